Background: an optimization exercise with open tools, aiming at small area and a short achievable clock period. Do not read the settings as production practice.
Where RTL was checked, it was by simulation tests only, not by an equivalence proof against the original.
Runs are listed by start time; runs that overlapped did not see each other's results, and the first one shown may already differ from the original design.
Not every run is shown, and edits may drop behaviour that the tests do not exercise.
No functional check of the RTL was part of runs 3 and 4.

===== flow/config.mk =====
export PLATFORM = sky130hd
export DESIGN_NAME = mod_cpu
export DESIGN_NICKNAME = mod_cpu
export VERILOG_FILES = /design/flow/design.v
export SDC_FILE = /design/flow/constraint.sdc
export NUM_CORES = 8
export LEC_CHECK = 0
export CAP_MARGIN = 20
export CORE_MARGIN = 2
export CORE_UTILIZATION = 30
export PLACE_DENSITY = 0.45
export SLEW_MARGIN = 20

===== flow/constraint.sdc =====
create_clock -name core_clock -period 20.0 [get_ports {clk_i}]
set_input_delay 4.0000 -clock core_clock [delete_from_list [all_inputs] [get_ports {clk_i}]]
set_output_delay 4.0000 -clock core_clock [all_outputs]
set_load 0.01 [all_outputs]

===== flow/design.v =====
module mod_alu (
    input logic [32-1:0] pc_i,
    input logic [32-1:0] alu_operand_1_i,
    input logic [32-1:0] alu_operand_2_i,
    input logic [32-1:0] immediate_i,
    input logic [7-1:0] opcode_i,
    input logic [3-1:0] funct3_i,
    input logic [7-1:0] funct7_i,
    output logic [32-1:0] target_address_o,
    output logic b_cond_met_o,
    output logic [32-1:0] alu_result_o
);
  logic [32-1:0] pc_plus_immediate;
  logic [32-1:0] next_pc_i;
  logic [32-1:0] effective_addr;
  logic [32-1:0] jump_register_addr;
  logic [4:0] immediate_shift_amount;
  logic [4:0] register_shift_amount;
  assign next_pc_i = pc_i + 4;
  assign pc_plus_immediate = pc_i + immediate_i;
  assign effective_addr = alu_operand_1_i + immediate_i;
  assign jump_register_addr = {effective_addr[31:1], 1'b0};
  assign immediate_shift_amount = immediate_i[4:0];
  assign register_shift_amount = alu_operand_2_i[4:0];
  always_comb begin
    case (opcode_i)
      7'b0110111: alu_result_o = immediate_i;
      7'b0010111: alu_result_o = pc_plus_immediate;
      7'b1101111: alu_result_o = next_pc_i;
      7'b1100111: alu_result_o = next_pc_i;
      7'b0000011, 7'b0100011: alu_result_o = effective_addr;
      7'b0010011: begin
        case (funct3_i)
          3'b000: alu_result_o = alu_operand_1_i + immediate_i;
          3'b010:
          alu_result_o = ($signed(alu_operand_1_i) < $signed(immediate_i)) ? 32'b1 : 32'b0;
          3'b011: alu_result_o = (alu_operand_1_i < immediate_i) ? 32'b1 : 32'b0;
          3'b100: alu_result_o = alu_operand_1_i ^ immediate_i;
          3'b110: alu_result_o = alu_operand_1_i | immediate_i;
          3'b111: alu_result_o = alu_operand_1_i & immediate_i;
          3'b001: alu_result_o = alu_operand_1_i << immediate_shift_amount;
          3'b101: begin
            case (funct7_i)
              7'b0000000: alu_result_o = alu_operand_1_i >> immediate_shift_amount;
              7'b0100000: alu_result_o = $signed(alu_operand_1_i) >>> immediate_shift_amount;
              default: alu_result_o = 32'b0;
            endcase
          end
          default: alu_result_o = 32'b0;
        endcase
      end
      7'b0110011: begin
        case (funct3_i)
          3'b000: begin
            case (funct7_i)
              7'b0000000: alu_result_o = alu_operand_1_i + alu_operand_2_i;
              7'b0100000: alu_result_o = alu_operand_1_i - alu_operand_2_i;
              default: alu_result_o = 32'b0;
            endcase
          end
          3'b001: alu_result_o = alu_operand_1_i << register_shift_amount;
          3'b010:
          alu_result_o = ($signed(alu_operand_1_i) < $signed(alu_operand_2_i)) ? 32'b1 : 32'b0;
          3'b011: alu_result_o = (alu_operand_1_i < alu_operand_2_i) ? 32'b1 : 32'b0;
          3'b100: alu_result_o = alu_operand_1_i ^ alu_operand_2_i;
          3'b101: begin
            case (funct7_i)
              7'b0000000: alu_result_o = alu_operand_1_i >> register_shift_amount;
              7'b0100000: alu_result_o = $signed(alu_operand_1_i) >>> register_shift_amount;
              default: alu_result_o = 32'b0;
            endcase
          end
          3'b110: alu_result_o = alu_operand_1_i | alu_operand_2_i;
          3'b111: alu_result_o = alu_operand_1_i & alu_operand_2_i;
          default: alu_result_o = 32'b0;
        endcase
      end
      default: alu_result_o = 32'b0;
    endcase
  end
  always_comb begin
    case (opcode_i)
      7'b1101111: target_address_o = pc_plus_immediate;
      7'b1100111: target_address_o = jump_register_addr;
      7'b1100011: target_address_o = pc_plus_immediate;
      default: target_address_o = 32'b0;
    endcase
  end
  always_comb begin
    case (opcode_i)
      7'b1101111, 7'b1100111: b_cond_met_o = 1'b1;
      7'b1100011: begin
        case (funct3_i)
          3'b000: b_cond_met_o = (alu_operand_1_i == alu_operand_2_i) ? 1'b1 : 1'b0;
          3'b001: b_cond_met_o = (alu_operand_1_i != alu_operand_2_i) ? 1'b1 : 1'b0;
          3'b100:
          b_cond_met_o = ($signed(alu_operand_1_i) < $signed(alu_operand_2_i)) ? 1'b1 : 1'b0;
          3'b101:
          b_cond_met_o = ($signed(alu_operand_1_i) >= $signed(alu_operand_2_i)) ? 1'b1 : 1'b0;
          3'b110: b_cond_met_o = (alu_operand_1_i < alu_operand_2_i) ? 1'b1 : 1'b0;
          3'b111: b_cond_met_o = (alu_operand_1_i >= alu_operand_2_i) ? 1'b1 : 1'b0;
          default: b_cond_met_o = 1'b0;
        endcase
      end
      default: b_cond_met_o = 1'b0;
    endcase
  end
endmodule
module mod_control (
    input logic [7-1:0] opcode_i,
    output logic reg_write_en_o,
    output logic mem_to_reg_o,
    output logic mem_write_en_o,
    output logic mem_read_en_o,
    output logic alu_op2_src_o,
    output logic b_instr_o,
    output logic j_instr_o
);
  logic default_reg_write_en_o;
  logic default_mem_to_reg_o;
  logic default_mem_write_en_o;
  logic default_mem_read_en_o;
  logic default_alu_op2_src_o;
  logic default_b_instr_o;
  logic default_j_instr_o;
  assign default_reg_write_en_o = 1'b0;
  assign default_mem_to_reg_o   = 1'b0;
  assign default_mem_write_en_o = 1'b0;
  assign default_mem_read_en_o  = 1'b0;
  assign default_alu_op2_src_o  = 1'b0;
  assign default_b_instr_o      = 1'b0;
  assign default_j_instr_o      = 1'b0;
  always_comb begin
    reg_write_en_o = default_reg_write_en_o;
    mem_to_reg_o   = default_mem_to_reg_o;
    mem_write_en_o = default_mem_write_en_o;
    mem_read_en_o  = default_mem_read_en_o;
    alu_op2_src_o  = default_alu_op2_src_o;
    b_instr_o      = default_b_instr_o;
    j_instr_o      = default_j_instr_o;
    unique case (opcode_i)
      7'b0010111, 7'b0110111: begin
        reg_write_en_o = 1'b1;
        alu_op2_src_o  = 1'b1;
      end
      7'b0010011: begin
        reg_write_en_o = 1'b1;
        alu_op2_src_o  = 1'b1;
      end
      7'b0110011: begin
        reg_write_en_o = 1'b1;
      end
      7'b0000011: begin
        reg_write_en_o = 1'b1;
        mem_to_reg_o   = 1'b1;
        mem_read_en_o  = 1'b1;
        alu_op2_src_o  = 1'b1;
      end
      7'b0100011: begin
        mem_write_en_o = 1'b1;
        alu_op2_src_o  = 1'b1;
      end
      7'b1101111, 7'b1100111: begin
        reg_write_en_o = 1'b1;
        alu_op2_src_o  = 1'b1;
        j_instr_o      = 1'b1;
      end
      7'b1100011: begin
        b_instr_o = 1'b1;
      end
      default: begin
      end
    endcase
  end
endmodule
module mod_ex (
    input logic rst_i,
    input logic clk_i,
    input logic [32-1:0] pc_i,
    input logic [32-1:0] immediate_i,
    input logic [3-1:0] funct3_i,
    input logic [7-1:0] funct7_i,
    input logic [7-1:0] opcode_i,
    input logic [32-1:0] alu_operand_1_i,
    input logic [32-1:0] alu_operand_2_i,
    output logic [32-1:0] target_address_o,
    output logic b_cond_met_o,
    output logic [32-1:0] alu_result_o,
    output logic ex_stb_o
);
  logic muldiv_stb_o;
  logic [32-1:0] alu_result, muldiv_data;
  mod_alu u_alu (
      .pc_i(pc_i),
      .alu_operand_1_i(alu_operand_1_i),
      .alu_operand_2_i(alu_operand_2_i),
      .immediate_i(immediate_i),
      .opcode_i(opcode_i),
      .funct3_i(funct3_i),
      .funct7_i(funct7_i),
      .target_address_o(target_address_o),
      .b_cond_met_o(b_cond_met_o),
      .alu_result_o(alu_result)
  );
  mod_muldiv u_muldiv (
      .clk_i(clk_i),
      .rst_i(rst_i),
      .opcode_i(opcode_i),
      .funct3_i(funct3_i),
      .funct7_i(funct7_i),
      .muldiv_rs0_i(alu_operand_1_i),
      .muldiv_rs1_i(alu_operand_2_i),
      .muldiv_stb_o(muldiv_stb_o),
      .muldiv_data (muldiv_data)
  );
  always_comb begin
    if (opcode_i == 7'b0110011 && funct7_i == 7'b0000001) begin
      alu_result_o = muldiv_data;
      ex_stb_o = muldiv_stb_o;
    end else begin
      alu_result_o = alu_result;
      ex_stb_o = 1;
    end
  end
endmodule
module mod_ex2mem (
    input logic clk_i,
    input logic stall_i,
    input logic rst_i,
    input logic reg_write_en_i,   
    input logic mem_to_reg_i,
    input logic mem_write_en_i,
    input logic mem_read_en_i,
    input logic [3-1:0] funct3_i,   
    input logic [5-1:0] rd_i,
    input logic [          32-1:0] alu_out_i,
    input logic [          32-1:0] reg_2_i,
    input logic [          32-1:0] instr_i,
    output logic                       reg_write_en_o,
    output logic                       mem_to_reg_o,
    output logic                       mem_write_en_o,
    output logic                       mem_read_en_o,
    output logic [  3-1:0] funct3_o,
    output logic [5-1:0] rd_o,
    output logic [          32-1:0] alu_out_o,
    output logic [          32-1:0] reg_2_o,
    output logic [          32-1:0] instr_o
);
  always_ff @(posedge clk_i) begin
    if (rst_i) begin
      reg_write_en_o <= 0;
      mem_to_reg_o   <= 0;
      mem_write_en_o <= 0;
      mem_read_en_o  <= 0;
      funct3_o       <= 0;
      rd_o           <= 0;
      alu_out_o      <= 0;
      reg_2_o        <= 0;
      instr_o        <= 0;
    end else if (!stall_i) begin
      reg_write_en_o <= reg_write_en_i;
      mem_to_reg_o   <= mem_to_reg_i;
      mem_write_en_o <= mem_write_en_i;
      mem_read_en_o  <= mem_read_en_i;
      funct3_o       <= funct3_i;
      rd_o           <= rd_i;
      alu_out_o      <= alu_out_i;
      reg_2_o        <= reg_2_i;
      instr_o        <= instr_i;
    end
  end
endmodule
module mod_hazard (
    input logic [5-1:0] rs1_E_i,
    input logic [5-1:0] rs2_E_i,
    input logic [5-1:0] rd_M_i,
    input logic [5-1:0] rd_W_i,
    input logic                       reg_write_en_M_i,
    input logic                       reg_write_en_W_i,
    input logic [5-1:0] rs1_D_i,
    input logic [5-1:0] rs2_D_i,
    input logic                       mem_to_reg_E_i,
    input logic b_taken_E_i,
    output logic [1:0] alu_op1_sel_o,
    output logic [1:0] alu_op2_sel_o,
    output logic pc_stall_o,
    output logic if2id_stall_o,
    output logic if2id_flush_o,
    output logic id2ex_flush_o
);
  logic lw_hazard;
  assign pc_stall_o    = lw_hazard;
  assign if2id_stall_o = lw_hazard;
  assign id2ex_flush_o = lw_hazard || b_taken_E_i;
  assign if2id_flush_o = b_taken_E_i;
  always_comb begin
    if (reg_write_en_M_i && rd_M_i != 0) begin
      alu_op1_sel_o = (rd_M_i == rs1_E_i) ? 2'b01 : 2'b00;
      alu_op2_sel_o = (rd_M_i == rs2_E_i) ? 2'b01 : 2'b00;
    end else if (reg_write_en_W_i && rd_W_i != 0) begin
      alu_op1_sel_o = (rd_W_i == rs1_E_i && rd_M_i != rs1_E_i) ? 2'b10 : 2'b00;
      alu_op2_sel_o = (rd_W_i == rs2_E_i && rd_M_i != rs2_E_i) ? 2'b10 : 2'b00;
    end else begin
      alu_op1_sel_o = 2'b00;
      alu_op2_sel_o = 2'b00;
    end
    lw_hazard = (((rs1_D_i == rs1_E_i && rs1_D_i != 0) || (rs2_D_i == rs2_E_i && rs2_E_i != 0)) && mem_to_reg_E_i) ? 1'b1 : 1'b0;
  end
endmodule
module mod_id2ex (
    input logic clk_i,
    input logic stall_i,
    input logic rst_i,
    input logic [7-1:0] opcode_i,         
    input logic [3-1:0] funct3_i,         
    input logic [7-1:0] funct7_i,         
    input logic                     reg_write_en_i,   
    input logic                     mem_to_reg_i,
    input logic                     mem_write_en_i,
    input logic                     mem_read_en_i,
    input logic                     b_instr_i,
    input logic                     j_instr_i,
    input logic [          32-1:0] reg_1_i,       
    input logic [          32-1:0] reg_2_i,       
    input logic [          32-1:0] immediate_i,   
    input logic [          32-1:0] pc_i,          
    input logic [5-1:0] rs1_i,         
    input logic [5-1:0] rs2_i,         
    input logic [5-1:0] rd_i,
    input logic [          32-1:0] instr_i,
    output logic [  7-1:0] opcode_o,
    output logic [  3-1:0] funct3_o,
    output logic [  7-1:0] funct7_o,
    output logic                       reg_write_en_o,
    output logic                       mem_to_reg_o,
    output logic                       mem_write_en_o,
    output logic                       mem_read_en_o,
    output logic                       b_instr_o,
    output logic                       j_instr_o,
    output logic [          32-1:0] reg_1_o,
    output logic [          32-1:0] reg_2_o,
    output logic [          32-1:0] immediate_o,
    output logic [          32-1:0] pc_o,
    output logic [5-1:0] rs1_o,
    output logic [5-1:0] rs2_o,
    output logic [5-1:0] rd_o,
    output logic [          32-1:0] instr_o
);
  always_ff @(posedge clk_i) begin
    if (rst_i) begin
      opcode_o       <= 0;
      funct3_o       <= 0;
      funct7_o       <= 0;
      reg_write_en_o <= 0;
      mem_to_reg_o   <= 0;
      mem_write_en_o <= 0;
      mem_read_en_o  <= 0;
      b_instr_o      <= 0;
      j_instr_o      <= 0;
      reg_1_o        <= 0;
      reg_2_o        <= 0;
      immediate_o    <= 0;
      pc_o           <= 0;
      rs1_o          <= 0;
      rs2_o          <= 0;
      rd_o           <= 0;
      instr_o        <= 0;
    end else if (!stall_i) begin
      opcode_o       <= opcode_i;
      funct3_o       <= funct3_i;
      funct7_o       <= funct7_i;
      reg_write_en_o <= reg_write_en_i;
      mem_to_reg_o   <= mem_to_reg_i;
      mem_write_en_o <= mem_write_en_i;
      mem_read_en_o  <= mem_read_en_i;
      b_instr_o      <= b_instr_i;
      j_instr_o      <= j_instr_i;
      reg_1_o        <= reg_1_i;
      reg_2_o        <= reg_2_i;
      immediate_o    <= immediate_i;
      pc_o           <= pc_i;
      rs1_o          <= rs1_i;
      rs2_o          <= rs2_i;
      rd_o           <= rd_i;
      instr_o        <= instr_i;
    end
  end
endmodule
module mod_if2id (
    input logic clk_i,
    input logic stall_i,
    input logic rst_i,
    input  logic [32-1:0] pc_i,
    input  logic [32-1:0] instr_i,
    output logic [32-1:0] pc_o,
    output logic [32-1:0] instr_o
);
  always_ff @(posedge clk_i) begin
    if (rst_i) begin
      pc_o    <= 0;
      instr_o <= 0;
    end else if (!stall_i) begin
      pc_o    <= pc_i;
      instr_o <= instr_i;
    end
  end
endmodule
module mod_instr_decode (
    input  logic [          32-1:0] instr_i,
    output logic [  7-1:0] funct7_o,
    output logic [5-1:0] rs2_o,
    output logic [5-1:0] rs1_o,
    output logic [  3-1:0] funct3_o,
    output logic [5-1:0] rd_o,
    output logic [  7-1:0] opcode_o,
    output logic [          32-1:0] immediate_o
);
  logic [32-1:0] i_immediate;
  logic [32-1:0] s_immediate;
  logic [32-1:0] b_immediate;
  logic [32-1:0] u_immediate;
  logic [32-1:0] j_immediate;
  logic [32-1:0] data;
  assign data = instr_i;
  assign funct7_o = data[31:25];
  assign funct3_o = data[14:12];
  assign rs1_o = data[19:15];
  assign rs2_o = data[24:20];
  assign rd_o = data[11:7];
  assign opcode_o = data[6:0];
  assign i_immediate = {{20{data[31]}}, data[31:20]};
  assign s_immediate = {{20{data[31]}}, data[31:25], data[11:7]};
  assign b_immediate = {{20{data[31]}}, data[7], data[30:25], data[11:8], 1'b0};
  assign u_immediate = {data[31:12], 12'b0};
  assign j_immediate = {{12{data[31]}}, data[19:12], data[20], data[30:21], 1'b0};
  always_comb begin
    unique case (opcode_o)
      7'b0010011, 7'b0000011, 7'b1100111: begin
        immediate_o = i_immediate;
      end
      7'b0100011: begin
        immediate_o = s_immediate;
      end
      7'b1100011: begin
        immediate_o = b_immediate;
      end
      7'b0110111, 7'b0010111: begin
        immediate_o = u_immediate;
      end
      7'b1101111: begin
        immediate_o = j_immediate;
      end
      default: begin
        immediate_o = 32'b0;
      end
    endcase
  end
endmodule
module mod_mem2wb (
    input logic clk_i,
    input logic stall_i,
    input logic rst_i,
    input logic reg_write_en_i,   
    input logic mem_to_reg_i,
    input logic [5-1:0] rd_i,
    input logic [          32-1:0] mem_read_i,
    input logic [          32-1:0] alu_out_i,
    input logic [          32-1:0] instr_i,
    output logic                       reg_write_en_o,
    output logic                       mem_to_reg_o,
    output logic [5-1:0] rd_o,
    output logic [          32-1:0] mem_read_o,
    output logic [          32-1:0] alu_out_o,
    output logic [          32-1:0] instr_o
);
  always_ff @(posedge clk_i) begin
    if (rst_i) begin
      reg_write_en_o <= 0;
      mem_to_reg_o   <= 0;
      rd_o           <= 0;
      mem_read_o     <= 0;
      alu_out_o      <= 0;
      instr_o        <= 0;
    end else if (!stall_i) begin
      reg_write_en_o <= reg_write_en_i;
      mem_to_reg_o   <= mem_to_reg_i;
      rd_o           <= rd_i;
      mem_read_o     <= mem_read_i;
      alu_out_o      <= alu_out_i;
      instr_o        <= instr_i;
    end
  end
endmodule
module mod_mem_byteenable (
    input logic [3-1:0] funct3_i,
    input logic [32-1:0] memory_address_unaligned_i,
    output logic [32-1:0] memory_address_aligned_o,
    output logic [4-1:0] memory_byteenable_o
);
  logic [32-3:0] unused_byte_offset;
  logic [1:0] mem_load_store_byte_offset;
  assign {unused_byte_offset, mem_load_store_byte_offset} = memory_address_unaligned_i % 4;
  assign memory_address_aligned_o = memory_address_unaligned_i & 32'hFFFFFFFC;
  always_comb begin
    /*verilator lint_off CASEOVERLAP*/
    case (funct3_i)
      3'b000, 3'b100, 3'b000: begin
        memory_byteenable_o = 4'b0001 << mem_load_store_byte_offset;
      end
      3'b001, 3'b101, 3'b001: begin
        memory_byteenable_o = 4'b0011 << mem_load_store_byte_offset;
      end
      3'b010, 3'b010: begin
        memory_byteenable_o = 4'b1111;
      end
      default: begin
        memory_byteenable_o = 0;
      end
    endcase
    /*verilator lint_on CASEOVERLAP*/
  end
endmodule
module mod_mem_cache (
    input logic clk_i,
    input logic rst_i,
    input logic abort_i,
    input logic [32-1:0] address_i,
    input logic [32-1:0] writedata_i,
    input logic read_i,
    input logic write_i,
    input logic [4-1:0] byteenable_i,
    output logic [32-1:0] readdata_o,
    output logic [32-1:0] address_o,
    output logic stb_o,
    output logic busy_o,
    input logic [32-1:0] memory_readdata_i,
    input logic memory_operation_stb_i, 
    output logic [32-1:0] memory_address_o,
    output logic [32-1:0] memory_writedata_o,
    output logic memory_write_o,
    output logic memory_read_o,
    output logic [4-1:0] memory_byteenable_o
);
  enum {
    IDLE,
    WRITE,
    MISS,
    ABORT,
    DONE
  }
      current_state, next_state;
  assign busy_o = current_state != IDLE;
  localparam CACHE_BANK_BITS = 5;
  localparam CACHE_BANK_ENTRIES = 2 ** CACHE_BANK_BITS;
  localparam CACHE_TAG_BITS = 28;
  typedef logic [32-1:0] xlen_t;
  typedef logic [CACHE_TAG_BITS-1:0] cache_tag_t;
  typedef struct packed {
    cache_tag_t tag;
    logic valid;
    xlen_t data;
  } cache_row_t;
  logic [4-1:0] memory_byteenable_q;
  logic [32-1:0] memory_address_q, memory_writedata_q, address_q;
  logic memory_write_q, memory_read_q;
  assign memory_byteenable_o = memory_byteenable_q;
  assign memory_address_o = memory_address_q;
  assign memory_writedata_o = memory_writedata_q;
  assign memory_write_o = memory_write_q;
  assign memory_read_o = memory_read_q;
  assign address_o = address_q;
  cache_tag_t [CACHE_BANK_ENTRIES-1:0] cache_tags;
  logic [CACHE_BANK_ENTRIES-1:0] cache_valids;
  xlen_t [CACHE_BANK_ENTRIES-1:0] cache_datas;
  logic [CACHE_BANK_BITS-1:0] cache_row_number;
  assign cache_row_number = current_state == IDLE ? address_i[CACHE_BANK_BITS-1+2:2] : memory_address_q[CACHE_BANK_BITS-1+2:2];
  cache_row_t cache_row;
  assign cache_row.tag = cache_tags[cache_row_number];
  assign cache_row.valid = cache_valids[cache_row_number];
  assign cache_row.data = cache_datas[cache_row_number];
  cache_tag_t cache_row_tag;
  assign cache_row_tag = cache_row.tag;
  logic cache_row_valid;
  assign cache_row_valid = cache_row.valid;
  xlen_t cache_row_data;
  assign cache_row_data = cache_row.data;
  assign stb_o = current_state == DONE;
  xlen_t readdata_q;
  assign readdata_o = readdata_q;
  logic [CACHE_TAG_BITS-1:0] address_tag;
  assign address_tag = current_state == IDLE ? address_i[31-:CACHE_TAG_BITS] : memory_address_q[31-:CACHE_TAG_BITS];
  always_ff @(posedge clk_i) begin
    if (rst_i) begin
      cache_tags   <= '0;
      cache_valids <= '0;
      cache_datas  <= '0;
    end else if (!abort_i && current_state != next_state && next_state == DONE) begin
      if (current_state == MISS) begin
        cache_tags[cache_row_number] <= address_tag;
        cache_datas[cache_row_number] <= memory_readdata_i;
        cache_valids[cache_row_number] <= 1;
      end else if (current_state == WRITE) begin
        if (memory_byteenable_q == 4'b1111) begin
          cache_tags[cache_row_number]   <= address_tag;
          cache_datas[cache_row_number]  <= memory_writedata_q;
          cache_valids[cache_row_number] <= 1;
        end else begin
          cache_valids[cache_row_number] <= 0;
        end
      end
    end
  end
  always_ff @(posedge clk_i) begin
    if (rst_i || abort_i) begin
      memory_address_q <= 0;
      memory_writedata_q <= 0;
      memory_byteenable_q <= 0;
      memory_read_q <= 0;
      memory_write_q <= 0;
    end else if (current_state != next_state) begin 
      case (next_state)
        MISS: begin
          memory_address_q <= address_i;
          memory_writedata_q <= 0;
          memory_byteenable_q <= byteenable_i;
          memory_read_q <= 1;
          memory_write_q <= 0;
        end
        WRITE: begin
          memory_address_q <= address_i;
          memory_writedata_q <= writedata_i;
          memory_byteenable_q <= byteenable_i;
          memory_read_q <= 0;
          memory_write_q <= 1;
        end
        default: begin
          memory_address_q <= 0;
          memory_writedata_q <= 0;
          memory_byteenable_q <= 0;
          memory_read_q <= 0;
          memory_write_q <= 0;
        end
      endcase
    end
  end
  always_comb begin
    next_state = current_state;
    case (current_state)
      IDLE: begin
        if (abort_i) begin
          next_state = IDLE;
        end else if (write_i) begin
          next_state = WRITE;
        end else if (read_i) begin
          if (cache_row_valid && cache_row_tag == address_tag) begin
            next_state = DONE;
          end else begin
            next_state = MISS;
          end
        end else begin
          next_state = IDLE;
        end
      end
      DONE: begin
        next_state = IDLE;
      end
      MISS: begin
        if (memory_operation_stb_i) begin 
          next_state = DONE;
        end else if (abort_i) begin
          next_state = ABORT;
        end else begin
          next_state = MISS;
        end
      end
      ABORT: begin
        if (memory_operation_stb_i) begin
          next_state = DONE;
        end
      end
      WRITE: begin
        if (memory_operation_stb_i) begin
          next_state = DONE;
        end else if (abort_i) begin
          next_state = ABORT;
        end else begin
          next_state = WRITE;
        end
      end
    endcase
  end
  always_ff @(posedge clk_i) begin
    if (rst_i) begin
      current_state <= IDLE;
    end else begin
      current_state <= next_state;
    end
  end
  always_ff @(posedge clk_i) begin
    if (rst_i || abort_i) begin
      address_q  <= 0;
      readdata_q <= 0;
    end else if (current_state != next_state) begin
      case (next_state)
        DONE: begin
          if (current_state == IDLE) begin
            address_q <= address_i;
          end else if (current_state == ABORT) begin
            address_q <= 0;
          end else begin
            address_q <= memory_address_q;
          end
          if (current_state == IDLE) begin
            readdata_q <= cache_row_data;
          end else if (current_state == ABORT) begin
            readdata_q <= 0;
          end else if (current_state == MISS) begin
            readdata_q <= memory_readdata_i;
          end
        end
        IDLE: begin
        end
        default: begin
          address_q  <= 0;
          readdata_q <= 0;
        end
      endcase
    end
  end
endmodule
module mod_mem_ctrl (
    input logic clk_i,
    input logic rst_i,
    input logic [32-1:0] instruction_address_i, 
    input logic instruction_address_stb_i,
    output logic [32-1:0] instruction_readdata_o,
    output logic instruction_readdata_stb_o,
    input logic [32-1:0] loadstore_address_i,
    input logic loadstore_address_stb_i,
    input logic [32-1:0] loadstore_writedata_i,
    input logic loadstore_writedata_stb_i,
    output logic [32-1:0] loadstore_readdata_o,
    output logic loadstore_stb_o,
    input  logic [4-1:0] loadstore_byteenable_i,
    output logic [4-1:0] memory_byteenable_o,
    input logic memory_waitrequest_i,
    input logic [32-1:0] memory_readdata_i,
    output logic [32-1:0] memory_writedata_o,
    output logic [32-1:0] memory_address_o,
    output logic memory_write_o,
    output logic memory_read_o
);
  logic [32-1:0] loadstore_writedata_q;
  logic [32-1:0] instruction_readdata_q, loadstore_readdata_q;
  logic [4-1:0] memory_byteenable_q;
  logic [32-1:0] memory_address_q;
  logic memory_write_q, memory_read_q;
  enum {
    IDLE,
    WAIT_LOAD,
    WAIT_STORE,
    WAIT_IFETCH,
    DONE_LOAD,
    DONE_STORE,
    DONE_IFETCH
  }
      current_state, next_state;
  logic waitrequest_d;
  assign waitrequest_d = memory_waitrequest_i;
  always_comb begin
    case (current_state)
      IDLE: begin
        if (loadstore_address_stb_i && loadstore_writedata_stb_i) begin
          next_state = WAIT_STORE;
        end else if (loadstore_address_stb_i) begin
          next_state = WAIT_LOAD;
        end else if (instruction_address_stb_i) begin
          next_state = WAIT_IFETCH;
        end else begin
          next_state = current_state;
        end
      end
      WAIT_LOAD: begin
        if (waitrequest_d == 0) begin
          next_state = DONE_LOAD;
        end else begin
          next_state = current_state;
        end
      end
      WAIT_STORE: begin
        if (waitrequest_d == 0) begin
          next_state = DONE_STORE;
        end else begin
          next_state = current_state;
        end
      end
      WAIT_IFETCH: begin
        if (waitrequest_d == 0) begin
          next_state = DONE_IFETCH;
        end else begin
          next_state = current_state;
        end
      end
      DONE_LOAD: begin
        next_state = IDLE;
      end
      DONE_STORE: begin
        next_state = IDLE;
      end
      DONE_IFETCH: begin
        next_state = IDLE;
      end
      default: begin
        next_state = IDLE;
      end
    endcase
  end
  always_ff @(posedge clk_i) begin
    if (rst_i) begin
      current_state <= IDLE;
    end else begin
      current_state <= next_state;
    end
  end
  always_ff @(posedge clk_i) begin
    if (rst_i) begin
      memory_address_q <= 0;
      loadstore_writedata_q <= 0;
      memory_byteenable_q <= 0;
      memory_read_q <= 0;
      memory_write_q <= 0;
    end else if (current_state != next_state) begin 
      case (next_state)
        WAIT_LOAD: begin
          memory_address_q <= loadstore_address_i;
          memory_byteenable_q <= loadstore_byteenable_i;
          memory_read_q <= 1;
        end
        WAIT_STORE: begin
          memory_address_q <= loadstore_address_i;
          loadstore_writedata_q <= loadstore_writedata_i;
          memory_byteenable_q <= loadstore_byteenable_i;
          memory_write_q <= 1;
        end
        WAIT_IFETCH: begin
          memory_address_q <= instruction_address_i;
          memory_byteenable_q <= 4'b1111;
          memory_read_q <= 1;
        end
        default: begin
          memory_address_q <= 0;
          loadstore_writedata_q <= 0;
          memory_byteenable_q <= 0;
          memory_read_q <= 0;
          memory_write_q <= 0;
        end
      endcase
    end
  end
  assign memory_address_o = memory_address_q;
  assign memory_writedata_o = loadstore_writedata_q;
  assign memory_byteenable_o = memory_byteenable_q;
  assign memory_read_o = memory_read_q;
  assign memory_write_o = memory_write_q;
  always_ff @(posedge clk_i) begin
    if (rst_i) begin
      instruction_readdata_q <= 0;
      loadstore_readdata_q   <= 0;
    end else if (current_state != next_state) begin
      case (current_state)
        IDLE: begin
        end
        DONE_LOAD: begin
          loadstore_readdata_q <= memory_readdata_i;
        end
        DONE_STORE: begin
        end
        DONE_IFETCH: begin
          instruction_readdata_q <= memory_readdata_i;
        end
        default: begin
          instruction_readdata_q <= 0;
          loadstore_readdata_q   <= 0;
        end
      endcase
    end
  end
  assign loadstore_readdata_o = (current_state == DONE_LOAD) ? memory_readdata_i : loadstore_readdata_q;
  assign loadstore_stb_o = current_state == DONE_STORE || current_state == DONE_LOAD;
  assign instruction_readdata_o = (current_state == DONE_IFETCH) ? memory_readdata_i : instruction_readdata_q;
  assign instruction_readdata_stb_o = current_state == DONE_IFETCH;
endmodule
module mod_mem_data_cache (
    input logic clk_i,
    input logic rst_i,
    input logic [32-1:0] address_i,
    input logic [32-1:0] writedata_i,
    input logic read_i,
    input logic write_i,
    input logic [4-1:0] byteenable_i,
    output logic [32-1:0] readdata_o,
    output logic stb_o,
    output logic busy_o,
    input logic [32-1:0] memory_readdata_i,
    input logic memory_operation_stb_i,
    output logic [32-1:0] memory_address_o,
    output logic [32-1:0] memory_writedata_o,
    output logic memory_write_o,
    output logic memory_read_o,
    output logic [4-1:0] memory_byteenable_o
);
  mod_mem_cache u_mem_cache (
      .clk_i(clk_i),
      .rst_i(rst_i),
      .abort_i(1'b0),
      .address_i(address_i),
      .writedata_i(writedata_i),
      .read_i(read_i),
      .write_i(write_i),
      .byteenable_i(byteenable_i),
      .readdata_o(readdata_o),
      /*verilator lint_off PINCONNECTEMPTY*/
      .address_o(),
      /*verilator lint_on PINCONNECTEMPTY*/
      .stb_o(stb_o),
      .busy_o(busy_o),
      .memory_readdata_i(memory_readdata_i),
      .memory_operation_stb_i(memory_operation_stb_i),
      .memory_address_o(memory_address_o),
      .memory_writedata_o(memory_writedata_o),
      .memory_write_o(memory_write_o),
      .memory_read_o(memory_read_o),
      .memory_byteenable_o(memory_byteenable_o)
  );
endmodule
module mod_mem_instruction_cache (
    input logic clk_i,
    input logic rst_i,
    input logic abort_i,
    input logic [32-1:0] address_i,
    input logic read_i,
    output logic [32-1:0] readdata_o,
    output logic stb_o,
    output logic [32-1:0] address_o,
    output logic busy_o,
    input logic [32-1:0] memory_readdata_i,
    input logic memory_operation_stb_i,
    output logic [32-1:0] memory_address_o,
    output logic memory_read_o
);
  logic [4-1:0] byteenable;
  assign byteenable = 4'b1111;
  mod_mem_cache u_mem_cache (
      .clk_i(clk_i),
      .rst_i(rst_i),
      .abort_i(abort_i),
      .address_i(address_i),
      .writedata_i(32'b0),
      .read_i(read_i),
      .write_i(1'b0),
      .byteenable_i(byteenable),
      .readdata_o(readdata_o),
      .address_o(address_o),
      .stb_o(stb_o),
      .busy_o(busy_o),
      .memory_readdata_i(memory_readdata_i),
      .memory_operation_stb_i(memory_operation_stb_i),
      .memory_address_o(memory_address_o),
      /*verilator lint_off PINCONNECTEMPTY*/
      .memory_writedata_o(),
      .memory_write_o(),
      /*verilator lint_on PINCONNECTEMPTY*/
      .memory_read_o(memory_read_o),
      /*verilator lint_off PINCONNECTEMPTY*/
      .memory_byteenable_o()
      /*verilator lint_on PINCONNECTEMPTY*/
  );
endmodule
module mod_mem_load_data_aligner (
    input logic [3-1:0] funct3_i,
    input logic [32-1:0] memory_address_unaligned_i,
    input logic [32-1:0] memory_readdata_i,
    output logic [32-1:0] aligned_value_o
);
  logic [32-3:0] unused_byte_offset;
  logic [1:0] mem_load_store_byte_offset;
  assign {unused_byte_offset, mem_load_store_byte_offset} = memory_address_unaligned_i % 4;
  function automatic logic [32-1:0] signextend16to32(input [15:0] x);
    begin
      signextend16to32 = ((x & 16'h8000) != 0) ? {16'hFFFF, x} : {16'b0, x};
    end
  endfunction
  function automatic logic [32-1:0] zeroextend16to32(input [15:0] x);
    begin
      zeroextend16to32 = {16'b0, x};
    end
  endfunction
  function automatic logic [32-1:0] signextend8to32(input [7:0] x);
    begin
      signextend8to32 = ((x & 8'h80) != 0) ? {24'hFFFFFF, x} : {24'b0, x};
    end
  endfunction
  function automatic logic [32-1:0] zeroextend8to32(input [7:0] x);
    begin
      zeroextend8to32 = {24'b0, x};
    end
  endfunction
  always_comb begin
    case (funct3_i)
      3'b000: begin
        case (mem_load_store_byte_offset)
          0: aligned_value_o = signextend8to32(memory_readdata_i[7:0]);
          1: aligned_value_o = signextend8to32(memory_readdata_i[15:8]);
          2: aligned_value_o = signextend8to32(memory_readdata_i[23:16]);
          default: aligned_value_o = signextend8to32(memory_readdata_i[31:24]);
        endcase
      end
      3'b001: begin
        case (mem_load_store_byte_offset)
          0: aligned_value_o = signextend16to32(memory_readdata_i[15:0]);
          default: aligned_value_o = signextend16to32(memory_readdata_i[31:16]);
        endcase
      end
      3'b010: begin
        aligned_value_o = memory_readdata_i;
      end
      3'b100: begin
        case (mem_load_store_byte_offset)
          0: aligned_value_o = zeroextend8to32(memory_readdata_i[7:0]);
          1: aligned_value_o = zeroextend8to32(memory_readdata_i[15:8]);
          2: aligned_value_o = zeroextend8to32(memory_readdata_i[23:16]);
          default: aligned_value_o = zeroextend8to32(memory_readdata_i[31:24]);
        endcase
      end
      3'b101: begin
        case (mem_load_store_byte_offset)
          0: aligned_value_o = zeroextend16to32(memory_readdata_i[15:0]);
          default: aligned_value_o = zeroextend16to32(memory_readdata_i[31:16]);
        endcase
      end
      default: begin
        aligned_value_o = 0;
      end
    endcase
  end
endmodule
module mod_mem_store_data_aligner (
    input logic [3-1:0] funct3_i,
    input logic [32-1:0] memory_address_unaligned_i,
    input logic [32-1:0] register_value_i,
    output logic [32-1:0] aligned_value_o
);
  logic [32-3:0] unused_byte_offset;
  logic [1:0] mem_load_store_byte_offset;
  assign {unused_byte_offset, mem_load_store_byte_offset} = memory_address_unaligned_i % 4;
  always_comb begin
    case (funct3_i)
      3'b000: begin
        case (mem_load_store_byte_offset)
          3: aligned_value_o = (register_value_i << 24) & 32'hFF000000;
          2: aligned_value_o = (register_value_i << 16) & 32'h00FF0000;
          1: aligned_value_o = (register_value_i << 8) & 32'h0000FF00;
          default: aligned_value_o = register_value_i & 32'h000000FF;
        endcase
      end
      3'b001: begin
        aligned_value_o = (mem_load_store_byte_offset == 0) ? (register_value_i & 32'h0000FFFF) : (register_value_i << 16);
      end
      3'b010: begin
        aligned_value_o = register_value_i;
      end
      default: begin
        aligned_value_o = 0;
      end
    endcase
  end
endmodule
module mod_muldiv(
    input logic                                   clk_i,
    input logic                                   rst_i,
	input logic [7-1:0] 			  opcode_i,
    input logic [3-1:0] 			  funct3_i,
	input logic [7-1:0] 			  funct7_i,
	input logic [32-1:0]                       muldiv_rs0_i,
	input logic [32-1:0]                       muldiv_rs1_i,
	output logic                               	  muldiv_stb_o,
	output logic [32-1:0]                   	  muldiv_data	
);
	logic is_muldiv_special, muldiv_trigger;
	reg [3-1:0] previous_funct3;
    reg [32-1:0] previous_muldiv_rs0;
    reg [32-1:0] previous_muldiv_rs1;
    always_comb begin
		if((opcode_i == 7'b0110011)&(funct7_i == 7'b0000001)) begin
			case(funct3_i)
				3'b000: begin
					if((previous_funct3 == 3'b001)&(previous_muldiv_rs0 == muldiv_rs0_i)&(previous_muldiv_rs1 == muldiv_rs1_i)) begin
						is_muldiv_special = 1;
					end
					else begin
						is_muldiv_special = 0;
					end
				end
				3'b001: begin
					if((previous_funct3 == 3'b000)&(previous_muldiv_rs0 == muldiv_rs0_i)&(previous_muldiv_rs1 == muldiv_rs1_i)) begin
						is_muldiv_special = 1;
					end
					else begin
						is_muldiv_special = 0;
					end
				end
				3'b100: begin
					if((previous_funct3 == 3'b110)&(previous_muldiv_rs0 == muldiv_rs0_i)&(previous_muldiv_rs1 == muldiv_rs1_i)) begin
						is_muldiv_special = 1;
					end
					else begin
						is_muldiv_special = 0;
					end
				end
				3'b101: begin
					if((previous_funct3 == 3'b111)&(previous_muldiv_rs0 == muldiv_rs0_i)&(previous_muldiv_rs1 == muldiv_rs1_i)) begin
						is_muldiv_special = 1;
					end
					else begin
						is_muldiv_special = 0;
					end
				end
				3'b110: begin
					if((previous_funct3 == 3'b100)&(previous_muldiv_rs0 == muldiv_rs0_i)&(previous_muldiv_rs1 == muldiv_rs1_i)) begin
						is_muldiv_special = 1;
					end
					else begin
						is_muldiv_special = 0;
					end
				end
				3'b111: begin
					if((previous_funct3 == 3'b101)&(previous_muldiv_rs0 == muldiv_rs0_i)&(previous_muldiv_rs1 == muldiv_rs1_i)) begin
						is_muldiv_special = 1;
					end
					else begin
						is_muldiv_special = 0;
					end
				end
				default: is_muldiv_special = 0;
				endcase
		end
		else begin
			is_muldiv_special = 0;
		end
		muldiv_trigger = ((previous_funct3 != funct3_i)|(previous_muldiv_rs0 != muldiv_rs0_i)|(previous_muldiv_rs1 != muldiv_rs1_i))&!(is_muldiv_special);
    end
    always_ff@(posedge clk_i) begin
		if((opcode_i == 7'b0110011)&(funct7_i == 7'b0000001)) begin
			if(muldiv_trigger) begin
				previous_funct3 <= funct3_i;
				previous_muldiv_rs0 <= muldiv_rs0_i;
				previous_muldiv_rs1 <= muldiv_rs1_i;
			end
		end
    end
	logic muldiv_rs0_sign;
	logic muldiv_rs1_sign;
	logic [32-1:0] muldiv_rs0_data;
	logic [32-1:0] muldiv_rs1_data;
	logic muldiv_direct;
	logic highest_pos_compare;
	always_comb begin
		muldiv_rs0_sign = funct3_i[2] ? (~funct3_i[0] & muldiv_rs0_i[31]) : ( (funct3_i[1:0]!=2'b11) & muldiv_rs0_i[31] );
		muldiv_rs1_sign = funct3_i[2] ? (~funct3_i[0] & muldiv_rs1_i[31]) : ( ~funct3_i[1] & muldiv_rs1_i[31] );	
		muldiv_rs0_data = muldiv_rs0_sign ? ( ~muldiv_rs0_i + 1'b1 ) : muldiv_rs0_i;
		muldiv_rs1_data = muldiv_rs1_sign ? ( ~muldiv_rs1_i + 1'b1 ) : muldiv_rs1_i;		
		muldiv_direct = funct3_i[2] ? ((muldiv_rs1_data==0)|(muldiv_rs0_data<muldiv_rs1_data)) : ((muldiv_rs0_data==0)|(muldiv_rs1_data==0));
		highest_pos_compare = highest_pos(muldiv_rs0_data)<highest_pos(muldiv_rs1_data);
	end
    logic [5:0] i, i_next;
    logic [31:0] mul_a, mul_b;
	logic mul_valid_out;
	logic [63:0] mul_data;
	logic [63:0] mul_data_negative;
	logic [31:0] mp;
	logic [31:0] mp_next;
	logic [63:0] mc;
	logic [63:0] mc_next;
	logic [63:0] acc;
	logic [63:0] acc_next;
    logic [3:0] mp_nibble;
    assign mp_nibble = mp[3:0];
    function [5:0] highest_pos(input [32-1:0] d);
	integer k;
	begin
	    highest_pos = 0;
	    for (k=0;k<32;k++) begin
		    if ( d[k] )
	            highest_pos = k[5:0];
		end
	end
	endfunction
    always_comb begin
        mul_a = highest_pos_compare ? muldiv_rs1_data : muldiv_rs0_data;
		mul_b = highest_pos_compare ? muldiv_rs0_data : muldiv_rs1_data;
        if (muldiv_trigger == 1) begin
			if (muldiv_direct) begin
				i_next = 8;
				acc_next = 0;
				mp_next = 0;
				mc_next = 0;
			end
			else begin
				mp_next = mul_b;
				mc_next = {32'b0,mul_a};
				acc_next = 0;
				i_next = 0;
			end
        end
        else if (i != 8) begin
            acc_next = acc + mp_nibble * mc;
            mp_next = mp >> 4;
            mc_next = mc << 4;
            if (mp_next==0) begin
                i_next=8;
            end
            else begin
                i_next = i + 1;
            end
        end
		else begin
			mp_next = mp;
			mc_next = mc;
			acc_next = acc;
			i_next = i;
		end
    end
    always_ff @(posedge clk_i) begin
		if(rst_i) begin
			mp <= 0;
			mc <= 0;
			acc <= 0;
			i <= 0;
			mul_data <= 0;
			mul_data_negative <= 0;
			mul_valid_out <= 0;
		end
		else begin
			mp <= mp_next;
			mc <= mc_next;
			acc <= acc_next;
			i <= i_next;
			if (i_next==8) begin
				mul_data <= acc_next;
				mul_data_negative <= ~acc_next+1'b1;
				mul_valid_out <= 1'b1;
			end
			else begin
				mul_data <= 0;
				mul_data_negative <= 0;
				mul_valid_out <= 0;
			end
		end
    end
	logic [63:0] dividend_copy;
    logic [63:0] dividend_copy_next;
    logic [63:0] divisor_copy;
    logic [63:0] divisor_copy_next; 
    logic [31:0] quotient;
    logic [31:0] quotient_next;
    logic [5:0] j, j_next;
	logic div_valid_out;
	logic [31:0] div_quotient;
	logic [31:0] div_quotient_negative;
	logic [31:0] div_remainder;
	logic [31:0] div_remainder_negative;
    always_comb begin
        if (muldiv_trigger == 1) begin
			if (muldiv_direct) begin
				if(muldiv_rs1_data==0) begin
					j_next = 32;
					if(muldiv_rs0_sign) begin
						quotient_next = 32'b1;
					end
					else begin
						quotient_next = 32'hFFFFFFFF;
					end
					dividend_copy_next = {32'b0,muldiv_rs0_data};
					divisor_copy_next = 0;
				end
				else begin
					j_next = 32;
					quotient_next = 0;
					dividend_copy_next = {32'b0,muldiv_rs0_data};
					divisor_copy_next = 0;
				end
			end
			else begin
				j_next = highest_pos(muldiv_rs1_data)+31-highest_pos(muldiv_rs0_data);
				dividend_copy_next = {32'b0, muldiv_rs0_data};
				divisor_copy_next = {1'b0, muldiv_rs1_data, 31'b0} >> j_next;
				quotient_next = quotient << j_next;
			end
        end
        else if (j != 32) begin
            quotient_next = quotient << 1;
			dividend_copy_next = dividend_copy;
            if(dividend_copy >= divisor_copy) begin
                dividend_copy_next = dividend_copy - divisor_copy;
                quotient_next[0] = 1'b1;
            end
            divisor_copy_next = divisor_copy >> 1;
            j_next = j + 1;
        end
		else begin
			j_next = j;
			dividend_copy_next = dividend_copy;
			divisor_copy_next = divisor_copy;
			quotient_next = quotient;			
		end
    end
    always_ff@(posedge clk_i) begin
		if(rst_i) begin
			dividend_copy <= 0;
			divisor_copy <= 0;
			quotient <= 0;
			j <= 0;
			div_quotient <= 0;
			div_remainder <= 0;
			div_valid_out <= 0;
		end
		else begin
			dividend_copy <= dividend_copy_next;
			divisor_copy <= divisor_copy_next;
			quotient <= quotient_next;
			j <= j_next;
			if(j_next == 32) begin
				div_quotient <= quotient_next;
				div_quotient_negative <= ~quotient_next + 1'b1;
				div_remainder <= dividend_copy_next[31:0];
				div_remainder_negative <= ~dividend_copy_next[31:0] + 1'b1;
				div_valid_out <= 1'b1;
			end
			else begin
				div_quotient <= 0;
				div_quotient_negative <= 0;
				div_remainder <= 0;
				div_remainder_negative <= 0;
				div_valid_out <= 0;
			end
		end
    end
	always_comb begin
		if(opcode_i == 7'b0110011) begin
			if(muldiv_trigger) begin
				muldiv_data = 0;
				muldiv_stb_o = 0;
			end
			else begin
				case(funct3_i) 
					3'b000: begin
						muldiv_data = (muldiv_rs0_sign ^ muldiv_rs1_sign)? mul_data_negative[31:0] : mul_data[31:0];
						muldiv_stb_o = mul_valid_out;
					end
					3'b001,3'b010,3'b011: begin
						muldiv_data = (muldiv_rs0_sign ^ muldiv_rs1_sign)? mul_data_negative[63:32] : mul_data[63:32];
						muldiv_stb_o = mul_valid_out;
					end
					3'b100, 3'b101: begin
						muldiv_data = (muldiv_rs0_sign ^ muldiv_rs1_sign)? div_quotient_negative : div_quotient;
						muldiv_stb_o = div_valid_out;
					end
					3'b110, 3'b111: begin
						muldiv_data = (muldiv_rs0_sign)? div_remainder_negative : div_remainder;
						muldiv_stb_o = div_valid_out;
					end
					default: begin
						muldiv_data = 0;
						muldiv_stb_o = 0;
					end
				endcase
			end
		end
		else begin
			muldiv_data = 0;
			muldiv_stb_o = 0;
		end
	end
endmodule
module mod_pc (
    input logic clk_i,
    input logic rst_i,
    input  logic             stall_i,
    input  logic [32-1:0] pc_i,
    input  logic             pc_stb_i,
    output logic [32-1:0] pc_o
);
  logic [32-1:0] pc;
  assign pc_o = pc;
  always_ff @(posedge clk_i) begin
    if (rst_i) begin
      pc <= 32'hBFC00000;
    end else if (pc == 0) begin
      pc <= 0;
    end else if (pc_stb_i) begin
      pc <= pc_i;
    end else if (!stall_i) begin
      if (pc_stb_i) begin
        pc <= pc_i;
      end else begin
        pc <= pc + 4;
      end
    end
  end
endmodule
module mod_reg_file (
    input  logic                       clk_i,
    input  logic                       rst_i,
    input  logic                       write_enable_i,
    input  logic [5-1:0] read_addr_1_i,
    input  logic [5-1:0] read_addr_2_i,
    input  logic [5-1:0] write_addr_i,
    input  logic [          32-1:0] write_val_i,
    output logic [          32-1:0] reg_1_o,
    output logic [          32-1:0] reg_2_o,
    output logic [          32-1:0] register_a0
);
  logic [32-1:1][32-1:0] registers;
  assign reg_1_o = (read_addr_1_i == '0) ? 32'b0 : registers[read_addr_1_i];
  assign reg_2_o = (read_addr_2_i == '0) ? 32'b0 : registers[read_addr_2_i];
  assign register_a0 = registers[10];
  always_ff @(posedge clk_i) begin
    if (rst_i) begin   
      registers <= '0;
    end else if (write_enable_i && (write_addr_i != '0)) begin
      registers[write_addr_i] <= write_val_i;
    end
  end
endmodule
module mod_stall_control (
    input logic if_stall_req_i,
    input logic id_stall_req_i,
    input logic ex_stall_req_i,
    input logic mem_stall_req_i,
    output logic pc_stall_o,
    output logic if2id_stall_o,
    output logic id2ex_stall_o,
    output logic ex2mem_stall_o,
    output logic mem2wb_stall_o
);
  logic [4:0] stall_sig;
  assign pc_stall_o = stall_sig[0];
  assign if2id_stall_o = stall_sig[1];
  assign id2ex_stall_o = stall_sig[2];
  assign ex2mem_stall_o = stall_sig[3];
  assign mem2wb_stall_o = stall_sig[4];
  always_comb begin
    if (mem_stall_req_i) begin
      stall_sig = 5'b11111;
    end else if (ex_stall_req_i) begin
      stall_sig = 5'b01111;
    end else if (id_stall_req_i) begin
      stall_sig = 5'b00111;
    end else if (if_stall_req_i) begin
      stall_sig = 5'b00011;
    end else begin
      stall_sig = 5'b00000;
    end
  end
endmodule
module mod_cpu (
    input logic clk_i,
    input logic rst_i,
    output logic [31:0] register_a0,
    output logic [31:0] wb_adr_o,
    input logic [31:0] wb_dat_i,
    output logic [31:0] wb_dat_o,
    output logic wb_we_o,
    output logic [3:0] wb_sel_o,
    output logic wb_stb_o,
    input logic wb_ack_i,
    output logic wb_cyc_o
);
  logic read;
  logic waitrequest;
  assign waitrequest = !wb_ack_i;
  assign wb_stb_o = read || wb_we_o;
  assign wb_cyc_o = read || wb_we_o;
  logic pc_stall, if2id_stall, id2ex_stall, ex2mem_stall, mem2wb_stall;
  logic pc_stall_hazard, if2id_stall_hazard;
  logic if2id_flush_hazard, id2ex_flush_hazard;
  logic if2id_flush, id2ex_flush, ex2mem_flush, mem2wb_flush;
  assign if2id_flush  = if2id_flush_hazard;
  assign id2ex_flush  = id2ex_flush_hazard;
  assign ex2mem_flush = 0;
  assign mem2wb_flush = 0;
  logic [32-1:0] pc, id_pc_in;
  logic [32-1:0] ex_target_address;
  logic ex_branch_taken;
  mod_pc u_mod_pc (
      .clk_i(clk_i),
      .rst_i(rst_i),
      .stall_i(pc_stall || pc_stall_hazard),
      .pc_i(ex_target_address),
      .pc_stb_i(ex_branch_taken),
      .pc_o(pc)
  );
  logic is_instruction_read;
  assign is_instruction_read = !ex_branch_taken && (!pc_stall || pc == 32'hBFC00000);
  logic [32-1:0] mem_alu_out, mem_reg_2, mem_instr_o;
  logic mem_mem_write_en, mem_mem_read_en;
  /*verilator lint_off UNUSED*/
  logic instruction_cache_stb, instruction_cache_busy, data_cache_stb, data_cache_busy;
  /*verilator lint_on UNUSED*/
  logic is_data_load_operation, is_data_store_operation;
  assign is_data_load_operation  = mem_mem_read_en;
  assign is_data_store_operation = mem_mem_write_en;
  logic [32-1:0]
      instruction_cache_readdata,
      instruction_cache_readdata_address,
      data_cache_readdata,
      data_cache_writedata,
      data_cache_address,
      id_instruction_in;
  logic [32-1:0]
      mem_ctrl_instruction_address,
      mem_ctrl_instruction_readdata,
      c2m_loadstore_address,
      m2c_loadstore_readdata,
      c2m_loadstore_writedata;
  logic
      mem_ctrl_instruction_address_stb,
      mem_ctrl_instruction_readdata_stb,
      c2m_loadstore_read,
      c2m_loadstore_write,
      m2c_loadstore_stb;
  logic [4-1:0] c2m_loadstore_byteenable, data_cache_byteenable;
  mod_mem_ctrl u_mem_ctrl (
      .clk_i(clk_i),
      .rst_i(rst_i),
      .instruction_address_i(mem_ctrl_instruction_address),
      .instruction_address_stb_i(mem_ctrl_instruction_address_stb),
      .instruction_readdata_o(mem_ctrl_instruction_readdata),
      .instruction_readdata_stb_o(mem_ctrl_instruction_readdata_stb),
      .loadstore_address_i(c2m_loadstore_address),
      .loadstore_address_stb_i(c2m_loadstore_read || c2m_loadstore_write),
      .loadstore_writedata_i(c2m_loadstore_writedata),
      .loadstore_writedata_stb_i(c2m_loadstore_write),
      .loadstore_readdata_o(m2c_loadstore_readdata),
      .loadstore_stb_o(m2c_loadstore_stb),
      .loadstore_byteenable_i(c2m_loadstore_byteenable),
      .memory_byteenable_o(wb_sel_o),
      .memory_waitrequest_i(waitrequest),
      .memory_readdata_i(wb_dat_i),
      .memory_writedata_o(wb_dat_o),
      .memory_address_o(wb_adr_o),
      .memory_write_o(wb_we_o),
      .memory_read_o(read)
  );
  mod_mem_instruction_cache u_mod_mem_instruction_cache (
      .clk_i(clk_i),
      .rst_i(rst_i),
      .abort_i(ex_branch_taken),
      .address_i(pc & 32'hFFFFFFFC),
      .read_i(is_instruction_read),
      .readdata_o(instruction_cache_readdata),
      .address_o(instruction_cache_readdata_address),
      .stb_o(instruction_cache_stb),
      .busy_o(instruction_cache_busy),
      .memory_readdata_i(mem_ctrl_instruction_readdata),
      .memory_operation_stb_i(mem_ctrl_instruction_readdata_stb),
      .memory_address_o(mem_ctrl_instruction_address),
      .memory_read_o(mem_ctrl_instruction_address_stb)
  );
  mod_mem_data_cache u_mod_mem_data_cache (
      .clk_i(clk_i),
      .rst_i(rst_i),
      .address_i(data_cache_address & 32'hFFFFFFFC),
      .writedata_i(data_cache_writedata),
      .read_i(is_data_load_operation),
      .write_i(is_data_store_operation),
      .byteenable_i(data_cache_byteenable),
      .readdata_o(data_cache_readdata),
      .stb_o(data_cache_stb),
      .busy_o(data_cache_busy),
      .memory_readdata_i(m2c_loadstore_readdata),
      .memory_operation_stb_i(m2c_loadstore_stb),
      .memory_address_o(c2m_loadstore_address),
      .memory_writedata_o(c2m_loadstore_writedata),
      .memory_write_o(c2m_loadstore_write),
      .memory_read_o(c2m_loadstore_read),
      .memory_byteenable_o(c2m_loadstore_byteenable)
  );
  logic if2id_stall_input;
  assign if2id_stall_input = if2id_stall || if2id_stall_hazard;
  mod_if2id u_mod_if2id (
      .clk_i(clk_i),
      .stall_i(if2id_stall_input),
      .rst_i(rst_i || if2id_flush || (if2id_stall_input && !id2ex_stall)),
      .pc_i(instruction_cache_readdata_address),
      .instr_i(instruction_cache_readdata),
      .pc_o(id_pc_in),
      .instr_o(id_instruction_in)
  );
  logic [7-1:0] id_funct7;
  logic [5-1:0] id_rs1, id_rs2, id_rs2_muxed, id_rd;
  logic [3-1:0] id_funct3;
  logic [7-1:0] id_opcode;
  logic [32-1:0] id_immediate;
  mod_instr_decode u_mod_instr_decode (
      .instr_i(id_instruction_in),
      .funct7_o(id_funct7),
      .rs1_o(id_rs1),
      .rs2_o(id_rs2),
      .funct3_o(id_funct3),
      .rd_o(id_rd),
      .opcode_o(id_opcode),
      .immediate_o(id_immediate)
  );
  logic
      id_reg_write_en,
      id_mem_to_reg,
      id_mem_write_en,
      id_mem_read_en,
      id_alu_op2_src,
      id_b_instr,
      id_j_instr;
  assign id_rs2_muxed = id_alu_op2_src ? 0 : id_rs2;
  mod_control u_mod_control (
      .opcode_i(id_opcode),
      .reg_write_en_o(id_reg_write_en),
      .mem_to_reg_o(id_mem_to_reg),
      .mem_write_en_o(id_mem_write_en),
      .mem_read_en_o(id_mem_read_en),
      .alu_op2_src_o(id_alu_op2_src),
      .b_instr_o(id_b_instr),
      .j_instr_o(id_j_instr)
  );
  logic [32-1:0] id_reg_1_data, id_reg_1_data_muxed, id_reg_2_data, id_reg_2_data_muxed;
  logic [32-1:0] wb_value;
  logic wb_reg_write_en;
  logic [5-1:0] wb_rd;
  mod_reg_file u_mod_reg_file (
      .clk_i(clk_i),
      .rst_i(rst_i),
      .read_addr_1_i(id_rs1),
      .read_addr_2_i(id_rs2),
      .write_enable_i(wb_reg_write_en),
      .write_addr_i(wb_rd),
      .write_val_i(wb_value),
      .reg_1_o(id_reg_1_data),
      .reg_2_o(id_reg_2_data),
      .register_a0(register_a0)
  );
  assign id_reg_1_data_muxed = (wb_reg_write_en && id_rs1 == wb_rd) ? wb_value : id_reg_1_data;
  assign id_reg_2_data_muxed = (wb_reg_write_en && id_rs2 == wb_rd) ? wb_value : id_reg_2_data;
  logic [7-1:0] ex_opcode;
  logic [3-1:0] ex_funct3;
  logic [7-1:0] ex_funct7;
  logic ex_reg_write_en, ex_mem_to_reg, ex_mem_write_en, ex_mem_read_en, ex_b_instr, ex_j_instr;
  logic [32-1:0] ex_reg_1, ex_reg_2, ex_immediate, ex_pc, ex_instr_o;
  logic [5-1:0] ex_rs1, ex_rs2, ex_rd;
  mod_id2ex u_mod_id2ex (
      .clk_i         (clk_i),
      .stall_i       (id2ex_stall),
      .rst_i         (rst_i || id2ex_flush || (id2ex_stall && !ex2mem_stall)),
      .opcode_i      (id_opcode),
      .funct3_i      (id_funct3),
      .funct7_i      (id_funct7),
      .reg_write_en_i(id_reg_write_en),
      .mem_to_reg_i  (id_mem_to_reg),
      .mem_write_en_i(id_mem_write_en),
      .mem_read_en_i (id_mem_read_en),
      .b_instr_i     (id_b_instr),
      .j_instr_i     (id_j_instr),
      .reg_1_i       (id_reg_1_data_muxed),
      .reg_2_i       (id_reg_2_data_muxed),
      .immediate_i   (id_immediate),
      .pc_i          (id_pc_in),
      .rs1_i         (id_rs1),
      .rs2_i         (id_rs2_muxed),
      .rd_i          (id_rd),
      .instr_i       (id_instruction_in),
      .opcode_o      (ex_opcode),
      .funct3_o      (ex_funct3),
      .funct7_o      (ex_funct7),
      .reg_write_en_o(ex_reg_write_en),
      .mem_to_reg_o  (ex_mem_to_reg),
      .mem_write_en_o(ex_mem_write_en),
      .mem_read_en_o (ex_mem_read_en),
      .b_instr_o     (ex_b_instr),
      .j_instr_o     (ex_j_instr),
      .reg_1_o       (ex_reg_1),
      .reg_2_o       (ex_reg_2),
      .immediate_o   (ex_immediate),
      .pc_o          (ex_pc),
      .rs1_o         (ex_rs1),
      .rs2_o         (ex_rs2),
      .rd_o          (ex_rd),
      .instr_o       (ex_instr_o)
  );
  logic [1:0] alu_op1_sel, alu_op2_sel;
  logic [32-1:0] ex_alu_operand_1, ex_alu_operand_2;
  always_comb begin
    case (alu_op1_sel)
      2'b00: ex_alu_operand_1 = ex_reg_1;
      2'b01: ex_alu_operand_1 = mem_alu_out;
      2'b10: ex_alu_operand_1 = wb_value;
      default: begin
        ex_alu_operand_1 = 0;
      end
    endcase
  end
  always_comb begin
    case (alu_op2_sel)
      2'b00: ex_alu_operand_2 = ex_reg_2;
      2'b01: ex_alu_operand_2 = mem_alu_out;
      2'b10: ex_alu_operand_2 = wb_value;
      default: begin
        ex_alu_operand_2 = 0;
      end
    endcase
  end
  logic ex_b_cond_met;
  assign ex_branch_taken = ex_j_instr || (ex_b_instr && ex_b_cond_met);
  logic [32-1:0] ex_alu_result;
  logic ex_stb_o;
  mod_ex u_mod_ex (
      .rst_i(rst_i),
      .clk_i(clk_i),
      .pc_i(ex_pc),
      .alu_operand_1_i(ex_alu_operand_1),
      .alu_operand_2_i(ex_alu_operand_2),
      .immediate_i(ex_immediate),
      .opcode_i(ex_opcode),
      .funct3_i(ex_funct3),
      .funct7_i(ex_funct7),
      .target_address_o(ex_target_address),
      .b_cond_met_o(ex_b_cond_met),
      .alu_result_o(ex_alu_result),
      .ex_stb_o(ex_stb_o)
  );
  logic mem_reg_write_en, mem_mem_to_reg;
  logic [5-1:0] mem_rd;
  logic [3-1:0] mem_funct3;
  logic [32-1:0] mem_loaded_value;
  mod_ex2mem u_mod_ex2mem (
      .clk_i(clk_i),
      .stall_i(ex2mem_stall),
      .rst_i(rst_i || ex2mem_flush || (ex2mem_stall && !mem2wb_stall)),
      .reg_write_en_i(ex_reg_write_en),
      .mem_to_reg_i(ex_mem_to_reg),
      .mem_write_en_i(ex_mem_write_en),
      .mem_read_en_i(ex_mem_read_en),
      .funct3_i(ex_funct3),
      .rd_i(ex_rd),
      .alu_out_i(ex_alu_result),
      .reg_2_i(ex_alu_operand_2),
      .instr_i(ex_instr_o),
      .reg_write_en_o(mem_reg_write_en),
      .mem_to_reg_o(mem_mem_to_reg),
      .mem_write_en_o(mem_mem_write_en),
      .mem_read_en_o(mem_mem_read_en),
      .funct3_o(mem_funct3),
      .rd_o(mem_rd),
      .alu_out_o(mem_alu_out),
      .reg_2_o(mem_reg_2),
      .instr_o(mem_instr_o)
  );
  mod_mem_byteenable u_mod_mem_byteenable (
      .funct3_i(mem_funct3),
      .memory_address_unaligned_i(mem_alu_out),
      .memory_address_aligned_o(data_cache_address),
      .memory_byteenable_o(data_cache_byteenable)
  );
  mod_mem_load_data_aligner u_mod_mem_load_data_aligner (
      .funct3_i(mem_funct3),
      .memory_address_unaligned_i(mem_alu_out),
      .memory_readdata_i(data_cache_readdata),
      .aligned_value_o(mem_loaded_value)
  );
  mod_mem_store_data_aligner u_mod_mem_store_data_aligner (
      .funct3_i(mem_funct3),
      .memory_address_unaligned_i(mem_alu_out),
      .register_value_i(mem_reg_2),
      .aligned_value_o(data_cache_writedata)
  );
  logic             wb_mem_to_reg;
  logic [32-1:0] wb_mem_read;
  logic [32-1:0] wb_alu_out;
  /*verilator lint_off UNUSED*/
  logic [32-1:0] wb_instr_o;
  assign wb_value = wb_mem_to_reg ? wb_mem_read : wb_alu_out;
  mod_mem2wb u_mod_mem2wb (
      .clk_i(clk_i),
      .stall_i(mem2wb_stall),
      .rst_i(rst_i || mem2wb_flush),
      .reg_write_en_i(mem_reg_write_en),
      .mem_to_reg_i(mem_mem_to_reg),
      .rd_i(mem_rd),
      .mem_read_i(mem_loaded_value),
      .alu_out_i(mem_alu_out),
      .instr_i(mem_instr_o),
      .reg_write_en_o(wb_reg_write_en),
      .mem_to_reg_o(wb_mem_to_reg),
      .rd_o(wb_rd),
      .mem_read_o(wb_mem_read),
      .alu_out_o(wb_alu_out),
      .instr_o(wb_instr_o)
  );
  logic if_stall_req, id_stall_req, ex_stall_req, mem_stall_req;
  assign if_stall_req  = instruction_cache_busy;
  assign id_stall_req  = 0;
  assign ex_stall_req  = !ex_stb_o;
  assign mem_stall_req = !data_cache_stb && (mem_mem_read_en || mem_mem_write_en);
  mod_stall_control u_mod_stall_control (
      .if_stall_req_i(if_stall_req || id_b_instr || id_j_instr),
      .id_stall_req_i(id_stall_req),
      .ex_stall_req_i(ex_stall_req),
      .mem_stall_req_i(mem_stall_req),
      .pc_stall_o(pc_stall),
      .if2id_stall_o(if2id_stall),
      .id2ex_stall_o(id2ex_stall),
      .ex2mem_stall_o(ex2mem_stall),
      .mem2wb_stall_o(mem2wb_stall)
  );
  mod_hazard u_mod_hazard (
      .rs1_E_i(ex_rs1),
      .rs2_E_i(ex_rs2),
      .rd_M_i(mem_rd),
      .rd_W_i(wb_rd),
      .reg_write_en_M_i(mem_reg_write_en),
      .reg_write_en_W_i(wb_reg_write_en),
      .rs1_D_i(id_rs1),
      .rs2_D_i(id_rs2),
      .mem_to_reg_E_i(ex_mem_to_reg),
      .b_taken_E_i(ex_branch_taken),
      .alu_op1_sel_o(alu_op1_sel),
      .alu_op2_sel_o(alu_op2_sel),
      .pc_stall_o(pc_stall_hazard),
      .if2id_stall_o(if2id_stall_hazard),
      .if2id_flush_o(if2id_flush_hazard),
      .id2ex_flush_o(id2ex_flush_hazard)
  );
endmodule

===== flow/run.sh =====
#!/bin/bash
# synth_recipe.tcl (not shown) runs the flow's synth.tcl, then flattens the netlist and writes it again
# the make line also repeats each setting of config.mk as NAME=value (left out here)
make -C /OpenROAD-flow-scripts/flow DESIGN_CONFIG=/design/flow/config.mk WORK_HOME=/design/flow/orfs CLKGATE_MAP_FILE= SYNTH_SCRIPT=/design/flow/synth_recipe.tcl finish

==> results.toml, run 1 <==
[flow_run]
drv_cap = 0

[setup_path]
cp_top_family = "buffers and inverters"
critPathSlowestCell = "and2_1"
path_depth = 31
path_class = "reg2reg"
path_max_fanout = 55
cp_common_cell = "buf_4"
r2r_cells = 31
r2r_slack_ns = 8.10
worstSetupEndpointType = "flop"
path_buf_inv = 9
startpoint_type = "flop"
cp.arrival_ns = 12.93
critPathRequiredTime_ns = 21.03
critical_path.max_stage_delay_ns = 0.97

[grt]
antenna_found_initial = 173
grt.total_usage_pct = 31.55
grt_overflow = 0
grt_pass1_wl_um = 2451000
grt_start_max_net_pins = 196
first_global_vias = 294746

[clock_tree]
cts_made_buffers = 749
cts_tree = "built"
cts_resized = 0
ctsLongestPathBuffers = 5
path_clk_slew_ns = 0.06
h-tree-depth = 6
post-cts-setup-buffer-count = 0
clock_latency_ns = 1.22
cts_hold_repair.buffers = 0
clock_sinks = 6376
cts_root_buffer = "clkbuf_16"

[synth]
synth-seq-area-share_pct = 40.05
synth_top_family_by_area = "compound AO/OA/AOI/OAI gates"
synth.avg_cell_area_um2 = 8.178
synth_adder_area_share_pct = 3.066
yosys.area_share.simple_pct = 19.72
synth_xor_area_share_pct = 1.492
yosysTopAreaCell = "dfxtp_1"
synth_edf_count = 131
synth_area_mm2 = 0.3220
yosysUniqueCellTypes = 126
synthArstFlopShare_pct = 0
ys_ff_latch = 6376
synthMuxAreaShare_pct = 6.520
netlist_instances = 39375
synth_compound_area_share_pct = 24.20
yosys.area.top_type_share_pct = 38.82
netlist_top_cells_area = "dfxtp_1, nand2_1, a22o_1"
synthFlopType = "dfxtp_1"
yosysWarnings = 19

[route]
totalWireLength_um = 1793000
drt_iter0_drc = 43075
via_per_inst = 6.030
dr.pass1.iters = 8
route.detailed.drc = 0
wl_per_cell_um = 33.78
vias = 320074
final_antenna_net_count = 0

[layout]
fin_cells = 53080
syn2layout_area_growth_pct = 14.04
fillers = 111454
nNetsFinal = 38717
drive_gt1_share_pct = 9.953

[place]
dp_hpwl_um = 1216000
place_ws_ns = 8.534
place_inst = 51581
io_buffers = 135
gp_congestion = 1.013

[outcome]
status = "timing/DRC/antenna clean"

[sta]
fmax_mhz = 84.02
slew_viol_final = 0
hold_viol = 0
min_period_ns = 11.90
fin_tns_setup_ns = 0
slew_headroom_pct = 9.812
finalCritPeriodShare_pct = 59.51
fin_ws_ns = 8.098
worst_pin_slew_ns = 1.344
rsz0062_at_grt = "false"
setup_viol = 0
fin_skew_ns = 0.1473

[die]
io_pins = 138
fp.dieArea_mm2 = 1.082
core_mm2 = 1.070
start_util_pct = 30.09
row_count = 380
die_h_um = 1040
dieWidth_um = 1040

[min_path]
hp-class = "reg2reg"
min_path_cells = 2
==> cells in the mapped netlist (195+ instances only) <==
cell type	count
o22ai_1	235
mux2i_1	590
nand3_1	1305
nor3_1	415
fa_1	197
dfxtp_1	6245
xor2_1	195
a31oi_1	363
a22o_1	2092
a211oi_1	1385
a311oi_1	653
o21ai_0	2295
inv_1	663
ha_1	474
clkbuf_1	2960
a21oi_1	2171
mux4_2	615
o32ai_1	209
buf_1	367
nor2_1	4506
a22oi_1	413
and2_1	209
nand2_1	7080
and3_1	562
xnor2_1	350
==> per-stage QoR <==
| step | hold WS (ns) | area, µm² | utilization [%] |
|---|---|---|---|
| 3_3_place_gp | 0.4280 | 340600 | 31.82 |
| 3_5_place_dp | 0.4346 | 340900 | 31.85 |
| 2_1_floorplan | 0.4064 | 322100 | - |
| 6_report | 0.4457 | 367200 | 34.31 |
| 5_1_grt | 0.4655 | 367100 | 34.30 |
| 4_1_cts | 0.4431 | 366800 | 34.27 |
==> layout by cell type, fill, tap and decap left out, types with 196 or more instances in the layout <==
cell and count:
a211oi_1 1380, a21oi_1 2128, a22o_1 2092, a22oi_1 412
a311oi_1 635, a31oi_1 346, and2_1 201, and3_1 558
buf_4 1134, clkbuf_16 758, dfxtp_1 6226, fa_1 196
ha_1 470, inv_1 657, mux2i_1 552, mux4_2 615
nand2_1 7034, nand3_1 1296, nor2_1 4398, nor3_1 380
o21ai_0 2258, o22ai_1 233, o32ai_1 208, xnor2_1 335
==> final cells by class <==
class,instances,area (µm²),area share (%)
multi-input cells,28863,180500,49.15
flip-flops and latches,6376,129000,35.13
inverters,698,2686,0.7315
diodes,125,312.8,0.08518
well taps,14325,17920,4.881
clock buffers,1089,22060,6.008
repair buffers,1323,10960,2.983
clock inverters,281,3805,1.036
==> metal layers <==
| metal | vias up | wire [µm] | global-route usage, % |
|---|---|---|---|
| met5 | - | 313 | 0 |
| met4 | 44 | 117100 | 17.47 |
| met3 | 3773 | 165800 | 6.510 |
| met2 | 17745 | 750000 | 46.56 |
| met1 | 159767 | 759800 | 42.93 |
| li1 | 138745 | - | - |
==> sequential cells by signal (all words and copies together), names as in the netlist, 63 cells and up, named ones only <==
signal and count:
u_mod_ex.u_muldiv.acc 64, u_mod_ex.u_muldiv.dividend_copy 64, u_mod_ex.u_muldiv.divisor_copy 63, u_mod_ex.u_muldiv.mc 64, u_mod_ex.u_muldiv.mul_data 64, u_mod_ex.u_muldiv.mul_data_negative 63
u_mod_mem_data_cache.u_mem_cache.cache_datas 1024, u_mod_mem_data_cache.u_mem_cache.cache_tags 896, u_mod_mem_instruction_cache.u_mem_cache.cache_datas 1024, u_mod_mem_instruction_cache.u_mem_cache.cache_tags 896, u_mod_reg_file.registers 992
==> cell families (layout without fill, tap and decap cells) <==
family,after synthesis,after routing
fa+ha+maj,671,671
xor+xnor,547,547
compound gates,11283,11283
buf+inv,4166,3391
other cells,1,156
flops,6376,6376
mux,1315,1315
simple gates,15016,15016
==> path summary, 6_finish.rpt <==
| kind | from | endpoint |
|---|---|---|
| max | u_mod_mem2wb.rd_o[0]$_SDFFE_PP0N_ | flop |
| min | u_mod_if2id.pc_o[11]$_SDFFE_PP0P_ | u_mod_id2ex.pc_o[11]$_SDFFE_PP0P_ |
| max reg2reg | u_mod_mem2wb.rd_o[0]$_SDFFE_PP0N_ | flop |
| min reg2reg | u_mod_if2id.pc_o[11]$_SDFFE_PP0P_ | u_mod_id2ex.pc_o[11]$_SDFFE_PP0P_ |
==> worst reg2reg max path, delay by kind of cell (launching register included) <==
| kind | cells | cell delay [ns] |
|---|---|---|
| and+or+nand+nor | 6 | 3.15 |
| buffers and inverters | 9 | 3.84 |
| DFF | 1 | 0.72 |
| adders and majority gates | 2 | 0.54 |
| AOI/OAI and AO/OA | 14 | 3.57 |
Power of run 1 is not shown: the default activity estimate is doubtful for this run.
==> run 2: changes to the inputs <==
==> flow/design.v (replaced) <==
module mod_alu (
    input logic [32-1:0] pc_i,
    input logic [32-1:0] alu_operand_1_i,
    input logic [32-1:0] alu_operand_2_i,
    input logic [32-1:0] immediate_i,
    input logic c_lui_i,
    input logic c_auipc_i,
    input logic c_jal_i,
    input logic c_jalr_i,
    input logic c_br_i,
    input logic c_load_i,
    input logic c_store_i,
    input logic c_imm_i,
    input logic c_op_i,
    input logic [3-1:0] funct3_i,
    input logic f7_zero_i,   
    input logic f7_sub_i,    
    output logic [32-1:0] target_address_o,
    output logic branch_taken_o,
    output logic [32-1:0] alu_result_o
);
  logic [31:0] a, b;
  assign a = alu_operand_1_i;
  assign b = (c_op_i || c_br_i) ? alu_operand_2_i : immediate_i;
  logic sub;
  assign sub = c_br_i || ((c_op_i || c_imm_i) && funct3_i[2:1] == 2'b01)
               || (c_op_i && funct3_i == 3'b000 && f7_sub_i);
  logic [32:0] sum33;
  assign sum33 = {1'b0, a} + {1'b0, b ^ {32{sub}}} + {32'b0, sub};
  logic [31:0] sum;
  assign sum = sum33[31:0];
  logic ltu, lt;
  assign ltu = !sum33[32];
  assign lt  = (a[31] ^ b[31]) ? a[31] : ltu;
  logic eq;
  assign eq = alu_operand_1_i == alu_operand_2_i;
  logic cond;
  always_comb begin
    case (funct3_i)
      3'b000:  cond = eq;
      3'b001:  cond = !eq;
      3'b100:  cond = lt;
      3'b101:  cond = !lt;
      3'b110:  cond = ltu;
      3'b111:  cond = !ltu;
      default: cond = 1'b0;
    endcase
  end
  assign branch_taken_o = c_jal_i || c_jalr_i || (c_br_i && cond);
  logic [31:0] pc_imm, pc_4;
  assign pc_imm = pc_i + immediate_i;
  assign pc_4   = pc_i + 32'd4;
  assign target_address_o = c_jalr_i ? {sum[31:1], 1'b0} : pc_imm;
  logic [4:0] shamt;
  assign shamt = c_op_i ? alu_operand_2_i[4:0] : immediate_i[4:0];
  logic left;
  assign left = !funct3_i[2];
  logic [31:0] sh_in, sh_out, sh_res;
  always_comb begin
    for (int k = 0; k < 32; k++) sh_in[k] = left ? a[31-k] : a[k];
  end
  logic fill;
  assign fill = f7_sub_i && a[31] && !left;
  assign sh_out = 32'($signed({fill, sh_in}) >>> shamt);
  always_comb begin
    for (int k = 0; k < 32; k++) sh_res[k] = left ? sh_out[31-k] : sh_out[k];
  end
  logic sh_ok;
  assign sh_ok = left || f7_zero_i || f7_sub_i;
  always_comb begin
    alu_result_o = 32'b0;
    if (c_lui_i) alu_result_o = immediate_i;
    else if (c_auipc_i) alu_result_o = pc_imm;
    else if (c_jal_i || c_jalr_i) alu_result_o = pc_4;
    else if (c_load_i || c_store_i) alu_result_o = sum;
    else if (c_imm_i || c_op_i) begin
      case (funct3_i)
        3'b000: alu_result_o = (c_imm_i || f7_zero_i || f7_sub_i) ? sum : 32'b0;
        3'b010: alu_result_o = {31'b0, lt};
        3'b011: alu_result_o = {31'b0, ltu};
        3'b100: alu_result_o = a ^ b;
        3'b110: alu_result_o = a | b;
        3'b111: alu_result_o = a & b;
        default: alu_result_o = sh_ok ? sh_res : 32'b0;   
      endcase
    end
  end
endmodule
module mod_ex (
    input logic rst_i,
    input logic clk_i,
    input logic [32-1:0] pc_i,
    input logic [32-1:0] immediate_i,
    input logic c_lui_i,
    input logic c_auipc_i,
    input logic c_jal_i,
    input logic c_jalr_i,
    input logic c_br_i,
    input logic c_load_i,
    input logic c_store_i,
    input logic c_imm_i,
    input logic c_op_i,
    input logic [3-1:0] funct3_i,
    input logic f7_zero_i,
    input logic f7_sub_i,
    input logic f7_md_i,
    input logic [32-1:0] alu_operand_1_i,
    input logic [32-1:0] alu_operand_2_i,
    output logic [32-1:0] target_address_o,
    output logic branch_taken_o,
    output logic [32-1:0] alu_result_o,
    output logic ex_stb_o
);
  logic muldiv_stb;
  logic [32-1:0] alu_result, muldiv_data;
  logic is_md;
  assign is_md = c_op_i && f7_md_i;
  mod_alu u_alu (
      .pc_i(pc_i),
      .alu_operand_1_i(alu_operand_1_i),
      .alu_operand_2_i(alu_operand_2_i),
      .immediate_i(immediate_i),
      .c_lui_i(c_lui_i),
      .c_auipc_i(c_auipc_i),
      .c_jal_i(c_jal_i),
      .c_jalr_i(c_jalr_i),
      .c_br_i(c_br_i),
      .c_load_i(c_load_i),
      .c_store_i(c_store_i),
      .c_imm_i(c_imm_i),
      .c_op_i(c_op_i),
      .funct3_i(funct3_i),
      .f7_zero_i(f7_zero_i),
      .f7_sub_i(f7_sub_i),
      .target_address_o(target_address_o),
      .branch_taken_o(branch_taken_o),
      .alu_result_o(alu_result)
  );
  mod_muldiv u_muldiv (
      .clk_i(clk_i),
      .rst_i(rst_i),
      .is_muldiv_i(is_md),
      .funct3_i(funct3_i),
      .muldiv_rs0_i(alu_operand_1_i),
      .muldiv_rs1_i(alu_operand_2_i),
      .muldiv_stb_o(muldiv_stb),
      .muldiv_data(muldiv_data)
  );
  assign alu_result_o = is_md ? muldiv_data : alu_result;
  assign ex_stb_o = !is_md || muldiv_stb;
endmodule
module mod_mem_cache #(
    parameter int TAG_BITS = 25
) (
    input logic clk_i,
    input logic rst_i,
    input  logic [         4:0] rd_row_i,
    output logic [TAG_BITS-1:0] rd_tag_o,
    output logic                rd_valid_o,
    output logic [ 32-1:0]   rd_data_o,
    input logic                we_i,
    input logic                inv_i,
    input logic [         4:0] wr_row_i,
    input logic [TAG_BITS-1:0] wr_tag_i,
    input logic [ 32-1:0]   wr_data_i
);
  logic [31:0][TAG_BITS-1:0] tags;
  logic [31:0][32-1:0] datas;
  logic [31:0] valids;
  assign rd_tag_o   = tags[rd_row_i];
  assign rd_data_o  = datas[rd_row_i];
  assign rd_valid_o = valids[rd_row_i];
  always_ff @(posedge clk_i) begin
    for (int r = 0; r < 32; r++) begin
      if (we_i && wr_row_i == r[4:0]) begin
        tags[r]  <= wr_tag_i;
        datas[r] <= wr_data_i;
      end
    end
  end
  always_ff @(posedge clk_i) begin
    for (int r = 0; r < 32; r++) begin
      if (rst_i) valids[r] <= 1'b0;
      else if ((we_i || inv_i) && wr_row_i == r[4:0]) valids[r] <= we_i;
    end
  end
endmodule
module mod_mem_ctrl (
    input logic clk_i,
    input logic rst_i,
    input logic [32-1:0] instruction_address_i,
    input logic instruction_address_stb_i,
    output logic instruction_readdata_stb_o,
    input logic [32-1:0] loadstore_address_i,
    input logic loadstore_read_i,
    input logic loadstore_write_i,
    input logic [32-1:0] loadstore_writedata_i,
    input logic [4-1:0] loadstore_byteenable_i,
    output logic loadstore_stb_o,
    input logic memory_ack_i,
    output logic [32-1:0] memory_writedata_o,
    output logic [32-1:0] memory_address_o,
    output logic [4-1:0] memory_byteenable_o,
    output logic memory_write_o,
    output logic memory_strobe_o
);
  logic st_idle, st_wait_load, st_wait_store, st_wait_if, st_done_load, st_done_store, st_done_if;
  logic [31:2] addr_q;
  logic start_store, start_load, start_if;
  assign start_store = st_idle && loadstore_write_i;
  assign start_load  = st_idle && !loadstore_write_i && loadstore_read_i;
  assign start_if    = st_idle && !loadstore_write_i && !loadstore_read_i && instruction_address_stb_i;
  logic in_wait;
  assign in_wait = st_wait_load || st_wait_store || st_wait_if;
  always_ff @(posedge clk_i) begin
    if (rst_i) begin
      st_idle       <= 1'b1;
      st_wait_load  <= 1'b0;
      st_wait_store <= 1'b0;
      st_wait_if    <= 1'b0;
      st_done_load  <= 1'b0;
      st_done_store <= 1'b0;
      st_done_if    <= 1'b0;
    end else begin
      st_idle       <= (st_idle && !loadstore_write_i && !loadstore_read_i && !instruction_address_stb_i)
                     || st_done_load || st_done_store || st_done_if;
      st_wait_load  <= start_load || (st_wait_load && !memory_ack_i);
      st_wait_store <= start_store || (st_wait_store && !memory_ack_i);
      st_wait_if    <= start_if || (st_wait_if && !memory_ack_i);
      st_done_load  <= st_wait_load && memory_ack_i;
      st_done_store <= st_wait_store && memory_ack_i;
      st_done_if    <= st_wait_if && memory_ack_i;
    end
  end
  always_ff @(posedge clk_i) begin
    if (rst_i || (in_wait && memory_ack_i)) addr_q <= '0;
    else if (start_store || start_load) addr_q <= loadstore_address_i[31:2];
    else if (start_if) addr_q <= instruction_address_i[31:2];
  end
  assign memory_address_o = {addr_q, 2'b00};
  assign memory_writedata_o = st_wait_store ? loadstore_writedata_i : '0;
  assign memory_byteenable_o = st_wait_if ? 4'b1111 :
                               (st_wait_load || st_wait_store) ? loadstore_byteenable_i : 4'b0000;
  assign memory_write_o = st_wait_store;
  assign memory_strobe_o = in_wait;
  assign loadstore_stb_o = st_done_load || st_done_store;
  assign instruction_readdata_stb_o = st_done_if;
endmodule
module mod_mem_data_cache (
    input logic clk_i,
    input logic rst_i,
    input logic [32-1:0] address_i,   
    input logic [32-1:0] writedata_i,
    input logic read_i,
    input logic write_i,
    input logic [4-1:0] byteenable_i,
    output logic [32-1:0] readdata_o,
    output logic stb_o,
    input logic [32-1:0] memory_readdata_i,
    input logic memory_operation_stb_i,
    output logic [32-1:0] memory_address_o,
    output logic [32-1:0] memory_writedata_o,
    output logic [4-1:0] memory_byteenable_o,
    output logic memory_write_o,
    output logic memory_read_o
);
  logic st_idle, st_write, st_miss, st_done;
  logic [31:2] maddr_q;
  logic [31:0] wdata_q;
  logic [3:0] be_q;
  logic [31:0] data_q;
  logic [24:0] row_tag;
  logic row_valid;
  logic [31:0] row_data;
  logic miss_done, write_done;
  assign miss_done  = st_miss && memory_operation_stb_i;
  assign write_done = st_write && memory_operation_stb_i;
  mod_mem_cache #(.TAG_BITS(25)) u_store (
      .clk_i(clk_i),
      .rst_i(rst_i),
      .rd_row_i(address_i[6:2]),
      .rd_tag_o(row_tag),
      .rd_valid_o(row_valid),
      .rd_data_o(row_data),
      .we_i(miss_done || (write_done && be_q == 4'b1111)),
      .inv_i(write_done),
      .wr_row_i(maddr_q[6:2]),
      .wr_tag_i(maddr_q[31:7]),
      .wr_data_i(st_miss ? memory_readdata_i : wdata_q)
  );
  logic hit;
  assign hit = row_valid && (row_tag == address_i[31:7]);
  always_ff @(posedge clk_i) begin
    if (rst_i) begin
      st_idle  <= 1'b1;
      st_write <= 1'b0;
      st_miss  <= 1'b0;
      st_done  <= 1'b0;
    end else begin
      st_idle  <= st_done || (st_idle && !write_i && !read_i);
      st_write <= (st_idle && write_i) || (st_write && !memory_operation_stb_i);
      st_miss  <= (st_idle && !write_i && read_i && !hit) || (st_miss && !memory_operation_stb_i);
      st_done  <= (st_idle && !write_i && read_i && hit) || miss_done || write_done;
    end
  end
  always_ff @(posedge clk_i) begin
    if (st_idle) begin
      maddr_q <= address_i[31:2];
      wdata_q <= writedata_i;
      be_q    <= byteenable_i;
    end
  end
  always_ff @(posedge clk_i) begin
    if (!st_done) data_q <= st_miss ? memory_readdata_i : row_data;
  end
  assign stb_o = st_done;
  assign readdata_o = data_q;
  assign memory_address_o = {maddr_q, 2'b00};
  assign memory_writedata_o = wdata_q;
  assign memory_byteenable_o = be_q;
  assign memory_write_o = st_write;
  assign memory_read_o = st_miss;
endmodule
module mod_mem_instruction_cache (
    input logic clk_i,
    input logic rst_i,
    input logic abort_i,
    input logic [32-1:0] address_i,   
    input logic read_i,
    output logic [32-1:0] readdata_o,
    output logic [32-1:0] address_o,
    output logic busy_o,
    input logic [32-1:0] memory_readdata_i,
    input logic memory_operation_stb_i,
    output logic [32-1:0] memory_address_o,
    output logic memory_read_o
);
  logic st_idle, st_miss, st_abort, st_done;
  logic pend_q;
  logic [31:2] maddr_q;
  logic [31:2] addr_q;
  logic [31:0] data_q;
  logic [24:0] row_tag;
  logic row_valid;
  logic [31:0] row_data;
  mod_mem_cache #(.TAG_BITS(25)) u_store (
      .clk_i(clk_i),
      .rst_i(rst_i),
      .rd_row_i(address_i[6:2]),
      .rd_tag_o(row_tag),
      .rd_valid_o(row_valid),
      .rd_data_o(row_data),
      .we_i(pend_q),
      .inv_i(1'b0),
      .wr_row_i(addr_q[6:2]),
      .wr_tag_i(addr_q[31:7]),
      .wr_data_i(data_q)
  );
  logic hit;
  assign hit = row_valid && (row_tag == address_i[31:7]);
  logic lookup, go_done_hit, go_miss, miss_done, abort_done;
  assign lookup      = st_idle && read_i;
  assign go_done_hit = lookup && hit;
  assign go_miss     = lookup && !hit;
  assign miss_done   = st_miss && memory_operation_stb_i;
  assign abort_done  = st_abort && memory_operation_stb_i;
  always_ff @(posedge clk_i) begin
    if (rst_i) begin
      st_idle  <= 1'b1;
      st_miss  <= 1'b0;
      st_abort <= 1'b0;
      st_done  <= 1'b0;
    end else begin
      st_idle  <= st_done || (st_idle && (abort_i || !read_i));
      st_miss  <= (st_idle && !abort_i && go_miss) || (st_miss && !memory_operation_stb_i && !abort_i);
      st_abort <= (st_miss && !memory_operation_stb_i && abort_i) || (st_abort && !memory_operation_stb_i);
      st_done  <= (st_idle && !abort_i && go_done_hit) || miss_done || abort_done;
    end
  end
  always_ff @(posedge clk_i) begin
    if (st_idle) maddr_q <= address_i[31:2];
  end
  always_ff @(posedge clk_i) begin
    pend_q <= !rst_i && !abort_i && miss_done;
  end
  always_ff @(posedge clk_i) begin
    if (rst_i || abort_i) begin
      addr_q <= '0;
      data_q <= '0;
    end else if (go_done_hit) begin
      addr_q <= address_i[31:2];
      data_q <= row_data;
    end else if (go_miss || abort_done) begin
      addr_q <= '0;
      data_q <= '0;
    end else if (miss_done) begin
      addr_q <= maddr_q;
      data_q <= memory_readdata_i;
    end
  end
  assign busy_o = !st_idle;
  assign readdata_o = data_q;
  assign address_o = {addr_q, 2'b00};
  assign memory_read_o = st_miss;
  assign memory_address_o = {maddr_q, 2'b00};
endmodule
module mod_muldiv (
    input logic clk_i,
    input logic rst_i,
    input logic is_muldiv_i,   
    input logic [3-1:0] funct3_i,
    input logic [32-1:0] muldiv_rs0_i,
    input logic [32-1:0] muldiv_rs1_i,
    output logic muldiv_stb_o,   
    output logic [32-1:0] muldiv_data
);
  logic [2:0] f3;
  logic [31:0] rs0, rs1;
  assign f3  = funct3_i;
  assign rs0 = muldiv_rs0_i;
  assign rs1 = muldiv_rs1_i;
  logic [2:0] prev_f3;
  logic [31:0] prev_rs0, prev_rs1;
  logic ops_eq, f3_eq, pair;
  assign ops_eq = (prev_rs0 == rs0) && (prev_rs1 == rs1);
  assign f3_eq  = prev_f3 == f3;
  always_comb begin
    case (f3)
      3'b000:  pair = prev_f3 == 3'b001;
      3'b001:  pair = prev_f3 == 3'b000;
      3'b100:  pair = prev_f3 == 3'b110;
      3'b110:  pair = prev_f3 == 3'b100;
      3'b101:  pair = prev_f3 == 3'b111;
      3'b111:  pair = prev_f3 == 3'b101;
      default: pair = 1'b0;
    endcase
  end
  logic trigger;
  assign trigger = !(ops_eq && (f3_eq || (is_muldiv_i && pair)));
  always_ff @(posedge clk_i) begin
    if (is_muldiv_i && trigger) begin
      prev_f3  <= f3;
      prev_rs0 <= rs0;
      prev_rs1 <= rs1;
    end
  end
  logic s0, s1;
  assign s0 = f3[2] ? (!f3[0] && rs0[31]) : ((f3[1:0] != 2'b11) && rs0[31]);
  assign s1 = f3[2] ? (!f3[0] && rs1[31]) : (!f3[1] && rs1[31]);
  logic [31:0] m0, m1;
  assign m0 = s0 ? -rs0 : rs0;
  assign m1 = s1 ? -rs1 : rs1;
  function automatic logic [4:0] highest_pos(input logic [31:0] d);
    highest_pos = 5'd0;
    for (int k = 0; k < 32; k++) if (d[k]) highest_pos = k[4:0];
  endfunction
  logic [4:0] hp0, hp1;
  assign hp0 = highest_pos(m0);
  assign hp1 = highest_pos(m1);
  logic m0_zero, m1_zero;
  assign m0_zero = m0 == 32'b0;
  assign m1_zero = m1 == 32'b0;
  logic direct;
  assign direct = f3[2] ? (m1_zero || (m0 < m1)) : (m0_zero || m1_zero);
  logic hpc;   
  assign hpc = hp0 < hp1;
  logic mul_done;
  logic [2:0] mul_k;
  logic [31:0] mul_a, mul_b;
  logic [63:0] acc;
  logic [3:0] nib;
  assign nib = mul_b[{mul_k, 2'b00}+:4];
  logic [35:0] nib_a;
  assign nib_a = (nib[0] ? {4'b0, mul_a} : 36'b0) + (nib[1] ? {3'b0, mul_a, 1'b0} : 36'b0)
               + (nib[2] ? {2'b0, mul_a, 2'b0} : 36'b0) + (nib[3] ? {1'b0, mul_a, 3'b0} : 36'b0);
  always_ff @(posedge clk_i) begin
    if (rst_i) begin
      mul_done   <= 1'b0;
      mul_k      <= 3'd0;
      mul_b[3:0] <= 4'd0;
      acc        <= 64'd0;
    end else if (trigger) begin
      mul_done <= direct;
      mul_k    <= hpc ? hp0[4:2] : hp1[4:2];
      mul_b    <= hpc ? m0 : m1;
      mul_a    <= hpc ? m1 : m0;
      acc      <= 64'd0;
    end else if (!mul_done) begin
      acc <= {acc[59:0], 4'b0} + {28'b0, nib_a};
      if (mul_k == 3'd0) mul_done <= 1'b1;
      mul_k <= mul_k - 3'd1;
    end
  end
  logic [5:0] div_j;
  logic [31:0] dvd, dvs, quo;
  logic [4:0] rot;
  assign rot = hp0 - hp1;
  logic [31:0] m1_rot, align_mask;
  assign m1_rot = ({m1, m1} << rot) >> 32;
  always_comb begin
    for (int k = 0; k < 32; k++) align_mask[k] = (k[4:0] <= hp0);
  end
  logic [32:0] dvd_diff;
  assign dvd_diff = {1'b0, dvd} - {1'b0, dvs};
  logic ge;
  assign ge = !dvd_diff[32];
  always_ff @(posedge clk_i) begin
    if (rst_i) begin
      div_j <= 6'd0;
      dvd   <= 32'd0;
      dvs   <= 32'd0;
      quo   <= 32'd0;
    end else if (trigger) begin
      dvd <= m0;
      if (direct) begin
        div_j <= 6'd32;
        dvs   <= 32'd0;
        quo   <= m1_zero ? (s0 ? 32'd1 : 32'hFFFFFFFF) : 32'd0;
      end else begin
        div_j <= {1'b0, hp1} + 6'd31 - {1'b0, hp0};
        dvs   <= m1_rot & align_mask;
        quo   <= 32'd0;
      end
    end else if (div_j != 6'd32) begin
      quo   <= {quo[30:0], ge};
      if (ge) dvd <= dvd_diff[31:0];
      dvs   <= dvs >> 1;
      div_j <= div_j + 6'd1;
    end
  end
  logic mul_hi, neg;
  assign mul_hi = !f3[2] && (f3[1:0] != 2'b00);
  assign neg = (f3[2] && f3[1]) ? s0 : (s0 ^ s1);
  logic [31:0] sel;
  logic cin;
  always_comb begin
    case (f3)
      3'b000:  sel = acc[31:0];
      3'b001, 3'b010, 3'b011: sel = acc[63:32];
      3'b100, 3'b101: sel = quo;
      default: sel = dvd;
    endcase
  end
  assign cin = mul_hi ? (acc[31:0] == 32'b0) : 1'b1;
  assign muldiv_data = neg ? (~sel + {31'b0, cin}) : sel;
  assign muldiv_stb_o = !trigger && (f3[2] ? (div_j == 6'd32) : mul_done);
endmodule
module mod_pc (
    input logic clk_i,
    input logic rst_i,
    input  logic             stall_i,
    input  logic [32-1:0] pc_i,
    input  logic             pc_stb_i,
    output logic [32-1:0] pc_o
);
  logic [32-1:1] pc;
  assign pc_o = {pc, 1'b0};
  logic pc_zero;
  assign pc_zero = pc == '0;
  always_ff @(posedge clk_i) begin
    if (rst_i) begin
      pc <= 32'hBFC00000 >> 1;
    end else if (pc_zero) begin
      pc <= '0;
    end else if (pc_stb_i) begin
      pc <= pc_i[32-1:1];
    end else if (!stall_i) begin
      pc <= pc + 2;
    end
  end
endmodule
module mod_reg_file (
    input  logic                       clk_i,
    input  logic                       rst_i,
    input  logic                       write_enable_i,
    input  logic [5-1:0] read_addr_1_i,
    input  logic [5-1:0] read_addr_2_i,
    input  logic [5-1:0] write_addr_i,
    input  logic [          32-1:0] write_val_i,
    output logic [          32-1:0] reg_1_o,
    output logic [          32-1:0] reg_2_o,
    output logic [          32-1:0] register_a0
);
  logic [31:1][32-1:0] registers;
  logic [31:0][32-1:0] table_r;
  assign table_r = {registers, 32'b0};
  logic [32-1:0] wval;
  assign wval = rst_i ? '0 : write_val_i;
  always_ff @(posedge clk_i) begin
    for (int r = 1; r < 32; r++) begin
      if (rst_i || (write_enable_i && write_addr_i == r[4:0])) registers[r] <= wval;
    end
  end
  assign reg_1_o = table_r[read_addr_1_i];
  assign reg_2_o = table_r[read_addr_2_i];
  assign register_a0 = registers[10];
endmodule
module mod_cpu (
    input logic clk_i,
    input logic rst_i,
    output logic [31:0] register_a0,
    output logic [31:0] wb_adr_o,
    input logic [31:0] wb_dat_i,
    output logic [31:0] wb_dat_o,
    output logic wb_we_o,
    output logic [3:0] wb_sel_o,
    output logic wb_stb_o,
    input logic wb_ack_i,
    output logic wb_cyc_o
);
  logic mem_stall, ex_stall, if_stall_req, lw_hazard;
  logic pc_stall;   
  logic ex_branch_taken;
  logic [32-1:0] ex_target_address;
  logic [32-1:0] pc;
  logic [32-1:0] id_pc, id_instr;
  logic ex_c_lui, ex_c_auipc, ex_c_jal, ex_c_jalr, ex_c_br, ex_c_load, ex_c_store, ex_c_imm, ex_c_op;
  logic [2:0] ex_funct3;
  logic ex_f7_zero, ex_f7_sub, ex_f7_md;
  logic [32-1:0] ex_reg_1, ex_reg_2, ex_immediate, ex_pc;
  logic [4:0] ex_rs1, ex_rs2, ex_rd;
  logic mem_reg_write_en, mem_load, mem_store;
  logic [2:0] mem_funct3;
  logic [4:0] mem_rd;
  logic [32-1:0] mem_alu_out, mem_reg_2;
  logic wb_reg_write_en;
  logic [4:0] wb_rd;
  logic [32-1:0] wb_value;
  logic ic_busy;
  logic [32-1:0] ic_readdata, ic_readdata_address;
  logic [32-1:0] ic_mem_address;
  logic ic_mem_read, ic_mem_stb;
  logic dc_stb;
  logic [32-1:0] dc_readdata, dc_writedata;
  logic [3:0] dc_byteenable;
  logic [32-1:0] dc_mem_address, dc_mem_writedata;
  logic [3:0] dc_mem_byteenable;
  logic dc_mem_write, dc_mem_read, dc_mem_stb;
  mod_mem_ctrl u_mem_ctrl (
      .clk_i(clk_i),
      .rst_i(rst_i),
      .instruction_address_i(ic_mem_address),
      .instruction_address_stb_i(ic_mem_read),
      .instruction_readdata_stb_o(ic_mem_stb),
      .loadstore_address_i(dc_mem_address),
      .loadstore_read_i(dc_mem_read),
      .loadstore_write_i(dc_mem_write),
      .loadstore_writedata_i(dc_mem_writedata),
      .loadstore_byteenable_i(dc_mem_byteenable),
      .loadstore_stb_o(dc_mem_stb),
      .memory_ack_i(wb_ack_i),
      .memory_writedata_o(wb_dat_o),
      .memory_address_o(wb_adr_o),
      .memory_byteenable_o(wb_sel_o),
      .memory_write_o(wb_we_o),
      .memory_strobe_o(wb_stb_o)
  );
  assign wb_cyc_o = wb_stb_o;
  mod_pc u_mod_pc (
      .clk_i(clk_i),
      .rst_i(rst_i),
      .stall_i(pc_stall || lw_hazard),
      .pc_i(ex_target_address),
      .pc_stb_i(ex_branch_taken),
      .pc_o(pc)
  );
  logic is_instruction_read;
  assign is_instruction_read = !ex_branch_taken && (!pc_stall || pc == 32'hBFC00000);
  mod_mem_instruction_cache u_mod_mem_instruction_cache (
      .clk_i(clk_i),
      .rst_i(rst_i),
      .abort_i(ex_branch_taken),
      .address_i({pc[31:2], 2'b00}),
      .read_i(is_instruction_read),
      .readdata_o(ic_readdata),
      .address_o(ic_readdata_address),
      .busy_o(ic_busy),
      .memory_readdata_i(wb_dat_i),
      .memory_operation_stb_i(ic_mem_stb),
      .memory_address_o(ic_mem_address),
      .memory_read_o(ic_mem_read)
  );
  logic if2id_stall;
  assign if2id_stall = pc_stall || lw_hazard;
  always_ff @(posedge clk_i) begin
    if (rst_i || ex_branch_taken || (if2id_stall && !(mem_stall || ex_stall))) begin
      id_pc    <= '0;
      id_instr <= '0;
    end else if (!if2id_stall) begin
      id_pc    <= ic_readdata_address;
      id_instr <= ic_readdata;
    end
  end
  logic [6:0] id_opcode;
  logic [2:0] id_funct3;
  logic [6:0] id_funct7;
  logic [4:0] id_rs1, id_rs2, id_rd;
  assign id_opcode = id_instr[6:0];
  assign id_funct3 = id_instr[14:12];
  assign id_funct7 = id_instr[31:25];
  assign id_rs1 = id_instr[19:15];
  assign id_rs2 = id_instr[24:20];
  assign id_rd = id_instr[11:7];
  logic id_c_lui, id_c_auipc, id_c_jal, id_c_jalr, id_c_br, id_c_load, id_c_store, id_c_imm, id_c_op;
  assign id_c_lui   = id_opcode == 7'b0110111;
  assign id_c_auipc = id_opcode == 7'b0010111;
  assign id_c_jal   = id_opcode == 7'b1101111;
  assign id_c_jalr  = id_opcode == 7'b1100111;
  assign id_c_br    = id_opcode == 7'b1100011;
  assign id_c_load  = id_opcode == 7'b0000011;
  assign id_c_store = id_opcode == 7'b0100011;
  assign id_c_imm   = id_opcode == 7'b0010011;
  assign id_c_op    = id_opcode == 7'b0110011;
  logic id_alu_op2_src;
  assign id_alu_op2_src = id_c_lui || id_c_auipc || id_c_imm || id_c_load || id_c_store
                          || id_c_jal || id_c_jalr;
  logic [32-1:0] id_immediate;
  always_comb begin
    if (id_c_imm || id_c_load || id_c_jalr) id_immediate = {{20{id_instr[31]}}, id_instr[31:20]};
    else if (id_c_store) id_immediate = {{20{id_instr[31]}}, id_instr[31:25], id_instr[11:7]};
    else if (id_c_br)
      id_immediate = {{20{id_instr[31]}}, id_instr[7], id_instr[30:25], id_instr[11:8], 1'b0};
    else if (id_c_lui || id_c_auipc) id_immediate = {id_instr[31:12], 12'b0};
    else if (id_c_jal)
      id_immediate = {{12{id_instr[31]}}, id_instr[19:12], id_instr[20], id_instr[30:21], 1'b0};
    else id_immediate = '0;
  end
  logic [32-1:0] id_reg_1_data, id_reg_2_data, id_reg_1_fwd, id_reg_2_fwd;
  mod_reg_file u_mod_reg_file (
      .clk_i(clk_i),
      .rst_i(rst_i),
      .read_addr_1_i(id_rs1),
      .read_addr_2_i(id_rs2),
      .write_enable_i(wb_reg_write_en),
      .write_addr_i(wb_rd),
      .write_val_i(wb_value),
      .reg_1_o(id_reg_1_data),
      .reg_2_o(id_reg_2_data),
      .register_a0(register_a0)
  );
  assign id_reg_1_fwd = (wb_reg_write_en && id_rs1 == wb_rd) ? wb_value : id_reg_1_data;
  assign id_reg_2_fwd = (wb_reg_write_en && id_rs2 == wb_rd) ? wb_value : id_reg_2_data;
  assign lw_hazard = ((id_rs1 == ex_rs1 && id_rs1 != 0) || (id_rs2 == ex_rs2 && ex_rs2 != 0))
                     && ex_c_load;
  always_ff @(posedge clk_i) begin
    if (rst_i || lw_hazard || ex_branch_taken) begin
      ex_c_lui     <= 1'b0;
      ex_c_auipc   <= 1'b0;
      ex_c_jal     <= 1'b0;
      ex_c_jalr    <= 1'b0;
      ex_c_br      <= 1'b0;
      ex_c_load    <= 1'b0;
      ex_c_store   <= 1'b0;
      ex_c_imm     <= 1'b0;
      ex_c_op      <= 1'b0;
      ex_funct3    <= '0;
      ex_f7_zero   <= 1'b1;
      ex_f7_sub    <= 1'b0;
      ex_f7_md     <= 1'b0;
      ex_reg_1     <= '0;
      ex_reg_2     <= '0;
      ex_immediate <= '0;
      ex_pc        <= '0;
      ex_rs1       <= '0;
      ex_rs2       <= '0;
      ex_rd        <= '0;
    end else if (!(mem_stall || ex_stall)) begin
      ex_c_lui     <= id_c_lui;
      ex_c_auipc   <= id_c_auipc;
      ex_c_jal     <= id_c_jal;
      ex_c_jalr    <= id_c_jalr;
      ex_c_br      <= id_c_br;
      ex_c_load    <= id_c_load;
      ex_c_store   <= id_c_store;
      ex_c_imm     <= id_c_imm;
      ex_c_op      <= id_c_op;
      ex_funct3    <= id_funct3;
      ex_f7_zero   <= id_funct7 == 7'b0000000;
      ex_f7_sub    <= id_funct7 == 7'b0100000;
      ex_f7_md     <= id_funct7 == 7'b0000001;
      ex_reg_1     <= id_reg_1_fwd;
      ex_reg_2     <= id_reg_2_fwd;
      ex_immediate <= id_immediate;
      ex_pc        <= id_pc;
      ex_rs1       <= id_rs1;
      ex_rs2       <= id_alu_op2_src ? 5'd0 : id_rs2;
      ex_rd        <= id_rd;
    end
  end
  logic fw1_m, fw2_m, fw1_w, fw2_w;
  always_comb begin
    fw1_m = 1'b0;
    fw2_m = 1'b0;
    fw1_w = 1'b0;
    fw2_w = 1'b0;
    if (mem_reg_write_en && mem_rd != 0) begin
      fw1_m = mem_rd == ex_rs1;
      fw2_m = mem_rd == ex_rs2;
    end else if (wb_reg_write_en && wb_rd != 0) begin
      fw1_w = wb_rd == ex_rs1 && mem_rd != ex_rs1;
      fw2_w = wb_rd == ex_rs2 && mem_rd != ex_rs2;
    end
  end
  logic [32-1:0] ex_op1, ex_op2;
  assign ex_op1 = fw1_m ? mem_alu_out : fw1_w ? wb_value : ex_reg_1;
  assign ex_op2 = fw2_m ? mem_alu_out : fw2_w ? wb_value : ex_reg_2;
  logic [32-1:0] ex_alu_result;
  logic ex_stb;
  mod_ex u_mod_ex (
      .rst_i(rst_i),
      .clk_i(clk_i),
      .pc_i(ex_pc),
      .immediate_i(ex_immediate),
      .c_lui_i(ex_c_lui),
      .c_auipc_i(ex_c_auipc),
      .c_jal_i(ex_c_jal),
      .c_jalr_i(ex_c_jalr),
      .c_br_i(ex_c_br),
      .c_load_i(ex_c_load),
      .c_store_i(ex_c_store),
      .c_imm_i(ex_c_imm),
      .c_op_i(ex_c_op),
      .funct3_i(ex_funct3),
      .f7_zero_i(ex_f7_zero),
      .f7_sub_i(ex_f7_sub),
      .f7_md_i(ex_f7_md),
      .alu_operand_1_i(ex_op1),
      .alu_operand_2_i(ex_op2),
      .target_address_o(ex_target_address),
      .branch_taken_o(ex_branch_taken),
      .alu_result_o(ex_alu_result),
      .ex_stb_o(ex_stb)
  );
  logic ex_reg_write_en;
  assign ex_reg_write_en = ex_c_lui || ex_c_auipc || ex_c_imm || ex_c_op || ex_c_load
                           || ex_c_jal || ex_c_jalr;
  always_ff @(posedge clk_i) begin
    if (rst_i || (ex_stall && !mem_stall)) begin
      mem_reg_write_en <= 1'b0;
      mem_load         <= 1'b0;
      mem_store        <= 1'b0;
      mem_funct3       <= '0;
      mem_rd           <= '0;
      mem_alu_out      <= '0;
      mem_reg_2        <= '0;
    end else if (!(mem_stall || ex_stall)) begin
      mem_reg_write_en <= ex_reg_write_en;
      mem_load         <= ex_c_load;
      mem_store        <= ex_c_store;
      mem_funct3       <= ex_funct3;
      mem_rd           <= ex_rd;
      mem_alu_out      <= ex_alu_result;
      mem_reg_2        <= ex_op2;
    end
  end
  logic [1:0] mem_off;
  assign mem_off = mem_alu_out[1:0];
  always_comb begin
    case (mem_funct3)
      3'b000, 3'b100: dc_byteenable = 4'b0001 << mem_off;
      3'b001, 3'b101: dc_byteenable = 4'b0011 << mem_off;
      3'b010: dc_byteenable = 4'b1111;
      default: dc_byteenable = 4'b0000;
    endcase
  end
  always_comb begin
    case (mem_funct3)
      3'b000: begin
        case (mem_off)
          2'd3: dc_writedata = {mem_reg_2[7:0], 24'b0};
          2'd2: dc_writedata = {8'b0, mem_reg_2[7:0], 16'b0};
          2'd1: dc_writedata = {16'b0, mem_reg_2[7:0], 8'b0};
          default: dc_writedata = {24'b0, mem_reg_2[7:0]};
        endcase
      end
      3'b001: dc_writedata = (mem_off == 2'd0) ? {16'b0, mem_reg_2[15:0]} : {mem_reg_2[15:0], 16'b0};
      3'b010: dc_writedata = mem_reg_2;
      default: dc_writedata = '0;
    endcase
  end
  mod_mem_data_cache u_mod_mem_data_cache (
      .clk_i(clk_i),
      .rst_i(rst_i),
      .address_i({mem_alu_out[31:2], 2'b00}),
      .writedata_i(dc_writedata),
      .read_i(mem_load),
      .write_i(mem_store),
      .byteenable_i(dc_byteenable),
      .readdata_o(dc_readdata),
      .stb_o(dc_stb),
      .memory_readdata_i(wb_dat_i),
      .memory_operation_stb_i(dc_mem_stb),
      .memory_address_o(dc_mem_address),
      .memory_writedata_o(dc_mem_writedata),
      .memory_byteenable_o(dc_mem_byteenable),
      .memory_write_o(dc_mem_write),
      .memory_read_o(dc_mem_read)
  );
  logic [32-1:0] mem_loaded_value;
  logic [7:0] ld_byte;
  logic [15:0] ld_half;
  always_comb begin
    case (mem_off)
      2'd0: ld_byte = dc_readdata[7:0];
      2'd1: ld_byte = dc_readdata[15:8];
      2'd2: ld_byte = dc_readdata[23:16];
      default: ld_byte = dc_readdata[31:24];
    endcase
    ld_half = (mem_off == 2'd0) ? dc_readdata[15:0] : dc_readdata[31:16];
    case (mem_funct3)
      3'b000: mem_loaded_value = {{24{ld_byte[7]}}, ld_byte};
      3'b001: mem_loaded_value = {{16{ld_half[15]}}, ld_half};
      3'b010: mem_loaded_value = dc_readdata;
      3'b100: mem_loaded_value = {24'b0, ld_byte};
      3'b101: mem_loaded_value = {16'b0, ld_half};
      default: mem_loaded_value = '0;
    endcase
  end
  always_ff @(posedge clk_i) begin
    if (rst_i) begin
      wb_reg_write_en <= 1'b0;
      wb_rd           <= '0;
      wb_value        <= '0;
    end else if (!mem_stall) begin
      wb_reg_write_en <= mem_reg_write_en;
      wb_rd           <= mem_rd;
      wb_value        <= mem_load ? mem_loaded_value : mem_alu_out;
    end
  end
  assign mem_stall = !dc_stb && (mem_load || mem_store);
  assign ex_stall = !ex_stb;
  assign if_stall_req = ic_busy || id_c_br || id_c_jal || id_c_jalr;
  assign pc_stall = mem_stall || ex_stall || if_stall_req;
endmodule
==> run 2 against run 1 <==
  * Still clean
  * Register-to-register slack better by 1.4 ns
  * Cell count down 48%
  * Sequential share of layout area is 21 points higher
  * First-iteration DRC count decreased by 59%
  * Synthesized cell count fell by 61%
  * Die area decreased by 22%
==> results.toml, run 2 <==
[layout]
final_cell_mix = "edfxtp_1, mux4_2, nor2_1"
layout_commonest_cell = "edfxtp_1"
final_util_pct = 34.63
nNetsFinal = 16082
syn2layout_area_growth_pct = 14.95
drive_gt1_share_pct = 22.94
fin_cells = 27407
largestRegisters = "u_mod_mem_data_cache.u_store.datas x1024, u_mod_mem_instruction_cache.u_store.datas x1024, u_mod_reg_file.registers x992"

[synth]
yosysWarnings = 9
synth.avg_cell_area_um2 = 16.26
yosys-top-cells-count = "edfxtp_1, mux4_2, nor2_1"
yosysMostFrequentCell = "edfxtp_1"
yosysTopAreaCell = "edfxtp_1"
ys_ff_latch = 5603
netlist_top_cells_area = "edfxtp_1, mux4_2, dfxtp_1"
synthArstFlopShare_pct = 0
synth_area_mm2 = 0.2509
synth_edf_count = 4895
synthFlopType = "edfxtp_1"
yosysUniqueCellTypes = 111
netlist_instances = 15435
synth-seq-area-share_pct = 64.23
yosys.area.top_type_share_pct = 58.58

[sta]
fin_skew_ns = 0.1061
slew_viol_final = 0
worst_pin_slew_ns = 1.235
holdWs_ns = 0.4462
fmax_mhz = 94.85
setup_viol = 0
rsz0062_at_grt = "false"
fin_tns_setup_ns = 0
finalCritPeriodShare_pct = 52.71
hold_viol = 0
min_period_ns = 10.54
slew_headroom_pct = 17.05

[clock_tree]
cts_root_buffer = "clkbuf_16"
clock_sinks = 5603
clock_latency_ns = 1.17
ctsLongestPathBuffers = 4
path_clk_slew_ns = 0.06
cts_tree = "built"
cts_resized = 0
post-cts-setup-buffer-count = 0
h-tree-depth = 6
cts_made_buffers = 635
cts_hold_repair.buffers = 0

[place]
gp_congestion = 0.9420
dp_hpwl_um = 583900
place_inst = 26183
io_buffers = 135

[setup_path]
cp.arrival_ns = 11.45
critical_path.max_stage_delay_ns = 0.77
startpoint_type = "flop"
cp_common_cell = "buf_4"
path_max_fanout = 73
critPathRequiredTime_ns = 20.91
path_class = "reg2reg"
critPathSlowestCell = "buf_4"
cp_top_family = "compound AO/OA/AOI/OAI gates"
path_depth = 26
worstSetupEndpointType = "flop"
r2r_cells = 26
path_buf_inv = 4

[grt]
antenna_found_initial = 60
grt.total_usage_pct = 21.35
grt_overflow = 0
grt_start_max_net_pins = 139
first_global_vias = 147670
grt_pass1_wl_um = 1272000

[route]
drt_iter0_drc = 17736
vias = 150168
via_per_inst = 5.479
totalWireLength_um = 933100
dr.pass1.iters = 8
final_antenna_net_count = 0
route.detailed.drc = 0
wl_per_cell_um = 34.05

[min_path]
hp-class = "reg2reg"
min_path_cells = 2

[flow_run]
drv_cap = 0

[die]
core_mm2 = 0.8329
start_util_pct = 30.13
die_h_um = 918.5
row_count = 335
fp.dieArea_mm2 = 0.8437
io_pins = 138
dieWidth_um = 918.5

[outcome]
status = "timing/DRC/antenna clean"
run 2: cell types whose count changed after synthesis, sizes merged, moves of 289 or more:
cell	change
a211oi	-1187
a21oi	-1590
a22o	-2012
a311oi	-644
a31oi	-289
and3	-488
clkbuf	-2214
dfxtp	-5537
edfxtp	+4764
mux4	+1167
nand2	-6249
nand3	-1142
nor2	-3486
o21ai	-1801
run 2: routing by layer:
metal | routed length (µm) | GRT usage (%) | part of all wire (%)
met2 | 437300 | 34.36 | 47
met3 | 58300 | 3.168 | 6.2
met5 | 158 | 0 | 0.017
met1 | 403800 | 29.86 | 43
met4 | 33550 | 6.807 | 3.6
run 2: cells by family (layout without fill, tap and decap cells):
group,after synthesis,in the layout,synth area share [%]
adder cells (fa/ha/maj),342,342,1.985
flip-flops,5603,5603,64.23
multiplexers,2479,2479,18.85
other,1,64,0.001495
XOR/XNOR,466,466,1.642
AO/OA/AOI/OAI,2325,2325,6.101
AND/OR/NAND/NOR,2730,2730,4.854
buffers and inverters,1489,2277,2.333
run 2: worst paths after layout:
| kind | from | end | slack [ns] |
|---|---|---|---|
| max | mem_rd[1]$_SDFFE_PP0P_ | ex_reg_2[27]$_SDFFE_PP0P_ | 9.46 |
| min | u_mod_ex.u_muldiv.mul_b[3]$_SDFFE_PP0N_ | u_mod_ex.u_muldiv.mul_b[3]$_SDFFE_PP0N_ | 0.45 |
| max reg2reg | mem_rd[1]$_SDFFE_PP0P_ | ex_reg_2[27]$_SDFFE_PP0P_ | 9.46 |
| min reg2reg | u_mod_ex.u_muldiv.mul_b[3]$_SDFFE_PP0N_ | u_mod_ex.u_muldiv.mul_b[3]$_SDFFE_PP0N_ | 0.45 |
run 2: layout make-up:
class | instances | area, µm²
Sequential cell | 5603 | 161300
Antenna cell | 62 | 155.1
Inverter | 428 | 1639
Timing Repair Buffer | 695 | 5851
Tap cell | 11121 | 13910
Clock buffer | 824 | 17010
Fill cell | 79365 | 544400
Multi-Input combinational cell | 8344 | 85330
Clock inverter | 330 | 3246
run 2: stage by stage:
| step | cell area, µm² | setup WS, ns |
|---|---|---|
| floorplan | 250900 | 13.00 |
| global placement | 267400 | 9.458 |
| detailed placement | 267700 | 9.213 |
| CTS | 287900 | 9.142 |
| global route | 288400 | 8.863 |
| finish | 288400 | 9.457 |
run 2: tightest hold or removal path: stages (launching register included):
cell     delay [ns]
dfxtp_1        0.31
nand2_1        0.05
o21ai_1        0.05
Power of run 2 is not shown: the default activity estimate is doubtful for this run.
==> run 3: changes to the inputs <==
--- a/flow/design.v
+++ b/flow/design.v
@@ -167,9 +167,20 @@
   logic [31:0][TAG_BITS-1:0] tags;
   logic [31:0][32-1:0] datas;
   logic [31:0] valids;
-  assign rd_tag_o   = tags[rd_row_i];
-  assign rd_data_o  = datas[rd_row_i];
-  assign rd_valid_o = valids[rd_row_i];
+  logic [31:0] rsel;
+  always_comb begin
+    for (int r = 0; r < 32; r++) rsel[r] = rd_row_i == r[4:0];
+  end
+  always_comb begin
+    rd_tag_o   = '0;
+    rd_data_o  = '0;
+    rd_valid_o = 1'b0;
+    for (int r = 0; r < 32; r++) begin
+      rd_tag_o   = rd_tag_o | (tags[r] & {TAG_BITS{rsel[r]}});
+      rd_data_o  = rd_data_o | (datas[r] & {32{rsel[r]}});
+      rd_valid_o = rd_valid_o | (valids[r] & rsel[r]);
+    end
+  end
   always_ff @(posedge clk_i) begin
     for (int r = 0; r < 32; r++) begin
       if (we_i && wr_row_i == r[4:0]) begin
@@ -470,9 +481,8 @@
   logic [63:0] acc;
   logic [3:0] nib;
   assign nib = mul_b[{mul_k, 2'b00}+:4];
-  logic [35:0] nib_a;
-  assign nib_a = (nib[0] ? {4'b0, mul_a} : 36'b0) + (nib[1] ? {3'b0, mul_a, 1'b0} : 36'b0)
-               + (nib[2] ? {2'b0, mul_a, 2'b0} : 36'b0) + (nib[3] ? {1'b0, mul_a, 3'b0} : 36'b0);
+  logic [63:0] acc_step;
+  assign acc_step = {acc[59:0], 4'b0} + nib * mul_a;
   always_ff @(posedge clk_i) begin
     if (rst_i) begin
       mul_done   <= 1'b0;
@@ -486,7 +496,7 @@
       mul_a    <= hpc ? m1 : m0;
       acc      <= 64'd0;
     end else if (!mul_done) begin
-      acc <= {acc[59:0], 4'b0} + {28'b0, nib_a};
+      acc <= acc_step;
       if (mul_k == 3'd0) mul_done <= 1'b1;
       mul_k <= mul_k - 3'd1;
     end
@@ -582,8 +592,6 @@
     output logic [          32-1:0] register_a0
 );
   logic [31:1][32-1:0] registers;
-  logic [31:0][32-1:0] table_r;
-  assign table_r = {registers, 32'b0};
   logic [32-1:0] wval;
   assign wval = rst_i ? '0 : write_val_i;
   always_ff @(posedge clk_i) begin
@@ -591,8 +599,14 @@
       if (rst_i || (write_enable_i && write_addr_i == r[4:0])) registers[r] <= wval;
     end
   end
-  assign reg_1_o = table_r[read_addr_1_i];
-  assign reg_2_o = table_r[read_addr_2_i];
+  always_comb begin
+    reg_1_o = '0;
+    reg_2_o = '0;
+    for (int r = 1; r < 32; r++) begin
+      reg_1_o = reg_1_o | (registers[r] & {32{read_addr_1_i == r[4:0]}});
+      reg_2_o = reg_2_o | (registers[r] & {32{read_addr_2_i == r[4:0]}});
+    end
+  end
   assign register_a0 = registers[10];
 endmodule
 module mod_cpu (
@@ -714,6 +728,8 @@
   logic id_alu_op2_src;
   assign id_alu_op2_src = id_c_lui || id_c_auipc || id_c_imm || id_c_load || id_c_store
                           || id_c_jal || id_c_jalr;
+  logic [4:0] id_rs2_muxed;
+  assign id_rs2_muxed = id_alu_op2_src ? 5'd0 : id_rs2;
   logic [32-1:0] id_immediate;
   always_comb begin
     if (id_c_imm || id_c_load || id_c_jalr) id_immediate = {{20{id_instr[31]}}, id_instr[31:20]};
@@ -783,22 +799,33 @@
       ex_immediate <= id_immediate;
       ex_pc        <= id_pc;
       ex_rs1       <= id_rs1;
-      ex_rs2       <= id_alu_op2_src ? 5'd0 : id_rs2;
+      ex_rs2       <= id_rs2_muxed;
       ex_rd        <= id_rd;
     end
   end
   logic fw1_m, fw2_m, fw1_w, fw2_w;
-  always_comb begin
-    fw1_m = 1'b0;
-    fw2_m = 1'b0;
-    fw1_w = 1'b0;
-    fw2_w = 1'b0;
-    if (mem_reg_write_en && mem_rd != 0) begin
-      fw1_m = mem_rd == ex_rs1;
-      fw2_m = mem_rd == ex_rs2;
-    end else if (wb_reg_write_en && wb_rd != 0) begin
-      fw1_w = wb_rd == ex_rs1 && mem_rd != ex_rs1;
-      fw2_w = wb_rd == ex_rs2 && mem_rd != ex_rs2;
+  logic ex_reg_write_en;
+  assign ex_reg_write_en = ex_c_lui || ex_c_auipc || ex_c_imm || ex_c_op || ex_c_load
+                           || ex_c_jal || ex_c_jalr;
+  function automatic logic [1:0] fw_sel(input logic m_wen, input logic [4:0] m_rd,
+                                        input logic w_wen, input logic [4:0] w_rd,
+                                        input logic [4:0] rs);
+    if (m_wen && m_rd != 0) fw_sel = {m_rd == rs, 1'b0};
+    else if (w_wen && w_rd != 0) fw_sel = {1'b0, w_rd == rs && m_rd != rs};
+    else fw_sel = 2'b00;
+  endfunction
+  logic [1:0] fw1_go, fw2_go, fw1_ex, fw2_ex;
+  assign fw1_go = fw_sel(ex_reg_write_en, ex_rd, mem_reg_write_en, mem_rd, id_rs1);
+  assign fw2_go = fw_sel(ex_reg_write_en, ex_rd, mem_reg_write_en, mem_rd, id_rs2_muxed);
+  assign fw1_ex = fw_sel(1'b0, 5'd0, mem_reg_write_en, mem_rd, ex_rs1);
+  assign fw2_ex = fw_sel(1'b0, 5'd0, mem_reg_write_en, mem_rd, ex_rs2);
+  always_ff @(posedge clk_i) begin
+    if (rst_i || lw_hazard || ex_branch_taken) begin
+      {fw1_m, fw1_w} <= 2'b00;
+      {fw2_m, fw2_w} <= 2'b00;
+    end else if (!mem_stall) begin
+      {fw1_m, fw1_w} <= ex_stall ? fw1_ex : fw1_go;
+      {fw2_m, fw2_w} <= ex_stall ? fw2_ex : fw2_go;
     end
   end
   logic [32-1:0] ex_op1, ex_op2;
@@ -831,9 +858,6 @@
       .alu_result_o(ex_alu_result),
       .ex_stb_o(ex_stb)
   );
-  logic ex_reg_write_en;
-  assign ex_reg_write_en = ex_c_lui || ex_c_auipc || ex_c_imm || ex_c_op || ex_c_load
-                           || ex_c_jal || ex_c_jalr;
   always_ff @(posedge clk_i) begin
     if (rst_i || (ex_stall && !mem_stall)) begin
       mem_reg_write_en <= 1'b0;
==> run 3 against run 2 <==
  * Global-route usage grew 6.2 points
  * Cell area shrank 4.6%
  * Fmax grew 14%
  * Die area shrank 5.3%
  * Still clean
  * Worst setup slack gained 1.3 ns
  * Largest cell class unchanged
  * Sequential share of layout area grew 2.7 points
  * Wire length grew 24%
  * Register-to-register slack gained 1.3 ns
  * Synthesized cell count grew 13%
  * Critical path depth shrank 8
  * Via count grew 17%
==> results.toml, run 3 <==
[sta]
slew_headroom_pct = 12.53
fmax_mhz = 108.3
finalCritPeriodShare_pct = 46.18
worst_pin_slew_ns = 1.312
fin_skew_ns = 0.1093
rsz0062_at_grt = "false"
fin_ws_ns = 10.76
fin_tns_setup_ns = 0
hold_viol = 0
setup_viol = 0
min_period_ns = 9.236
slew_viol_final = 0

[synth]
yosysUniqueCellTypes = 106
yosys.area.top_type_share_pct = 61.87
synth_area_mm2 = 0.2376
synth_edf_count = 4895
yosysTopAreaCell = "edfxtp_1"
netlist_instances = 17438
netlist_top_cells_area = "edfxtp_1, dfxtp_1, a22oi_1"
synthArstFlopShare_pct = 0
yosysWarnings = 9
synth_adder_area_share_pct = 2.150
ys_ff_latch = 5607
synth_top_family_by_area = "compound AO/OA/AOI/OAI gates"
synthMuxAreaShare_pct = 2.082
yosys.area_share.simple_pct = 7.660
synth-seq-area-share_pct = 67.87
synth_compound_area_share_pct = 15.69
yosys-top-cells-count = "edfxtp_1, a22oi_1, nor2_1"
synthFlopType = "edfxtp_1"
yosysMostFrequentCell = "edfxtp_1"
synth_xor_area_share_pct = 1.876
synth.avg_cell_area_um2 = 13.62

[die]
row_count = 326
start_util_pct = 30.13
fp.dieArea_mm2 = 0.7990
die_h_um = 893.9
io_pins = 138
dieWidth_um = 893.9
core_mm2 = 0.7885

[route]
final_antenna_net_count = 0
via_per_inst = 6.144
vias = 176415
dr.pass1.iters = 8
wl_per_cell_um = 40.16
drt_iter0_drc = 30382
route.detailed.drc = 0
totalWireLength_um = 1153000

[clock_tree]
cts_made_buffers = 619
h-tree-depth = 6
cts_hold_repair.buffers = 0
cts_resized = 0
path_clk_slew_ns = 0.06
clock_sinks = 5607
ctsLongestPathBuffers = 4
cts_tree = "built"
post-cts-setup-buffer-count = 0
clock_latency_ns = 1.18
cts_root_buffer = "clkbuf_16"

[setup_path]
cp_top_family = "simple AND/OR/NAND/NOR gates"
cp-startpoint = "fw1_m$_SDFFE_PP0N_"
r2r_end = "u_mod_ex.u_muldiv.mul_a[31]$_DFFE_PP_"
cp.arrival_ns = 10.13
path_buf_inv = 3
worstSetupEndpointType = "flop"
path_class = "reg2reg"
critical_path.max_stage_delay_ns = 0.89
critPathSlowestCell = "clkinv_1"
critPathRequiredTime_ns = 20.89
r2r_cells = 18
path_max_fanout = 61
startpoint_type = "flop"
r2r_slack_ns = 10.76
r2r-start = "fw1_m$_SDFFE_PP0N_"
crit_chain = "buf_4 > o21a_1 > ha_1 > o311ai_1 > nor3_2 > and4_1 > nand4_1 > o21ai_0 > xnor2_1 > nand2_1 > nor4_1 > nand2_1 > inv_1 > ha_1 > a21o_1 > a31oi_4 > clkinv_1 > o21ai_0"

[grt]
grt.total_usage_pct = 27.60
grt_overflow = 0
antenna_found_initial = 101
grt_start_max_net_pins = 94
first_global_vias = 165351
grt_pass1_wl_um = 1524000

[place]
place_ws_ns = 11.16
io_buffers = 135
dp_hpwl_um = 671800
placed_area_mm2 = 0.2549
gp_congestion = 0.9426

[layout]
syn2layout_area_growth_pct = 15.84
regArea_mm2 = 0.1613
fillers = 76220
nNetsFinal = 18026
largestRegisters = "u_mod_mem_data_cache.u_store.datas x1024, u_mod_mem_instruction_cache.u_store.datas x1024, u_mod_reg_file.registers x992"
final_cell_mix = "edfxtp_1, a22oi_1, nand2_1"
layout_commonest_cell = "edfxtp_1"
multi_input_area_mm2 = 0.07216
final_cell_area_mm2 = 0.2752
drive_gt1_share_pct = 11.85

[flow_run]
drv_cap = 0

[min_path]
whs_endpoint = "u_mod_mem_instruction_cache.st_idle$_SDFF_PP1_"
min_path_cells = 1
hp-class = "reg2reg"
min_from = "u_mod_mem_instruction_cache.st_done$_SDFF_PP0_"

[outcome]
status = "timing/DRC/antenna clean"
run 3: cell families (layout without fill, tap and decap cells):
group                      Yosys count  after routing
DFF                               5607           5607
AOI/OAI and AO/OA                 5116           5116
and+or+nand+nor                   3824           3824
buffers and inverters             1609           2291
xor gates and xnor gates           502            502
muxes                              427            427
adders and majority gates          352            352
other                                1             98
run 3: worst max path at each step:
stage                                              to  slack [ns]  depth (start not counted)
6_report        u_mod_ex.u_muldiv.mul_a[31]$_DFFE_PP_       10.76                         18
5_1_grt         u_mod_ex.u_muldiv.mul_a[31]$_DFFE_PP_       10.32                         18
4_1_cts        u_mod_ex.u_muldiv.dvs[23]$_SDFFE_PP0P_       11.10                         22
3_5_place_dp   u_mod_ex.u_muldiv.dvs[23]$_SDFFE_PP0P_       11.16                         24
3_3_place_gp    u_mod_ex.u_muldiv.mul_b[21]$_DFFE_PP_       11.24                         18
2_1_floorplan  u_mod_ex.u_muldiv.acc[57]$_SDFFE_PP0N_       13.37                         27
run 3: area by class of cell:
class	instances	area share [%]
clock inverters	316	1.258
flip-flops and latches	5607	58.61
diodes	96	0.08729
inverters	354	0.4942
clock buffers	786	5.998
multi-input cells	10223	26.22
repair buffers	835	2.555
well taps	10496	4.772
run 3: metal layers:
layer | part of all wire (%) | up-vias | global-route usage (%)
met3 | 10 | 2496 | 6.600
li1 | - | 69967 | -
met5 | 0.019 | - | 0
met2 | 44 | 11515 | 42.41
met4 | 5.4 | 34 | 12.71
met1 | 40 | 92403 | 36.95
run 3: stage by stage:
step           hold slack [ns]  instances  util (%)
3_5_place_dp            0.4072      27513     32.33
4_1_cts                 0.4274      28615     34.86
3_3_place_gp            0.4100      27507     32.31
2_1_floorplan           0.3945      17439         -
6_report                0.4281      28713     34.90
5_1_grt                 0.4519      28681     34.89
Power of run 3 is not shown: the default activity estimate is doubtful for this run.
==> run 4: changes to the inputs <==
--- a/flow/design.v
+++ b/flow/design.v
@@ -150,22 +150,23 @@
   assign ex_stb_o = !is_md || muldiv_stb;
 endmodule
 module mod_mem_cache #(
-    parameter int TAG_BITS = 25
+    parameter int TAG_BITS  = 25,
+    parameter int DATA_BITS = 32
 ) (
     input logic clk_i,
     input logic rst_i,
     input  logic [         4:0] rd_row_i,
     output logic [TAG_BITS-1:0] rd_tag_o,
     output logic                rd_valid_o,
-    output logic [ 32-1:0]   rd_data_o,
+    output logic [DATA_BITS-1:0] rd_data_o,
     input logic                we_i,
     input logic                inv_i,
     input logic [         4:0] wr_row_i,
     input logic [TAG_BITS-1:0] wr_tag_i,
-    input logic [ 32-1:0]   wr_data_i
+    input logic [DATA_BITS-1:0] wr_data_i
 );
   logic [31:0][TAG_BITS-1:0] tags;
-  logic [31:0][32-1:0] datas;
+  logic [31:0][DATA_BITS-1:0] datas;
   logic [31:0] valids;
   logic [31:0] rsel;
   always_comb begin
@@ -177,7 +178,7 @@
     rd_valid_o = 1'b0;
     for (int r = 0; r < 32; r++) begin
       rd_tag_o   = rd_tag_o | (tags[r] & {TAG_BITS{rsel[r]}});
-      rd_data_o  = rd_data_o | (datas[r] & {32{rsel[r]}});
+      rd_data_o  = rd_data_o | (datas[r] & {DATA_BITS{rsel[r]}});
       rd_valid_o = rd_valid_o | (valids[r] & rsel[r]);
     end
   end
@@ -217,6 +218,9 @@
 );
   logic st_idle, st_wait_load, st_wait_store, st_wait_if, st_done_load, st_done_store, st_done_if;
   logic [31:2] addr_q;
+  logic [31:0] wdata_q;
+  logic [3:0] be_q;
+  logic stb_q;
   logic start_store, start_load, start_if;
   assign start_store = st_idle && loadstore_write_i;
   assign start_load  = st_idle && !loadstore_write_i && loadstore_read_i;
@@ -248,12 +252,22 @@
     else if (start_store || start_load) addr_q <= loadstore_address_i[31:2];
     else if (start_if) addr_q <= instruction_address_i[31:2];
   end
+  always_ff @(posedge clk_i) begin
+    if (rst_i || (in_wait && memory_ack_i)) begin
+      wdata_q <= '0;
+      be_q    <= '0;
+      stb_q   <= 1'b0;
+    end else if (start_store || start_load || start_if) begin
+      wdata_q <= start_store ? loadstore_writedata_i : '0;
+      be_q    <= start_if ? 4'b1111 : loadstore_byteenable_i;
+      stb_q   <= 1'b1;
+    end
+  end
   assign memory_address_o = {addr_q, 2'b00};
-  assign memory_writedata_o = st_wait_store ? loadstore_writedata_i : '0;
-  assign memory_byteenable_o = st_wait_if ? 4'b1111 :
-                               (st_wait_load || st_wait_store) ? loadstore_byteenable_i : 4'b0000;
+  assign memory_writedata_o = wdata_q;
+  assign memory_byteenable_o = be_q;
   assign memory_write_o = st_wait_store;
-  assign memory_strobe_o = in_wait;
+  assign memory_strobe_o = stb_q;
   assign loadstore_stb_o = st_done_load || st_done_store;
   assign instruction_readdata_stb_o = st_done_if;
 endmodule
@@ -338,7 +352,7 @@
     input logic abort_i,
     input logic [32-1:0] address_i,   
     input logic read_i,
-    output logic [32-1:0] readdata_o,
+    output logic [28:0] readdata_o,   
     output logic [32-1:0] address_o,
     output logic busy_o,
     input logic [32-1:0] memory_readdata_i,
@@ -350,11 +364,27 @@
   logic pend_q;
   logic [31:2] maddr_q;
   logic [31:2] addr_q;
-  logic [31:0] data_q;
+  logic [28:0] data_q;
   logic [24:0] row_tag;
   logic row_valid;
-  logic [31:0] row_data;
-  mod_mem_cache #(.TAG_BITS(25)) u_store (
+  logic [28:0] row_data;
+  function automatic logic [3:0] opcode_class(input logic [6:0] op);
+    case (op)
+      7'b0110111:    opcode_class = 4'd1;
+      7'b0010111:  opcode_class = 4'd2;
+      7'b1101111:    opcode_class = 4'd3;
+      7'b1100111:   opcode_class = 4'd4;
+      7'b1100011: opcode_class = 4'd5;
+      7'b0000011:   opcode_class = 4'd6;
+      7'b0100011:  opcode_class = 4'd7;
+      7'b0010011:    opcode_class = 4'd8;
+      7'b0110011:     opcode_class = 4'd9;
+      default:    opcode_class = 4'd0;
+    endcase
+  endfunction
+  logic [28:0] mem_word;
+  assign mem_word = {memory_readdata_i[31:7], opcode_class(memory_readdata_i[6:0])};
+  mod_mem_cache #(.TAG_BITS(25), .DATA_BITS(29)) u_store (
       .clk_i(clk_i),
       .rst_i(rst_i),
       .rd_row_i(address_i[6:2]),
@@ -396,19 +426,19 @@
   end
   always_ff @(posedge clk_i) begin
     if (rst_i || abort_i) begin
-      addr_q <= '0;
       data_q <= '0;
     end else if (go_done_hit) begin
-      addr_q <= address_i[31:2];
       data_q <= row_data;
     end else if (go_miss || abort_done) begin
-      addr_q <= '0;
       data_q <= '0;
     end else if (miss_done) begin
-      addr_q <= maddr_q;
-      data_q <= memory_readdata_i;
+      data_q <= mem_word;
     end
   end
+  always_ff @(posedge clk_i) begin
+    if (go_done_hit) addr_q <= address_i[31:2];
+    else if (miss_done) addr_q <= maddr_q;
+  end
   assign busy_o = !st_idle;
   assign readdata_o = data_q;
   assign address_o = {addr_q, 2'b00};
@@ -458,42 +488,66 @@
   logic s0, s1;
   assign s0 = f3[2] ? (!f3[0] && rs0[31]) : ((f3[1:0] != 2'b11) && rs0[31]);
   assign s1 = f3[2] ? (!f3[0] && rs1[31]) : (!f3[1] && rs1[31]);
-  logic [31:0] m0, m1;
-  assign m0 = s0 ? -rs0 : rs0;
-  assign m1 = s1 ? -rs1 : rs1;
+  logic [31:0] y0, y1, m0, m1;
+  assign y0 = rs0 ^ {32{s0}};
+  assign y1 = rs1 ^ {32{s1}};
+  assign m0 = y0 + {31'b0, s0};
+  assign m1 = y1 + {31'b0, s1};
   function automatic logic [4:0] highest_pos(input logic [31:0] d);
     highest_pos = 5'd0;
     for (int k = 0; k < 32; k++) if (d[k]) highest_pos = k[4:0];
   endfunction
+  function automatic logic carries_out_top(input logic [31:0] x);
+    carries_out_top = !x[0];
+    for (int k = 0; k < 31; k++) if (x[k] && !x[k+1]) carries_out_top = 1'b0;
+  endfunction
   logic [4:0] hp0, hp1;
-  assign hp0 = highest_pos(m0);
-  assign hp1 = highest_pos(m1);
+  assign hp0 = highest_pos(y0) + {4'b0, s0 && carries_out_top(rs0)};
+  assign hp1 = highest_pos(y1) + {4'b0, s1 && carries_out_top(rs1)};
   logic m0_zero, m1_zero;
-  assign m0_zero = m0 == 32'b0;
-  assign m1_zero = m1 == 32'b0;
+  assign m0_zero = rs0 == 32'b0;
+  assign m1_zero = rs1 == 32'b0;
+  logic [32:0] yd;
+  assign yd = {1'b0, y0} - {1'b0, y1};
+  logic yd_neg, yd_zero, yd_m1;
+  assign yd_neg  = yd[32];
+  assign yd_zero = y0 == y1;
+  assign yd_m1   = yd == 33'h1FFFFFFFF;
+  logic m_lt;
+  always_comb begin
+    case ({s0, s1})
+      2'b10:   m_lt = yd_neg && !yd_m1;
+      2'b01:   m_lt = yd_neg || yd_zero;
+      default: m_lt = yd_neg;
+    endcase
+  end
   logic direct;
-  assign direct = f3[2] ? (m1_zero || (m0 < m1)) : (m0_zero || m1_zero);
+  assign direct = f3[2] ? (m1_zero || m_lt) : (m0_zero || m1_zero);
   logic hpc;   
   assign hpc = hp0 < hp1;
-  logic mul_done;
+  logic mul_done, mul_sw;
   logic [2:0] mul_k;
-  logic [31:0] mul_a, mul_b;
+  logic [31:0] mul_x, mul_y;
   logic [63:0] acc;
   logic [3:0] nib;
-  assign nib = mul_b[{mul_k, 2'b00}+:4];
+  assign nib = mul_sw ? mul_x[{mul_k, 2'b00}+:4] : mul_y[{mul_k, 2'b00}+:4];
+  logic [31:0] mul_a;
+  assign mul_a = mul_sw ? mul_y : mul_x;
   logic [63:0] acc_step;
   assign acc_step = {acc[59:0], 4'b0} + nib * mul_a;
   always_ff @(posedge clk_i) begin
     if (rst_i) begin
       mul_done   <= 1'b0;
+      mul_sw     <= 1'b0;
       mul_k      <= 3'd0;
-      mul_b[3:0] <= 4'd0;
+      mul_y[3:0] <= 4'd0;
       acc        <= 64'd0;
     end else if (trigger) begin
       mul_done <= direct;
+      mul_sw   <= hpc;
       mul_k    <= hpc ? hp0[4:2] : hp1[4:2];
-      mul_b    <= hpc ? m0 : m1;
-      mul_a    <= hpc ? m1 : m0;
+      mul_x    <= m0;
+      mul_y    <= m1;
       acc      <= 64'd0;
     end else if (!mul_done) begin
       acc <= acc_step;
@@ -503,39 +557,49 @@
   end
   logic [5:0] div_j;
   logic [31:0] dvd, dvs, quo;
-  logic [4:0] rot;
-  assign rot = hp0 - hp1;
-  logic [31:0] m1_rot, align_mask;
-  assign m1_rot = ({m1, m1} << rot) >> 32;
+  logic div_first;
+  logic [4:0] div_rot, div_top;
+  logic [31:0] dvs_rot, align_mask, dvs_eff;
+  assign dvs_rot = ({dvs, dvs} << div_rot) >> 32;
   always_comb begin
-    for (int k = 0; k < 32; k++) align_mask[k] = (k[4:0] <= hp0);
+    for (int k = 0; k < 32; k++) align_mask[k] = (k[4:0] <= div_top);
   end
+  assign dvs_eff = div_first ? (dvs_rot & align_mask) : dvs;
   logic [32:0] dvd_diff;
-  assign dvd_diff = {1'b0, dvd} - {1'b0, dvs};
+  assign dvd_diff = {1'b0, dvd} - {1'b0, dvs_eff};
   logic ge;
   assign ge = !dvd_diff[32];
   always_ff @(posedge clk_i) begin
     if (rst_i) begin
-      div_j <= 6'd0;
-      dvd   <= 32'd0;
-      dvs   <= 32'd0;
-      quo   <= 32'd0;
+      div_j     <= 6'd0;
+      dvd       <= 32'd0;
+      dvs       <= 32'd0;
+      quo       <= 32'd0;
+      div_first <= 1'b0;
     end else if (trigger) begin
-      dvd <= m0;
+      dvd       <= m0;
+      div_first <= !direct;
       if (direct) begin
         div_j <= 6'd32;
         dvs   <= 32'd0;
         quo   <= m1_zero ? (s0 ? 32'd1 : 32'hFFFFFFFF) : 32'd0;
       end else begin
         div_j <= {1'b0, hp1} + 6'd31 - {1'b0, hp0};
-        dvs   <= m1_rot & align_mask;
+        dvs   <= m1;
         quo   <= 32'd0;
       end
     end else if (div_j != 6'd32) begin
-      quo   <= {quo[30:0], ge};
+      quo       <= {quo[30:0], ge};
       if (ge) dvd <= dvd_diff[31:0];
-      dvs   <= dvs >> 1;
-      div_j <= div_j + 6'd1;
+      dvs       <= dvs_eff >> 1;
+      div_j     <= div_j + 6'd1;
+      div_first <= 1'b0;
+    end
+  end
+  always_ff @(posedge clk_i) begin
+    if (trigger) begin
+      div_rot <= hp0 - hp1;
+      div_top <= hp0;
     end
   end
   logic mul_hi, neg;
@@ -627,7 +691,8 @@
   logic ex_branch_taken;
   logic [32-1:0] ex_target_address;
   logic [32-1:0] pc;
-  logic [32-1:0] id_pc, id_instr;
+  logic [32-1:0] id_pc;
+  logic [28:0] id_instr;   
   logic ex_c_lui, ex_c_auipc, ex_c_jal, ex_c_jalr, ex_c_br, ex_c_load, ex_c_store, ex_c_imm, ex_c_op;
   logic [2:0] ex_funct3;
   logic ex_f7_zero, ex_f7_sub, ex_f7_md;
@@ -641,7 +706,8 @@
   logic [4:0] wb_rd;
   logic [32-1:0] wb_value;
   logic ic_busy;
-  logic [32-1:0] ic_readdata, ic_readdata_address;
+  logic [28:0] ic_readdata;
+  logic [32-1:0] ic_readdata_address;
   logic [32-1:0] ic_mem_address;
   logic ic_mem_read, ic_mem_stb;
   logic dc_stb;
@@ -698,33 +764,36 @@
   assign if2id_stall = pc_stall || lw_hazard;
   always_ff @(posedge clk_i) begin
     if (rst_i || ex_branch_taken || (if2id_stall && !(mem_stall || ex_stall))) begin
-      id_pc    <= '0;
       id_instr <= '0;
     end else if (!if2id_stall) begin
-      id_pc    <= ic_readdata_address;
       id_instr <= ic_readdata;
     end
   end
-  logic [6:0] id_opcode;
+  always_ff @(posedge clk_i) begin
+    if (!if2id_stall) id_pc <= ic_readdata_address;
+  end
+  logic [32-1:0] id_ins;   
+  assign id_ins = {id_instr[28:4], 7'b0};
+  logic [3:0] id_code;
+  assign id_code = id_instr[3:0];
   logic [2:0] id_funct3;
   logic [6:0] id_funct7;
   logic [4:0] id_rs1, id_rs2, id_rd;
-  assign id_opcode = id_instr[6:0];
-  assign id_funct3 = id_instr[14:12];
-  assign id_funct7 = id_instr[31:25];
-  assign id_rs1 = id_instr[19:15];
-  assign id_rs2 = id_instr[24:20];
-  assign id_rd = id_instr[11:7];
+  assign id_funct3 = id_ins[14:12];
+  assign id_funct7 = id_ins[31:25];
+  assign id_rs1 = id_ins[19:15];
+  assign id_rs2 = id_ins[24:20];
+  assign id_rd = id_ins[11:7];
   logic id_c_lui, id_c_auipc, id_c_jal, id_c_jalr, id_c_br, id_c_load, id_c_store, id_c_imm, id_c_op;
-  assign id_c_lui   = id_opcode == 7'b0110111;
-  assign id_c_auipc = id_opcode == 7'b0010111;
-  assign id_c_jal   = id_opcode == 7'b1101111;
-  assign id_c_jalr  = id_opcode == 7'b1100111;
-  assign id_c_br    = id_opcode == 7'b1100011;
-  assign id_c_load  = id_opcode == 7'b0000011;
-  assign id_c_store = id_opcode == 7'b0100011;
-  assign id_c_imm   = id_opcode == 7'b0010011;
-  assign id_c_op    = id_opcode == 7'b0110011;
+  assign id_c_lui   = id_code == 4'd1;
+  assign id_c_auipc = id_code == 4'd2;
+  assign id_c_jal   = id_code == 4'd3;
+  assign id_c_jalr  = id_code == 4'd4;
+  assign id_c_br    = id_code == 4'd5;
+  assign id_c_load  = id_code == 4'd6;
+  assign id_c_store = id_code == 4'd7;
+  assign id_c_imm   = id_code == 4'd8;
+  assign id_c_op    = id_code == 4'd9;
   logic id_alu_op2_src;
   assign id_alu_op2_src = id_c_lui || id_c_auipc || id_c_imm || id_c_load || id_c_store
                           || id_c_jal || id_c_jalr;
@@ -732,13 +801,13 @@
   assign id_rs2_muxed = id_alu_op2_src ? 5'd0 : id_rs2;
   logic [32-1:0] id_immediate;
   always_comb begin
-    if (id_c_imm || id_c_load || id_c_jalr) id_immediate = {{20{id_instr[31]}}, id_instr[31:20]};
-    else if (id_c_store) id_immediate = {{20{id_instr[31]}}, id_instr[31:25], id_instr[11:7]};
+    if (id_c_imm || id_c_load || id_c_jalr) id_immediate = {{20{id_ins[31]}}, id_ins[31:20]};
+    else if (id_c_store) id_immediate = {{20{id_ins[31]}}, id_ins[31:25], id_ins[11:7]};
     else if (id_c_br)
-      id_immediate = {{20{id_instr[31]}}, id_instr[7], id_instr[30:25], id_instr[11:8], 1'b0};
-    else if (id_c_lui || id_c_auipc) id_immediate = {id_instr[31:12], 12'b0};
+      id_immediate = {{20{id_ins[31]}}, id_ins[7], id_ins[30:25], id_ins[11:8], 1'b0};
+    else if (id_c_lui || id_c_auipc) id_immediate = {id_ins[31:12], 12'b0};
     else if (id_c_jal)
-      id_immediate = {{12{id_instr[31]}}, id_instr[19:12], id_instr[20], id_instr[30:21], 1'b0};
+      id_immediate = {{12{id_ins[31]}}, id_ins[19:12], id_ins[20], id_ins[30:21], 1'b0};
     else id_immediate = '0;
   end
   logic [32-1:0] id_reg_1_data, id_reg_2_data, id_reg_1_fwd, id_reg_2_fwd;
@@ -770,13 +839,8 @@
       ex_c_imm     <= 1'b0;
       ex_c_op      <= 1'b0;
       ex_funct3    <= '0;
-      ex_f7_zero   <= 1'b1;
-      ex_f7_sub    <= 1'b0;
-      ex_f7_md     <= 1'b0;
       ex_reg_1     <= '0;
       ex_reg_2     <= '0;
-      ex_immediate <= '0;
-      ex_pc        <= '0;
       ex_rs1       <= '0;
       ex_rs2       <= '0;
       ex_rd        <= '0;
@@ -791,18 +855,22 @@
       ex_c_imm     <= id_c_imm;
       ex_c_op      <= id_c_op;
       ex_funct3    <= id_funct3;
-      ex_f7_zero   <= id_funct7 == 7'b0000000;
-      ex_f7_sub    <= id_funct7 == 7'b0100000;
-      ex_f7_md     <= id_funct7 == 7'b0000001;
       ex_reg_1     <= id_reg_1_fwd;
       ex_reg_2     <= id_reg_2_fwd;
-      ex_immediate <= id_immediate;
-      ex_pc        <= id_pc;
       ex_rs1       <= id_rs1;
       ex_rs2       <= id_rs2_muxed;
       ex_rd        <= id_rd;
     end
   end
+  always_ff @(posedge clk_i) begin
+    if (!(mem_stall || ex_stall)) begin
+      ex_f7_zero   <= id_funct7 == 7'b0000000;
+      ex_f7_sub    <= id_funct7 == 7'b0100000;
+      ex_f7_md     <= id_funct7 == 7'b0000001;
+      ex_immediate <= id_immediate;
+      ex_pc        <= id_pc;
+    end
+  end
   logic fw1_m, fw2_m, fw1_w, fw2_w;
   logic ex_reg_write_en;
   assign ex_reg_write_en = ex_c_lui || ex_c_auipc || ex_c_imm || ex_c_op || ex_c_load
==> flow/flow/run.sh (new file) <==
#!/bin/bash
# Layout: the standard flow (standard.sh), unchanged except that every
# setup repair (after floorplan, CTS and global routing) aims for a slack
# margin well above zero. The clock period and all constraints stay as they
# are; the margin only makes the resizer shorten the critical paths, which
# lowers the period the layout achieves.
export SETUP_SLACK_MARGIN=13.5
bash standard.sh finish > standard.log 2>&1
==> flow/standard.sh (new file) <==
#!/bin/bash
# synth_recipe.tcl (not shown) runs the flow's synth.tcl, then flattens the netlist and writes it again
# the make line also repeats each setting of config.mk as NAME=value (left out here)
make -C /OpenROAD-flow-scripts/flow DESIGN_CONFIG=/design/flow/config.mk WORK_HOME=/design/flow/orfs CLKGATE_MAP_FILE= SYNTH_SCRIPT=/design/flow/synth_recipe.tcl "${@:-finish}"
removed: flow/run.sh
==> run 4 against run 3 <==
  * Still clean on timing, DRC and antenna
  * Worst setup slack improved by 2.7 ns
  * Wire length is 6.8% higher
  * Clock-buffer cell count rose by 18
==> results.toml, run 4 <==
[outcome]
status = "timing/DRC/antenna clean"

[clock_tree]
clock_latency_ns = 1.17
clock_sinks = 5554
cts_root_buffer = "clkbuf_16"
cts_hold_repair.buffers = 0
cts_tree = "built"
cts_made_buffers = 623
h-tree-depth = 6
ctsLongestPathBuffers = 4
path_clk_slew_ns = 0.07

[sta]
setup_viol = 0
fin_skew_ns = 0.1272
worst_pin_slew_ns = 1.331
fin_tns_setup_ns = 0
slew_headroom_pct = 10.99
min_period_ns = 6.571
fin_ws_ns = 13.43
fmax_mhz = 152.2
slew_viol_final = 0
hold_viol = 0
finalCritPeriodShare_pct = 32.86
rsz0062_at_grt = "false"

[setup_path]
cp_top_family = "compound AO/OA/AOI/OAI gates"
path_buf_inv = 3
critical_path.max_stage_delay_ns = 0.64
crit_chain = "buf_12 > mux2i_1 > o21a_1 > clkinv_1 > xnor2_1 > ha_1 > a21o_1 > a211o_1 > a2111oi_0 > a221oi_1 > nand4_1 > nor4b_1 > nand4_1 > or3_4 > o31ai_4 > buf_12 > nand2_1 > o221a_2"
worstSetupEndpointType = "flop"
critPathSlowestCell = "clkinv_1"
startpoint_type = "flop"
path_class = "reg2reg"
path_depth = 18
r2r_cells = 18
cp.arrival_ns = 7.61
path_max_fanout = 17
critPathRequiredTime_ns = 21.04

[synth]
netlist_instances = 18061
ys_ff_latch = 5554
yosysTopAreaCell = "edfxtp_1"
yosys.area.top_type_share_pct = 61.03
synth_area_mm2 = 0.2428
synthFlopType = "edfxtp_1"
yosysUniqueCellTypes = 103
yosysMostFrequentCell = "edfxtp_1"
synth.avg_cell_area_um2 = 13.44
netlist_top_cells_area = "edfxtp_1, a22oi_1, dfxtp_1"
synthArstFlopShare_pct = 0
yosys-top-cells-count = "edfxtp_1, a22oi_1, nand2_1"
synth-seq-area-share_pct = 66.15
synth_edf_count = 4934
yosysWarnings = 10

[layout]
final_cell_area_mm2 = 0.2828
largestRegisters = "u_mod_mem_data_cache.u_store.datas x1024, u_mod_reg_file.registers x992, u_mod_mem_instruction_cache.u_store.datas x928"
final_cell_mix = "edfxtp_1, a22oi_1, nand2_1"
drive_gt1_share_pct = 14.16
nNetsFinal = 18805
syn2layout_area_growth_pct = 16.51
fillers = 78429
largest_reg_flops = 1024
layout_commonest_cell = "edfxtp_1"
top_register = "u_mod_mem_data_cache.u_store.datas"
final_util_pct = 35.06

[die]
core_mm2 = 0.8068
io_pins = 138
fp.dieArea_mm2 = 0.8164
start_util_pct = 30.09
row_count = 330
die_h_um = 903.5
dieWidth_um = 903.5

[grt]
antenna_found_initial = 112
first_global_vias = 171889
grt_start_max_net_pins = 84
grt_overflow = 0
grt.total_usage_pct = 28.82
grt_pass1_wl_um = 1617000

[route]
vias = 184731
dr.pass1.iters = 11
totalWireLength_um = 1232000
via_per_inst = 6.208
route.detailed.drc = 0
final_antenna_net_count = 0
wl_per_cell_um = 41.40
drt_iter0_drc = 31791

[place]
dp_hpwl_um = 758600
gp_congestion = 0.9944
placed_area_mm2 = 0.2610
io_buffers = 135
place_ws_ns = 11.11

[flow_run]
drv_cap = 0

[min_path]
hp-class = "reg2reg"
min_path_cells = 0
-- run 4: cell count changes after synthesis, moves of 60 or more --
cell | previous run | this run
nor2_1 | 1146 | 1042
o21ai_0 | 453 | 543
a2111oi_0 | 13 | 73
dfxtp_1 | 712 | 620
nor3_1 | 155 | 332
a21oi_1 | 777 | 668
and3_1 | 50 | 164
nand2_1 | 984 | 1142
a22o_1 | 460 | 347
mux2_2 | 83 | 241
a221oi_1 | 480 | 381
o211ai_1 | 53 | 145
-- run 4: layer usage --
layer	GRT usage, %	up-vias	share of wire, %
li1	-	72777	-
met2	44.00	12002	44
met1	39.58	97347	41
met3	6.093	2540	10
met5	0.1273	-	0.044
met4	12.71	65	5.4
-- run 4: cells by family (layout without fill, tap and decap cells) --
group,count (synthesis),after routing,synth area share [%]
AOI/OAI and AO/OA,5175,5175,15.55
xor gates and xnor gates,543,543,1.959
adders and majority gates,362,362,2.166
buffers and inverters,1654,2499,2.700
DFF,5554,5554,66.15
muxes,615,618,3.214
other,1,56,0.001545
and+or+nand+nor,4157,4160,8.266
-- run 4: layout make-up --
class | instances | area (µm²) | area share (%)
flip-flops and latches | 5554 | 160700 | 56.80
clock inverters | 326 | 3201 | 1.132
repair buffers | 1017 | 8775 | 3.102
clock buffers | 804 | 16510 | 5.837
multi-input cells | 10860 | 78670 | 27.81
inverters | 352 | 1384 | 0.4893
well taps | 10790 | 13500 | 4.773
diodes | 54 | 135.1 | 0.04778
-- run 4: per-stage QoR --
stage / hold WS [ns] / cells
after floorplan: 0.3821 / 18062
after global placement: 0.4010 / 28470
after detailed placement: 0.4020 / 28480
after CTS: 0.4155 / 29654
after global routing: 0.4210 / 29713
final: 0.4147 / 29757
-- run 4: what timing repair did --
item / in CTS / in global routing
setup endpoints to repair: 434 / 306
pin swaps: 11 / 26
resized for setup: 124 / 89
gates cloned: 13 / 5
setup buffers: 31 / 35
-- run 4: worst reg2reg max path: cells and delay by family (launching register included) --
family | cells | cell delay [ns]
flops | 1 | 0.42
fa+ha+maj | 1 | 0.39
mux | 1 | 0.27
xor+xnor | 1 | 0.64
simple gates | 5 | 1.41
compound gates | 7 | 2.30
buf+inv | 3 | 1.07
-- run 4: worst paths after layout --
path	from	end	slack [ns]
worst max-delay path	fw2_w$_SDFFE_PP0N_	u_mod_ex.u_muldiv.div_j[5]$_SDFFE_PP0P_	13.43
worst min-delay path	id_pc[20]$_DFFE_PP_	ex_pc[20]$_DFFE_PP_	0.41
worst min register to register	id_pc[20]$_DFFE_PP_	ex_pc[20]$_DFFE_PP_	0.41
worst max register to register	fw2_w$_SDFFE_PP0N_	u_mod_ex.u_muldiv.div_j[5]$_SDFFE_PP0P_	13.43
Power of run 4 is not shown: the default activity estimate is doubtful for this run.
==> run 5: changes to the inputs <==
--- a/flow/design.v
+++ b/flow/design.v
@@ -290,10 +290,6 @@
     output logic memory_read_o
 );
   logic st_idle, st_write, st_miss, st_done;
-  logic [31:2] maddr_q;
-  logic [31:0] wdata_q;
-  logic [3:0] be_q;
-  logic [31:0] data_q;
   logic [24:0] row_tag;
   logic row_valid;
   logic [31:0] row_data;
@@ -307,11 +303,11 @@
       .rd_tag_o(row_tag),
       .rd_valid_o(row_valid),
       .rd_data_o(row_data),
-      .we_i(miss_done || (write_done && be_q == 4'b1111)),
+      .we_i(miss_done || (write_done && byteenable_i == 4'b1111)),
       .inv_i(write_done),
-      .wr_row_i(maddr_q[6:2]),
-      .wr_tag_i(maddr_q[31:7]),
-      .wr_data_i(st_miss ? memory_readdata_i : wdata_q)
+      .wr_row_i(address_i[6:2]),
+      .wr_tag_i(address_i[31:7]),
+      .wr_data_i(st_miss ? memory_readdata_i : writedata_i)
   );
   logic hit;
   assign hit = row_valid && (row_tag == address_i[31:7]);
@@ -328,21 +324,11 @@
       st_done  <= (st_idle && !write_i && read_i && hit) || miss_done || write_done;
     end
   end
-  always_ff @(posedge clk_i) begin
-    if (st_idle) begin
-      maddr_q <= address_i[31:2];
-      wdata_q <= writedata_i;
-      be_q    <= byteenable_i;
-    end
-  end
-  always_ff @(posedge clk_i) begin
-    if (!st_done) data_q <= st_miss ? memory_readdata_i : row_data;
-  end
   assign stb_o = st_done;
-  assign readdata_o = data_q;
-  assign memory_address_o = {maddr_q, 2'b00};
-  assign memory_writedata_o = wdata_q;
-  assign memory_byteenable_o = be_q;
+  assign readdata_o = row_data;
+  assign memory_address_o = {address_i[31:2], 2'b00};
+  assign memory_writedata_o = writedata_i;
+  assign memory_byteenable_o = byteenable_i;
   assign memory_write_o = st_write;
   assign memory_read_o = st_miss;
 endmodule
--- a/flow/flow/run.sh
+++ b/flow/flow/run.sh
@@ -4,5 +4,5 @@
 # margin well above zero. The clock period and all constraints stay as they
 # are; the margin only makes the resizer shorten the critical paths, which
 # lowers the period the layout achieves.
-export SETUP_SLACK_MARGIN=13.5
+export SETUP_SLACK_MARGIN=14.5
 bash standard.sh finish > standard.log 2>&1
--- a/flow/config.mk
+++ b/flow/config.mk
@@ -7,6 +7,6 @@
 export LEC_CHECK = 0
 export CAP_MARGIN = 20
 export CORE_MARGIN = 2
-export CORE_UTILIZATION = 30
-export PLACE_DENSITY = 0.45
+export CORE_UTILIZATION = 45
+export PLACE_DENSITY = 0.6
 export SLEW_MARGIN = 20
==> run 5 against run 4 <==
  * The layout now fails its checks (max-capacitance violations, max-slew violations)
  * Worst hold slack improved by 0.00087 ns
  * Flip-flop and latch count down 98
  * Clock skew fell by 0.020 ns
  * Cell count down 13%
  * Wire length shrank 10%
  * First-iteration DRC count is 13% higher
  * Die area shrank 34%
  * Clock-buffer cell count down 38
  * Fmax rose by 6.4%
==> results.toml, run 5 <==
[sta]
min_period_ns = 6.177
setup_viol = 0
slew_headroom_pct = -0.6750
fin_skew_ns = 0.1075
fmax_mhz = 161.9
fin_tns_setup_ns = 0
finalCritPeriodShare_pct = 30.89
worst_pin_slew_ns = 1.500
rsz0062_at_grt = "true"
slew_viol_final = 7
hold_viol = 0

[setup_path]
r2r_end = "u_mod_ex.u_muldiv.acc[23]$_SDFFE_PP0N_"
r2r_slack_ns = 13.82
critPathRequiredTime_ns = 21.02
r2r_cells = 23
cp-startpoint = "u_mod_ex.u_muldiv.mul_y[30]$_DFFE_PP_"
r2r-start = "u_mod_ex.u_muldiv.mul_y[30]$_DFFE_PP_"
path_max_fanout = 7
worstSetupEndpointType = "flop"
startpoint_type = "flop"
path_class = "reg2reg"
cp.arrival_ns = 7.20
endpoint = "u_mod_ex.u_muldiv.acc[23]$_SDFFE_PP0N_"

[die]
die_h_um = 732.3
row_count = 267
dieWidth_um = 732.3
core_mm2 = 0.5285
io_pins = 138
start_util_pct = 45.16
fp.dieArea_mm2 = 0.5362

[place]
io_buffers = 135
gp_congestion = 1.079
dp_hpwl_um = 654900

[synth]
netlist_instances = 17804
yosysTopAreaCell = "edfxtp_1"
yosys.area.top_type_share_pct = 60.85
yosysMostFrequentCell = "edfxtp_1"
yosysUniqueCellTypes = 105
synth-seq-area-share_pct = 66.05
synth.avg_cell_area_um2 = 13.41
yosys-top-cells-count = "edfxtp_1, a22oi_1, nand2_1"
yosysWarnings = 10
synthFlopType = "edfxtp_1"
synth_edf_count = 4836
netlist_top_cells_area = "edfxtp_1, a22oi_1, dfxtp_1"
ys_ff_latch = 5456
synth_area_mm2 = 0.2387
synthArstFlopShare_pct = 0

[outcome]
violations = "max-capacitance violations, max-slew violations"
status = "failed layout checks"

[clock_tree]
h-tree-depth = 6
cts_made_buffers = 576
clock_latency_ns = 1.17
ctsLongestPathBuffers = 4
clock_sinks = 5456
cts_tree = "built"
path_clk_slew_ns = 0.06
cts_root_buffer = "clkbuf_16"

[grt]
grt.total_usage_pct = 39.46
antenna_found_initial = 62
grt_start_max_net_pins = 84
grt_pass1_wl_um = 1468000
first_global_vias = 170081
grt_overflow = 0

[layout]
largest_reg_flops = 1024
syn2layout_area_growth_pct = 16.74
nNetsFinal = 18726
largestRegisters = "u_mod_mem_data_cache.u_store.datas x1024, u_mod_reg_file.registers x992, u_mod_mem_instruction_cache.u_store.datas x928"
layout_commonest_cell = "edfxtp_1"
final_cell_mix = "edfxtp_1, a22oi_1, nand2_1"
top_register = "u_mod_mem_data_cache.u_store.datas"
drive_gt1_share_pct = 17.79

[min_path]
hp-class = "reg2reg"

[route]
drt_iter0_drc = 36076
vias = 185791
route.detailed.drc = 0
totalWireLength_um = 1108000
final_antenna_net_count = 0
via_per_inst = 7.196
wl_per_cell_um = 42.93
dr.pass1.iters = 11

[flow_run]
drv_cap = 1
-- run 5: cell types whose count changed after synthesis, sizes merged, moves of 60 or more --
cell    delta
o21ai    -106
edfxtp    -98
nand2     +91
a221oi    +89
and3      -85
a22oi     -68
clkbuf    -61
a22o      +60
-- run 5: kinds of logic (layout without fill, tap and decap cells) --
group / after synthesis / in the layout / share of synthesized area, %
flip-flops: 5456 / 5456 / 66.05
AO/OA/AOI/OAI: 5116 / 5121 / 15.73
AND/OR/NAND/NOR: 4125 / 4133 / 8.247
buffers and inverters: 1613 / 2585 / 2.691
multiplexers: 606 / 612 / 3.160
XOR/XNOR: 528 / 528 / 1.938
adder cells (fa/ha/maj): 359 / 359 / 2.186
other: 1 / 29 / 0.001571
-- run 5: how the worst min path moves through the flow --
stage / startpoint / end / cells after the start
final: id_pc[13]$_DFFE_PP_ / ex_pc[13]$_DFFE_PP_ / 0
after global placement: u_mod_mem_instruction_cache.st_done$_SDFF_PP0_ / u_mod_mem_instruction_cache.st_idle$_SDFF_PP1_ / 2
after detailed placement: u_mod_mem_instruction_cache.st_done$_SDFF_PP0_ / u_mod_mem_instruction_cache.st_idle$_SDFF_PP1_ / 2
after floorplan: u_mod_mem_instruction_cache.st_done$_SDFF_PP0_ / u_mod_mem_instruction_cache.st_idle$_SDFF_PP1_ / 2
after CTS: id_pc[27]$_DFFE_PP_ / ex_pc[27]$_DFFE_PP_ / 0
after global routing: id_pc[19]$_DFFE_PP_ / ex_pc[19]$_DFFE_PP_ / 0
-- run 5: worst max-delay path: stages (launching register included) --
cell and delay [ns]:
edfxtp_1 0.52, mux4_2 0.57, mux4_2 0.59, nand2_2 0.10, fa_1 0.42, inv_2 0.07
fa_1 0.42, fa_1 0.54, ha_4 0.22, a21o_1 0.19, a211o_1 0.25, a21o_1 0.18
or4_4 0.42, o22a_4 0.28, buf_4 0.14, buf_4 0.13, buf_6 0.12, a21bo_4 0.22
a21oi_2 0.12, nor2_1 0.05, nor2_1 0.12, xnor2_1 0.16, nand2_1 0.07, a21oi_1 0.15
-- run 5: area by class of cell --
type,count,area (µm²)
antenna,27,67.56
clock buffer,766,15710
clock inverter,275,2831
fill,44005,249900
inverter,321,1446
multi-input combinational,10755,80030
sequential,5456,158000
tap,6994,8751
timing repair buffer,1222,11790
timing repair inverter,1,5.005
-- run 5: per-stage QoR --
step                setup slack [ns]  hold slack [ns]  cells  area (µm²)  utilization, %
floorplan                      14.09           0.3821  17805      239200               -
global placement               12.02           0.4016  24268      250700           47.43
detailed placement             11.91           0.4024  24271      250800           47.45
CTS                            13.78           0.4057  25659      275500           52.13
global route                   13.63           0.4239  25793      278600           52.71
finish                         13.82           0.4156  25817      278600           52.72
-- run 5: per-layer routing --
| layer | routed length (µm) | vias to the layer above | GRT usage (%) |
|---|---|---|---|
| met3 | 161900 | 3763 | 12.45 |
| met4 | 85320 | 44 | 23.17 |
| met1 | 397600 | 93217 | 52.10 |
| met5 | 521 | - | 0.06231 |
| met2 | 463000 | 16777 | 57.23 |
| li1 | - | 71990 | - |
-- run 5: repair_timing --
item / 4_1_cts / 5_1_grt
setup endpoints to repair: 1664 / 686
resized for setup: 1176 / 354
pin swaps: 123 / 184
hold endpoints to repair: 0 / 0
cloned: 39 / 18
setup buffers: 308 / 101
hold buffers: 0 / 0
Power of run 5 is not shown: the default activity estimate is doubtful for this run.
==> run 6: changes to the inputs <==
--- a/flow/design.v
+++ b/flow/design.v
@@ -513,32 +513,51 @@
   assign hpc = hp0 < hp1;
   logic mul_done, mul_sw;
   logic [2:0] mul_k;
+  logic [3:0] nib;
   logic [31:0] mul_x, mul_y;
   logic [63:0] acc;
-  logic [3:0] nib;
-  assign nib = mul_sw ? mul_x[{mul_k, 2'b00}+:4] : mul_y[{mul_k, 2'b00}+:4];
-  logic [31:0] mul_a;
+  function automatic logic [6:0] top_nibble(input logic [31:0] m);
+    logic [7:0] nz;
+    logic seen;
+    for (int j = 0; j < 8; j++) nz[j] = |m[4*j+:4];
+    top_nibble = 7'd0;
+    seen = 1'b0;
+    for (int j = 7; j >= 0; j--) begin
+      if (nz[j] && !seen) top_nibble = {j[2:0], m[4*j+:4]};
+      seen = seen | nz[j];
+    end
+  endfunction
+  logic [6:0] top0, top1, top_b;
+  assign top0 = top_nibble(m0);
+  assign top1 = top_nibble(m1);
+  assign top_b = hpc ? top0 : top1;
+  logic [31:0] mul_a, mul_b;
   assign mul_a = mul_sw ? mul_y : mul_x;
+  assign mul_b = mul_sw ? mul_x : mul_y;
+  logic [2:0] mul_k_next;
+  assign mul_k_next = mul_k - 3'd1;
   logic [63:0] acc_step;
   assign acc_step = {acc[59:0], 4'b0} + nib * mul_a;
   always_ff @(posedge clk_i) begin
     if (rst_i) begin
-      mul_done   <= 1'b0;
-      mul_sw     <= 1'b0;
-      mul_k      <= 3'd0;
-      mul_y[3:0] <= 4'd0;
-      acc        <= 64'd0;
+      mul_done <= 1'b0;
+      mul_sw   <= 1'b0;
+      mul_k    <= 3'd0;
+      nib      <= 4'd0;
+      acc      <= 64'd0;
     end else if (trigger) begin
       mul_done <= direct;
       mul_sw   <= hpc;
-      mul_k    <= hpc ? hp0[4:2] : hp1[4:2];
+      mul_k    <= top_b[6:4];
+      nib      <= top_b[3:0];
       mul_x    <= m0;
       mul_y    <= m1;
       acc      <= 64'd0;
     end else if (!mul_done) begin
       acc <= acc_step;
       if (mul_k == 3'd0) mul_done <= 1'b1;
-      mul_k <= mul_k - 3'd1;
+      mul_k <= mul_k_next;
+      nib   <= mul_b[{mul_k_next, 2'b00}+:4];
     end
   end
   logic [5:0] div_j;
==> flow/flow/run.sh (replaced) <==
#!/bin/bash
# Layout: the standard flow (standard.sh), unchanged except that every
# setup repair (after floorplan, CTS and global routing) aims for a slack
# margin well above zero, and does not clone gates (cloning once overloaded a
# driver past its max slew / max capacitance). The clock period and all
# constraints stay as they are; the margin only makes the resizer shorten the
# critical paths, which lowers the period the layout achieves.
export SETUP_SLACK_MARGIN=14.2
export SKIP_GATE_CLONING=1
bash standard.sh finish > standard.log 2>&1
--- a/flow/config.mk
+++ b/flow/config.mk
@@ -7,6 +7,9 @@
 export LEC_CHECK = 0
 export CAP_MARGIN = 20
 export CORE_MARGIN = 2
-export CORE_UTILIZATION = 45
-export PLACE_DENSITY = 0.6
+export CORE_UTILIZATION = 50
+export CTS_BUF_LIST = sky130_fd_sc_hd__clkbuf_16
+export CTS_CLUSTER_DIAMETER = 80
+export CTS_CLUSTER_SIZE = 24
+export PLACE_DENSITY = 0.65
 export SLEW_MARGIN = 20
==> run 6 against run 5 <==
  * Now clean on timing, DRC and antenna
  * Via count shrank 2.3%
  * Clock-buffer cell count shrank 465
  * Critical path depth shrank 10
  * Cell area shrank 6.1%
  * Flip-flop and latch count grew 4
  * Register-to-register slack gained 0.12 ns
  * Global-route usage grew 2.2 points
  * Non-clock buffer count shrank 234
  * Worst setup slack gained 0.12 ns
  * First-iteration DRC count grew 11%
  * Clock skew grew 0.016 ns
  * Area after synthesis shrank 0.78%
  * Largest cell class unchanged
==> results.toml, run 6 <==
[grt]
met2_usage_pct = 59.01
grt_overflow = 0
antenna_found_initial = 78
grt_pass1_wl_um = 1385000
use_met3_pct = 15.81
use_met1_pct = 54.64
grt_most_used_layer = "met2"
grt.total_usage_pct = 41.62
grt_start_max_net_pins = 138
first_global_vias = 164943

[clock_tree]
h-tree-depth = 5
ctsLongestPathBuffers = 4
cts_hold_repair.buffers = 0
cts_root_buffer = "clkbuf_16"
clock_sinks = 5460
cts_made_buffers = 294
cts_tree = "built"
path_clk_slew_ns = 0.10
clock_latency_ns = 1.10

[place]
gp_congestion = 1.078
io_buffers = 135
placed_area_mm2 = 0.2476
dp_hpwl_um = 618800
place_ws_ns = 12.08
place_inst = 23284

[layout]
top_register = "u_mod_mem_data_cache.u_store.datas"
fillers = 38074
syn2layout_area_growth_pct = 10.44
largestRegisters = "u_mod_mem_data_cache.u_store.datas x1024, u_mod_reg_file.registers x992, u_mod_mem_instruction_cache.u_store.datas x928"
final_cell_mix = "edfxtp_1, a22oi_1, nand2_1"
layout_commonest_cell = "edfxtp_1"
fin_cells = 24081
nNetsFinal = 17990
drive_gt1_share_pct = 12.74
final_cell_area_mm2 = 0.2615
largest_reg_flops = 1024

[synth]
yosys-top-cells-count = "edfxtp_1, a22oi_1, nor2_1"
synthFlopType = "edfxtp_1"
yosysUniqueCellTypes = 128
yosysWarnings = 10
ys_ff_latch = 5460
synth.avg_cell_area_um2 = 13.49
netlist_top_cells_area = "edfxtp_1, a22oi_1, dfxtp_1"
netlist_instances = 17556
synth-seq-area-share_pct = 66.62
synthArstFlopShare_pct = 0
synth_area_mm2 = 0.2368
yosysTopAreaCell = "edfxtp_1"
yosys.area.top_type_share_pct = 61.38
yosysMostFrequentCell = "edfxtp_1"
synth_edf_count = 4840

[setup_path]
cp_top_family = "compound AO/OA/AOI/OAI gates"
cp.arrival_ns = 6.85
critPathRequiredTime_ns = 20.80
critPathSlowestCell = "a31oi_1"
worstSetupEndpointType = "flop"
startpoint_type = "flop"
crit_chain = "buf_12 > and2_2 > buf_4 > a22oi_1 > nor4_1 > nand4_1 > nor4_4 > buf_4 > a21oi_1 > a21oi_2 > buf_4 > o221ai_1 > a31oi_1"
critical_path.max_stage_delay_ns = 0.93
path_class = "reg2reg"
path_buf_inv = 4
path_max_fanout = 26
cp_common_cell = "buf_4"

[die]
fp.dieArea_mm2 = 0.4791
core_mm2 = 0.4714
start_util_pct = 50.24
row_count = 252
die_h_um = 692.2
dieWidth_um = 692.2
io_pins = 138

[sta]
fin_tns_setup_ns = 0
slew_viol_final = 0
setup_viol = 0
finalCritPeriodShare_pct = 30.27
min_period_ns = 6.053
fin_ws_ns = 13.95
fmax_mhz = 165.2
hold_viol = 0
rsz0062_at_grt = "true"
fin_skew_ns = 0.1232
worst_pin_slew_ns = 1.366
slew_headroom_pct = 8.947

[route]
wl_per_cell_um = 43.19
final_antenna_net_count = 0
via_per_inst = 7.541
dr.pass1.iters = 12
vias = 181603
drt_iter0_drc = 39891
totalWireLength_um = 1040000
route.detailed.drc = 0

[outcome]
status = "timing/DRC/antenna clean"

[flow_run]
drv_cap = 0

[min_path]
hp-class = "reg2reg"
==> run 6: cell types whose count changed in the layout (fill, tap and decap cells not counted), moves of 75 or more <==
cell and delta:
inv_1 +108, clkbuf_16 -303, buf_4 -144, clkbuf_1 -148, nor2_1 +137, nand2_1 -119, buf_6 -126, clkinv_1 -99
a22oi_1 +76, clkinv_2 -75
==> run 6: worst paths after layout <==
path / from / to / slack (ns) / cells after the start
worst max-delay path: ex_c_op$_SDFFE_PP0P_ / mem_alu_out[3]$_SDFFE_PP0P_ / 13.95 / 13
worst min-delay path: id_pc[31]$_DFFE_PP_ / ex_pc[31]$_DFFE_PP_ / 0.33 / 0
worst min register to register: id_pc[31]$_DFFE_PP_ / ex_pc[31]$_DFFE_PP_ / 0.33 / 0
worst max register to register: ex_c_op$_SDFFE_PP0P_ / mem_alu_out[3]$_SDFFE_PP0P_ / 13.95 / 13
==> run 6: cell type report <==
| type | instances | area (µm²) | area share (%) |
|---|---|---|---|
| flip-flops and latches | 5460 | 158000 | 60.40 |
| clock inverters | 165 | 1583 | 0.6052 |
| multi-input cells | 10515 | 76080 | 29.09 |
| diodes | 95 | 237.7 | 0.09090 |
| well taps | 6223 | 7786 | 2.977 |
| inverters | 334 | 1451 | 0.5550 |
| repair buffers | 988 | 8897 | 3.402 |
| clock buffers | 301 | 7532 | 2.880 |
==> run 6: cell families (layout without fill, tap and decap cells) <==
group | count (synthesis) | after routing | synth area share (%)
AO/OA/AOI/OAI | 5068 | 5068 | 15.66
XOR/XNOR | 564 | 564 | 2.086
AND/OR/NAND/NOR | 4048 | 4048 | 8.187
multiplexers | 471 | 471 | 2.505
other | 1 | 97 | 0.001584
buffers and inverters | 1582 | 1788 | 2.721
adder cells (fa/ha/maj) | 362 | 362 | 2.220
flip-flops | 5460 | 5460 | 66.62
==> run 6: per-layer routing <==
metal | vias to the layer above | part of all wire [%]
li1 | 69746 | -
met4 | 42 | 7.5
met5 | - | 0.065
met2 | 17687 | 41
met3 | 3966 | 17
met1 | 90162 | 35
==> run 6: worst register-to-register path: cells and delay by family (launching register included) <==
kind,cells,cell delay (ns)
compound gates,5,2.30
simple gates,4,1.53
buf+inv,4,1.50
flops,1,0.44
==> run 6: timing repair <==
action                                  in CTS  in global routing
resized for setup                          592                317
pin swaps                                   17                 47
endpoints found under the setup margin     552                685
endpoints found under the hold margin        0                  0
buffers inserted                            90                128
==> run 6: metrics by stage <==
stage	utilization, %	hold slack (ns)
5_1_grt	55.43	0.3688
3_5_place_dp	52.54	0.4052
2_1_floorplan	-	0.3933
6_report	55.48	0.3312
3_3_place_gp	52.52	0.4023
4_1_cts	54.82	0.3315
Power of run 6 is not shown: the default activity estimate is doubtful for this run.
==> run 7: changes to the inputs <==
--- a/flow/design.v
+++ b/flow/design.v
@@ -936,18 +936,19 @@
       mem_reg_write_en <= 1'b0;
       mem_load         <= 1'b0;
       mem_store        <= 1'b0;
-      mem_funct3       <= '0;
       mem_rd           <= '0;
-      mem_alu_out      <= '0;
-      mem_reg_2        <= '0;
     end else if (!(mem_stall || ex_stall)) begin
       mem_reg_write_en <= ex_reg_write_en;
       mem_load         <= ex_c_load;
       mem_store        <= ex_c_store;
-      mem_funct3       <= ex_funct3;
       mem_rd           <= ex_rd;
-      mem_alu_out      <= ex_alu_result;
-      mem_reg_2        <= ex_op2;
+    end
+  end
+  always_ff @(posedge clk_i) begin
+    if (!(mem_stall || ex_stall)) begin
+      mem_funct3  <= ex_funct3;
+      mem_alu_out <= ex_alu_result;
+      mem_reg_2   <= ex_op2;
     end
   end
   logic [1:0] mem_off;
@@ -1016,12 +1017,14 @@
   always_ff @(posedge clk_i) begin
     if (rst_i) begin
       wb_reg_write_en <= 1'b0;
-      wb_rd           <= '0;
-      wb_value        <= '0;
     end else if (!mem_stall) begin
       wb_reg_write_en <= mem_reg_write_en;
-      wb_rd           <= mem_rd;
-      wb_value        <= mem_load ? mem_loaded_value : mem_alu_out;
+    end
+  end
+  always_ff @(posedge clk_i) begin
+    if (!mem_stall) begin
+      wb_rd    <= mem_rd;
+      wb_value <= mem_load ? mem_loaded_value : mem_alu_out;
     end
   end
   assign mem_stall = !dc_stb && (mem_load || mem_store);
==> run 7 against run 6 <==
  * Wire length decreased by 1.0%
  * Worst hold slack improved by 0.087 ns
  * Still clean
  * Via count decreased by 1.5%
  * Die area increased by 0.32%
  * Register-to-register slack got worse by 0.11 ns
==> results.toml, run 7 <==
[clock_tree]
cts_hold_repair.buffers = 0
path_clk_slew_ns = 0.10
clock_latency_ns = 1.07
ctsLongestPathBuffers = 4
cts_tree = "built"
h-tree-depth = 5
clock_sinks = 5460
cts_root_buffer = "clkbuf_16"
cts_made_buffers = 288

[sta]
fin_skew_ns = 0.1073
slew_headroom_pct = 10.91
min_period_ns = 6.160
worst_pin_slew_ns = 1.332
setup_viol = 0
fmax_mhz = 162.3
slew_viol_final = 0
rsz0062_at_grt = "true"
fin_tns_setup_ns = 0
finalCritPeriodShare_pct = 30.80
hold_viol = 0

[setup_path]
critical_path.max_stage_delay_ns = 0.52
cp.arrival_ns = 7.06
path_class = "reg2reg"
startpoint_type = "flop"
r2r_cells = 22
critPathSlowestCell = "o21a_2"
r2r_end = "u_mod_ex.u_muldiv.dvs[20]$_SDFFE_PP0P_"
crit_chain = "buf_12 > buf_12 > mux2i_1 > o21a_2 > inv_1 > xnor2_1 > ha_1 > a21oi_1 > xnor2_1 > nand4_1 > nor2_1 > o2111ai_1 > nor4_2 > nand4_1 > nor4_2 > o2111ai_1 > a2111oi_2 > or4b_4 > o31a_1 > buf_12 > buf_8 > o31ai_1"
cp_common_cell = "buf_12"
r2r-start = "fw2_w$_SDFFE_PP0N_"
r2r_slack_ns = 13.84
worstSetupEndpointType = "flop"
path_max_fanout = 19
critPathRequiredTime_ns = 20.90

[layout]
regArea_mm2 = 0.1589
final_cell_mix = "edfxtp_1, a22oi_1, nand2_1"
largest_reg_flops = 1024
drive_gt1_share_pct = 12.18
fin_cells = 24026
largestRegisters = "u_mod_mem_data_cache.u_store.datas x1024, u_mod_reg_file.registers x992, u_mod_mem_instruction_cache.u_store.datas x928"
fillers = 38454
nNetsFinal = 17951
layout_commonest_cell = "edfxtp_1"
syn2layout_area_growth_pct = 9.999
multi_input_area_mm2 = 0.07582
top_register = "u_mod_mem_data_cache.u_store.datas"

[outcome]
status = "timing/DRC/antenna clean"

[min_path]
min_from = "u_mod_mem_instruction_cache.st_done$_SDFF_PP0_"
whs_endpoint = "u_mod_mem_instruction_cache.st_idle$_SDFF_PP1_"
min_path_cells = 2
hp-class = "reg2reg"

[place]
place_inst = 23281
io_buffers = 135
gp_congestion = 1.017
dp_hpwl_um = 606200

[synth]
netlist_instances = 17576
yosysMostFrequentCell = "edfxtp_1"
synth_edf_count = 4944
synth.avg_cell_area_um2 = 13.52
yosys.area.top_type_share_pct = 62.49
ys_ff_latch = 5460
synth-seq-area-share_pct = 66.84
synth_area_mm2 = 0.2376
yosys-top-cells-count = "edfxtp_1, a22oi_1, nand2_1"
yosysWarnings = 10
synthFlopType = "edfxtp_1"
yosysUniqueCellTypes = 112
netlist_top_cells_area = "edfxtp_1, a22oi_1, dfxtp_1"
synthArstFlopShare_pct = 0
yosysTopAreaCell = "edfxtp_1"

[grt]
antenna_found_initial = 67
first_global_vias = 163942
grt_pass1_wl_um = 1374000
grt.total_usage_pct = 41.31
grt_overflow = 0
grt_start_max_net_pins = 85

[die]
die_h_um = 693.3
core_mm2 = 0.4739
row_count = 253
start_util_pct = 50.13
io_pins = 138
dieWidth_um = 693.3
fp.dieArea_mm2 = 0.4807

[route]
via_per_inst = 7.442
dr.pass1.iters = 14
route.detailed.drc = 0
wl_per_cell_um = 42.84
final_antenna_net_count = 0
vias = 178808
totalWireLength_um = 1029000
drt_iter0_drc = 35638

[flow_run]
drv_cap = 0
[run 7: cell type report]
cell class / count / area share, %
Antenna cell: 64 / 0.06129
Clock buffer: 290 / 2.777
Clock inverter: 161 / 0.5679
Inverter: 383 / 0.6363
Multi-Input combinational cell: 10494 / 29.01
Sequential cell: 5460 / 60.82
Tap cell: 6247 / 2.991
Timing Repair Buffer: 927 / 3.128
[run 7: kinds of logic after synthesis]
family                   count (synthesis)  share of synthesized area (%)
AO/OA/AOI/OAI                         5038                          15.46
buffers and inverters                 1623                          2.736
adder cells (fa/ha/maj)                362                          2.213
multiplexers                           462                          2.494
flip-flops                            5460                          66.84
XOR/XNOR                               564                          2.079
AND/OR/NAND/NOR                       4066                          8.173
other                                    1                       0.001579
[run 7: timing repair]
action,CTS,global route
buffers inserted,111,103
resized for setup,537,225
setup endpoints to repair,1597,904
pin swaps,19,32
[run 7: worst max-delay path, delay by kind of cell (launching register included)]
family	cells	cell delay, ns
AO/OA/AOI/OAI	7	1.79
multiplexers	1	0.30
adder cells (fa/ha/maj)	1	0.43
AND/OR/NAND/NOR	6	1.47
flip-flops	1	0.36
buffers and inverters	5	1.00
XOR/XNOR	2	0.65
[run 7: how the worst max path moves through the flow]
stage	endpoint	slack (ns)	depth (start not counted)	from
floorplan	u_mod_ex.u_muldiv.dvs[12]$_SDFFE_PP0P_	13.61	30	mem_alu_out[31]$_DFFE_PP_
global placement	u_mod_mem_instruction_cache.addr_q[24]$_DFFE_PP_	11.54	23	fw1_m$_SDFFE_PP0N_
detailed placement	u_mod_mem_instruction_cache.addr_q[23]$_DFFE_PP_	11.49	23	fw1_m$_SDFFE_PP0N_
CTS	u_mod_reg_file.registers[318]$_DFFE_PP_	14.08	5	rst_i
global route	u_mod_ex.u_muldiv.div_j[4]$_SDFFE_PP0P_	13.65	25	wb_value[31]$_DFFE_PN_
finish	u_mod_ex.u_muldiv.dvs[20]$_SDFFE_PP0P_	13.84	22	fw2_w$_SDFFE_PP0N_
[run 7: per-stage QoR]
step / instance area [µm²] / utilization [%] / setup slack, ns / hold slack (ns)
6_report: 261300 / 55.14 / 13.84 / 0.4179
5_1_grt: 261200 / 55.11 / 13.65 / 0.4315
4_1_cts: 259000 / 54.65 / 14.08 / 0.4151
3_5_place_dp: 248100 / 52.35 / 11.49 / 0.3926
3_3_place_gp: 248000 / 52.34 / 11.54 / 0.3891
2_1_floorplan: 237800 / - / 13.61 / 0.3821
[run 7: routing by layer]
layer	part of all wire, %	track usage (%)
met1	34	51.26
met2	43	61.38
met3	15	13.86
met4	8.8	27.82
met5	0.075	1.090
Power of run 7 is not shown: the default activity estimate is doubtful for this run.
==> run 8: changes to the inputs <==
--- a/flow/design.v
+++ b/flow/design.v
@@ -561,50 +561,43 @@
     end
   end
   logic [5:0] div_j;
-  logic [31:0] dvd, dvs, quo;
-  logic div_first;
-  logic [4:0] div_rot, div_top;
+  logic [31:0] dvd, quo;
+  logic [4:0] div_rot;
+  logic [5:0] div_top;   
   logic [31:0] dvs_rot, align_mask, dvs_eff;
-  assign dvs_rot = ({dvs, dvs} << div_rot) >> 32;
+  assign dvs_rot = ({mul_y, mul_y} << div_rot) >> 32;
   always_comb begin
-    for (int k = 0; k < 32; k++) align_mask[k] = (k[4:0] <= div_top);
+    for (int k = 0; k < 32; k++) align_mask[k] = !div_top[5] && (k[4:0] <= div_top[4:0]);
   end
-  assign dvs_eff = div_first ? (dvs_rot & align_mask) : dvs;
+  assign dvs_eff = dvs_rot & align_mask;
   logic [32:0] dvd_diff;
   assign dvd_diff = {1'b0, dvd} - {1'b0, dvs_eff};
   logic ge;
   assign ge = !dvd_diff[32];
   always_ff @(posedge clk_i) begin
     if (rst_i) begin
-      div_j     <= 6'd0;
-      dvd       <= 32'd0;
-      dvs       <= 32'd0;
-      quo       <= 32'd0;
-      div_first <= 1'b0;
+      div_j   <= 6'd0;
+      dvd     <= 32'd0;
+      quo     <= 32'd0;
+      div_top <= 6'h3F;
     end else if (trigger) begin
-      dvd       <= m0;
-      div_first <= !direct;
+      dvd     <= m0;
+      div_rot <= hp0 - hp1;
       if (direct) begin
-        div_j <= 6'd32;
-        dvs   <= 32'd0;
-        quo   <= m1_zero ? (s0 ? 32'd1 : 32'hFFFFFFFF) : 32'd0;
+        div_j   <= 6'd32;
+        div_top <= 6'h3F;
+        quo     <= m1_zero ? (s0 ? 32'd1 : 32'hFFFFFFFF) : 32'd0;
       end else begin
-        div_j <= {1'b0, hp1} + 6'd31 - {1'b0, hp0};
-        dvs   <= m1;
-        quo   <= 32'd0;
+        div_j   <= {1'b0, hp1} + 6'd31 - {1'b0, hp0};
+        div_top <= {1'b0, hp0};
+        quo     <= 32'd0;
       end
     end else if (div_j != 6'd32) begin
-      quo       <= {quo[30:0], ge};
+      quo     <= {quo[30:0], ge};
       if (ge) dvd <= dvd_diff[31:0];
-      dvs       <= dvs_eff >> 1;
-      div_j     <= div_j + 6'd1;
-      div_first <= 1'b0;
-    end
-  end
-  always_ff @(posedge clk_i) begin
-    if (trigger) begin
-      div_rot <= hp0 - hp1;
-      div_top <= hp0;
+      div_rot <= div_rot - 5'd1;
+      if (!div_top[5]) div_top <= div_top - 6'd1;
+      div_j   <= div_j + 6'd1;
     end
   end
   logic mul_hi, neg;
@@ -936,19 +929,18 @@
       mem_reg_write_en <= 1'b0;
       mem_load         <= 1'b0;
       mem_store        <= 1'b0;
+      mem_funct3       <= '0;
       mem_rd           <= '0;
+      mem_alu_out      <= '0;
+      mem_reg_2        <= '0;
     end else if (!(mem_stall || ex_stall)) begin
       mem_reg_write_en <= ex_reg_write_en;
       mem_load         <= ex_c_load;
       mem_store        <= ex_c_store;
+      mem_funct3       <= ex_funct3;
       mem_rd           <= ex_rd;
-    end
-  end
-  always_ff @(posedge clk_i) begin
-    if (!(mem_stall || ex_stall)) begin
-      mem_funct3  <= ex_funct3;
-      mem_alu_out <= ex_alu_result;
-      mem_reg_2   <= ex_op2;
+      mem_alu_out      <= ex_alu_result;
+      mem_reg_2        <= ex_op2;
     end
   end
   logic [1:0] mem_off;
@@ -1017,14 +1009,12 @@
   always_ff @(posedge clk_i) begin
     if (rst_i) begin
       wb_reg_write_en <= 1'b0;
+      wb_rd           <= '0;
+      wb_value        <= '0;
     end else if (!mem_stall) begin
       wb_reg_write_en <= mem_reg_write_en;
-    end
-  end
-  always_ff @(posedge clk_i) begin
-    if (!mem_stall) begin
-      wb_rd    <= mem_rd;
-      wb_value <= mem_load ? mem_loaded_value : mem_alu_out;
+      wb_rd           <= mem_rd;
+      wb_value        <= mem_load ? mem_loaded_value : mem_alu_out;
     end
   end
   assign mem_stall = !dc_stb && (mem_load || mem_store);
==> run 8 against run 7 <==
  * The layout now fails its checks (antenna violations)
  * Utilization increased by 0.75 points
  * Synthesized cell count increased by 0.41%
  * Wire length increased by 2.8%
  * Critical path depth decreased by 17
  * Clock-buffer cell count increased by 14
  * Register-to-register slack improved by 0.26 ns
  * Critical path type is now in2reg
  * Critical endpoint is now u_mod_reg_file.registers[348]$_DFFE_PP_
==> results.toml, run 8 <==
[die]
start_util_pct = 50.21
core_mm2 = 0.4714
fp.dieArea_mm2 = 0.4789
die_h_um = 692
dieWidth_um = 692
row_count = 252
io_pins = 138

[setup_path]
worstSetupEndpointType = "flop"
cp-startpoint = "rst_i"
path_class = "in2reg"
cp_top_family = "buffers and inverters"
path_buf_inv = 4
cp_common_cell = "buf_4"
critical_path.max_stage_delay_ns = 0.78
crit_chain = "buf_8 > buf_4 > buf_6 > a21o_2 > buf_4"
path_max_fanout = 46
r2r-start = "u_mod_pc.pc[4]$_SDFFE_PP0P_"
critPathSlowestCell = "buf_4"
cp.arrival_ns = 6.58
startpoint_type = "input port"
critPathRequiredTime_ns = 20.64

[layout]
final_cell_mix = "edfxtp_1, a22oi_1, nand2_1"
regArea_mm2 = 0.1572
top_register = "u_mod_mem_data_cache.u_store.datas"
largestRegisters = "u_mod_mem_data_cache.u_store.datas x1024, u_mod_reg_file.registers x992, u_mod_mem_instruction_cache.u_store.datas x928"
multi_input_area_mm2 = 0.07786
nNetsFinal = 18148
fillers = 37973
layout_commonest_cell = "edfxtp_1"
largest_reg_flops = 1024
drive_gt1_share_pct = 13.73
syn2layout_area_growth_pct = 11.32

[clock_tree]
ctsLongestPathBuffers = 4
cts_root_buffer = "clkbuf_16"
path_clk_slew_ns = 0.09
cts_tree = "built"
clock_sinks = 5428
h-tree-depth = 5
cts_made_buffers = 296
clock_latency_ns = 1.04

[sta]
fmax_mhz = 168.3
hold_viol = 0
worst_pin_slew_ns = 1.475
slew_headroom_pct = 1.326
fin_tns_setup_ns = 0
finalCritPeriodShare_pct = 29.71
min_period_ns = 5.942
setup_viol = 0
holdWs_ns = 0.4250
rsz0062_at_grt = "true"
fin_skew_ns = 0.07865
slew_viol_final = 0

[synth]
yosysMostFrequentCell = "edfxtp_1"
synth_area_mm2 = 0.2367
synth.avg_cell_area_um2 = 13.41
netlist_top_cells_area = "edfxtp_1, a22oi_1, dfxtp_1"
ys_ff_latch = 5428
netlist_instances = 17648
synthFlopType = "edfxtp_1"
synth_edf_count = 4835
yosysUniqueCellTypes = 113
yosysTopAreaCell = "edfxtp_1"
yosysWarnings = 10
yosys.area.top_type_share_pct = 61.35
yosys-top-cells-count = "edfxtp_1, a22oi_1, nand2_1"
synthArstFlopShare_pct = 0
synth-seq-area-share_pct = 66.36

[route]
drt_iter0_drc = 37522
route.detailed.drc = 0
totalWireLength_um = 1058000
vias = 181815
via_per_inst = 7.510
wl_per_cell_um = 43.68
final_antenna_net_count = 1
dr.pass1.iters = 14

[min_path]
hp-class = "reg2reg"
min_from = "id_pc[27]$_DFFE_PP_"

[place]
gp_congestion = 1.070
dp_hpwl_um = 635400
io_buffers = 135

[outcome]
violations = "antenna violations"
status = "failed layout checks"

[grt]
antenna_found_initial = 68
grt_pass1_wl_um = 1405000
grt_overflow = 0
first_global_vias = 165766
grt.total_usage_pct = 42.46
grt_start_max_net_pins = 80

[flow_run]
drv_cap = 0
==> run 8: cell type report <==
cell class              instances  share of cell area (%)
diodes                         75                 0.07123
clock buffers                 304                   2.887
clock inverters               161                  0.5808
inverters                     341                  0.5746
multi-input cells           10609                   29.55
flip-flops and latches       5428                   59.68
well taps                    6223                   2.955
repair buffers               1070                   3.702
==> run 8: cell families (layout without fill, tap and decap cells) <==
logic type               Yosys count  in the layout  synth area share, %
XOR/XNOR                         537            537                1.987
AO/OA/AOI/OAI                   5107           5107                15.79
other                              1             77             0.001584
adder cells (fa/ha/maj)          367            367                2.248
buffers and inverters           1612           1876                2.706
flip-flops                      5428           5428                66.36
AND/OR/NAND/NOR                 4083           4083                8.223
multiplexers                     513            513                2.677
==> run 8: through the flow <==
step	util, %	setup WS (ns)	area, µm²	instances
after floorplan	-	13.72	237000	17649
after global placement	52.48	11.67	247400	23332
after detailed placement	52.50	11.60	247500	23333
after CTS	55.13	14.04	259900	23964
after global routing	55.86	14.07	263300	24142
final	55.89	14.06	263500	24211
==> run 8: final timing paths <==
kind	endpoint	slack, ns	depth (start not counted)
hold / removal	ex_pc[27]$_DFFE_PP_	0.43	0
hold reg to reg	ex_pc[27]$_DFFE_PP_	0.43	0
setup reg to reg	u_mod_mem_instruction_cache.addr_q[25]$_DFFE_PP_	14.10	19
setup / recovery	u_mod_reg_file.registers[348]$_DFFE_PP_	14.06	5
==> run 8: timing repair <==
action / 4_1_cts / 5_1_grt
pin swaps: 36 / 99
hold buffers: 0 / 0
endpoints found under the setup margin: 621 / 313
resized for setup: 637 / 329
buffers inserted: 166 / 147
hold endpoints to repair: 0 / 0
==> run 8: routing by layer <==
metal | track usage, % | up-vias | routed length, µm
met1 | 52.91 | 90147 | 356300
met3 | 15.08 | 4391 | 159200
met2 | 63.09 | 17033 | 452000
met5 | 0.1900 | - | 862
li1 | - | 70194 | -
met4 | 26.90 | 50 | 89170
Power of run 8 is not shown: the default activity estimate is doubtful for this run.
==> run 9: changes to the inputs <==
--- a/flow/design.v
+++ b/flow/design.v
@@ -103,7 +103,7 @@
     input logic [3-1:0] funct3_i,
     input logic f7_zero_i,
     input logic f7_sub_i,
-    input logic f7_md_i,
+    input logic is_md_i,   
     input logic [32-1:0] alu_operand_1_i,
     input logic [32-1:0] alu_operand_2_i,
     output logic [32-1:0] target_address_o,
@@ -114,7 +114,7 @@
   logic muldiv_stb;
   logic [32-1:0] alu_result, muldiv_data;
   logic is_md;
-  assign is_md = c_op_i && f7_md_i;
+  assign is_md = is_md_i;
   mod_alu u_alu (
       .pc_i(pc_i),
       .alu_operand_1_i(alu_operand_1_i),
@@ -693,7 +693,7 @@
   logic [28:0] id_instr;   
   logic ex_c_lui, ex_c_auipc, ex_c_jal, ex_c_jalr, ex_c_br, ex_c_load, ex_c_store, ex_c_imm, ex_c_op;
   logic [2:0] ex_funct3;
-  logic ex_f7_zero, ex_f7_sub, ex_f7_md;
+  logic ex_f7_zero, ex_f7_sub, ex_is_md;
   logic [32-1:0] ex_reg_1, ex_reg_2, ex_immediate, ex_pc;
   logic [4:0] ex_rs1, ex_rs2, ex_rd;
   logic mem_reg_write_en, mem_load, mem_store;
@@ -836,6 +836,7 @@
       ex_c_store   <= 1'b0;
       ex_c_imm     <= 1'b0;
       ex_c_op      <= 1'b0;
+      ex_is_md     <= 1'b0;
       ex_funct3    <= '0;
       ex_reg_1     <= '0;
       ex_reg_2     <= '0;
@@ -852,6 +853,7 @@
       ex_c_store   <= id_c_store;
       ex_c_imm     <= id_c_imm;
       ex_c_op      <= id_c_op;
+      ex_is_md     <= id_c_op && id_funct7 == 7'b0000001;
       ex_funct3    <= id_funct3;
       ex_reg_1     <= id_reg_1_fwd;
       ex_reg_2     <= id_reg_2_fwd;
@@ -864,7 +866,6 @@
     if (!(mem_stall || ex_stall)) begin
       ex_f7_zero   <= id_funct7 == 7'b0000000;
       ex_f7_sub    <= id_funct7 == 7'b0100000;
-      ex_f7_md     <= id_funct7 == 7'b0000001;
       ex_immediate <= id_immediate;
       ex_pc        <= id_pc;
     end
@@ -916,7 +917,7 @@
       .funct3_i(ex_funct3),
       .f7_zero_i(ex_f7_zero),
       .f7_sub_i(ex_f7_sub),
-      .f7_md_i(ex_f7_md),
+      .is_md_i(ex_is_md),
       .alu_operand_1_i(ex_op1),
       .alu_operand_2_i(ex_op2),
       .target_address_o(ex_target_address),
==> run 9 against run 8 <==
  * The run now finishes clean
  * Critical endpoint is now register_a0[29]
  * Global-route usage is 0.44 points lower
  * Register-to-register slack better by 0.10 ns
  * Non-clock buffer count is 148 lower
  * Cell area is 0.78% lower
  * Clock-buffer cell count is 7 lower
  * Via count is 1.1% higher
  * Area after synthesis is 0.45% higher
==> results.toml, run 9 <==
[outcome]
status = "timing/DRC/antenna clean"

[route]
dr.pass1.iters = 14
vias = 183864
route.detailed.drc = 0
drt_iter0_drc = 41633
via_per_inst = 7.609
totalWireLength_um = 1050000
wl_per_cell_um = 43.46
final_antenna_net_count = 0

[grt]
grt_start_max_net_pins = 88
grt_overflow = 0
first_global_vias = 166081
antenna_found_initial = 70
grt.total_usage_pct = 42.03
grt_pass1_wl_um = 1401000

[synth]
synth_edf_count = 4834
netlist_top_cells_area = "edfxtp_1, a22oi_1, dfxtp_1"
synthFlopType = "edfxtp_1"
synthArstFlopShare_pct = 0
yosysTopAreaCell = "edfxtp_1"
yosys-top-cells-count = "edfxtp_1, a22oi_1, nand2_1"
yosysUniqueCellTypes = 101
yosysWarnings = 10
ys_ff_latch = 5428
yosysMostFrequentCell = "edfxtp_1"
synth_area_mm2 = 0.2377
netlist_instances = 17794
synth-seq-area-share_pct = 66.06
synth.avg_cell_area_um2 = 13.36
yosys.area.top_type_share_pct = 61.06

[sta]
worst_pin_slew_ns = 1.416
min_period_ns = 5.944
finalCritPeriodShare_pct = 29.72
rsz0062_at_grt = "true"
setup_viol = 0
slew_headroom_pct = 5.365
slew_viol_final = 0
fin_skew_ns = 0.1106
fmax_mhz = 168.2
holdWs_ns = 0.4045
hold_viol = 0
fin_tns_setup_ns = 0

[layout]
final_cell_area_mm2 = 0.2614
syn2layout_area_growth_pct = 9.958
drive_gt1_share_pct = 12.30
layout_commonest_cell = "edfxtp_1"
largest_reg_flops = 1024
top_register = "u_mod_mem_data_cache.u_store.datas"
largestRegisters = "u_mod_mem_data_cache.u_store.datas x1024, u_mod_reg_file.registers x992, u_mod_mem_instruction_cache.u_store.datas x928"
fin_cells = 24165
nNetsFinal = 18119
final_cell_mix = "edfxtp_1, a22oi_1, nand2_1"

[setup_path]
cp_top_family = "flip-flops"
path_class = "reg2out"
crit_chain = "buf_6"
cp.arrival_ns = 1.94
startpoint_type = "flop"
critPathSlowestCell = "edfxtp_1"
worstSetupEndpointType = "output pin"
path_buf_inv = 1
critical_path.max_stage_delay_ns = 0.58
path_max_fanout = 2
critPathRequiredTime_ns = 16.00

[die]
fp.dieArea_mm2 = 0.4810
start_util_pct = 50.13
die_h_um = 693.5
io_pins = 138
row_count = 253
core_mm2 = 0.4742
dieWidth_um = 693.5

[place]
placed_area_mm2 = 0.2486
gp_congestion = 1.052
dp_hpwl_um = 637600
place_inst = 23494
io_buffers = 135

[clock_tree]
path_clk_slew_ns = 0.10
cts_made_buffers = 291
cts_tree = "built"
h-tree-depth = 5
cts_root_buffer = "clkbuf_16"
clock_latency_ns = 1.13
clock_sinks = 5428
ctsLongestPathBuffers = 4

[min_path]
hp-class = "reg2reg"

[flow_run]
drv_cap = 0
-- run 9: metrics by stage --
step                setup slack, ns  util (%)
global placement              11.96     52.40
global route                  14.06     55.11
floorplan                     13.99         -
finish                        14.06     55.13
CTS                           14.03     54.65
detailed placement            11.84     52.42
-- run 9: cell families (layout without fill, tap and decap cells) --
| family | after synthesis | count (layout) | synth area share (%) |
|---|---|---|---|
| AOI/OAI and AO/OA | 5194 | 5194 | 15.87 |
| xor gates and xnor gates | 551 | 551 | 2.030 |
| adders and majority gates | 367 | 367 | 2.238 |
| buffers and inverters | 1640 | 1725 | 2.706 |
| DFF | 5428 | 5428 | 66.06 |
| muxes | 526 | 526 | 2.797 |
| other | 1 | 40 | 0.001577 |
| and+or+nand+nor | 4087 | 4087 | 8.297 |
-- run 9: path summary, 6_finish.rpt --
check / start / endpoint / slack (ns) / depth (start not counted)
worst max-delay path: u_mod_reg_file.registers[317]$_DFFE_PP_ / register_a0[29] / 14.06 / 1
worst min-delay path: id_pc[19]$_DFFE_PP_ / ex_pc[19]$_DFFE_PP_ / 0.40 / 0
worst max register to register: fw2_w$_SDFFE_PP0N_ / mem_alu_out[31]$_SDFFE_PP0P_ / 14.20 / 20
worst min register to register: id_pc[19]$_DFFE_PP_ / ex_pc[19]$_DFFE_PP_ / 0.40 / 0
-- run 9: area by class of cell --
| cell class | instances | area (µm²) |
|---|---|---|
| Clock buffer | 297 | 7432 |
| Timing Repair Buffer | 922 | 8120 |
| Multi-Input combinational cell | 10727 | 77550 |
| Fill cell | 38533 | 212800 |
| Inverter | 347 | 1524 |
| Antenna cell | 38 | 95.09 |
| Tap cell | 6247 | 7816 |
| Sequential cell | 5428 | 157300 |
| Clock inverter | 159 | 1568 |
-- run 9: repair_timing --
item,4_1_cts,5_1_grt
resized for setup,566,225
setup endpoints to repair,708,659
buffers inserted,73,86
hold buffers,0,0
pin swaps,10,25
-- run 9: layer usage --
layer  track usage, %  share of wire (%)
met4            23.10                7.2
met3            15.54                 17
met1            56.98                 35
met5           0.8301              0.095
met2            58.36                 40
Power of run 9 is not shown: the default activity estimate is doubtful for this run.
==> run 10: changes to the inputs <==
--- a/flow/design.v
+++ b/flow/design.v
@@ -493,20 +493,10 @@
   logic m0_zero, m1_zero;
   assign m0_zero = rs0 == 32'b0;
   assign m1_zero = rs1 == 32'b0;
-  logic [32:0] yd;
-  assign yd = {1'b0, y0} - {1'b0, y1};
-  logic yd_neg, yd_zero, yd_m1;
-  assign yd_neg  = yd[32];
-  assign yd_zero = y0 == y1;
-  assign yd_m1   = yd == 33'h1FFFFFFFF;
+  logic [33:0] mdiff;
+  assign mdiff = {2'b0, y0} + {2'b11, ~y1} + {33'b0, s0} + {33'b0, !s1};
   logic m_lt;
-  always_comb begin
-    case ({s0, s1})
-      2'b10:   m_lt = yd_neg && !yd_m1;
-      2'b01:   m_lt = yd_neg || yd_zero;
-      default: m_lt = yd_neg;
-    endcase
-  end
+  assign m_lt = mdiff[33];
   logic direct;
   assign direct = f3[2] ? (m1_zero || m_lt) : (m0_zero || m1_zero);
   logic hpc;   
--- a/flow/flow/run.sh
+++ b/flow/flow/run.sh
@@ -7,4 +7,6 @@
 # critical paths, which lowers the period the layout achieves.
 export SETUP_SLACK_MARGIN=14.2
 export SKIP_GATE_CLONING=1
+# more rounds of antenna repair after detailed routing (default 5)
+export MAX_REPAIR_ANTENNAS_ITER_DRT=12
 bash standard.sh finish > standard.log 2>&1
==> run 10 against run 9 <==
  * Cell count down 1.2%
  * Highest routed layer unchanged
  * Worst hold slack better by 0.020 ns
  * Wire length down 1.5%
  * Area after synthesis is 0.67% lower
  * Die area decreased by 0.67%
  * First-iteration DRC count shrank 4.6%
  * Cell area decreased by 0.81%
  * Non-clock buffer count is 43 higher
  * Flip-flop and latch count stayed put
  * Clock-buffer cell count down 4
  * Still clean
  * Register-to-register slack got worse by 0.06 ns
  * Synthesized cell count shrank 2.1%
==> results.toml, run 10 <==
[outcome]
status = "timing/DRC/antenna clean"

[synth]
netlist_top_cells_area = "edfxtp_1, a22oi_1, dfxtp_1"
yosysWarnings = 10
ys_ff_latch = 5428
yosys.area.top_type_share_pct = 61.47
yosys-top-cells-count = "edfxtp_1, a22oi_1, nand2_1"
synth.avg_cell_area_um2 = 13.55
synthArstFlopShare_pct = 0
yosysUniqueCellTypes = 129
synth-seq-area-share_pct = 66.51
synth_edf_count = 4834
synthFlopType = "edfxtp_1"
netlist_instances = 17422
synth_area_mm2 = 0.2361
yosysMostFrequentCell = "edfxtp_1"
yosysTopAreaCell = "edfxtp_1"

[layout]
largestRegisters = "u_mod_mem_data_cache.u_store.datas x1024, u_mod_reg_file.registers x992, u_mod_mem_instruction_cache.u_store.datas x928"
drive_gt1_share_pct = 12.27
nNetsFinal = 17851
syn2layout_area_growth_pct = 9.802
fillers = 38289
layout_commonest_cell = "edfxtp_1"
largest_reg_flops = 1024
top_register = "u_mod_mem_data_cache.u_store.datas"
final_cell_mix = "edfxtp_1, a22oi_1, nand2_1"

[setup_path]
r2r_slack_ns = 14.14
r2r-start = "fw2_w$_SDFFE_PP0N_"
cp.arrival_ns = 1.86
crit_chain = "buf_12 > buf_8"
path_max_fanout = 2
path_depth = 2
r2r_cells = 20
path_buf_inv = 2
path_class = "reg2out"
critical_path.max_stage_delay_ns = 0.45
cp-startpoint = "u_mod_reg_file.registers[318]$_DFFE_PP_"
critPathRequiredTime_ns = 16.00
worstSetupEndpointType = "output pin"
cp_top_family = "flip-flops"
r2r_end = "mem_alu_out[28]$_SDFFE_PP0P_"
endpoint = "register_a0[30]"
critPathSlowestCell = "edfxtp_1"
startpoint_type = "flop"

[die]
die_h_um = 691.2
fp.dieArea_mm2 = 0.4778
dieWidth_um = 691.2
io_pins = 138
row_count = 252
start_util_pct = 50.16
core_mm2 = 0.4707

[grt]
grt.total_usage_pct = 41.65
grt_overflow = 0
grt_start_max_net_pins = 113
first_global_vias = 163846
grt_pass1_wl_um = 1379000
antenna_found_initial = 67

[clock_tree]
clock_latency_ns = 1.08
clock_sinks = 5428
cts_root_buffer = "clkbuf_16"
cts_tree = "built"
ctsLongestPathBuffers = 4
cts_made_buffers = 290
path_clk_slew_ns = 0.09
h-tree-depth = 5

[route]
wl_per_cell_um = 43.35
via_per_inst = 7.518
wl_met1_um = 357100
drt_iter0_drc = 39703
vias = 179467
top_layer = "met5"
totalWireLength_um = 1035000
route.detailed.drc = 0
wl_met3_um = 172600
dr.pass1.iters = 13
met2_length_um = 424300
final_antenna_net_count = 0

[sta]
fin_skew_ns = 0.09384
worst_pin_slew_ns = 1.308
finalCritPeriodShare_pct = 29.29
min_period_ns = 5.857
fin_tns_setup_ns = 0
slew_viol_final = 0
hold_viol = 0
setup_viol = 0
slew_headroom_pct = 12.62
rsz0062_at_grt = "true"
fmax_mhz = 170.7

[place]
dp_hpwl_um = 624900
gp_congestion = 1.039
io_buffers = 135

[flow_run]
drv_cap = 0

[min_path]
hp-class = "reg2reg"
run 10: changes by cell type in the layout (fill, tap and decap cells not counted), sizes merged, moves of 42 or more:
cell,before,now
a211oi,135,93
nand3,389,307
nor4,161,115
nor2,910,1054
xor2,171,218
nor3,301,241
buf,815,876
and3,99,55
nand2,1206,1162
xnor2,380,316
inv,416,459
a22oi,2019,1887
a221oi,348,429
a22o,283,374
run 10: logic make-up after synthesis:
| family | Yosys count | synth area share, % |
|---|---|---|
| other | 1 | 0.001588 |
| xor gates and xnor gates | 534 | 1.990 |
| AOI/OAI and AO/OA | 5091 | 15.81 |
| and+or+nand+nor | 3896 | 7.878 |
| buffers and inverters | 1586 | 2.756 |
| muxes | 492 | 2.660 |
| adders and majority gates | 394 | 2.396 |
| DFF | 5428 | 66.51 |
run 10: cell type report:
cell class / instances / area, µm² / area share [%]
Clock inverter: 192 / 1654 / 0.6379
Sequential cell: 5428 / 157300 / 60.65
Timing Repair Buffer: 965 / 8367 / 3.227
Clock buffer: 293 / 7332 / 2.828
Multi-Input combinational cell: 10409 / 75410 / 29.09
Antenna cell: 33 / 82.58 / 0.03185
Tap cell: 6223 / 7786 / 3.003
Inverter: 328 / 1396 / 0.5385
run 10: timing repair:
item,CTS,global route
setup buffers,115,48
hold buffers,0,0
setup endpoints to repair,710,343
pin swaps,23,25
gates resized for setup,573,118
run 10: routing by layer:
layer  vias up  GRT usage, %
li1      69121             -
met1     88966         54.94
met2     17494         58.88
met3      3848         15.09
met4        38         24.86
met5         -        0.8601
run 10: how the worst min path moves through the flow:
stage                     slack [ns]                                             end  cells after the start                                      startpoint
after floorplan                 0.38  u_mod_mem_instruction_cache.st_idle$_SDFF_PP1_                      2  u_mod_mem_instruction_cache.st_done$_SDFF_PP0_
after global placement          0.39  u_mod_mem_instruction_cache.st_idle$_SDFF_PP1_                      2  u_mod_mem_instruction_cache.st_done$_SDFF_PP0_
after detailed placement        0.40                             ex_pc[20]$_DFFE_PP_                      0                             id_pc[20]$_DFFE_PP_
after CTS                       0.42                              ex_pc[4]$_DFFE_PP_                      0                              id_pc[4]$_DFFE_PP_
after global routing            0.43                              ex_pc[5]$_DFFE_PP_                      0                              id_pc[5]$_DFFE_PP_
final                           0.42                              ex_pc[4]$_DFFE_PP_                      0                              id_pc[4]$_DFFE_PP_
run 10: through the flow:
| step | hold slack [ns] | instance area (µm²) | instances | worst slack, ns | util, % |
|---|---|---|---|---|---|
| final | 0.4244 | 259300 | 23871 | 14.14 | 55.08 |
| after global routing | 0.4256 | 259200 | 23840 | 14.17 | 55.06 |
| after CTS | 0.4239 | 258000 | 23778 | 14.17 | 54.81 |
| after detailed placement | 0.4045 | 247200 | 23178 | 11.54 | 52.51 |
| after global placement | 0.3906 | 247100 | 23175 | 11.53 | 52.50 |
| after floorplan | 0.3821 | 236200 | 17423 | 13.95 | - |
Power of run 10 is not shown: the default activity estimate is doubtful for this run.
==> run 11: changes to the inputs <==
--- a/flow/config.mk
+++ b/flow/config.mk
@@ -7,9 +7,9 @@
 export LEC_CHECK = 0
 export CAP_MARGIN = 20
 export CORE_MARGIN = 2
-export CORE_UTILIZATION = 50
+export CORE_UTILIZATION = 55
 export CTS_BUF_LIST = sky130_fd_sc_hd__clkbuf_16
 export CTS_CLUSTER_DIAMETER = 80
 export CTS_CLUSTER_SIZE = 24
-export PLACE_DENSITY = 0.65
+export PLACE_DENSITY = 0.7
 export SLEW_MARGIN = 20
==> run 11 against run 10 <==
  * Utilization up 5.2 points
  * Cell area down 0.60%
  * Register-to-register slack worse by 0.25 ns
  * Critical endpoint is now u_mod_mem_data_cache.st_done$_SDFF_PP0_
  * Flip-flop and latch count unchanged
  * Die area down 9.0%
==> results.toml, run 11 <==
[outcome]
status = "timing/DRC/antenna clean"

[synth]
synth_area_mm2 = 0.2361
yosysUniqueCellTypes = 129
synthFlopType = "edfxtp_1"
yosys.area.top_type_share_pct = 61.47
yosys-top-cells-count = "edfxtp_1, a22oi_1, nand2_1"
netlist_top_cells_area = "edfxtp_1, a22oi_1, dfxtp_1"
yosysTopAreaCell = "edfxtp_1"
synthArstFlopShare_pct = 0
synth-seq-area-share_pct = 66.51
yosysWarnings = 10
netlist_instances = 17422
ys_ff_latch = 5428
yosysMostFrequentCell = "edfxtp_1"
synth_edf_count = 4834
synth.avg_cell_area_um2 = 13.55

[layout]
largestRegisters = "u_mod_mem_data_cache.u_store.datas x1024, u_mod_reg_file.registers x992, u_mod_mem_instruction_cache.u_store.datas x928"
drive_gt1_share_pct = 12.04
multi_input_area_mm2 = 0.07538
regArea_mm2 = 0.1573
layout_commonest_cell = "edfxtp_1"
fillers = 32633
syn2layout_area_growth_pct = 9.144
top_register = "u_mod_mem_data_cache.u_store.datas"
nNetsFinal = 17777
final_cell_mix = "edfxtp_1, a22oi_1, nand2_1"
largest_reg_flops = 1024

[sta]
hold_viol = 0
fmax_mhz = 163.7
min_period_ns = 6.108
fin_tns_setup_ns = 0
worst_pin_slew_ns = 1.398
rsz0062_at_grt = "true"
fin_skew_ns = 0.1121
finalCritPeriodShare_pct = 30.54
setup_viol = 0
slew_headroom_pct = 6.805
slew_viol_final = 0

[die]
start_util_pct = 55.26
dieWidth_um = 659.3
io_pins = 138
die_h_um = 659.3
row_count = 240
fp.dieArea_mm2 = 0.4346
core_mm2 = 0.4273

[clock_tree]
cts_root_buffer = "clkbuf_16"
cts_made_buffers = 290
ctsLongestPathBuffers = 4
path_clk_slew_ns = 0.10
cts_tree = "built"
h-tree-depth = 5
clock_latency_ns = 1.07
cts_hold_repair.buffers = 0
clock_sinks = 5428

[route]
vias = 179993
route.detailed.drc = 0
dr.pass1.iters = 14
drt_iter0_drc = 38764
via_per_inst = 7.745
wl_per_cell_um = 44.62
final_antenna_net_count = 0
totalWireLength_um = 1037000

[grt]
first_global_vias = 163924
grt_pass1_wl_um = 1383000
grt_start_max_net_pins = 79
grt.total_usage_pct = 46.33
grt_overflow = 0
antenna_found_initial = 67

[setup_path]
cp.arrival_ns = 7.06
startpoint_type = "flop"
cp-startpoint = "mem_alu_out[5]$_SDFFE_PP0P_"
critPathSlowestCell = "nor4_1"
crit_chain = "buf_4 > nand3b_1 > nor2_4 > buf_4 > buf_4 > a22oi_1 > nand4_1 > nor2_1 > nand2_1 > xor2_1 > nor4_1 > nand4_1 > o22a_1 > nor2_1"
worstSetupEndpointType = "flop"
critical_path.max_stage_delay_ns = 1.10
critPathRequiredTime_ns = 20.95
r2r-start = "mem_alu_out[5]$_SDFFE_PP0P_"
cp_common_cell = "buf_4"
path_class = "reg2reg"
path_max_fanout = 31

[min_path]
hp-class = "reg2reg"
min_from = "id_pc[31]$_DFFE_PP_"

[place]
dp_hpwl_um = 630600
gp_congestion = 1.066
io_buffers = 135

[flow_run]
drv_cap = 0
## run 11: cell counts after synthesis
No cell type changed its count.
## run 11: path summary, 6_finish.rpt
check                                             to  slack (ns)  cells after the start
max reg2reg  u_mod_mem_data_cache.st_done$_SDFF_PP0_       13.89                     14
min                              ex_pc[31]$_DFFE_PP_        0.42                      0
min reg2reg                      ex_pc[31]$_DFFE_PP_        0.42                      0
max          u_mod_mem_data_cache.st_done$_SDFF_PP0_       13.89                     14
## run 11: kinds of logic after synthesis
| logic type | after synthesis | share of synthesized area, % |
|---|---|---|
| compound gates | 5091 | 15.81 |
| flops | 5428 | 66.51 |
| fa+ha+maj | 394 | 2.396 |
| mux | 492 | 2.660 |
| simple gates | 3896 | 7.878 |
| other cells | 1 | 0.001588 |
| xor+xnor | 534 | 1.990 |
| buf+inv | 1586 | 2.756 |
## run 11: repair_timing
action | in CTS | in global routing
hold endpoints to repair | 0 | 0
buffers inserted | 92 | 45
endpoints found under the setup margin | 571 | 319
gates resized for setup | 521 | 138
pin swaps | 14 | 15
## run 11: per-layer routing
layer | routed length (µm) | GRT usage [%] | vias to the layer above
li1 | - | - | 68926
met1 | 348700 | 59.98 | 88267
met2 | 429100 | 65.99 | 18298
met3 | 163600 | 15.06 | 4441
met4 | 94890 | 32.67 | 61
met5 | 747 | 0.7535 | -
## run 11: area by class of cell
class / instances / share of cell area (%)
inverter: 328 / 0.5379
clock buffer: 297 / 2.884
clock inverter: 148 / 0.4864
timing repair buffer: 891 / 3.005
antenna: 52 / 0.05049
sequential: 5428 / 61.03
tap: 5687 / 2.761
multi-input combinational: 10409 / 29.25
## run 11: stage by stage
stage | util (%) | instances | setup WS, ns | hold WS, ns | instance area (µm²)
after floorplan | - | 17423 | 13.95 | 0.3821 | 236200
after global placement | 57.57 | 22587 | 11.99 | 0.4038 | 246000
after detailed placement | 57.58 | 22589 | 12.03 | 0.4045 | 246000
after CTS | 59.99 | 23126 | 14.17 | 0.4184 | 256300
after global routing | 60.29 | 23195 | 14.14 | 0.4408 | 257600
final | 60.32 | 23240 | 13.89 | 0.4248 | 257700
## run 11: worst max-delay path, delay by kind of cell (launching register included)
kind / cells / cell delay, ns
xor+xnor: 1 / 0.13
flops: 1 / 0.32
buf+inv: 3 / 1.76
simple gates: 8 / 3.19
compound gates: 2 / 0.59
Power of run 11 is not shown: the default activity estimate is doubtful for this run.

-- port drivers added, routing unchanged --
Ports are ideal in the flow. The routed layouts listed here were re-timed in OpenROAD.
Step 1: set_driving_cell puts a clkbuf_16 on clk_i and a buf_2 on each other input, an assumption about the parent block.
Step 2 adds t to the input delays and takes it off the output delays; t is the mean of the earliest and latest rising clock arrival at the registers after step 1. Input paths then give back, and output paths get back, about the clock's delay inside the block.
Three values: ideal ports, drivers, drivers and shift; two values: the first two.
| run | t, ns | setup WS [ns] | worst data-port slew with drivers (ns) | pins driven straight from the clock port |
|---|---|---|---|---|
| run 1 | 1.304 | 8.098 / 8.098 / 8.098 | 0.60 | 1 |
| run 2 | 1.249 | 9.457 / 9.457 / 9.457 | 0.08 | 1 |
| run 3 | 1.292 | 10.764 / 10.764 / 10.764 | 0.23 | 1 |
| run 4 | 1.278 | 13.429 / 13.367 / 12.526 | 0.27 | 1 |
| run 5 | 1.254 | 13.823 / 13.823 / 13.176 | 0.23 | 1 |
| run 6 | 1.157 | 13.947 / 13.947 / 12.953 | 0.51 | 1 |
| run 7 | 1.152 | 13.840 / 13.840 / 13.027 | 0.24 | 1 |
| run 8 | 1.130 | 14.058 / 14.029 / 13.000 | 0.53 | 1 |
| run 9 | 1.184 | 14.056 / 13.955 / 12.896 | 0.27 | 1 |
| run 10 | 1.170 | 14.143 / 14.010 / 13.096 | 0.33 | 1 |
| run 11 | 1.150 | 13.892 / 13.892 / 13.073 | 0.25 | 1 |
For run 9, which loses most, drivers alone change the setup slack by -0.101 ns; drivers and shift together by -1.160 ns.
